Background: an optimization exercise with open tools, aiming at small area. Do not read the settings as production practice.
RTL that was checked went through simulation tests only; none was proved equivalent to the original.
Order is by start time. A run may have started before the one above it ended, and the first run may already hold edits.
Some runs may be left out. An edit can pass the tests and still lose a function that they never use.
Only the layout flow was run in runs 3 to 7 and 10; the RTL was not checked for function there.

--- config.mk ---
export PLATFORM = sky130hd
export DESIGN_NAME = Digitales2_TopMod
export DESIGN_NICKNAME = Digitales2_TopMod
export VERILOG_FILES = /design/flow/design.v
export SDC_FILE = /design/flow/constraint.sdc
export NUM_CORES = 4
export LEC_CHECK = 0
export CAP_MARGIN = 20
export CORE_MARGIN = 2
export CORE_UTILIZATION = 40
export PLACE_DENSITY = 0.6
export SLEW_MARGIN = 20
--- design.v ---
`timescale 1ns / 1ps
module Clock_Contador(
    input wire clk,
	 input wire rst,
    output wire clk_mod,
	 output wire clk_control
    );
reg [17:0] cont;    
always @ (posedge clk, posedge rst)    
begin
	if (rst) begin cont<=0; end
	else begin cont<=cont+1'b1; end
end
assign clk_mod = (cont[16:0] == 17'h0FFFF);  
assign clk_control = (cont == 18'h1FFFF);  
endmodule
`timescale 1ns / 1ps
module FMS_Control(input wire act_0,
		input wire clk,
		input wire en,
		input wire rst,
		output wire EN_out,
		output wire EN_in,
		output reg [1:0] Est
    );
localparam State_0 = 2'd0, 
			  State_1 = 2'd1, 
			  State_2 = 2'd2,
			  State_3 = 2'd3;
reg [1:0] Est_act;
reg [1:0] Est_sig;
assign EN_out = (Est_act == State_3);
assign EN_in = (Est_act == State_1);
always @ *
begin
	Est = 2'b00;
	case (Est_act)
		State_1: begin Est = 2'b01; end
		State_2: begin Est = 2'b10; end
		State_3: begin Est = 2'b11; end
	endcase
end
always @ (posedge clk or posedge rst)
begin
	if (rst) Est_act <= State_0;
	else if (en) Est_act <= Est_sig;
end
always @ *
begin
	Est_sig = Est_act;
	case (Est_act)
		State_0: begin 
			if (act_0) Est_sig = State_1;
		end
		State_1: begin
			 Est_sig = State_2;
		end
		State_2: begin
			Est_sig = State_3;
		end
		State_3: begin Est_sig = State_1; end
	endcase
end
endmodule
`timescale 1ns / 1ps
module FMS_Display(input wire clk,
		input wire en,
		input wire rst,
		input wire [1:0] est,
		input wire [4:0] uni,
		input wire [1:0] dec,
		output reg [3:0] anodo,
		output reg [7:0] catodo
    );
localparam State_0 = 2'd0,     
			  State_1 = 2'd1, 	 
			  State_2 = 2'd2,
			  State_3 = 2'd3;
reg [1:0] Est_act;
reg [1:0] Est_sig;
always @ *
begin
	case (Est_act)
		State_0: begin
			anodo <= 4'b1110;
			case(est)       
			2'b00 : catodo = 8'b11000000;
			2'b01 : catodo = 8'b11111001;    
			2'b10 : catodo = 8'b10100100;    
			2'b11 : catodo = 8'b10110000;
			default : catodo = 8'b10000000;
			endcase
		end
		State_1: begin        
			anodo <= 4'b1101;
			 catodo=8'b10111111;
		end
		State_2: begin 
			anodo <= 4'b1011;       
			case(uni)
			5'b0000 : catodo = 8'b11000000;
			5'b0001 : catodo = 8'b11111001;
			5'b0010 : catodo = 8'b10100100;     
			5'b0011 : catodo = 8'b10110000;
			5'b0100 : catodo = 8'b10011001;
			5'b0101 : catodo = 8'b10010010;
			5'b0110 : catodo = 8'b10000010;
			5'b0111 : catodo = 8'b11111000;
			5'b1000 : catodo = 8'b10000000;
			5'b1001 : catodo = 8'b10010000;
			default : catodo = 8'b10000000;
			endcase
		end
		State_3: begin
			anodo <= 4'b0111;         
			case(dec)
			2'b00 : catodo = 8'b10100100;    
			2'b01 : catodo = 8'b10110000;	  
			2'b10 : catodo = 8'b10011001;
			2'b11 : catodo = 8'b10010010;
			endcase
		end
	endcase
end
always @ (posedge clk, posedge rst)      
begin
	if (rst) Est_act <= State_0;   
	else if (en) Est_act <= Est_sig;       
end
always @ *
begin
	Est_sig = Est_act;          
	case (Est_act)
		State_0: begin         
			Est_sig = State_1;     
		end
		State_1: begin
			Est_sig = State_2;
		end
		State_2: begin
			Est_sig = State_3;
		end
		State_3: begin 
			Est_sig = State_0; 
		end
	endcase
end
endmodule
`timescale 1ns / 1ps
module Reg_In(input wire [4:0] T,
		input wire C,
		input wire P,
		input wire EN,
		input wire rst,
		input wire clk,
		output reg [4:0] Temp,
		output reg Ca,
		output reg Pre
    );
always @(posedge clk or posedge rst)
begin
	if (rst) begin      
		Ca <= 1'b0;
		Temp <= 5'b0;
		Pre <= 1'b0;
	end
	else if (EN) begin     
		Ca <= C;            
		Temp <= T;
		Pre <= P;
	end
end
endmodule
`timescale 1ns / 1ps
module Reg_Out(input wire [1:0] LOG,
	input wire EN,
	input wire rst,
	input wire clk,
	output reg [1:0] out
    );
always @ (posedge clk or posedge rst)
begin
	if (rst) begin
		out <= 2'b0;     
	end
	else if (EN) begin   
		out <= LOG;
	end
end
endmodule
`timescale 1ns / 1ps
module Modulo_Logica(
    input wire[4:2] Tempe,
    input wire Carro,
    input wire Presencia,
    output wire [1:0] Salida
    );
	 reg [1:0] C_S;
	always @ *       
		if (Carro)      
			C_S = 2'B00;
		else if (!Presencia)   
			C_S=2'B00;
		else if(Tempe[4] | Tempe[3])   
			C_S = 2'B11;
		else if(Tempe[2])           
			C_S = 2'B01;
		else 
			C_S = 2'B00;
	assign Salida = C_S;  
endmodule
`timescale 1ns / 1ps
module Uni_Dec(input wire [4:0] temp,
		output reg [4:0] Uni,
		output reg [1:0] Dec
    );
always @ *
begin
	Uni = (temp<5'b01010) ? temp : (temp<5'b10100) ? (temp-5'b01010) :
		(temp<5'b11110) ? (temp-5'b10100) : (temp-5'b11110) ;
	Dec = (temp<5'b01010) ? 2'b00 : (temp<5'b10100) ? 2'b01 :
		(temp<5'b11110) ? 2'b10 : 2'b11 ;    
end
endmodule
`timescale 1ns / 1ps
module Sistema_Maestro(
		input [4:0] Temp,
		input Pres,
		input Carro,
		input clk,
		input m_rst,
		input active,
		output [1:0] Alarm_Vent,
		output [7:0] Catodos,
		output [3:0] Anodos
    );
wire clk_control;  
wire clk_mod;  
wire in_flag;  
wire out_flag;  
wire [1:0] state;  
wire [4:0] T;  
wire P;  
wire C;  
wire [1:0] log;  
wire [4:0] Uni;  
wire [1:0] Dec;  
FMS_Control Control (.act_0(active),
	.clk(clk),
	.en(clk_control),
	.rst(m_rst),
	.EN_out(out_flag),
	.EN_in(in_flag),
	.Est(state)
	);
Reg_In Entradas (.T(Temp),
	.C(Carro),
	.P(Pres),
	.EN(in_flag),
	.rst(m_rst),
	.clk(clk),
	.Temp(T),
	.Ca(C),
	.Pre(P)
	);
Modulo_Logica Logica (.Tempe(T[4:2]),
	.Carro(C),
	.Presencia(P),
	.Salida(log)
	);
Reg_Out Salidas (.LOG(log),
	.EN(out_flag),
	.rst(m_rst),
	.clk(clk),
	.out(Alarm_Vent)
	);
Uni_Dec BCD (.temp(T),
	.Uni(Uni),
	.Dec(Dec)
	);
FMS_Display Display (
      .clk(clk),
    .en(clk_mod), 
    .rst(m_rst),
	 .est(state), 
    .uni(Uni), 
    .dec(Dec), 
    .anodo(Anodos), 
    .catodo(Catodos)
    );
Clock_Contador CLOCK_modif (
    .clk(clk), 
    .rst(m_rst), 
    .clk_mod(clk_mod),
	 .clk_control(clk_control)
    );
endmodule
`timescale 1ns / 1ps
module Modulo_Activador(
    input wire [7:0] dato,
	 input wire tick,
	 input wire rst,
    output wire Inicio_Tomadatos
    );
reg Salida;
always @ *
	if (rst)
		Salida = 1'b0;
	else if (tick) 
		Salida =(dato==8'b00011101) ? 1'b1 : 1'b0;
	else 
		Salida = 1'b0;
assign Inicio_Tomadatos = Salida;	
endmodule
`timescale 1ns / 1ps
module Validador_Caracter(
    input wire rst,
    input wire [7:0] dato,
    input wire tick,
    output Verificador_C
    );
reg Reg_Sal;
always @ *
	if (rst)
		Reg_Sal = 1'b0;
	else if (tick)
		begin
		Reg_Sal = (dato==8'h16)? 1'b1 :
					(dato==8'h1E)? 1'b1 :
					(dato==8'h26)? 1'b1 :
					(dato==8'h25)? 1'b1 :
					(dato==8'h2E)? 1'b1 :
					(dato==8'h36)? 1'b1 :
					(dato==8'h3D)? 1'b1 :
					(dato==8'h3E)? 1'b1 :
					(dato==8'h46)? 1'b1 :
					(dato==8'h45)? 1'b1 :
					(dato==8'h43)? 1'b1 :
					(dato==8'h4D)? 1'b1 :
					(dato==8'h31)? 1'b1 :
					(dato==8'h5A)? 1'b1 : 1'b0;
		end
	else Reg_Sal = 1'b0;
assign Verificador_C = Reg_Sal;
endmodule
`timescale 1ns / 1ps
module Control_Recibir(
	 input wire rst,
    input wire clk,
    input wire cod_verificado,
    input wire inicio_datos,
    output reg active,
    output reg [3:0] registros
	 );
localparam 
			  State_1 = 3'b000, 
			  State_2 = 3'b001, 
			  State_3 = 3'b010,
			  State_4 = 3'b011,
			  State_5 = 3'b100,
			  State_6 = 3'b110;
reg [2:0]act_state,next_state; 
always @ (posedge clk, posedge rst)
	if (rst)  
		act_state <= State_1;
	else  
		act_state <= next_state;
always @ *
begin 
	next_state = act_state;
	case (act_state) 
		State_1: 
			if (inicio_datos==1'b1) 
				begin next_state = State_2; end
		State_2:  
			if (cod_verificado==1'b1) 
				begin next_state = State_3; end
		State_3:  
			if (cod_verificado==1'b1) 
				begin next_state = State_4; end
		State_4:  
			if (cod_verificado==1'b1)
				begin	next_state = State_5; end
		State_5:  
			if (cod_verificado==1'b1) 
				begin next_state = State_6; end	
		State_6:   
				begin next_state = State_1; end
	endcase
end
always @ *
	begin
		registros = 4'b0000;
		active = 1'b0;	
		case (act_state)
			State_1: begin 
				registros = 4'b0000;
				active = 1'b0;	
				end
			State_2: begin 
				registros = 4'b0001;
				active = 1'b0;	
				end
			State_3: begin 
				registros = 4'b0010;
				active = 1'b0;	
				end
			State_4: begin 
				registros = 4'b0100;
				active = 1'b0;	
				end
			State_5: begin 
				registros = 4'b1000;
				active = 1'b1;	
				end
			State_6: begin 
				registros = 4'b0000;
				active = 1'b1;	
				end
		endcase
	end
endmodule
`timescale 1ns / 1ps
module Reg_DatosListos(
		input wire [7:0] dato,
		input wire EN,
		input wire clk,
		input wire rst,
		output reg [7:0] dato_out
    );
always @ (posedge clk, posedge rst)
	if (rst)
		dato_out <= 8'b0;
	else if (EN)
		dato_out <= dato;
endmodule
`timescale 1ns / 1ps
module Decodificador_Datos(
	 input wire rst,
    input wire [7:0] decenas,
    input wire [7:0] unidades,
    input wire [7:0] presencia,
    input wire [7:0] ignicion,
    output reg [4:0] Temp,
    output reg Pres,
    output reg Carro
    );
reg [4:0] unidades_Decimal;
always @ *
	if(rst)
		begin
		unidades_Decimal = 5'd0;
		Temp = 5'b0;
		Pres = 0;
		Carro =0;
		end
	else
		begin
		unidades_Decimal = (unidades ==8'h16)? 5'd1:
								 (unidades ==8'h1E)? 5'd2:
								 (unidades ==8'h26)? 5'd3:
								 (unidades ==8'h25)? 5'd4:
								 (unidades ==8'h2E)? 5'd5:
								 (unidades ==8'h36)? 5'd6:
								 (unidades ==8'h3D)? 5'd7:
								 (unidades ==8'h3E)? 5'd8:
								 (unidades ==8'h46)? 5'd9: 5'd0;
		Pres = (presencia==8'h4D)? 1'b1:1'b0;
		Carro = (ignicion == 8'h43)? 1'b1 :1'b0;
		Temp = (decenas >= 8'h2E)? (unidades_Decimal+5'b11110):
				 (decenas == 8'h25)? (unidades_Decimal+5'b10100):
				 (decenas == 8'h26)? (unidades_Decimal+5'b01010): unidades_Decimal;
		end
endmodule
`timescale 1ns / 1ps
module Capturador_de_Datos(
    input [7:0] Dato,
    input Tick,
	 input rst,
	 input clk,
    output active,
    output [4:0] Temp,
    output Presencia,
    output Carro
    );
wire Yes;
wire Veri_Si;
wire [3:0] REG;
wire [7:0]C_Decenas;
wire [7:0]C_Unidades;
wire [7:0]C_Presencia;
wire [7:0]C_Ignicion;
 Modulo_Activador Activacion (
    .dato(Dato),
	 .tick(Tick),
	 .rst(rst),
    .Inicio_Tomadatos(Yes)
    );
 Validador_Caracter Validacion (
	 .rst(rst),
    .dato(Dato),
    .tick(Tick),
    .Verificador_C(Veri_Si)
	);
 Control_Recibir Control (
    .rst(rst),
    .clk(clk),
    .cod_verificado(Veri_Si),
    .inicio_datos(Yes),
    .active(active),
    .registros (REG)
	 );
 Reg_DatosListos Registro_Dec (
    .dato(Dato),
	 .EN(REG[0]),
    .clk(clk),
	 .rst(rst),
	 .dato_out(C_Decenas)
   );
 Reg_DatosListos Registro_Uni (
    .dato(Dato),
	 .EN(REG[1]),
    .clk(clk),
	 .rst(rst),
	 .dato_out(C_Unidades)
   );
 Reg_DatosListos Registro_Pre (
    .dato(Dato),
	 .EN(REG[2]),
    .clk(clk),
	 .rst(rst),
	 .dato_out(C_Presencia)
   );
 Reg_DatosListos Registro_Ign (
    .dato(Dato),
	 .EN(REG[3]),
    .clk(clk),
	 .rst(rst),
	 .dato_out(C_Ignicion)
   );
 Decodificador_Datos Salidas(
	 .rst(rst),
    .decenas(C_Decenas),
    .unidades(C_Unidades),
    .presencia(C_Presencia),
    .ignicion(C_Ignicion),
    .Temp(Temp),
    .Pres(Presencia),
    .Carro(Carro)
	 );
endmodule
`timescale 1ns / 1ps
module Proyecto_2(
    input wire [7:0] Dato ,
    input wire Tick,
    input wire clk,
    input wire rst,
    output [1:0] Alarma_Vent,
    output [7:0] Catodos,
    output [3:0] Anodos
    );
wire C_Active;
wire C_Presencia;
wire C_Carro;
wire [4:0] C_Temp;
Capturador_de_Datos Captador(
    .Dato(Dato),
    .Tick(Tick),
	 .rst(rst),
	 .clk(clk),
    .active(C_Active),
    .Temp(C_Temp),
    .Presencia(C_Presencia),
    .Carro(C_Carro)
    );
Sistema_Maestro Proyecto_1(
		.Temp(C_Temp),
		.Pres(C_Presencia),
		.Carro(C_Carro),
		.clk(clk),
		.m_rst(rst),
		.active(C_Active),
		.Alarm_Vent(Alarma_Vent),
		.Catodos(Catodos),
		.Anodos(Anodos)
    );
endmodule
`timescale 1ns / 1ps
module Get_Code_Mod(
    input wire clk, rst,
	 input wire [7:0] code,  
	 input wire tick_done,  
	 output reg tick_data,  
	 output reg tick_data2
	 );
localparam brk = 8'hf0;  
localparam wait_brk = 1'b0,  
			  get_code = 1'b1;  
reg act_state, next_state; 
always @ (posedge clk, posedge rst)
	if (rst)  
		act_state <= wait_brk;
	else  
		act_state <= next_state;
always @ *
begin 
	tick_data = 1'b0; 
	tick_data2= 1'b0;
	next_state = act_state;
	case (act_state)  
		wait_brk:  
			if (tick_done == 1'b1 && code == brk)  
				next_state = get_code;
		get_code:  
			if (tick_done)  
				begin
					tick_data = 1'b1;  
					tick_data2= 1'b1;
					next_state = wait_brk;
				end
	endcase
end
endmodule
`timescale 1ns / 1ps
module Protocolo_PS2(
		input wire clk, rst,EN,
		input wire data_in, ps2_c,
		output reg done_tick,
		output wire [7:0] data_out,
		output wire correct
    );
localparam [1:0]
	idle = 2'b00,
	cuenta = 2'b01,
	load = 2'b10;
reg [1:0] act_state, next_state;  
reg [7:0] filtro_act;  
wire [7:0] filtro_next;  
reg ps2_act;  
wire ps2_next;  
reg [3:0] cont_act, cont_next;  
reg [10:0] bus_act, bus_next;  
wire fall_edge;  
always @ (posedge clk, posedge rst)
	if (rst)  
		begin
			filtro_act <= 8'b0;
			ps2_act <= 1'b0;
		end
	else  
		begin
			filtro_act <= filtro_next;
			ps2_act <= ps2_next;
		end
assign filtro_next = {ps2_c, filtro_act[7:1]};  
assign ps2_next = (filtro_act == 8'hff) ? 1'b1 :  
						(filtro_act==8'h00) ? 1'b0 :  
						ps2_act;  
assign fall_edge = ps2_act & ~(ps2_next);  
always @ (posedge clk, posedge rst) 
	if(rst)  
		begin
			act_state <= idle;
			cont_act <= 4'b0;
			bus_act <= 11'b0;
		end
	else  
		begin
			act_state <= next_state;
			cont_act <= cont_next;
			bus_act <= bus_next;
		end
always @ * 
begin
	next_state = act_state; 
	done_tick = 1'b0;
	cont_next = cont_act;
	bus_next = bus_act;
	case (act_state)  
		idle:  
			if (fall_edge && EN)  
				begin
					bus_next = {data_in, bus_act[10:1]};  
					cont_next = 4'b1001;  
					next_state = cuenta;  
				end
		cuenta:  
			if (fall_edge)  
				begin
					bus_next = {data_in, bus_act[10:1]};  
					if (cont_act==0)  
						next_state = load;
					else  
						cont_next = cont_act - 1'b1; 
				end
		load:  
			begin
				next_state = idle;  
				done_tick = 1'b1;  
			end
		endcase
end
assign data_out = bus_act [8:1];  
assign correct = bus_act [0];
endmodule
`timescale 1ns / 1ps
module Reg_Data(
		input wire [7:0] dato,
		input wire EN,
		input wire clk,
		input wire rst,
		output reg [7:0] dato_out
    );
always @ (posedge clk, posedge rst)
	if (rst)
		dato_out <= 8'b0;
	else if (EN)
		dato_out <= dato;
endmodule
`timescale 1ns / 1ps
module Prueb_Teclado(
		input clk,
		input rst,
		input ps2d,
		input ps2c,
		input EN,
		output [7:0] code,
		output Tick,
		output correct
    );
wire tick_done;
wire tick_data;
wire [7:0] dato; 
Get_Code_Mod Toma_Dato (
    .clk(clk), 
    .rst(rst), 
    .code(dato), 
    .tick_done(tick_done), 
    .tick_data(tick_data),
	 .tick_data2(Tick)
    );
Protocolo_PS2 Protocolo (
    .clk(clk), 
    .rst(rst), 
	 .EN(EN),
    .data_in(ps2d), 
    .ps2_c(ps2c),  
    .done_tick(tick_done), 
    .data_out(dato), 
    .correct(correct)
    );
Reg_Data instance_name (
    .dato(dato), 
    .EN(tick_data), 
    .clk(clk), 
    .rst(rst), 
    .dato_out(code)
    );
endmodule
`timescale 1ns / 1ps
module Digitales2_TopMod(
		input clk, rst,EN,
		input ps2d, ps2c,
		output correct,
		output [1:0] Alarma_Vent,
		output [7:0] Catodos,
		output [3:0] Anodos 
    );
wire tick;
wire [7:0] Dato;
Proyecto_2 Enlace_P1_P2 (
    .Dato(Dato), 
    .Tick(tick), 
    .clk(clk), 
    .rst(rst), 
    .Alarma_Vent(Alarma_Vent), 
    .Catodos(Catodos), 
    .Anodos(Anodos)
    );
Prueb_Teclado Prueba(
		.clk(clk),
		.rst(rst),
		.EN(EN),
		.ps2d(ps2d),
		.ps2c(ps2c),
		.code(Dato),
		.Tick(tick),
		.correct(correct)
    );
endmodule
--- constraint.sdc ---
create_clock -name core_clock -period 10.0 [get_ports {clk}]
set_input_delay 2.0000 -clock core_clock [delete_from_list [all_inputs] [get_ports {clk}]]
set_output_delay 2.0000 -clock core_clock [all_outputs]
set_load 0.01 [all_outputs]
--- run.sh ---
#!/bin/bash
# synth_recipe.tcl (not shown) runs the flow's synth.tcl, then flattens the netlist and writes it again
# the make line also repeats each setting of config.mk as NAME=value (left out here)
make -C /OpenROAD-flow-scripts/flow DESIGN_CONFIG=/design/flow/config.mk WORK_HOME=/design/flow/orfs CLKGATE_MAP_FILE= SYNTH_SCRIPT=/design/flow/synth_recipe.tcl finish
==> flow_summary_export.csv, run 1 <==
group,metric,value,unit
route,drt_iter0_markers,203,
worst_setup_path,cp_num_buf_inv,3,
sta,finClkSkew,0.00813,ns
synthesis,netlist_area,5400,um2
grt,first_global_vias,3656,
clock_tree,cts_buffers,9,
clock_tree,root_buffer,"clkbuf_16",
floorplanning,initial_utilization,0.409,
sta,worst_slew_pin_slew,0.917,ns
floorplanning,die_y,120,um
clock_tree,h-tree-depth,3,
run,drv_cap,0,
worst_setup_path,worst-setup-path-type,"register to primary output",
worst_setup_path,arrival,3.49,ns
cells_and_area,layout.nets,578,
worst_setup_path,crit_family,"buffers and inverters",
worst_setup_path,end_kind,"primary output",
clock_tree,cts.sinks,101,
floorplanning,rows,42,
route,postRouteAntennaNets,0,
sta,setup_viol_count_final,0,
synthesis,syn_inst,524,
route,firstDrtPassIters,4,
grt,grt_pass1_wl,17.3,mm
grt,grt_usage,0.149,
placed_design,hpwl,7.04,mm
route,post_drt_via_cell_ratio,5.18,
clock_tree,cts_tree,"done",
synthesis,synth_cell_type_count,59,
route,drcViolationCount,0,
worst_hold_path,hp-class,"register to register",
synthesis,yosys-top-cells-area,"dfrtp_1, mux2_2, ha_1",
synthesis,synthArstFlopShare,1.00,
sta,period_needed,5.49,ns
sta,setup_tns,0,ns
route,finalWirelength,9.94,mm
synthesis,yosys.area.top_type,"dfrtp_1",
clock_tree,cts_setup_buffers,0,
sta,hold_viol_final,0,
sta,relSlewSlack,0.386,
route,wire_per_inst,13.9,um
worst_setup_path,start_kind,"register",
clock_tree,cts_resized,0,
synthesis,synth_seq_area_share,0.468,
floorplanning,dieArea,14400,um2
clock_tree,cts_hold_buf,0,
floorplanning,io_pins,20,
route,vias,3716,
worst_setup_path,crit_slowest_cell,"clkdlybuf4s50_1",
synthesis,synth_nets,566,
synthesis,ys_ff_latch,101,
worst_setup_path,max_stage_delay,0.54,ns
grt,grt_max_degree,69,
cells_and_area,area_delta_synth_final,11.5,%
synthesis,yosysTopAreaCellShare,0.468,
placed_design,port_buffers,18,
cells_and_area,drive_gt1_frac,0.128,
sta,clock.fmax,182,MHz
sta,final_max_slew_viol_count,0,
worst_setup_path,cp_cell_sequence,"inv_2 > ha_1 > nor2_1 > a21oi_1 > mux2i_1 > xnor2_1 > inv_1 > ha_1 > o311a_1 > a21oi_1 > clkdlybuf4s50_1",
outcome,status,"complete, no violations",
synthesis,avgSynthCellArea,10.3,um2
grt,grt_overflow,0,
placed_design,place.gp.congestion,0.826,
floorplanning,coreArea,13200,um2
worst_setup_path,required,8.00,ns
floorplanning,die_w,120,um
synthesis,yosysWarnings,15,
synthesis,synth_ff_type,"dfrtp_1",
cells_and_area,num_antenna_cells,0,
sta,rsz0062_at_grt,"no",
clock_tree,ctsLongestPathBuffers,2,
grt,antenna_found_initial,0,
worst_setup_path,crit_fanout,9,
synthesis,synth_edf_count,0,
sta,timing.final.crit_share,0.549,
clock_tree,clkSlewWorstSetupHoldPaths,0.07,ns
clock_tree,clk_latency,0.35,ns
==> synth_stat cells (3+ instances only) <==
library cell and number:
o22ai_1 7, o211ai_1 3, nor4_1 3, nand3_1 15, mux2_2 42, mux2i_1 10
nor4b_1 5, a31oi_1 3, a21oi_1 15, clkbuf_1 11, nor3_1 5, nand4_1 9
nand2b_1 13, xor2_1 10, nor2b_1 3, nand2_1 60, o21ai_0 24, nor3_2 3
o311a_1 3, and3_1 7, xnor2_1 11, nand3b_1 4, dfrtp_1 101, ha_1 37
o21ai_1 4, inv_1 38, buf_2 4, nor2_1 31
==> cells in the final DEF, fill, tap and decap left out, types with 4 or more instances in the layout <==
cell type,synthesis,layout
a21oi_1,15,15
clkdlybuf4s50_1,0,18
inv_1,38,37
nand4_1,9,9
nor2_1,31,31
nand2b_1,13,13
nor4b_1,5,5
and3_1,7,7
o21ai_1,4,4
ha_1,37,37
clkbuf_16,0,9
xor2_1,10,10
nor3_1,5,5
mux2_2,42,42
o22ai_1,7,7
nand3_1,15,15
o21ai_0,24,24
nand2_1,60,60
xnor2_1,11,11
dfrtp_1,101,101
mux2i_1,10,10
nand3b_1,4,4
==> metal layers <==
| layer | part of all wire | GRT usage | wire length, um |
|---|---|---|---|
| met5 | 0 | 0 | 0 |
| met3 | 0.029 | 0.0413 | 290 |
| met2 | 0.49 | 0.245 | 4830 |
| met1 | 0.47 | 0.193 | 4700 |
| met4 | 0.012 | 0.0382 | 121 |
==> final timing paths <==
check	slack, ns	depth (start not counted)	startpoint	to
worst min register to register	0.40	0	Prueba.Protocolo.filtro_act[5]	Prueba.Protocolo.filtro_act[4]
worst min-delay path	0.40	0	Prueba.Protocolo.filtro_act[5]	Prueba.Protocolo.filtro_act[4]
worst max register to register	7.59	6	Prueba.Protocolo.filtro_act[1]	Prueba.Protocolo.cont_act[2]
min in group asynchronous	2.13	2	rst	Enlace_P1_P2.Proyecto_1.Entradas.Ca
worst max-delay path	4.51	11	Enlace_P1_P2.Proyecto_1.Entradas.Temp[2]	Catodos[1]
max in group asynchronous	6.67	3	rst	Enlace_P1_P2.Proyecto_1.CLOCK_modif.cont[6]
==> registers in the layout, indices dropped and copies added, names as in the netlist <==
name and cells:
Enlace_P1_P2.Proyecto_1.Entradas.Temp 5, Enlace_P1_P2.Captador.Registro_Pre.dato_out 8, Prueba.Toma_Dato.act_state 1, Enlace_P1_P2.Proyecto_1.Display.Est_act 2
Enlace_P1_P2.Captador.Registro_Dec.dato_out 8, Enlace_P1_P2.Proyecto_1.Salidas.out 2, Enlace_P1_P2.Captador.Registro_Uni.dato_out 8, Enlace_P1_P2.Captador.Registro_Ign.dato_out 8
Enlace_P1_P2.Captador.Control.act_state 3, Prueba.Protocolo.filtro_act 8, Enlace_P1_P2.Proyecto_1.Entradas.Ca 1, Enlace_P1_P2.Proyecto_1.CLOCK_modif.cont 18
Enlace_P1_P2.Proyecto_1.Control.Est_act 2, Prueba.Protocolo.act_state 2, Prueba.Protocolo.ps2_act 1, Prueba.instance_name.dato_out 8
Enlace_P1_P2.Proyecto_1.Entradas.Pre 1, Prueba.Protocolo.cont_act 4, Prueba.Protocolo.bus_act 11
==> worst register-to-register path: stages, from the launching register on <==
cell and delay [ns]:
dfrtp_1 0.40, nor4_1 0.46, nand3_1 0.21, nor2_1 0.75, nand2_1 0.16, o21ai_0 0.23, a22o_1 0.15
==> kinds of logic (layout without fill, tap and decap cells) <==
logic type,count (synthesis),count (layout),share of synthesized area
AO/OA/AOI/OAI,83,83,0.100
XOR/XNOR,21,21,0.0341
adder cells (fa/ha/maj),37,37,0.0858
buffers and inverters,57,74,0.0422
flip-flops,101,101,0.468
multiplexers,52,52,0.106
other,1,1,0.000695
AND/OR/NAND/NOR,172,172,0.162
==> cell type report <==
type | count | area [um2]
sequential | 101 | 2530
inverter | 39 | 149
tap | 176 | 220
multi-input combinational | 366 | 2640
clock inverter | 6 | 51.3
fill | 1231 | 7170
timing repair buffer | 19 | 188
clock buffer | 10 | 239
==> metrics by stage <==
stage | util | cells | setup slack, ns | cell area [um2] | hold WS [ns]
finish | 0.456 | 717 | 4.51 | 6020 | 0.404
CTS | 0.456 | 717 | 4.55 | 6020 | 0.406
floorplan | - | 524 | 5.05 | 5400 | 0.374
global route | 0.456 | 717 | 4.25 | 6020 | 0.427
global placement | 0.434 | 701 | 5.01 | 5730 | 0.385
detailed placement | 0.434 | 701 | 4.93 | 5730 | 0.383
Power of run 1 is not shown: the default activity estimate is doubtful for this run.
==> run 2: changes to the inputs <==
==> design.v (replaced) <==
`timescale 1ns / 1ps
module Digitales2_TopMod(
		input clk, rst,EN,
		input ps2d, ps2c,
		output correct,
		output [1:0] Alarma_Vent,
		output [7:0] Catodos,
		output [3:0] Anodos
    );
reg       smp;
reg [2:0] run;
reg       ps2_act;
wire      sat      = (run == 3'd7);
wire      ps2_next = sat ? smp : ps2_act;
wire      fall_edge = ps2_act & sat & ~smp;
always @(posedge clk, posedge rst)
	if (rst) begin
		smp <= 1'b0;
		run <= 3'd7;
		ps2_act <= 1'b0;
	end else begin
		smp <= ps2c;
		run <= (ps2c != smp) ? 3'd0 : sat ? 3'd7 : run + 3'd1;
		ps2_act <= ps2_next;
	end
reg [3:0]  rq;
reg [10:0] bus;
wire done  = (rq == 4'd1);
wire shift = fall_edge & ((rq == 4'd0) ? EN : (rq != 4'd1));
always @(posedge clk, posedge rst)
	if (rst) begin
		rq <= 4'd0;
		bus <= 11'd0;
	end else begin
		if (shift) bus <= {ps2d, bus[10:1]};
		if (rq == 4'd0) begin
			if (fall_edge & EN) rq <= 4'd11;
		end else if (done | fall_edge)
			rq <= rq - 4'd1;
	end
assign correct = bus[0];
reg brk;
wire tick = brk & done;
always @(posedge clk, posedge rst)
	if (rst) brk <= 1'b0;
	else if (done) brk <= ~brk & (bus[8:1] == 8'hF0);
wire [7:0] code = bus[8:1];
reg  [3:0] cls_in;
always @* begin
	case (code)
		8'h16: cls_in = 4'd1;
		8'h1E: cls_in = 4'd2;
		8'h26: cls_in = 4'd3;
		8'h25: cls_in = 4'd4;
		8'h2E: cls_in = 4'd5;
		8'h36: cls_in = 4'd6;
		8'h3D: cls_in = 4'd7;
		8'h3E: cls_in = 4'd8;
		8'h46: cls_in = 4'd9;
		8'h1D: cls_in = 4'd10;
		8'h45, 8'h31, 8'h5A: cls_in = 4'd11;
		8'h43: cls_in = 4'd12;
		8'h4D: cls_in = 4'd13;
		default: cls_in = (code >= 8'h2E) ? 4'd14 : 4'd0;
	endcase
end
reg [3:0] cls;
always @(posedge clk, posedge rst)
	if (rst) cls <= 4'd0;
	else if (tick) cls <= cls_in;
wire c_w   = (cls == 4'd10);
wire c_acc = (cls != 4'd0) & (cls != 4'd10) & (cls != 4'd14);
wire [3:0] c_uni = (cls <= 4'd9) ? cls : 4'd0;
reg  [1:0] c_dec;
always @* begin
	case (cls)
		4'd3: c_dec = 2'd1;
		4'd4: c_dec = 2'd2;
		4'd5, 4'd6, 4'd7, 4'd8, 4'd9, 4'd11, 4'd12, 4'd13, 4'd14: c_dec = 2'd3;
		default: c_dec = 2'd0;
	endcase
end
localparam S1 = 3'b000, S2 = 3'b001, S3 = 3'b010, S4 = 3'b011, S5 = 3'b100, S6 = 3'b110;
reg [2:0] cs;
always @(posedge clk, posedge rst)
	if (rst) cs <= S1;
	else case (cs)
		S1: if (tick & c_w) cs <= S2;
		S2: if (tick & c_acc) cs <= S3;
		S3: if (tick & c_acc) cs <= S4;
		S4: if (tick & c_acc) cs <= S5;
		S5: if (tick & c_acc) cs <= S6;
		S6: cs <= S1;
		default: cs <= cs;
	endcase
wire active = (cs == S5) | (cs == S6);
reg [1:0] r_dec;
reg [3:0] r_uni;
reg       r_pre, r_ign;
always @(posedge clk, posedge rst)
	if (rst) begin
		r_dec <= 2'd0;
		r_uni <= 4'd0;
		r_pre <= 1'b0;
		r_ign <= 1'b0;
	end else begin
		if (cs == S2) r_dec <= c_dec;
		if (cs == S3) r_uni <= c_uni;
		if (cs == S4) r_pre <= (cls == 4'd13);
		if (cs == S5) r_ign <= (cls == 4'd12);
	end
wire [4:0] temp = {1'b0, r_uni} + ((r_dec == 2'd3) ? 5'd30 : (r_dec == 2'd2) ? 5'd20 :
                                   (r_dec == 2'd1) ? 5'd10 : 5'd0);
reg [17:0] cont;
always @(posedge clk, posedge rst)
	if (rst) cont <= 18'd0;
	else cont <= cont + 18'd1;
wire en_mod  = (cont[16:0] == 17'h0FFFF);
wire en_ctrl = (cont == 18'h1FFFF);
reg [1:0] est;
always @(posedge clk, posedge rst)
	if (rst) est <= 2'd0;
	else if (en_ctrl) begin
		case (est)
			2'd0: if (active) est <= 2'd1;
			2'd1: est <= 2'd2;
			2'd2: est <= 2'd3;
			2'd3: est <= 2'd1;
		endcase
	end
reg [4:0] T;
reg       ok;
always @(posedge clk, posedge rst)
	if (rst) begin
		T <= 5'd0;
		ok <= 1'b0;
	end else if (est == 2'd1) begin
		T <= temp;
		ok <= r_pre & ~r_ign;
	end
reg [1:0] alarm;
always @(posedge clk, posedge rst)
	if (rst) alarm <= 2'd0;
	else if (est == 2'd3)
		alarm <= ~ok ? 2'b00 : (T[4] | T[3]) ? 2'b11 : T[2] ? 2'b01 : 2'b00;
assign Alarma_Vent = alarm;
reg dsp_hi;
always @(posedge clk, posedge rst)
	if (rst) dsp_hi <= 1'b0;
	else if (cont == 18'h2FFFF) dsp_hi <= ~dsp_hi;
wire [1:0] dsp = {dsp_hi, cont[17] ^ cont[16]};
wire [4:0] uni = (T < 5'd10) ? T : (T < 5'd20) ? T - 5'd10 : (T < 5'd30) ? T - 5'd20 : T - 5'd30;
wire [1:0] dec = (T < 5'd10) ? 2'd0 : (T < 5'd20) ? 2'd1 : (T < 5'd30) ? 2'd2 : 2'd3;
reg [3:0] an;
reg [7:0] cat;
always @* begin
	case (dsp)
		2'd0: begin
			an = 4'b1110;
			case (est)
				2'd0: cat = 8'b11000000;
				2'd1: cat = 8'b11111001;
				2'd2: cat = 8'b10100100;
				default: cat = 8'b10110000;
			endcase
		end
		2'd1: begin
			an = 4'b1101;
			cat = 8'b10111111;
		end
		2'd2: begin
			an = 4'b1011;
			case (uni[3:0])
				4'd0: cat = 8'b11000000;
				4'd1: cat = 8'b11111001;
				4'd2: cat = 8'b10100100;
				4'd3: cat = 8'b10110000;
				4'd4: cat = 8'b10011001;
				4'd5: cat = 8'b10010010;
				4'd6: cat = 8'b10000010;
				4'd7: cat = 8'b11111000;
				4'd8: cat = 8'b10000000;
				default: cat = 8'b10010000;
			endcase
		end
		default: begin
			an = 4'b0111;
			case (dec)
				2'd0: cat = 8'b10100100;
				2'd1: cat = 8'b10110000;
				2'd2: cat = 8'b10011001;
				default: cat = 8'b10010010;
			endcase
		end
	endcase
end
assign Anodos = an;
assign Catodos = cat;
endmodule
==> flow_summary_export.csv, run 2 <==
group,metric,value,unit
sta,relSlewSlack,0.474,
synthesis,yosys.area.top_type,"dfrtp_1",
floorplanning,die_y,104,um
floorplanning,dieArea,10800,um2
worst_setup_path,arrival,3.08,ns
worst_setup_path,end_kind,"primary output",
sta,worst_slew_pin_slew,0.788,ns
sta,finClkSkew,0.00716,ns
sta,setup_tns,0,ns
synthesis,avgSynthCellArea,9.55,um2
synthesis,ys_ff_latch,65,
route,vias,2937,
sta,setup_viol_count_final,0,
synthesis,yosysWarnings,1,
worst_setup_path,cp_num_buf_inv,2,
outcome,status,"complete, no violations",
floorplanning,initial_utilization,0.411,
cells_and_area,postLayoutCoreUtil,0.452,
cells_and_area,final_common_cell,"dfrtp_1",
grt,grt_usage,0.138,
clock_tree,cts_setup_buffers,0,
worst_hold_path,hp-class,"register to register",
worst_setup_path,start_kind,"register",
floorplanning,io_pins,20,
clock_tree,cts_buffers,9,
worst_hold_path,whs_path_depth,1,
sta,holdWs,0.447,ns
placed_design,hpwl,4.90,mm
clock_tree,cts_hold_buf,0,
clock_tree,clkSlewWorstSetupHoldPaths,0.07,ns
cells_and_area,regMostFlops,"cont",
grt,grt_pass1_wl,12.6,mm
cells_and_area,finalNonFillerCells,561,
synthesis,synth_cell_type_count,68,
sta,timing.final.crit_share,0.508,
cells_and_area,drive_gt1_frac,0.121,
worst_setup_path,cpMostUsedCell,"ha_1",
sta,hold_viol_final,0,
floorplanning,die_w,104,um
grt,antenna_found_initial,0,
route,wire_per_inst,12.4,um
clock_tree,cts.sinks,65,
sta,final_max_slew_viol_count,0,
worst_setup_path,crit_family,"simple AND/OR/NAND/NOR gates",
floorplanning,rows,36,
synthesis,synthArstFlopShare,1.00,
run,drv_cap,0,
grt,grt_overflow,0,
placed_design,place.gp.congestion,0.860,
route,firstDrtPassIters,4,
route,postRouteAntennaNets,0,
clock_tree,clk_latency,0.33,ns
clock_tree,h-tree-depth,3,
route,drt_iter0_markers,179,
placed_design,placed_cells,545,
worst_setup_path,max_stage_delay,0.59,ns
grt,grt_max_degree,66,
clock_tree,cts_tree,"done",
worst_setup_path,crit_fanout,10,
cells_and_area,layout_common_cells,"dfrtp_1, nand2_1, nor2_1",
cells_and_area,area_delta_synth_final,10.0,%
clock_tree,ctsLongestPathBuffers,2,
synthesis,yosys-top-cells-area,"dfrtp_1, ha_1, mux2_2",
synthesis,yosysTopAreaCellShare,0.388,
route,finalWirelength,6.95,mm
grt,first_global_vias,2755,
worst_setup_path,required,8.00,ns
sta,period_needed,5.08,ns
cells_and_area,num_antenna_cells,0,
synthesis,synth_seq_area_share,0.408,
placed_design,port_buffers,18,
cells_and_area,largest_reg_flops,18,
synthesis,synth_nets,445,
synthesis,netlist_area,4000,um2
worst_setup_path,worst-path-stages,10,
cells_and_area,layout.nets,449,
worst_setup_path,worst-setup-path-type,"register to primary output",
floorplanning,coreArea,9730,um2
sta,clock.fmax,197,MHz
worst_setup_path,crit_slowest_cell,"clkdlybuf4s50_1",
clock_tree,cts_resized,0,
sta,rsz0062_at_grt,"no",
synthesis,synth_edf_count,0,
route,post_drt_via_cell_ratio,5.24,
worst_setup_path,cp_cell_sequence,"inv_1 > ha_1 > nor2b_1 > nor2_1 > or3_4 > nand2_1 > ha_1 > o21ai_0 > o32ai_1 > clkdlybuf4s50_1",
synthesis,synth_most_common_cell,"dfrtp_1",
cells_and_area,reg_top3,"cont: 18 flops, bus: 11 flops, T: 5 flops",
worst_setup_path,r2r_cells,5,
clock_tree,root_buffer,"clkbuf_8",
synthesis,synth_ff_type,"dfrtp_1",
synthesis,synthTopCellsByCount,"dfrtp_1, nand2_1, nor2_1",
route,drcViolationCount,0,
synthesis,syn_inst,419,
[run 2: cell types whose count changed after synthesis, sizes merged, moves of 5 or more]
cell and delta:
o21ai -6, a31oi +5, dfrtp -39, buf +8, o22ai -5, a21oi +11
mux2i -8, nand2 -20, inv -20, ha -17, mux2 -28
[run 2: cells by family after synthesis]
group / after synthesis / synth area share
other cells: 1 / 0.000937
simple gates: 148 / 0.201
xor+xnor: 24 / 0.0526
mux: 16 / 0.0444
compound gates: 98 / 0.170
buf+inv: 46 / 0.0563
fa+ha+maj: 21 / 0.0676
flops: 65 / 0.408
[run 2: path summary, 6_finish.rpt]
check,from,endpoint,slack (ns)
worst min register to register,cont[0],cont[0],0.45
worst min-delay path,cont[0],cont[0],0.45
worst max register to register,run[0],bus[2],8.07
min in group asynchronous,rst,bus[10],2.22
worst max-delay path,T[2],Catodos[6],4.92
max in group asynchronous,rst,r_pre,7.27
[run 2: final cells by class]
type | count | area, um2
tap | 133 | 166
timing repair buffer | 20 | 195
clock buffer | 14 | 183
multi-input combinational | 308 | 2140
fill | 950 | 5330
inverter | 19 | 71.3
clock inverter | 2 | 10.0
sequential | 65 | 1630
[run 2: through the flow]
step           cell area [um2]  setup WS, ns
2_1_floorplan             4000          6.02
3_3_place_gp              4210          5.40
3_5_place_dp              4210          5.30
4_1_cts                   4400          4.91
5_1_grt                   4400          4.69
6_report                  4400          4.92
[run 2: metal layers]
metal	global-route usage	vias to the layer above	routed length, um
li1	-	1499	-
met1	0.180	1379	3360
met2	0.225	51	3250
met3	0.0363	8	258
met4	0.0425	0	73
met5	0	-	0
Power of run 2 is not shown: the default activity estimate is doubtful for this run.
==> run 3: changes to the inputs <==
--- a/design.v
+++ b/design.v
@@ -99,22 +99,24 @@
 reg       r_pre, r_ign;
-always @(posedge clk, posedge rst)
-	if (rst) begin
-		r_dec <= 2'd0;
-		r_uni <= 4'd0;
-		r_pre <= 1'b0;
-		r_ign <= 1'b0;
+always @(posedge clk) begin
+	if (cs == S2) r_dec <= c_dec;
+	if (cs == S3) r_uni <= c_uni;
+	if (cs == S4) r_pre <= (cls == 4'd13);
+	if (cs == S5) r_ign <= (cls == 4'd12);
+end
+wire       wrap  = (r_dec == 2'd3) & (r_uni[3] | r_uni[2] | r_uni[1]);
+wire [3:0] t_uni = wrap ? r_uni - 4'd2 : r_uni;
+wire [1:0] t_dec = wrap ? 2'd0 : r_dec;
+reg [14:0] lf;
+reg [2:0]  hi;
+wire lf_z14 = (lf[13:0] == 14'd0);
+wire wrap15 = lf_z14 & ~lf[14];
+always @(posedge clk, posedge rst)
+	if (rst) begin
+		lf <= 15'd1;
+		hi <= 3'd0;
 	end else begin
-		if (cs == S2) r_dec <= c_dec;
-		if (cs == S3) r_uni <= c_uni;
-		if (cs == S4) r_pre <= (cls == 4'd13);
-		if (cs == S5) r_ign <= (cls == 4'd12);
-	end
-wire [4:0] temp = {1'b0, r_uni} + ((r_dec == 2'd3) ? 5'd30 : (r_dec == 2'd2) ? 5'd20 :
-                                   (r_dec == 2'd1) ? 5'd10 : 5'd0);
-reg [17:0] cont;
-always @(posedge clk, posedge rst)
-	if (rst) cont <= 18'd0;
-	else cont <= cont + 18'd1;
-wire en_mod  = (cont[16:0] == 17'h0FFFF);
-wire en_ctrl = (cont == 18'h1FFFF);
+		lf <= {lf[13:0], lf[14] ^ lf[13] ^ lf_z14};
+		if (wrap15) hi <= hi + 3'd1;
+	end
+wire en_ctrl = wrap15 & hi[0] & hi[1] & ~hi[2];    
 reg [1:0] est;
@@ -130,3 +132,4 @@
 	end
-reg [4:0] T;
+reg [3:0] T_uni;
+reg [1:0] T_dec;
 reg       ok;
@@ -134,8 +137,10 @@
 	if (rst) begin
-		T <= 5'd0;
-		ok <= 1'b0;
+		T_uni <= 4'd0;
+		T_dec <= 2'd0;
 	end else if (est == 2'd1) begin
-		T <= temp;
-		ok <= r_pre & ~r_ign;
-	end
+		T_uni <= t_uni;
+		T_dec <= t_dec;
+	end
+always @(posedge clk)
+	if (est == 2'd1) ok <= r_pre & ~r_ign;
 reg [1:0] alarm;
@@ -144,3 +149,3 @@
 	else if (est == 2'd3)
-		alarm <= ~ok ? 2'b00 : (T[4] | T[3]) ? 2'b11 : T[2] ? 2'b01 : 2'b00;
+		alarm <= ~ok ? 2'b00 : ((T_dec != 2'd0) | T_uni[3]) ? 2'b11 : T_uni[2] ? 2'b01 : 2'b00;
 assign Alarma_Vent = alarm;
@@ -149,6 +154,4 @@
 	if (rst) dsp_hi <= 1'b0;
-	else if (cont == 18'h2FFFF) dsp_hi <= ~dsp_hi;
-wire [1:0] dsp = {dsp_hi, cont[17] ^ cont[16]};
-wire [4:0] uni = (T < 5'd10) ? T : (T < 5'd20) ? T - 5'd10 : (T < 5'd30) ? T - 5'd20 : T - 5'd30;
-wire [1:0] dec = (T < 5'd10) ? 2'd0 : (T < 5'd20) ? 2'd1 : (T < 5'd30) ? 2'd2 : 2'd3;
+	else if (wrap15 & hi[0] & ~hi[1] & hi[2]) dsp_hi <= ~dsp_hi;
+wire [1:0] dsp = {dsp_hi, hi[2] ^ hi[1]};
 reg [3:0] an;
@@ -172,3 +175,3 @@
 			an = 4'b1011;
-			case (uni[3:0])
+			case (T_uni)
 				4'd0: cat = 8'b11000000;
@@ -182,3 +185,4 @@
 				4'd8: cat = 8'b10000000;
-				default: cat = 8'b10010000;
+				4'd9: cat = 8'b10010000;
+				default: cat = 8'b10000000;
 			endcase
@@ -187,3 +191,3 @@
 			an = 4'b0111;
-			case (dec)
+			case (T_dec)
 				2'd0: cat = 8'b10100100;
--- a/config.mk
+++ b/config.mk
@@ -7,2 +7,3 @@
 export LEC_CHECK = 0
+export ABC_AREA = 1
 export CAP_MARGIN = 20
==> flow_summary_export.csv, run 3 <==
group,metric,value,unit
worst_setup_path,arrival,2.40,ns
synthesis,avgSynthCellArea,8.46,um2
cells_and_area,multi_input_area,1460,um2
synthesis,synth_cell_type_count,39,
worst_setup_path,crit_fanout,16,
route,drt_iter0_markers,63,
synthesis,syn_inst,401,
synthesis,synth_edf_count,9,
grt,grt_usage,0.149,
route,finalWirelength,5.96,mm
cells_and_area,area_delta_synth_final,14.5,%
clock_tree,cts_buffers,9,
worst_setup_path,timing.rr.start,"run[0]",
cells_and_area,finalNonFillerCells,536,
sta,setup_tns,0,ns
clock_tree,cts_resized,0,
clock_tree,cts.sinks,66,
cells_and_area,num_antenna_cells,0,
synthesis,netlist_area,3390,um2
clock_tree,root_buffer,"clkbuf_8",
cells_and_area,seqCellArea,1700,um2
synthesis,yosysTopAreaCellShare,0.391,
synthesis,yosysWarnings,1,
grt,grt_max_degree,34,
cells_and_area,postLayoutCoreUtil,0.472,
grt,antenna_found_initial,0,
cells_and_area,regMostFlops,"lf",
synthesis,synthTopCellsByCount,"nand2_1, dfrtp_1, nor2_1",
worst_hold_path,hp-class,"register to register",
worst_setup_path,start_kind,"register",
floorplanning,die_w,96.1,um
synthesis,synth_most_common_cell,"nand2_1",
clock_tree,cts_setup_buffers,0,
synthesis,synth_seq_area_share,0.502,
cells_and_area,layout.nets,446,
sta,worst_slew_pin_slew,0.663,ns
cells_and_area,layout_common_cells,"nand2_1, dfrtp_1, nor2_1",
placed_design,placed_cells,520,
floorplanning,io_pins,20,
cells_and_area,reg_top3,"lf: 15 flops, bus: 11 flops",
grt,grt_pass1_wl,10.7,mm
clock_tree,cts_hold_buf,0,
sta,clock.fmax,228,MHz
floorplanning,rows,33,
worst_setup_path,startpoint,"est[1]",
clock_tree,ctsLongestPathBuffers,2,
synthesis,yosys.area.top_type,"dfrtp_1",
floorplanning,die_y,96.1,um
route,wire_per_inst,11.1,um
synthesis,synth_nets,421,
route,vias,2567,
sta,holdWs,0.379,ns
clock_tree,clk_latency,0.34,ns
outcome,status,"complete, no violations",
synthesis,yosys-top-cells-area,"dfrtp_1, nand2_1, edfxtp_1",
sta,relSlewSlack,0.557,
cells_and_area,nFillCells,818,
worst_setup_path,required,8.00,ns
sta,final_max_slew_viol_count,0,
synthesis,synthArstFlopShare,0.864,
cells_and_area,final_common_cell,"nand2_1",
route,postRouteAntennaNets,0,
placed_design,place.gp.congestion,0.864,
sta,hold_viol_final,0,
clock_tree,h-tree-depth,3,
run,drv_cap,0,
route,drcViolationCount,0,
worst_setup_path,end_kind,"primary output",
sta,period_needed,4.40,ns
route,post_drt_via_cell_ratio,4.79,
clock_tree,clkSlewWorstSetupHoldPaths,0.08,ns
synthesis,ys_ff_latch,66,
grt,first_global_vias,2524,
sta,setup_viol_count_final,0,
floorplanning,initial_utilization,0.413,
sta,finClkSkew,0.00788,ns
floorplanning,dieArea,9230,um2
worst_hold_path,hold_start,"lf[6]",
worst_setup_path,worst-setup-path-type,"register to primary output",
placed_design,hpwl,4.49,mm
sta,timing.final.crit_share,0.440,
worst_setup_path,r2r_setup_slack,7.99,ns
cells_and_area,largest_reg_flops,15,
route,firstDrtPassIters,4,
grt,grt_overflow,0,
placed_design,port_buffers,18,
synthesis,synth_ff_type,"dfrtp_1",
cells_and_area,drive_gt1_frac,0.107,
clock_tree,cts_tree,"done",
sta,rsz0062_at_grt,"no",
floorplanning,coreArea,8220,um2
## run 3: layout make-up
type / instances / area share
clock buffer: 9 / 0.0319
clock inverter: 7 / 0.0197
inverter: 53 / 0.0519
multi-input combinational: 277 / 0.376
sequential: 66 / 0.438
tap: 105 / 0.0338
timing repair buffer: 19 / 0.0484
## run 3: final timing paths
| path | end | cells past startpoint |
|---|---|---|
| setup / recovery | Catodos[4] | 7 |
| hold / removal | lf[7] | 0 |
| setup reg to reg | bus[1] | 5 |
| hold reg to reg | lf[7] | 0 |
| max in group asynchronous | run[2] | 3 |
| min in group asynchronous | hi[0] | 2 |
## run 3: cell families (layout without fill, tap and decap cells)
kind of cell,Yosys count,count (layout),synth area share
AO/OA/AOI/OAI,60,60,0.102
other,1,1,0.00111
adder cells (fa/ha/maj),15,15,0.0554
XOR/XNOR,9,9,0.0232
buffers and inverters,58,88,0.0679
AND/OR/NAND/NOR,192,192,0.248
flip-flops,66,66,0.502
## run 3: per-layer routing
layer / GRT usage / part of all wire
met5: 0 / 0
met4: 0.0512 / 0.017
met3: 0.0540 / 0.034
met2: 0.244 / 0.47
met1: 0.180 / 0.48
## run 3: stage by stage
stage,cell area [um2],setup WS (ns)
after floorplan,3390,6.61
after global placement,3680,6.04
after detailed placement,3680,6.00
after CTS,3880,5.61
after global routing,3880,5.38
final,3880,5.60
## run 3: critical path: stages (launching register included)
cell and delay (ns):
dfrtp_1 0.42, inv_1 0.09, ha_1 0.47, inv_1 0.12
nand2_1 0.10, a21oi_1 0.07, a32oi_1 0.22, clkdlybuf4s50_1 0.56
Power of run 3 is not shown: the default activity estimate is doubtful for this run.
==> run 4: changes to the inputs <==
--- a/config.mk
+++ b/config.mk
@@ -11,2 +11,3 @@
 export CORE_UTILIZATION = 40
+export CTS_BUF_LIST = sky130_fd_sc_hd__clkbuf_4
 export PLACE_DENSITY = 0.6
==> flow_summary_export.csv, run 4 <==
group,metric,value,unit
placed_design,port_buffers,18,
floorplanning,initial_utilization,0.413,
route,drt_iter0_markers,90,
sta,worst_slew_pin_slew,0.664,ns
grt,antenna_found_initial,0,
clock_tree,clkSlewWorstSetupHoldPaths,0.12,ns
synthesis,synth_cell_type_count,39,
sta,hold_viol_final,0,
clock_tree,cts_tree,"done",
clock_tree,ctsLongestPathBuffers,2,
route,vias,2572,
worst_setup_path,worst-setup-path-type,"register to primary output",
floorplanning,coreArea,8220,um2
worst_setup_path,cp_cell_sequence,"inv_1 > ha_1 > inv_1 > nand2_1 > a21oi_1 > a32oi_1 > clkdlybuf4s50_1",
worst_setup_path,cpMostUsedCell,"inv_1",
worst_hold_path,hp-class,"register to register",
route,firstDrtPassIters,4,
floorplanning,die_y,96.1,um
sta,relSlewSlack,0.556,
grt,grt_pass1_wl,10.7,mm
route,post_drt_via_cell_ratio,4.80,
cells_and_area,regMostFlops,"lf",
synthesis,yosys-top-cells-area,"dfrtp_1, nand2_1, edfxtp_1",
synthesis,avgSynthCellArea,8.46,um2
cells_and_area,layout.nets,446,
sta,rsz0062_at_grt,"no",
clock_tree,h-tree-depth,3,
worst_setup_path,start_kind,"register",
worst_setup_path,max_stage_delay,0.56,ns
cells_and_area,final_common_cell,"nand2_1",
route,finalWirelength,6.00,mm
placed_design,place.gp.congestion,0.864,
clock_tree,cts.sinks,66,
outcome,status,"complete, no violations",
route,wire_per_inst,11.2,um
grt,grt_usage,0.149,
cells_and_area,nFillCells,821,
sta,clock.fmax,223,MHz
synthesis,netlist_area,3390,um2
synthesis,yosys.area.top_type,"dfrtp_1",
grt,grt_max_degree,34,
cells_and_area,num_antenna_cells,0,
floorplanning,rows,33,
worst_setup_path,crit_fanout,16,
clock_tree,cts_setup_buffers,0,
clock_tree,clk_latency,0.41,ns
run,drv_cap,0,
synthesis,synth_edf_count,9,
sta,finClkSkew,0.0135,ns
clock_tree,root_buffer,"clkbuf_4",
clock_tree,cts_hold_buf,0,
clock_tree,cts_resized,0,
worst_setup_path,required,8.00,ns
placed_design,post-place-ws,6.00,ns
synthesis,synthArstFlopShare,0.864,
worst_setup_path,crit_slowest_cell,"clkdlybuf4s50_1",
sta,timing.final.crit_share,0.448,
synthesis,syn_inst,401,
sta,setup_tns,0,ns
sta,final_max_slew_viol_count,0,
cells_and_area,area_delta_synth_final,12.8,%
clock_tree,cts_buffers,9,
synthesis,synth_seq_area_share,0.502,
synthesis,yosysTopAreaCellShare,0.391,
cells_and_area,drive_gt1_frac,0.107,
synthesis,synthTopCellsByCount,"nand2_1, dfrtp_1, nor2_1",
worst_setup_path,end_kind,"primary output",
synthesis,yosysWarnings,1,
cells_and_area,reg_top3,"lf: 15 flops, bus: 11 flops",
synthesis,synth_most_common_cell,"nand2_1",
sta,worst_slack,5.52,ns
placed_design,hpwl,4.49,mm
synthesis,ys_ff_latch,66,
floorplanning,die_w,96.1,um
route,drcViolationCount,0,
synthesis,synth_nets,421,
route,postRouteAntennaNets,0,
grt,first_global_vias,2530,
cells_and_area,largest_reg_flops,15,
worst_setup_path,arrival,2.48,ns
floorplanning,io_pins,20,
sta,period_needed,4.48,ns
sta,setup_viol_count_final,0,
floorplanning,dieArea,9230,um2
synthesis,synth_ff_type,"dfrtp_1",
cells_and_area,layout_common_cells,"nand2_1, dfrtp_1, nor2_1",
grt,grt_overflow,0,
==> run 4: worst paths after layout <==
check	start	to	slack, ns	cells after the start
worst max register to register	run[0]	bus[1]	7.98	5
worst min register to register	lf[4]	lf[5]	0.39	0
min in group asynchronous	rst	hi[0]	1.92	2
max in group asynchronous	rst	run[2]	7.25	3
worst max-delay path	est[1]	Catodos[4]	5.52	7
worst min-delay path	lf[4]	lf[5]	0.39	0
==> run 4: layer usage <==
metal	vias to the layer above	global-route usage	routed length, um
met4	0	0.0583	99
li1	1353	-	-
met2	42	0.244	2810
met1	1166	0.181	2850
met3	11	0.0517	244
met5	-	0	0
==> run 4: final cells by class <==
| cell class | count | area [um2] | area share |
|---|---|---|---|
| Sequential cell | 66 | 1700 | 0.445 |
| Inverter | 53 | 201 | 0.0527 |
| Clock inverter | 7 | 76.3 | 0.0200 |
| Clock buffer | 9 | 67.6 | 0.0177 |
| Multi-Input combinational cell | 277 | 1460 | 0.381 |
| Tap cell | 105 | 131 | 0.0343 |
| Timing Repair Buffer | 19 | 188 | 0.0491 |
==> run 4: critical path: cells and delay by family (launching register included) <==
family,cells,cell delay [ns]
adder cells (fa/ha/maj),1,0.46
flip-flops,1,0.43
buffers and inverters,3,0.77
AO/OA/AOI/OAI,2,0.29
AND/OR/NAND/NOR,1,0.10
==> run 4: cell families after synthesis <==
kind of cell	count (synthesis)	synth area share
flip-flops	66	0.502
other	1	0.00111
AO/OA/AOI/OAI	60	0.102
buffers and inverters	58	0.0679
adder cells (fa/ha/maj)	15	0.0554
AND/OR/NAND/NOR	192	0.248
XOR/XNOR	9	0.0232
==> run 4: stage by stage <==
step                hold slack, ns  std cells  utilization  area, um2
floorplan                    0.354        401            -       3390
global placement             0.356        520        0.448       3680
global route                 0.408        536        0.466       3820
detailed placement           0.359        520        0.448       3680
CTS                          0.391        536        0.466       3820
finish                       0.385        536        0.466       3820
Power of run 4 is not shown: the default activity estimate is doubtful for this run.
==> run 5: changes to the inputs <==
==> flow/run.sh (new file) <==
#!/bin/bash
set -euo pipefail
bash standard.sh \
  "ADDER_MAP_FILE=" \
  "BUFFER_PORTS_ARGS=-buffer_cell sky130_fd_sc_hd__buf_1" \
  "CTS_ARGS=-sink_clustering_enable -repair_clock_nets -dont_use_dummy_load -buf_list sky130_fd_sc_hd__clkbuf_4" \
  finish > flow_make.log 2>&1
==> standard.sh (new file) <==
#!/bin/bash
# synth_recipe.tcl (not shown) runs the flow's synth.tcl, then flattens the netlist and writes it again
# the make line also repeats each setting of config.mk as NAME=value (left out here)
make -C /OpenROAD-flow-scripts/flow DESIGN_CONFIG=/design/flow/config.mk WORK_HOME=/design/flow/orfs CLKGATE_MAP_FILE= SYNTH_SCRIPT=/design/flow/synth_recipe.tcl "${@:-finish}"
--- a/config.mk
+++ b/config.mk
@@ -11,3 +11,2 @@
 export CORE_UTILIZATION = 40
-export CTS_BUF_LIST = sky130_fd_sc_hd__clkbuf_4
 export PLACE_DENSITY = 0.6
removed: run.sh
==> flow_summary_export.csv, run 5 <==
group,metric,value,unit
clock_tree,clkSlewWorstSetupHoldPaths,0.12,ns
worst_setup_path,arrival,2.22,ns
placed_design,place.gp.congestion,0.907,
floorplanning,dieArea,8880,um2
clock_tree,cts_buffers,9,
clock_tree,ctsLongestPathBuffers,2,
synthesis,synthTopCellsByCount,"nand2_1, dfrtp_1, nor2_1",
synthesis,synth_most_common_cell,"nand2_1",
sta,relSlewSlack,0.422,
sta,worst_slew_pin_slew,0.864,ns
synthesis,yosys.area.top_type,"dfrtp_1",
sta,setup_viol_count_final,0,
clock_tree,cts_hold_buf,0,
worst_setup_path,crit_slowest_cell,"nor2_1",
clock_tree,clk_latency,0.40,ns
sta,rsz0062_at_grt,"no",
grt,first_global_vias,2491,
synthesis,yosysWarnings,1,
placed_design,hpwl,4.39,mm
cells_and_area,final_common_cell,"nand2_1",
synthesis,ys_ff_latch,66,
clock_tree,h-tree-depth,3,
worst_setup_path,crit_fanout,16,
sta,setup_tns,0,ns
grt,grt_usage,0.155,
synthesis,synth_seq_area_share,0.522,
worst_setup_path,cp_cell_sequence,"inv_1 > nor2_1 > o21ai_0 > o31ai_1 > inv_1 > o31ai_1 > buf_1",
outcome,status,"complete, no violations",
worst_hold_path,hp-class,"register to register",
synthesis,synth_nets,391,
sta,hold_viol_final,0,
sta,clock.fmax,237,MHz
floorplanning,io_pins,20,
synthesis,syn_inst,386,
worst_setup_path,r2r_setup_slack,8.27,ns
cells_and_area,largest_reg_flops,15,
cells_and_area,regMostFlops,"lf",
sta,final_max_slew_viol_count,0,
synthesis,synth_ff_type,"dfrtp_1",
clock_tree,cts_tree,"done",
clock_tree,cts_resized,0,
synthesis,avgSynthCellArea,8.44,um2
worst_setup_path,required,8.00,ns
sta,finClkSkew,0.0356,ns
route,drt_iter0_markers,93,
worst_setup_path,end_kind,"primary output",
grt,grt_overflow,0,
cells_and_area,area_delta_synth_final,7.18,%
floorplanning,rows,32,
grt,antenna_found_initial,0,
cells_and_area,layout_common_cells,"nand2_1, dfrtp_1, nor2_1",
run,drv_cap,0,
route,finalWirelength,6.00,mm
floorplanning,die_w,94.3,um
cells_and_area,num_antenna_cells,0,
synthesis,synthArstFlopShare,0.864,
synthesis,yosysTopAreaCellShare,0.407,
synthesis,synth_edf_count,9,
grt,grt_max_degree,58,
cells_and_area,drive_gt1_frac,0.108,
clock_tree,cts_setup_buffers,0,
floorplanning,die_y,94.3,um
route,drcViolationCount,0,
route,firstDrtPassIters,5,
worst_setup_path,worst-setup-path-type,"register to primary output",
route,post_drt_via_cell_ratio,5.00,
route,wire_per_inst,11.7,um
grt,grt_pass1_wl,10.8,mm
floorplanning,initial_utilization,0.417,
worst_setup_path,start_kind,"register",
floorplanning,coreArea,7810,um2
synthesis,netlist_area,3260,um2
sta,period_needed,4.22,ns
placed_design,port_buffers,18,
synthesis,yosys-top-cells-area,"dfrtp_1, nand2_1, edfxtp_1",
worst_setup_path,max_stage_delay,0.66,ns
cells_and_area,reg_top3,"lf: 15 flops, bus: 11 flops",
cells_and_area,layout.nets,416,
clock_tree,cts.sinks,66,
synthesis,synth_cell_type_count,40,
clock_tree,root_buffer,"clkbuf_4",
sta,timing.final.crit_share,0.422,
route,postRouteAntennaNets,0,
route,vias,2553,
## run 5: cell types whose count changed in the layout (fill, tap and decap cells not counted), moves of 5 or more
cell / before / now
clkdlybuf4s50_1: 18 / 0
o21ai_1: 4 / 12
o31ai_1: 0 / 5
nand3_1: 13 / 18
buf_1: 0 / 18
ha_1: 15 / 0
nand2_1: 99 / 90
o21ai_0: 26 / 16
xor2_1: 9 / 4
## run 5: worst max-delay path, delay by kind of cell, from the launching register on
family,cells,cell delay [ns]
simple gates,1,0.66
buf+inv,3,0.33
compound gates,3,0.41
flops,1,0.42
## run 5: final cells by class
| cell class | count | area (um2) |
|---|---|---|
| fillers | 772 | 4320 |
| clock buffers | 9 | 67.6 |
| multi-input cells | 264 | 1330 |
| repair buffers | 19 | 75.1 |
| inverters | 51 | 191 |
| well taps | 102 | 128 |
| flip-flops and latches | 66 | 1700 |
## run 5: routing by layer
layer  vias up  track usage  wire length (um)
met3         6       0.0514               206
met1      1196        0.193              2850
met2        43        0.257              2870
met4         0       0.0447                69
met5         -            0                 0
li1       1308            -                 -
## run 5: logic make-up after synthesis
group / synth area share
and+or+nand+nor: 0.279
AOI/OAI and AO/OA: 0.109
other: 0.00115
DFF: 0.522
buffers and inverters: 0.0699
xor gates and xnor gates: 0.0188
## run 5: final timing paths
path,endpoint,cells past startpoint,startpoint
worst max-delay path,Catodos[0],7,est[0]
worst min-delay path,lf[7],0,lf[6]
worst max register to register,bus[3],6,run[0]
worst min register to register,lf[7],0,lf[6]
max in group asynchronous,est[1],3,rst
min in group asynchronous,brk,3,rst
## run 5: per-stage QoR
step	util	hold slack (ns)	area [um2]	setup slack, ns	cells
floorplan	-	0.354	3260	6.61	386
global placement	0.439	0.359	3420	6.32	502
detailed placement	0.439	0.360	3420	6.17	502
CTS	0.447	0.346	3490	5.74	511
global route	0.447	0.359	3490	5.53	511
finish	0.447	0.340	3490	5.78	511
Power of run 5 is not shown: the default activity estimate is doubtful for this run.
==> run 6: changes to the inputs <==
==> flow/run.sh (replaced) <==
#!/bin/bash
set -euo pipefail
bash standard.sh \
  "ADDER_MAP_FILE=" \
  "BUFFER_PORTS_ARGS=-buffer_cell sky130_fd_sc_hd__buf_1" \
  "CTS_ARGS=-sink_clustering_enable -repair_clock_nets -dont_use_dummy_load -buf_list sky130_fd_sc_hd__clkbuf_8 -sink_clustering_size 25 -sink_clustering_max_diameter 200" \
  "RECOVER_POWER=100" \
  finish > flow_make.log 2>&1
==> flow_summary_export.csv, run 6 <==
group,metric,value,unit
route,drt_iter0_markers,106,
placed_design,hpwl,4.39,mm
cells_and_area,layout.nets,416,
sta,setup_viol_count_final,0,
outcome,violations,"capacitance limit, slew limit",
floorplanning,io_pins,20,
sta,rsz0062_at_grt,"no",
cells_and_area,reg_top3,"lf: 15 flops, bus: 11 flops",
synthesis,synth_simple_gate_area_frac,0.279,
sta,worst_slew_pin_slew,3.05,ns
clock_tree,cts_buffers,9,
cells_and_area,area_delta_synth_final,7.07,%
route,finalWirelength,6.06,mm
sta,period_needed,4.56,ns
outcome,status,"failed layout checks",
synthesis,synth_most_common_cell,"nand2_1",
clock_tree,root_buffer,"clkbuf_8",
synthesis,synthMuxAreaShare,0,
placed_design,placed_area,3420,um2
route,vias,2568,
cells_and_area,num_antenna_cells,0,
sta,clock.fmax,220,MHz
floorplanning,die_y,94.3,um
synthesis,synthAdderAreaFrac,0,
sta,timing.final.crit_share,0.456,
grt,grt_overflow,0,
synthesis,synth_ff_type,"dfrtp_1",
worst_setup_path,worst-setup-path-type,"input pin to asynchronous set/reset pin",
worst_setup_path,arrival,4.30,ns
worst_setup_path,start_kind,"input pin",
sta,hold_viol_final,0,
grt,grt_pass1_wl,10.8,mm
worst_setup_path,crit_fanout,57,
route,post_drt_via_cell_ratio,5.03,
grt,grt_usage,0.155,
floorplanning,die_w,94.3,um
cells_and_area,largest_reg_flops,15,
synthesis,avgSynthCellArea,8.44,um2
floorplanning,coreArea,7810,um2
synthesis,synth_seq_area_share,0.522,
clock_tree,clkSlewWorstSetupHoldPaths,0.08,ns
placed_design,place.gp.congestion,0.907,
cells_and_area,drive_gt1_frac,0.0782,
synthesis,yosysWarnings,1,
synthesis,yosys-top-cells-area,"dfrtp_1, nand2_1, edfxtp_1",
synthesis,synth_nets,391,
clock_tree,cts.sinks,66,
placed_design,port_buffers,18,
sta,holdWs,0.350,ns
cells_and_area,nFillCells,771,
worst_setup_path,required,9.75,ns
clock_tree,cts_resized,0,
synthesis,synth_edf_count,9,
synthesis,syn_inst,386,
synthesis,netlist_area,3260,um2
synthesis,synth_cell_type_count,40,
floorplanning,rows,32,
synthesis,synth_xor_area_frac,0.0188,
clock_tree,cts_tree,"done",
floorplanning,dieArea,8880,um2
worst_setup_path,end_kind,"asynchronous set/reset pin",
clock_tree,clk_latency,0.33,ns
route,drcViolationCount,0,
synthesis,synth_top_family_by_area,"simple AND/OR/NAND/NOR gates",
synthesis,synthArstFlopShare,0.864,
cells_and_area,layout_common_cells,"nand2_1, nor2_1, dfrtp_1",
sta,finClkSkew,0.0217,ns
grt,antenna_found_initial,0,
route,firstDrtPassIters,5,
synthesis,yosys.area.top_type,"dfrtp_1",
worst_hold_path,hp-class,"register to register",
synthesis,synthTopCellsByCount,"nand2_1, dfrtp_1, nor2_1",
cells_and_area,regMostFlops,"lf",
cells_and_area,postLayoutCoreUtil,0.447,
clock_tree,cts_hold_buf,0,
synthesis,synth_compound_area_frac,0.109,
clock_tree,ctsLongestPathBuffers,2,
cells_and_area,final_common_cell,"nand2_1",
cells_and_area,stdcell_area,3490,um2
route,postRouteAntennaNets,0,
clock_tree,h-tree-depth,3,
clock_tree,cts_setup_buffers,0,
sta,final_max_slew_viol_count,58,
route,wire_per_inst,11.9,um
synthesis,yosysTopAreaCellShare,0.407,
floorplanning,initial_utilization,0.417,
sta,relSlewSlack,-1.03,
grt,grt_max_degree,58,
run,drv_cap,1,
sta,setup_tns,0,ns
grt,first_global_vias,2509,
synthesis,ys_ff_latch,66,
-- run 6: layer usage --
metal | wire [um] | share of wire | vias to the layer above | GRT usage
li1 | - | - | 1307 | -
met1 | 2890 | 0.48 | 1211 | 0.194
met2 | 2900 | 0.48 | 48 | 0.253
met3 | 246 | 0.041 | 2 | 0.0498
met4 | 23 | 0.0038 | 0 | 0.0519
met5 | 0 | 0 | - | 0
-- run 6: stage by stage --
step,cells,worst slack (ns)
after floorplan,386,6.61
after global placement,502,6.32
after detailed placement,502,6.17
after global routing,511,4.72
after CTS,511,5.82
final,511,5.44
-- run 6: worst max-delay path, stage by stage --
cell	delay [ns]
buf_1	0.07
clkinv_1	0.03
clkbuf_1	2.13
-- run 6: cells by family after synthesis --
logic type,count (synthesis)
AOI/OAI and AO/OA,60
other,1
and+or+nand+nor,196
buffers and inverters,56
DFF,66
xor gates and xnor gates,7
-- run 6: cell type report --
class | count | area, um2 | share of cell area
flip-flops and latches | 66 | 1700 | 0.488
repair buffers | 19 | 71.3 | 0.0204
well taps | 102 | 128 | 0.0366
clock buffers | 9 | 124 | 0.0355
inverters | 51 | 191 | 0.0549
multi-input cells | 264 | 1270 | 0.365
-- run 6: final timing paths --
kind	startpoint	end	slack [ns]	cells past startpoint
worst max-delay path	rst	T_uni[2]	5.44	3
worst min-delay path	lf[6]	lf[7]	0.35	0
worst max register to register	run[0]	bus[3]	8.00	6
worst min register to register	lf[6]	lf[7]	0.35	0
max in group core_clock	est[0]	Catodos[0]	5.83	7
min in group asynchronous	rst	bus[9]	2.81	3
Power of run 6 is not shown: the default activity estimate is doubtful for this run.
==> run 7: changes to the inputs <==
==> flow/run.sh (replaced) <==
#!/bin/bash
set -euo pipefail
bash standard.sh \
  "ADDER_MAP_FILE=" \
  "BUFFER_PORTS_ARGS=-buffer_cell sky130_fd_sc_hd__buf_1" \
  "CTS_ARGS=-sink_clustering_enable -repair_clock_nets -dont_use_dummy_load -buf_list sky130_fd_sc_hd__clkbuf_4" \
  "RECOVER_POWER=100" \
  finish > flow_make.log 2>&1
==> flow_summary_export.csv, run 7 <==
group,metric,value,unit
sta,finClkSkew,0.0329,ns
synthesis,yosysWarnings,1,
synthesis,syn_inst,386,
synthesis,synth_nets,391,
cells_and_area,num_antenna_cells,0,
run,drv_cap,1,
floorplanning,io_pins,20,
grt,grt_max_degree,58,
grt,grt_pass1_wl,10.8,mm
sta,hold_viol_final,0,
placed_design,place.gp.congestion,0.907,
cells_and_area,largest_reg_flops,15,
synthesis,synth_seq_area_share,0.522,
outcome,violations,"capacitance limit, slew limit",
sta,setup_tns,0,ns
floorplanning,initial_utilization,0.417,
clock_tree,cts_setup_buffers,0,
synthesis,synth_cell_type_count,40,
clock_tree,root_buffer,"clkbuf_4",
worst_setup_path,start_kind,"input pin",
placed_design,hpwl,4.39,mm
synthesis,yosys-top-cells-area,"dfrtp_1, nand2_1, edfxtp_1",
clock_tree,cts_hold_buf,0,
route,wire_per_inst,11.8,um
synthesis,netlist_area,3260,um2
placed_design,port_buffers,18,
synthesis,synthTopCellsByCount,"nand2_1, dfrtp_1, nor2_1",
floorplanning,rows,32,
sta,relSlewSlack,-1.04,
route,drcViolationCount,0,
clock_tree,h-tree-depth,3,
sta,final_max_slew_viol_count,58,
route,drt_iter0_markers,102,
cells_and_area,multi_input_area,1270,um2
worst_setup_path,crit_fanout,57,
cells_and_area,drive_gt1_frac,0.0782,
cells_and_area,layout.nets,416,
clock_tree,cts.sinks,66,
grt,grt_overflow,0,
cells_and_area,regMostFlops,"lf",
clock_tree,clk_latency,0.40,ns
synthesis,yosysTopAreaCellShare,0.407,
clock_tree,cts_resized,0,
worst_setup_path,worst-setup-path-type,"input pin to asynchronous set/reset pin",
synthesis,synth_most_common_cell,"nand2_1",
sta,period_needed,4.48,ns
clock_tree,ctsLongestPathBuffers,2,
sta,worst_slew_pin_slew,3.06,ns
cells_and_area,seqCellArea,1700,um2
clock_tree,cts_buffers,9,
floorplanning,die_w,94.3,um
route,firstDrtPassIters,4,
synthesis,synth_edf_count,9,
grt,grt_usage,0.155,
cells_and_area,reg_top3,"lf: 15 flops, bus: 11 flops",
route,postRouteAntennaNets,0,
route,finalWirelength,6.02,mm
outcome,status,"failed layout checks",
sta,rsz0062_at_grt,"no",
sta,clock.fmax,223,MHz
grt,first_global_vias,2491,
floorplanning,dieArea,8880,um2
worst_setup_path,end_kind,"asynchronous set/reset pin",
floorplanning,die_y,94.3,um
cells_and_area,final_common_cell,"nand2_1",
synthesis,yosys.area.top_type,"dfrtp_1",
sta,setup_viol_count_final,0,
cells_and_area,nFillCells,780,
route,vias,2562,
cells_and_area,layout_common_cells,"nand2_1, nor2_1, dfrtp_1",
worst_hold_path,hp-class,"register to register",
synthesis,avgSynthCellArea,8.44,um2
worst_setup_path,r2r_setup_slack,7.99,ns
grt,antenna_found_initial,0,
worst_setup_path,arrival,4.29,ns
worst_setup_path,required,9.81,ns
floorplanning,coreArea,7810,um2
clock_tree,clkSlewWorstSetupHoldPaths,0.12,ns
route,post_drt_via_cell_ratio,5.01,
synthesis,ys_ff_latch,66,
cells_and_area,area_delta_synth_final,5.34,%
clock_tree,cts_tree,"done",
synthesis,synthArstFlopShare,0.864,
sta,timing.final.crit_share,0.448,
cells_and_area,postLayoutCoreUtil,0.440,
synthesis,synth_ff_type,"dfrtp_1",
[run 7: cell count changes in the layout (fill, tap and decap cells not counted)]
cell / delta
clkbuf_4: +9
clkbuf_8: -9
[run 7: layout make-up]
cell class / count / area share
clock buffer: 9 / 0.0197
inverter: 51 / 0.0558
multi-input combinational: 264 / 0.371
sequential: 66 / 0.496
tap: 102 / 0.0372
timing repair buffer: 19 / 0.0208
[run 7: final timing paths]
kind	startpoint	to	cells after the start
max	rst	T_uni[2]	3
min	lf[6]	lf[7]	0
max reg2reg	run[0]	bus[3]	6
min reg2reg	lf[6]	lf[7]	0
max in group core_clock	est[0]	Catodos[0]	7
min in group asynchronous	rst	bus[9]	3
[run 7: cell families (layout without fill, tap and decap cells)]
| kind of cell | after synthesis | in the layout | share of synthesized area |
|---|---|---|---|
| other | 1 | 1 | 0.00115 |
| buffers and inverters | 56 | 79 | 0.0699 |
| AO/OA/AOI/OAI | 60 | 60 | 0.109 |
| flip-flops | 66 | 66 | 0.522 |
| XOR/XNOR | 7 | 7 | 0.0188 |
| AND/OR/NAND/NOR | 196 | 196 | 0.279 |
[run 7: stage by stage]
stage / std cells / instance area [um2] / hold WS [ns] / setup slack, ns
after floorplan: 386 / 3260 / 0.354 / 6.61
after global placement: 502 / 3420 / 0.359 / 6.32
after detailed placement: 502 / 3420 / 0.360 / 6.17
after CTS: 511 / 3490 / 0.346 / 5.74
after global routing: 511 / 3430 / 0.359 / 4.80
final: 511 / 3430 / 0.342 / 5.52
[run 7: critical path, stage by stage]
cell and delay, ns:
buf_1 0.07, clkinv_1 0.03, clkbuf_1 2.14
[run 7: layer usage]
layer	global-route usage	share of wire	up-vias
met5	0	0	-
met4	0.0447	0.011	0
met3	0.0514	0.029	6
met2	0.257	0.48	33
met1	0.193	0.48	1215
li1	-	-	1308
Power of run 7 is not shown: the default activity estimate is doubtful for this run.
==> run 8: changes to the inputs <==
--- a/design.v
+++ b/design.v
@@ -18,3 +18,2 @@
 		smp <= 1'b0;
-		run <= 3'd7;
 		ps2_act <= 1'b0;
@@ -22,5 +21,6 @@
 		smp <= ps2c;
-		run <= (ps2c != smp) ? 3'd0 : sat ? 3'd7 : run + 3'd1;
 		ps2_act <= ps2_next;
 	end
+always @(posedge clk)
+	run <= (ps2c != smp) ? 3'd0 : sat ? 3'd7 : run + 3'd1;
 reg [3:0]  rq;
@@ -46,2 +46,10 @@
 	else if (done) brk <= ~brk & (bus[8:1] == 8'hF0);
+localparam [3:0] K_OLOW = 4'd2,    
+                 K_D1 = 4'd6, K_D2 = 4'd4, K_D3 = 4'd13, K_D4 = 4'd0, K_D5 = 4'd3,
+                 K_D6 = 4'd15, K_D7 = 4'd7, K_D8 = 4'd5, K_D9 = 4'd1,    
+                 K_W = 4'd10,      
+                 K_ACC = 4'd14,    
+                 K_IGN = 4'd9,     
+                 K_PRE = 4'd11,    
+                 K_OHIGH = 4'd12;  
 wire [7:0] code = bus[8:1];
@@ -50,16 +58,16 @@
 	case (code)
-		8'h16: cls_in = 4'd1;
-		8'h1E: cls_in = 4'd2;
-		8'h26: cls_in = 4'd3;
-		8'h25: cls_in = 4'd4;
-		8'h2E: cls_in = 4'd5;
-		8'h36: cls_in = 4'd6;
-		8'h3D: cls_in = 4'd7;
-		8'h3E: cls_in = 4'd8;
-		8'h46: cls_in = 4'd9;
-		8'h1D: cls_in = 4'd10;
-		8'h45, 8'h31, 8'h5A: cls_in = 4'd11;
-		8'h43: cls_in = 4'd12;
-		8'h4D: cls_in = 4'd13;
-		default: cls_in = (code >= 8'h2E) ? 4'd14 : 4'd0;
+		8'h16: cls_in = K_D1;
+		8'h1E: cls_in = K_D2;
+		8'h26: cls_in = K_D3;
+		8'h25: cls_in = K_D4;
+		8'h2E: cls_in = K_D5;
+		8'h36: cls_in = K_D6;
+		8'h3D: cls_in = K_D7;
+		8'h3E: cls_in = K_D8;
+		8'h46: cls_in = K_D9;
+		8'h1D: cls_in = K_W;
+		8'h45, 8'h31, 8'h5A: cls_in = K_ACC;
+		8'h43: cls_in = K_IGN;
+		8'h4D: cls_in = K_PRE;
+		default: cls_in = (code >= 8'h2E) ? K_OHIGH : K_OLOW;
 	endcase
@@ -68,14 +76,27 @@
 always @(posedge clk, posedge rst)
-	if (rst) cls <= 4'd0;
-	else if (tick) cls <= cls_in;
-wire c_w   = (cls == 4'd10);
-wire c_acc = (cls != 4'd0) & (cls != 4'd10) & (cls != 4'd14);
-wire [3:0] c_uni = (cls <= 4'd9) ? cls : 4'd0;
-reg  [1:0] c_dec;
+	if (rst) cls[3] <= 1'b0;
+	else if (tick) cls[3] <= cls_in[3];
+always @(posedge clk)
+	if (tick) cls[2:0] <= cls_in[2:0];
+reg       c_w, c_acc, c_pre, c_ign;
+reg [3:0] c_uni;
+reg [1:0] c_dec;
 always @* begin
+	c_w = 1'b0; c_acc = 1'b1; c_pre = 1'b0; c_ign = 1'b0; c_uni = 4'd0; c_dec = 2'd3;
 	case (cls)
-		4'd3: c_dec = 2'd1;
-		4'd4: c_dec = 2'd2;
-		4'd5, 4'd6, 4'd7, 4'd8, 4'd9, 4'd11, 4'd12, 4'd13, 4'd14: c_dec = 2'd3;
-		default: c_dec = 2'd0;
+		K_D1: begin c_uni = 4'd1; c_dec = 2'd0; end
+		K_D2: begin c_uni = 4'd2; c_dec = 2'd0; end
+		K_D3: begin c_uni = 4'd3; c_dec = 2'd1; end
+		K_D4: begin c_uni = 4'd4; c_dec = 2'd2; end
+		K_D5: c_uni = 4'd5;
+		K_D6: c_uni = 4'd6;
+		K_D7: c_uni = 4'd7;
+		K_D8: c_uni = 4'd8;
+		K_D9: c_uni = 4'd9;
+		K_W: begin c_w = 1'b1; c_acc = 1'b0; c_dec = 2'd0; end
+		K_ACC: ;
+		K_IGN: c_ign = 1'b1;
+		K_PRE: c_pre = 1'b1;
+		K_OHIGH: c_acc = 1'b0;
+		default: begin c_acc = 1'b0; c_dec = 2'd0; end    
 	endcase
@@ -102,4 +123,4 @@
 	if (cs == S3) r_uni <= c_uni;
-	if (cs == S4) r_pre <= (cls == 4'd13);
-	if (cs == S5) r_ign <= (cls == 4'd12);
+	if (cs == S4) r_pre <= c_pre;
+	if (cs == S5) r_ign <= c_ign;
 end
==> flow/run.sh (replaced) <==
#!/bin/bash
# Own layout flow: the standard layout (standard.sh), with
#  1. synthesis without half/full-adder cell extraction (ADDER_MAP_FILE empty);
#  2. the combinational logic of the synthesized netlist re-mapped by ABC for
#     area (remap.abc); every register cell, its name and its nets are kept, and
#     the new netlist is used only if a SAT proof shows it equal to the old one
#     with the registers cut (check.ys); otherwise the standard netlist is kept;
#  3. port buffers of sky130_fd_sc_hd__buf_1 (every port still gets one);
#  4. a clock tree of clkbuf_4 without dummy loads.
# Each tool writes its full output to its own log in this folder (flow_*.log),
# besides ORFS's own logs under orfs/logs.
set -euo pipefail
HERE=$(pwd)
F=$HERE/flow
R=$HERE/orfs/results/$FLOW_PLATFORM/Digitales2_TopMod/base
LIB=$FLOW_HOME/platforms/$FLOW_PLATFORM/lib/sky130_fd_sc_hd__tt_025C_1v80.lib
YOSYS=$FLOW_HOME/../tools/install/yosys/bin/yosys
[[ -x $YOSYS ]] || YOSYS=$(command -v yosys)

bash standard.sh "ADDER_MAP_FILE=" synth > flow_synth.log 2>&1

cp $R/1_2_yosys.v $HERE/netlist_std.v
SEQ=$(grep -o "sky130_fd_sc_hd__[a-z0-9_]*" $HERE/netlist_std.v | sort -u | grep -E "__(df|edf|sdf|dl|conb)" | tr '\n' ' ')
DU=$(cat $F/dont_use.txt)
cat > $HERE/remap.ys <<EOF
read_liberty -ignore_miss_func $LIB
blackbox $SEQ
read_verilog $HERE/netlist_std.v
hierarchy -top $FLOW_TOP
flatten
rename -hide w:*.*
opt -purge
abc -script $F/remap.abc -liberty $LIB $DU
opt_clean -purge
hilomap -singleton -hicell sky130_fd_sc_hd__conb_1 HI -locell sky130_fd_sc_hd__conb_1 LO
insbuf -buf sky130_fd_sc_hd__buf_4 A X
opt_clean -purge
check -mapped
stat -liberty $LIB
write_verilog -noattr -nohex -nodec $HERE/netlist_remap.v
EOF
use_remap=0
if $YOSYS -s $HERE/remap.ys > flow_remap.log 2>&1; then
  python3 $F/cutff.py $HERE/netlist_std.v $HERE/cut_std.v
  python3 $F/cutff.py $HERE/netlist_remap.v $HERE/cut_remap.v
  cat > $HERE/check.ys <<EOF
read_liberty -ignore_miss_func $LIB
read_verilog $HERE/cut_std.v
rename $FLOW_TOP gold
read_verilog $HERE/cut_remap.v
rename $FLOW_TOP gate
flatten gold gate
miter -equiv -flatten -make_outputs gold gate miter
hierarchy -top miter
sat -verify -prove trigger 0 miter
EOF
  if $YOSYS -s $HERE/check.ys > flow_check.log 2>&1; then use_remap=1; fi
fi
echo "use_remap=$use_remap" > flow_choice.log
if [[ $use_remap == 1 ]]; then
  cp $HERE/netlist_remap.v $R/1_2_yosys.v
  rm -f $R/1_synth.odb
fi

bash standard.sh "ADDER_MAP_FILE=" \
  "BUFFER_PORTS_ARGS=-buffer_cell sky130_fd_sc_hd__buf_1" \
  "CTS_ARGS=-sink_clustering_enable -repair_clock_nets -dont_use_dummy_load -buf_list {sky130_fd_sc_hd__clkbuf_4 sky130_fd_sc_hd__clkbuf_8}" \
  finish > flow_finish.log 2>&1
==> flow/cutff.py (new file) <==
import re,sys
# cut sequential cells out of a yosys-written flat netlist: Q nets become inputs, other pins outputs
src=open(sys.argv[1]).read()
seqpat=re.compile(r'\n\s*(sky130_fd_sc_hd__(?:df|edf|sdf|dl)\w*)\s+(\\\S+|\w+)\s*\((.*?)\);', re.S)
ins=[];outs=[];assigns=[]
def repl(m):
    cell,name,pins=m.group(1),m.group(2),m.group(3)
    key=re.sub(r'\W','_',name)
    for pm in re.finditer(r'\.(\w+)\(([^()]*)\)',pins):
        pin,net=pm.group(1),pm.group(2).strip()+' '
        if pin in ('Q','Q_N'):
            ins.append(f'ff_{key}_{pin}'); assigns.append(f'assign {net} = ff_{key}_{pin};')
        elif pin not in ('CLK','CLK_N'):
            outs.append(f'ff_{key}_{pin}'); assigns.append(f'assign ff_{key}_{pin} = {net};')
    return '\n'
conbpat=re.compile(r'\n\s*sky130_fd_sc_hd__conb_1\s+(\\\S+|\w+)\s*\((.*?)\);', re.S)
def rc(m):
    out=[]
    for pm in re.finditer(r'\.(\w+)\(([^()]*)\)',m.group(2)):
        pin,net=pm.group(1),pm.group(2).strip()+' '
        if net.strip(): out.append(f"assign {net} = 1'b{1 if pin=='HI' else 0};")
    return '\n'+'\n'.join(out)+'\n'
src=conbpat.sub(rc,src)
body=seqpat.sub(repl,src)
# add ports
m=re.search(r'module\s+(\w+)\s*\((.*?)\);',body,re.S)
ports=m.group(2).strip()
newports=ports+(', ' if ports else '')+', '.join(ins+outs)
decl='\n'.join([f'  input {p};' for p in ins]+[f'  output {p};' for p in outs]+assigns)
body=body[:m.start()]+f'module {m.group(1)}({newports});\n'+decl+body[m.end():]
open(sys.argv[2],'w').write(body)
==> flow/dont_use.txt (new file) <==
-dont_use sky130_fd_sc_hd__lpflow_bleeder_1 -dont_use sky130_fd_sc_hd__lpflow_clkbufkapwr_1 -dont_use sky130_fd_sc_hd__lpflow_clkbufkapwr_16 -dont_use sky130_fd_sc_hd__lpflow_clkbufkapwr_2 -dont_use sky130_fd_sc_hd__lpflow_clkbufkapwr_4 -dont_use sky130_fd_sc_hd__lpflow_clkbufkapwr_8 -dont_use sky130_fd_sc_hd__lpflow_clkinvkapwr_1 -dont_use sky130_fd_sc_hd__lpflow_clkinvkapwr_16 -dont_use sky130_fd_sc_hd__lpflow_clkinvkapwr_2 -dont_use sky130_fd_sc_hd__lpflow_clkinvkapwr_4 -dont_use sky130_fd_sc_hd__lpflow_clkinvkapwr_8 -dont_use sky130_fd_sc_hd__lpflow_decapkapwr_12 -dont_use sky130_fd_sc_hd__lpflow_decapkapwr_3 -dont_use sky130_fd_sc_hd__lpflow_decapkapwr_4 -dont_use sky130_fd_sc_hd__lpflow_decapkapwr_6 -dont_use sky130_fd_sc_hd__lpflow_decapkapwr_8 -dont_use sky130_fd_sc_hd__lpflow_inputiso0n_1 -dont_use sky130_fd_sc_hd__lpflow_inputiso0p_1 -dont_use sky130_fd_sc_hd__lpflow_inputiso1n_1 -dont_use sky130_fd_sc_hd__lpflow_inputiso1p_1 -dont_use sky130_fd_sc_hd__lpflow_inputisolatch_1 -dont_use sky130_fd_sc_hd__lpflow_isobufsrc_1 -dont_use sky130_fd_sc_hd__lpflow_isobufsrc_16 -dont_use sky130_fd_sc_hd__lpflow_isobufsrc_2 -dont_use sky130_fd_sc_hd__lpflow_isobufsrc_4 -dont_use sky130_fd_sc_hd__lpflow_isobufsrc_8 -dont_use sky130_fd_sc_hd__lpflow_isobufsrckapwr_16 -dont_use sky130_fd_sc_hd__lpflow_lsbuf_lh_hl_isowell_tap_1 -dont_use sky130_fd_sc_hd__lpflow_lsbuf_lh_hl_isowell_tap_2 -dont_use sky130_fd_sc_hd__lpflow_lsbuf_lh_hl_isowell_tap_4 -dont_use sky130_fd_sc_hd__lpflow_lsbuf_lh_isowell_4 -dont_use sky130_fd_sc_hd__lpflow_lsbuf_lh_isowell_tap_1 -dont_use sky130_fd_sc_hd__lpflow_lsbuf_lh_isowell_tap_2 -dont_use sky130_fd_sc_hd__lpflow_lsbuf_lh_isowell_tap_4 -dont_use sky130_fd_sc_hd__probe_p_8 -dont_use sky130_fd_sc_hd__probec_p_8 
==> flow/remap.abc (new file) <==
strash
&get -n
&deepsyn -T 20
&put
dch -f
amap
==> flow_summary_export.csv, run 8 <==
group,metric,value,unit
sta,worst_slew_pin_slew,0.834,ns
sta,hold_viol_final,0,
cells_and_area,reg_top3,"lf: 15 flops, bus: 11 flops",
synthesis,yosysWarnings,1,
worst_hold_path,whs_path_depth,0,
worst_setup_path,rr_endpoint,"cls[1]",
cells_and_area,num_antenna_cells,0,
floorplanning,rows,30,
sta,setup_tns,0,ns
synthesis,netlist_area,2870,um2
clock_tree,h-tree-depth,3,
grt,grt_max_degree,52,
worst_setup_path,end_kind,"primary output",
route,wl_met3,253,um
clock_tree,cts_buffers,9,
route,wire_per_inst,12.0,um
floorplanning,dieArea,7860,um2
placed_design,place.gp.congestion,0.845,
clock_tree,ctsLongestPathBuffers,2,
sta,period_needed,4.47,ns
placed_design,placed_area,3050,um2
grt,grt_overflow,0,
grt,grt_usage,0.151,
clock_tree,cts_setup_buffers,0,
route,postRouteAntennaNets,0,
sta,timing.final.crit_share,0.447,
worst_setup_path,crit_family,"compound AO/OA/AOI/OAI gates",
cells_and_area,layout.nets,335,
route,highest_layer,"met4",
worst_setup_path,max_stage_delay,0.37,ns
worst_hold_path,holdPathEnd,"lf[10]",
floorplanning,io_pins,20,
worst_hold_path,hold_start,"lf[9]",
clock_tree,cts.sinks,66,
clock_tree,clkSlewWorstSetupHoldPaths,0.07,ns
route,drt_iter0_markers,125,
worst_setup_path,arrival,2.47,ns
run,drv_cap,0,
worst_setup_path,cp_cell_sequence,"clkinv_1 > o22ai_1 > clkinv_1 > nand3_1 > o22ai_1 > o21a_1 > a311o_1 > or2_0 > buf_1",
route,drcViolationCount,0,
cells_and_area,nFillCells,682,
synthesis,synth_nets,307,
route,firstDrtPassIters,4,
clock_tree,root_buffer,"clkbuf_8",
outcome,status,"complete, no violations",
worst_setup_path,required,8.00,ns
clock_tree,clk_latency,0.34,ns
sta,clock.fmax,223,MHz
worst_setup_path,r2r_setup_slack,7.56,ns
clock_tree,cts_tree,"done",
cells_and_area,regMostFlops,"lf",
route,post_drt_via_cell_ratio,5.20,
cells_and_area,area_delta_synth_final,10.6,%
cells_and_area,stdcell_area,3170,um2
worst_setup_path,cp_num_buf_inv,3,
route,met2_length,2.55,mm
floorplanning,initial_utilization,0.417,
worst_setup_path,crit_fanout,6,
floorplanning,die_y,88.7,um
worst_setup_path,worst-setup-path-type,"register to primary output",
sta,relSlewSlack,0.444,
route,vias,2203,
worst_setup_path,r2r_cells,14,
sta,worst_slack,5.53,ns
cells_and_area,postLayoutCoreUtil,0.462,
grt,grt_pass1_wl,9.18,mm
worst_setup_path,timing.rr.start,"bus[2]",
worst_setup_path,crit_slowest_cell,"o22ai_1",
sta,final_max_slew_viol_count,0,
grt,antenna_found_initial,0,
cells_and_area,largest_reg_flops,15,
clock_tree,cts_hold_buf,0,
route,finalWirelength,5.10,mm
sta,setup_viol_count_final,0,
placed_design,post-place-ws,5.94,ns
worst_setup_path,start_kind,"register",
cells_and_area,layout_common_cells,"dfrtp_1, clkinv_1, nor2_1",
worst_hold_path,hp-class,"register to register",
cells_and_area,drive_gt1_frac,0.0335,
sta,finClkSkew,0.0249,ns
floorplanning,coreArea,6870,um2
worst_setup_path,worst-path-stages,9,
clock_tree,cts_resized,0,
floorplanning,die_w,88.7,um
placed_design,hpwl,3.71,mm
placed_design,port_buffers,18,
route,wl_met1,2.23,mm
synthesis,avgSynthCellArea,9.50,um2
synthesis,syn_inst,302,
sta,rsz0062_at_grt,"no",
grt,first_global_vias,2116,
## run 8: worst max-delay path by stage
| stage | startpoint | endpoint |
|---|---|---|
| 2_1_floorplan | hi[2] | Catodos[3] |
| 4_1_cts | hi[2] | Catodos[3] |
| 5_1_grt | hi[2] | Catodos[3] |
| 3_3_place_gp | hi[2] | Catodos[3] |
| 6_report | hi[2] | Catodos[3] |
| 3_5_place_dp | hi[2] | Catodos[3] |
## run 8: worst reg2reg max path, stage by stage (launching register included)
cell and delay [ns]:
dfrtp_1 0.39, clkinv_1 0.16, nor2_1 0.22, a32oi_1 0.08, nor3_1 0.21, nor2_1 0.08, nor3_1 0.20, nand2_1 0.13
o21ai_0 0.13, a31oi_1 0.10, o21ai_0 0.10, o21a_1 0.16, o21ai_0 0.10, a21oi_1 0.14, nand2b_1 0.10
## run 8: layout make-up
class                   count  area (um2)  share of cell area
flip-flops and latches     66        1700               0.535
multi-input cells         184         971               0.306
inverters                  51         193              0.0607
clock buffers               9         124              0.0390
well taps                  96         120              0.0379
repair buffers             18        67.6              0.0213
## run 8: per-layer routing
metal / track usage / vias up
met5: 0 / -
met4: 0.0427 / 0
met3: 0.0597 / 9
met2: 0.254 / 42
met1: 0.179 / 1039
li1: - / 1113
## run 8: stage by stage
stage          cells  hold WS (ns)
6_report         424         0.360
5_1_grt          424         0.367
4_1_cts          424         0.361
3_5_place_dp     415         0.362
3_3_place_gp     415         0.362
2_1_floorplan    302         0.354
Power of run 8 is not shown: the default activity estimate is doubtful for this run.
==> run 9: changes to the inputs <==
--- a/flow/run.sh
+++ b/flow/run.sh
@@ -66,3 +66,3 @@
   "BUFFER_PORTS_ARGS=-buffer_cell sky130_fd_sc_hd__buf_1" \
-  "CTS_ARGS=-sink_clustering_enable -repair_clock_nets -dont_use_dummy_load -buf_list {sky130_fd_sc_hd__clkbuf_4 sky130_fd_sc_hd__clkbuf_8}" \
+  "CTS_ARGS=-sink_clustering_enable -repair_clock_nets -dont_use_dummy_load -buf_list sky130_fd_sc_hd__clkbuf_4 -sink_clustering_size 8 -sink_clustering_max_diameter 60" \
   finish > flow_finish.log 2>&1
==> flow_summary_export.csv, run 9 <==
group,metric,value,unit
synthesis,avgSynthCellArea,9.53,um2
route,postRouteAntennaNets,0,
route,drt_iter0_markers,111,
sta,setup_viol_count_final,0,
clock_tree,clk_latency,0.39,ns
worst_setup_path,cp_cell_sequence,"clkinv_1 > o22ai_1 > clkinv_1 > nand3_1 > o22ai_1 > o21a_1 > a311o_1 > or2_0 > buf_1",
clock_tree,cts.sinks,66,
cells_and_area,area_delta_synth_final,8.82,%
grt,grt_pass1_wl,8.92,mm
cells_and_area,largest_reg_flops,15,
floorplanning,coreArea,6870,um2
cells_and_area,final_common_cell,"dfrtp_1",
clock_tree,cts_resized,0,
worst_setup_path,r2r_setup_slack,7.65,ns
worst_setup_path,crit_fanout,6,
cells_and_area,seqCellArea,1700,um2
synthesis,synth_nets,307,
sta,relSlewSlack,0.448,
floorplanning,die_w,88.8,um
placed_design,post-place-ws,5.83,ns
cells_and_area,regMostFlops,"lf",
grt,grt_usage,0.149,
sta,hold_viol_final,0,
grt,grt_max_degree,52,
placed_design,place.gp.congestion,0.870,
clock_tree,cts_tree,"done",
worst_setup_path,end_kind,"primary output",
clock_tree,clkSlewWorstSetupHoldPaths,0.10,ns
route,drcViolationCount,0,
worst_setup_path,required,8.00,ns
sta,worst_slew_pin_slew,0.827,ns
worst_hold_path,hold_start,"lf[8]",
worst_hold_path,whs_path_depth,0,
synthesis,yosysWarnings,1,
sta,finClkSkew,0.0253,ns
worst_hold_path,holdPathEnd,"lf[9]",
sta,worst_slack,5.41,ns
floorplanning,initial_utilization,0.419,
outcome,status,"complete, no violations",
worst_setup_path,arrival,2.59,ns
worst_setup_path,worst-setup-path-type,"register to primary output",
floorplanning,die_y,88.8,um
sta,timing.final.crit_share,0.459,
route,post_drt_via_cell_ratio,5.13,
cells_and_area,layout_common_cells,"dfrtp_1, clkinv_1, nor2_1",
route,firstDrtPassIters,6,
worst_setup_path,crit_slowest_cell,"o22ai_1",
floorplanning,dieArea,7890,um2
route,vias,2177,
sta,setup_tns,0,ns
clock_tree,cts_hold_buf,0,
sta,period_needed,4.59,ns
sta,clock.fmax,218,MHz
grt,antenna_found_initial,0,
cells_and_area,reg_top3,"lf: 15 flops, bus: 11 flops",
sta,final_max_slew_viol_count,0,
synthesis,syn_inst,302,
cells_and_area,multi_input_area,998,um2
sta,holdWs,0.381,ns
route,wire_per_inst,12.1,um
run,drv_cap,0,
placed_design,hpwl,3.74,mm
grt,first_global_vias,2059,
cells_and_area,layout.nets,335,
placed_design,port_buffers,18,
cells_and_area,num_antenna_cells,0,
grt,grt_overflow,0,
worst_setup_path,r2r_cells,10,
floorplanning,rows,30,
clock_tree,cts_setup_buffers,0,
worst_setup_path,start_kind,"register",
clock_tree,root_buffer,"clkbuf_4",
worst_setup_path,rr_endpoint,"bus[10]",
clock_tree,cts_buffers,9,
worst_setup_path,timing.rr.start,"run[0]",
worst_hold_path,hp-class,"register to register",
cells_and_area,drive_gt1_frac,0.0366,
synthesis,netlist_area,2880,um2
cells_and_area,nFillCells,673,
sta,rsz0062_at_grt,"no",
clock_tree,h-tree-depth,3,
floorplanning,io_pins,20,
worst_setup_path,max_stage_delay,0.40,ns
route,finalWirelength,5.12,mm
clock_tree,ctsLongestPathBuffers,2,
[run 9: how the worst max path moves through the flow]
stage	startpoint	end	slack, ns	depth (start not counted)
detailed placement	hi[2]	Catodos[3]	5.83	9
CTS	hi[2]	Catodos[3]	5.36	9
finish	hi[2]	Catodos[3]	5.41	9
floorplan	hi[2]	Catodos[3]	6.06	8
global placement	hi[2]	Catodos[3]	5.90	9
global route	hi[2]	Catodos[3]	5.09	9
[run 9: per-layer routing]
layer	global-route usage	vias up	routed length [um]
met3	0.0476	10	228
met2	0.244	48	2450
met1	0.181	1002	2360
met5	0	-	0
li1	-	1117	-
met4	0.0620	0	86
[run 9: area by class of cell]
type	instances	area share
clock buffers	9	0.0216
repair buffers	18	0.0216
well taps	96	0.0383
flip-flops and latches	66	0.542
inverters	48	0.0579
multi-input cells	187	0.319
[run 9: critical path: cells and delay by family, from the launching register on]
family | cells | cell delay, ns
AND/OR/NAND/NOR | 2 | 0.36
buffers and inverters | 3 | 0.48
AO/OA/AOI/OAI | 4 | 0.97
flip-flops | 1 | 0.38
[run 9: through the flow]
stage | cells | area [um2] | utilization
floorplan | 302 | 2880 | -
global placement | 415 | 3060 | 0.445
detailed placement | 415 | 3060 | 0.445
CTS | 424 | 3130 | 0.455
global route | 424 | 3130 | 0.456
finish | 424 | 3130 | 0.456
Power of run 9 is not shown: the default activity estimate is doubtful for this run.
==> run 10: changes to the inputs <==
--- a/design.v
+++ b/design.v
@@ -46,10 +46,10 @@
 	else if (done) brk <= ~brk & (bus[8:1] == 8'hF0);
-localparam [3:0] K_OLOW = 4'd2,    
-                 K_D1 = 4'd6, K_D2 = 4'd4, K_D3 = 4'd13, K_D4 = 4'd0, K_D5 = 4'd3,
-                 K_D6 = 4'd15, K_D7 = 4'd7, K_D8 = 4'd5, K_D9 = 4'd1,    
+localparam [3:0] K_OLOW = 4'd0,    
+                 K_D1 = 4'd13, K_D2 = 4'd2, K_D3 = 4'd3, K_D4 = 4'd15, K_D5 = 4'd5,
+                 K_D6 = 4'd4, K_D7 = 4'd7, K_D8 = 4'd8, K_D9 = 4'd9,    
                  K_W = 4'd10,      
-                 K_ACC = 4'd14,    
-                 K_IGN = 4'd9,     
-                 K_PRE = 4'd11,    
-                 K_OHIGH = 4'd12;  
+                 K_ACC = 4'd6,    
+                 K_IGN = 4'd11,     
+                 K_PRE = 4'd12,    
+                 K_OHIGH = 4'd14;  
 wire [7:0] code = bus[8:1];
@@ -119,3 +119,3 @@
 reg [3:0] r_uni;
-reg       r_pre, r_ign;
+reg       r_ok;    
 always @(posedge clk) begin
@@ -123,4 +123,4 @@
 	if (cs == S3) r_uni <= c_uni;
-	if (cs == S4) r_pre <= c_pre;
-	if (cs == S5) r_ign <= c_ign;
+	if (cs == S4) r_ok <= c_pre;
+	else if (cs == S5) r_ok <= r_ok & ~c_ign;
 end
@@ -165,3 +165,3 @@
 always @(posedge clk)
-	if (est == 2'd1) ok <= r_pre & ~r_ign;
+	if (est == 2'd1) ok <= r_ok;
 reg [1:0] alarm;
--- a/flow/run.sh
+++ b/flow/run.sh
@@ -4,5 +4,6 @@
 #  2. the combinational logic of the synthesized netlist re-mapped by ABC for
-#     area (remap.abc); every register cell, its name and its nets are kept, and
+#     area; every register cell, its name and its nets are kept, and
 #     the new netlist is used only if a SAT proof shows it equal to the old one
-#     with the registers cut (check.ys); otherwise the standard netlist is kept;
+#     with the registers cut (check_*.ys); ABC runs with four seeds and the
+#     smallest proven netlist is used; without one the standard netlist is kept;
 #  3. port buffers of sky130_fd_sc_hd__buf_1 (every port still gets one);
@@ -24,3 +25,8 @@
 DU=$(cat $F/dont_use.txt)
-cat > $HERE/remap.ys <<EOF
+# ABC runs with four random seeds in parallel; the smallest netlist that passes
+# the equivalence proof is used.
+remap() {  # remap SEED
+  local S=$1
+  printf 'strash\n&get -n\n&deepsyn -T 20 -S %s\n&put\ndch -f\namap\n' $S > $HERE/remap_$S.abc
+  cat > $HERE/remap_$S.ys <<EOF
 read_liberty -ignore_miss_func $LIB
@@ -32,3 +38,3 @@
 opt -purge
-abc -script $F/remap.abc -liberty $LIB $DU
+abc -script $HERE/remap_$S.abc -liberty $LIB $DU
 opt_clean -purge
@@ -38,10 +44,8 @@
 check -mapped
-stat -liberty $LIB
-write_verilog -noattr -nohex -nodec $HERE/netlist_remap.v
+tee -o $HERE/remap_$S.area stat -liberty $LIB
+write_verilog -noattr -nohex -nodec $HERE/netlist_remap_$S.v
 EOF
-use_remap=0
-if $YOSYS -s $HERE/remap.ys > flow_remap.log 2>&1; then
-  python3 $F/cutff.py $HERE/netlist_std.v $HERE/cut_std.v
-  python3 $F/cutff.py $HERE/netlist_remap.v $HERE/cut_remap.v
-  cat > $HERE/check.ys <<EOF
+  $YOSYS -s $HERE/remap_$S.ys > flow_remap_$S.log 2>&1 || return 1
+  python3 $F/cutff.py $HERE/netlist_remap_$S.v $HERE/cut_remap_$S.v || return 1
+  cat > $HERE/check_$S.ys <<EOF
 read_liberty -ignore_miss_func $LIB
@@ -49,3 +53,3 @@
 rename $FLOW_TOP gold
-read_verilog $HERE/cut_remap.v
+read_verilog $HERE/cut_remap_$S.v
 rename $FLOW_TOP gate
@@ -56,7 +60,19 @@
 EOF
-  if $YOSYS -s $HERE/check.ys > flow_check.log 2>&1; then use_remap=1; fi
+  $YOSYS -s $HERE/check_$S.ys > flow_check_$S.log 2>&1 || return 1
+  grep "Chip area" $HERE/remap_$S.area | tail -1 | awk '{print $NF}' > $HERE/remap_$S.ok
+}
+use_remap=0
+best=""
+if python3 $F/cutff.py $HERE/netlist_std.v $HERE/cut_std.v; then
+  for S in 0 1 2 3; do remap $S & done
+  wait || true
+  for S in 0 1 2 3; do
+    if [[ -s $HERE/remap_$S.ok ]]; then echo "$(cat $HERE/remap_$S.ok) $S"; fi
+  done > $HERE/remap_areas.txt
+  best=$(sort -g $HERE/remap_areas.txt | head -1 | awk '{print $2}') || best=""
+  [[ -n $best ]] && use_remap=1
 fi
-echo "use_remap=$use_remap" > flow_choice.log
+echo "use_remap=$use_remap seed=$best" > flow_choice.log
 if [[ $use_remap == 1 ]]; then
-  cp $HERE/netlist_remap.v $R/1_2_yosys.v
+  cp $HERE/netlist_remap_$best.v $R/1_2_yosys.v
   rm -f $R/1_synth.odb
removed: flow/remap.abc
==> flow_summary_export.csv, run 10 <==
group,metric,value,unit
route,postRouteAntennaNets,0,
route,post_drt_via_cell_ratio,5.18,
grt,grt_usage,0.148,
synthesis,netlist_area,2850,um2
grt,grt_overflow,0,
floorplanning,rows,30,
placed_design,hpwl,3.72,mm
route,finalWirelength,5.02,mm
clock_tree,cts_setup_buffers,0,
sta,finClkSkew,0.0307,ns
sta,rsz0062_at_grt,"no",
clock_tree,h-tree-depth,3,
cells_and_area,reg_top3,"lf: 15 flops, bus: 11 flops",
placed_design,port_buffers,18,
worst_setup_path,end_kind,"primary output",
grt,grt_max_degree,52,
sta,timing.final.crit_share,0.447,
sta,final_max_slew_viol_count,0,
sta,setup_viol_count_final,0,
cells_and_area,area_delta_synth_final,8.72,%
floorplanning,initial_utilization,0.418,
grt,antenna_found_initial,0,
cells_and_area,regMostFlops,"lf",
floorplanning,io_pins,20,
placed_design,post-place-ws,5.96,ns
grt,grt_pass1_wl,8.92,mm
sta,worst_slew_pin_slew,0.842,ns
floorplanning,coreArea,6830,um2
worst_setup_path,required,8.00,ns
grt,first_global_vias,2078,
clock_tree,cts_resized,0,
route,wire_per_inst,11.9,um
sta,clock.fmax,224,MHz
worst_hold_path,hp-class,"register to register",
route,drcViolationCount,0,
clock_tree,cts_hold_buf,0,
clock_tree,cts_tree,"done",
route,vias,2180,
clock_tree,root_buffer,"clkbuf_4",
route,firstDrtPassIters,6,
clock_tree,cts.sinks,65,
cells_and_area,largest_reg_flops,15,
cells_and_area,final_common_cell,"clkinv_1",
cells_and_area,nFillCells,685,
worst_setup_path,start_kind,"register",
sta,hold_viol_final,0,
cells_and_area,layout_common_cells,"clkinv_1, dfrtp_1, nor2_1",
placed_design,place.gp.congestion,0.859,
cells_and_area,finalNonFillerCells,421,
sta,relSlewSlack,0.438,
sta,period_needed,4.47,ns
clock_tree,ctsLongestPathBuffers,2,
floorplanning,dieArea,7830,um2
synthesis,avgSynthCellArea,9.55,um2
worst_setup_path,worst-setup-path-type,"register to primary output",
worst_setup_path,arrival,2.47,ns
floorplanning,die_w,88.5,um
sta,worst_slack,5.53,ns
cells_and_area,drive_gt1_frac,0.0338,
route,drt_iter0_markers,82,
synthesis,syn_inst,299,
floorplanning,die_y,88.5,um
clock_tree,clk_latency,0.40,ns
synthesis,synth_nets,304,
outcome,status,"complete, no violations",
sta,setup_tns,0,ns
cells_and_area,layout.nets,332,
cells_and_area,num_antenna_cells,0,
clock_tree,cts_buffers,9,
clock_tree,clkSlewWorstSetupHoldPaths,0.11,ns
placed_design,placed_cells,412,
synthesis,yosysWarnings,1,
run,drv_cap,0,
cells_and_area,postLayoutCoreUtil,0.454,
worst_setup_path,crit_fanout,6,
-- run 10: final timing paths --
path                       cells after the start  slack (ns)    from    endpoint
max in group asynchronous                      2        7.76     rst      cls[3]
min in group asynchronous                      2        1.70     rst       rq[3]
setup reg to reg                               9        7.40  bus[2]      cls[2]
hold / removal                                 0        0.37   lf[5]       lf[6]
hold reg to reg                                0        0.37   lf[5]       lf[6]
setup / recovery                              11        5.53   hi[1]  Catodos[3]
-- run 10: layout make-up --
class                           instances  area, um2  area share
Inverter                               52        196      0.0633
Sequential cell                        65       1670       0.537
Multi-Input combinational cell        181        983       0.317
Clock buffer                            9       67.6      0.0218
Timing Repair Buffer                   18       67.6      0.0218
Tap cell                               96        120      0.0387
-- run 10: critical path, stage by stage (launching register included) --
cell and delay (ns):
dfrtp_1 0.38, clkinv_1 0.13, o22ai_1 0.41, clkinv_1 0.19, nand2_1 0.15, nor2_1 0.08
nand2_1 0.09, nor3_1 0.05, a31oi_1 0.14, o221ai_1 0.14, or2_0 0.21, buf_1 0.12
-- run 10: layer usage --
metal,global-route usage,routed length [um],share of wire
met4,0.0840,136,0.027
met1,0.178,2310,0.46
met5,0,0,0
met3,0.0317,173,0.034
met2,0.245,2400,0.48
-- run 10: metrics by stage --
stage / hold WS [ns] / instance area, um2
after detailed placement: 0.363 / 3030
after global routing: 0.407 / 3100
final: 0.374 / 3100
after floorplan: 0.354 / 2850
after CTS: 0.381 / 3100
after global placement: 0.364 / 3030
Power of run 10 is not shown: the default activity estimate is doubtful for this run.
==> run 11: changes to the inputs <==
--- a/design.v
+++ b/design.v
@@ -46,10 +46,10 @@
 	else if (done) brk <= ~brk & (bus[8:1] == 8'hF0);
-localparam [3:0] K_OLOW = 4'd0,    
-                 K_D1 = 4'd13, K_D2 = 4'd2, K_D3 = 4'd3, K_D4 = 4'd15, K_D5 = 4'd5,
-                 K_D6 = 4'd4, K_D7 = 4'd7, K_D8 = 4'd8, K_D9 = 4'd9,    
+localparam [3:0] K_OLOW = 4'd2,    
+                 K_D1 = 4'd6, K_D2 = 4'd4, K_D3 = 4'd13, K_D4 = 4'd0, K_D5 = 4'd3,
+                 K_D6 = 4'd15, K_D7 = 4'd7, K_D8 = 4'd5, K_D9 = 4'd1,    
                  K_W = 4'd10,      
-                 K_ACC = 4'd6,    
-                 K_IGN = 4'd11,     
-                 K_PRE = 4'd12,    
-                 K_OHIGH = 4'd14;  
+                 K_ACC = 4'd14,    
+                 K_IGN = 4'd9,     
+                 K_PRE = 4'd11,    
+                 K_OHIGH = 4'd12;  
 wire [7:0] code = bus[8:1];
@@ -103,3 +103,3 @@
 end
-localparam S1 = 3'b000, S2 = 3'b001, S3 = 3'b010, S4 = 3'b011, S5 = 3'b100, S6 = 3'b110;
+localparam S1 = 3'b000, S2 = 3'b001, S3 = 3'b011, S4 = 3'b010, S5 = 3'b110, S6 = 3'b100;
 reg [2:0] cs;
@@ -116,3 +116,3 @@
 	endcase
-wire active = (cs == S5) | (cs == S6);
+wire active = cs[2];
 reg [1:0] r_dec;
==> flow_summary_export.csv, run 11 <==
group,metric,value,unit
outcome,status,"complete, no violations",
synthesis,avgSynthCellArea,9.66,um2
sta,setup_viol_count_final,0,
worst_setup_path,required,8.00,ns
cells_and_area,stdcell_area,3050,um2
route,finalWirelength,5.06,mm
route,post_drt_via_cell_ratio,5.21,
cells_and_area,num_antenna_cells,0,
floorplanning,io_pins,20,
grt,grt_max_degree,52,
grt,grt_usage,0.151,
route,postRouteAntennaNets,0,
sta,holdWs,0.381,ns
clock_tree,ctsLongestPathBuffers,2,
route,drt_iter0_markers,96,
route,firstDrtPassIters,4,
cells_and_area,finalNonFillerCells,412,
worst_setup_path,start_kind,"register",
sta,relSlewSlack,0.429,
worst_setup_path,arrival,2.43,ns
sta,rsz0062_at_grt,"no",
floorplanning,dieArea,7690,um2
sta,finClkSkew,0.0330,ns
clock_tree,clkSlewWorstSetupHoldPaths,0.09,ns
sta,period_needed,4.43,ns
clock_tree,h-tree-depth,3,
sta,final_max_slew_viol_count,0,
sta,setup_tns,0,ns
worst_setup_path,end_kind,"primary output",
sta,hold_viol_final,0,
floorplanning,die_y,87.7,um
clock_tree,cts_setup_buffers,0,
placed_design,placed_area,2980,um2
cells_and_area,reg_top3,"lf: 15 flops, bus: 11 flops",
grt,grt_pass1_wl,8.94,mm
cells_and_area,final_common_cell,"dfrtp_1",
floorplanning,initial_utilization,0.412,
route,vias,2148,
worst_hold_path,hp-class,"register to register",
clock_tree,root_buffer,"clkbuf_4",
floorplanning,die_w,87.7,um
cells_and_area,drive_gt1_frac,0.0348,
cells_and_area,multi_input_area,963,um2
floorplanning,coreArea,6790,um2
worst_setup_path,crit_fanout,11,
route,drcViolationCount,0,
clock_tree,cts_hold_buf,0,
sta,worst_slew_pin_slew,0.856,ns
clock_tree,cts.sinks,65,
floorplanning,rows,30,
clock_tree,cts_resized,0,
cells_and_area,largest_reg_flops,15,
cells_and_area,layout.nets,323,
run,drv_cap,0,
worst_setup_path,worst-setup-path-type,"register to primary output",
sta,timing.final.crit_share,0.443,
synthesis,synth_nets,295,
sta,clock.fmax,226,MHz
grt,first_global_vias,2088,
route,wire_per_inst,12.3,um
synthesis,netlist_area,2800,um2
cells_and_area,seqCellArea,1670,um2
placed_design,place.gp.congestion,0.861,
synthesis,syn_inst,290,
clock_tree,clk_latency,0.38,ns
cells_and_area,layout_common_cells,"dfrtp_1, nor2_1, clkinv_1",
placed_design,placed_cells,403,
grt,antenna_found_initial,0,
cells_and_area,nFillCells,660,
placed_design,port_buffers,18,
clock_tree,cts_buffers,9,
clock_tree,cts_tree,"done",
cells_and_area,area_delta_synth_final,8.89,%
cells_and_area,regMostFlops,"lf",
placed_design,hpwl,3.67,mm
worst_setup_path,r2r_setup_slack,7.78,ns
grt,grt_overflow,0,
synthesis,yosysWarnings,1,
run 11: changes by cell type in the layout (fill, tap and decap cells not counted), sizes merged, moves of 5 or more:
| cell | previous run | this run |
|---|---|---|
| clkinv | 52 | 43 |
| nand2 | 20 | 27 |
| nor2 | 39 | 44 |
| o21ai | 20 | 11 |
| o22ai | 8 | 16 |
| or2 | 5 | 0 |
run 11: path summary, 6_finish.rpt:
check | to | startpoint | cells after the start
hold / removal | lf[8] | lf[7] | 0
min in group asynchronous | bus[8] | rst | 2
max in group asynchronous | cls[3] | rst | 2
setup / recovery | Catodos[0] | est[0] | 8
setup reg to reg | bus[10] | run[0] | 8
hold reg to reg | lf[8] | lf[7] | 0
run 11: stage by stage:
step           setup slack [ns]   util
6_report                   5.57  0.449
2_1_floorplan              6.27      -
5_1_grt                    5.29  0.449
4_1_cts                    5.53  0.449
3_5_place_dp               6.00  0.439
3_3_place_gp               6.11  0.439
run 11: worst max-delay path: stages (launching register included):
cell and delay, ns:
dfrtp_1 0.39, clkinv_1 0.10, nor2_1 0.53, clkinv_1 0.34
a21oi_1 0.20, a31oi_1 0.05, o21ai_0 0.13, o21a_1 0.16
buf_1 0.15
run 11: cell type report:
cell class,instances,share of cell area
Clock buffer,9,0.0222
Inverter,43,0.0533
Multi-Input combinational cell,181,0.316
Sequential cell,65,0.547
Tap cell,96,0.0394
Timing Repair Buffer,18,0.0222
run 11: metal layers:
layer	global-route usage	share of wire	vias to the layer above	routed length, um
li1	-	-	1083	-
met1	0.174	0.44	1006	2250
met2	0.260	0.49	53	2480
met3	0.0575	0.052	6	262
met4	0.0476	0.013	0	67
met5	0	0	-	0
Power of run 11 is not shown: the default activity estimate is doubtful for this run.
==> run 12: changes to the inputs <==
--- a/flow/run.sh
+++ b/flow/run.sh
@@ -82,3 +82,3 @@
   "BUFFER_PORTS_ARGS=-buffer_cell sky130_fd_sc_hd__buf_1" \
-  "CTS_ARGS=-sink_clustering_enable -repair_clock_nets -dont_use_dummy_load -buf_list sky130_fd_sc_hd__clkbuf_4 -sink_clustering_size 8 -sink_clustering_max_diameter 60" \
+  "CTS_ARGS=-sink_clustering_enable -repair_clock_nets -dont_use_dummy_load -buf_list sky130_fd_sc_hd__clkbuf_4 -sink_clustering_size 16 -sink_clustering_max_diameter 100" \
   finish > flow_finish.log 2>&1
==> flow_summary_export.csv, run 12 <==
group,metric,value,unit
route,wire_per_inst,12.3,um
grt,grt_pass1_wl,8.94,mm
route,firstDrtPassIters,4,
cells_and_area,layout_common_cells,"dfrtp_1, nor2_1, clkinv_1",
worst_hold_path,hp-class,"register to register",
sta,setup_viol_count_final,0,
worst_setup_path,cp_cell_sequence,"clkinv_1 > nor2_1 > clkinv_1 > a21oi_1 > a31oi_1 > o21ai_0 > o21a_1 > buf_1",
placed_design,placed_cells,403,
synthesis,avgSynthCellArea,9.66,um2
worst_setup_path,crit_fanout,11,
placed_design,port_buffers,18,
sta,finClkSkew,0.0330,ns
worst_setup_path,rr_endpoint,"bus[10]",
worst_setup_path,startpoint,"est[0]",
placed_design,hpwl,3.67,mm
sta,worst_slew_pin_slew,0.856,ns
floorplanning,dieArea,7690,um2
cells_and_area,drive_gt1_frac,0.0348,
run,drv_cap,0,
floorplanning,initial_utilization,0.412,
cells_and_area,largest_reg_flops,15,
cells_and_area,final_common_cell,"dfrtp_1",
sta,setup_tns,0,ns
route,drt_iter0_markers,96,
worst_setup_path,r2r_setup_slack,7.78,ns
worst_setup_path,r2r_cells,8,
worst_setup_path,cp_num_buf_inv,3,
sta,worst_slack,5.57,ns
clock_tree,cts.sinks,65,
placed_design,post-place-ws,6.00,ns
outcome,status,"complete, no violations",
cells_and_area,regMostFlops,"lf",
clock_tree,clkSlewWorstSetupHoldPaths,0.09,ns
synthesis,netlist_area,2800,um2
cells_and_area,reg_top3,"lf: 15 flops, bus: 11 flops",
placed_design,place.gp.congestion,0.861,
sta,period_needed,4.43,ns
floorplanning,die_y,87.7,um
worst_hold_path,hold_start,"lf[7]",
grt,grt_overflow,0,
clock_tree,h-tree-depth,3,
grt,grt_usage,0.151,
worst_setup_path,max_stage_delay,0.53,ns
worst_setup_path,end_kind,"primary output",
cells_and_area,area_delta_synth_final,8.89,%
clock_tree,cts_buffers,9,
sta,clock.fmax,226,MHz
worst_setup_path,crit_slowest_cell,"nor2_1",
sta,hold_viol_final,0,
worst_setup_path,required,8.00,ns
floorplanning,die_w,87.7,um
synthesis,synth_nets,295,
sta,relSlewSlack,0.429,
grt,grt_max_degree,52,
grt,first_global_vias,2088,
grt,antenna_found_initial,0,
synthesis,syn_inst,290,
floorplanning,rows,30,
route,finalWirelength,5.06,mm
worst_setup_path,timing.rr.start,"run[0]",
route,drcViolationCount,0,
cells_and_area,finalNonFillerCells,412,
sta,timing.final.crit_share,0.443,
route,vias,2148,
clock_tree,clk_latency,0.38,ns
worst_hold_path,whs_path_depth,0,
clock_tree,cts_tree,"done",
floorplanning,coreArea,6790,um2
clock_tree,cts_setup_buffers,0,
clock_tree,ctsLongestPathBuffers,2,
route,post_drt_via_cell_ratio,5.21,
worst_setup_path,crit_family,"buffers and inverters",
sta,final_max_slew_viol_count,0,
route,postRouteAntennaNets,0,
sta,rsz0062_at_grt,"no",
clock_tree,root_buffer,"clkbuf_4",
worst_setup_path,worst-setup-path-type,"register to primary output",
cells_and_area,num_antenna_cells,0,
floorplanning,io_pins,20,
worst_setup_path,start_kind,"register",
worst_setup_path,arrival,2.43,ns
worst_setup_path,cpMostUsedCell,"clkinv_1",
cells_and_area,layout.nets,323,
clock_tree,cts_hold_buf,0,
cells_and_area,postLayoutCoreUtil,0.449,
clock_tree,cts_resized,0,
synthesis,yosysWarnings,1,
worst_hold_path,holdPathEnd,"lf[8]",
==> run 12: cell counts in the layout (fill, tap and decap cells not counted) <==
Identical to the previous run, type by type.
==> run 12: worst max path at each step <==
stage / end / slack [ns] / cells past startpoint
CTS: Catodos[0] / 5.53 / 8
detailed placement: Catodos[0] / 6.00 / 8
finish: Catodos[0] / 5.57 / 8
global route: Catodos[0] / 5.29 / 8
floorplan: Catodos[0] / 6.27 / 7
global placement: Catodos[0] / 6.11 / 8
==> run 12: final cells by class <==
| class | instances | area [um2] |
|---|---|---|
| tap | 96 | 120 |
| inverter | 43 | 163 |
| clock buffer | 9 | 67.6 |
| fill | 660 | 3740 |
| sequential | 65 | 1670 |
| timing repair buffer | 18 | 67.6 |
| multi-input combinational | 181 | 963 |
==> run 12: routing by layer <==
metal  GRT usage  vias up  share of wire
met4      0.0476        0          0.013
met2       0.260       53           0.49
li1            -     1083              -
met5           0        -              0
met1       0.174     1006           0.44
met3      0.0575        6          0.052
==> run 12: stage by stage <==
stage | hold WS, ns | instance area (um2)
after floorplan | 0.354 | 2800
after global placement | 0.360 | 2980
after detailed placement | 0.361 | 2980
after CTS | 0.375 | 3050
after global routing | 0.385 | 3050
final | 0.381 | 3050
Power of run 12 is not shown: the default activity estimate is doubtful for this run.
==> run 13: changes to the inputs <==
--- a/config.mk
+++ b/config.mk
@@ -10,4 +10,4 @@
 export CORE_MARGIN = 2
-export CORE_UTILIZATION = 40
-export PLACE_DENSITY = 0.6
+export CORE_UTILIZATION = 65
+export PLACE_DENSITY = 0.85
 export SLEW_MARGIN = 20
==> flow_summary_export.csv, run 13 <==
group,metric,value,unit
grt,grt.busiest_layer,"met2",
route,drt_iter0_markers,126,
clock_tree,cts.sinks,65,
cells_and_area,multi_input_area,977,um2
placed_design,port_buffers,18,
sta,final_max_slew_viol_count,0,
outcome,status,"complete, no violations",
sta,timing.final.crit_share,0.452,
worst_hold_path,hp-class,"register to register",
worst_setup_path,cpMostUsedCell,"clkinv_1",
worst_setup_path,r2r_setup_slack,7.61,ns
run,drv_cap,0,
floorplanning,io_pins,20,
worst_setup_path,timing.rr.start,"run[1]",
cells_and_area,area_delta_synth_final,6.78,%
worst_setup_path,worst-setup-path-type,"register to primary output",
sta,setup_tns,0,ns
clock_tree,cts_tree,"done",
grt,antenna_found_initial,0,
floorplanning,coreArea,4090,um2
clock_tree,root_buffer,"clkbuf_4",
worst_setup_path,cp_cell_sequence,"clkinv_1 > o22ai_1 > clkinv_1 > nand3_1 > a221oi_1 > a311o_1 > o21a_1 > buf_1",
worst_setup_path,r2r_cells,9,
sta,rsz0062_at_grt,"no",
worst_setup_path,rr_endpoint,"bus[8]",
route,drcViolationCount,0,
clock_tree,cts_buffers,9,
cells_and_area,nFillCells,278,
cells_and_area,layout.nets,325,
worst_setup_path,crit_fanout,7,
grt,grtUsageMet3,0.0851,
worst_setup_path,end_kind,"primary output",
sta,setup_viol_count_final,0,
floorplanning,die_y,69.9,um
worst_setup_path,start_kind,"register",
route,finalWirelength,5.97,mm
floorplanning,rows,23,
clock_tree,cts_hold_buf,0,
placed_design,place.gp.congestion,1.00,
worst_setup_path,crit_slowest_cell,"o22ai_1",
synthesis,syn_inst,292,
sta,hold_viol_final,0,
worst_setup_path,crit_family,"compound AO/OA/AOI/OAI gates",
cells_and_area,num_antenna_cells,0,
synthesis,yosysWarnings,1,
worst_setup_path,cp_num_buf_inv,3,
cells_and_area,seqCellArea,1670,um2
route,vias,2261,
grt,grt_max_degree,52,
route,firstDrtPassIters,6,
worst_hold_path,hold_start,"lf[8]",
route,postRouteAntennaNets,0,
cells_and_area,layout_common_cells,"dfrtp_1, clkinv_1, nor2_1",
floorplanning,dieArea,4890,um2
clock_tree,clkSlewWorstSetupHoldPaths,0.12,ns
grt,grtUsageMet2,0.479,
sta,relSlewSlack,0.428,
cells_and_area,drive_gt1_frac,0.0346,
synthesis,netlist_area,2830,um2
clock_tree,cts_setup_buffers,0,
sta,period_needed,4.52,ns
grt,grt_overflow,0,
route,wire_per_inst,16.2,um
cells_and_area,largest_reg_flops,15,
sta,worst_slew_pin_slew,0.856,ns
worst_setup_path,arrival,2.52,ns
synthesis,avgSynthCellArea,9.68,um2
route,post_drt_via_cell_ratio,6.14,
cells_and_area,final_common_cell,"dfrtp_1",
sta,clock.fmax,221,MHz
worst_setup_path,required,8.00,ns
clock_tree,h-tree-depth,3,
clock_tree,ctsLongestPathBuffers,2,
cells_and_area,reg_top3,"lf: 15 flops, bus: 11 flops",
worst_hold_path,whs_path_depth,0,
floorplanning,initial_utilization,0.691,
clock_tree,clk_latency,0.42,ns
grt,first_global_vias,2309,
worst_setup_path,max_stage_delay,0.42,ns
synthesis,synth_nets,297,
grt,grt_usage,0.271,
cells_and_area,regMostFlops,"lf",
sta,finClkSkew,0.0236,ns
clock_tree,cts_resized,0,
grt,grt_pass1_wl,10.2,mm
grt,grt_util_met1,0.305,
worst_hold_path,holdPathEnd,"lf[9]",
floorplanning,die_w,69.9,um
placed_design,hpwl,4.41,mm
[run 13: cell types whose count changed in the layout (fill, tap and decap cells not counted), sizes merged, moves of 3 or more]
cell / before / now
nand2: 27 / 30
o21ai: 11 / 14
nor2: 44 / 40
clkinv: 43 / 46
a21oi: 17 / 12
o22ai: 16 / 13
or2: 0 / 4
nor3: 14 / 9
[run 13: final cells by class]
class,instances,share of cell area
multi-input cells,180,0.324
repair buffers,18,0.0224
clock buffers,9,0.0224
flip-flops and latches,65,0.553
well taps,50,0.0207
inverters,46,0.0577
[run 13: worst reg2reg max path, stage by stage, from the launching register on]
cell,delay [ns]
dfxtp_1,0.36
nand2_1,0.08
clkinv_1,0.06
nand2_1,0.06
clkinv_1,0.08
nand3_1,0.13
nor2_1,0.65
clkinv_1,0.54
nor2_1,0.24
a21oi_1,0.07
[run 13: worst max-delay path by stage]
stage,start,cells after the start,end
finish,hi[1],8,Catodos[0]
global route,hi[2],8,Catodos[0]
CTS,hi[1],8,Catodos[0]
detailed placement,hi[1],8,Catodos[0]
global placement,hi[1],8,Catodos[0]
floorplan,hi[1],7,Catodos[0]
[run 13: metrics by stage]
| stage | cell area [um2] | worst slack [ns] | instances | util | hold slack, ns |
|---|---|---|---|---|---|
| final | 3020 | 5.48 | 368 | 0.738 | 0.376 |
| after global routing | 3020 | 5.21 | 368 | 0.738 | 0.392 |
| after CTS | 3020 | 5.53 | 368 | 0.738 | 0.377 |
| after detailed placement | 2950 | 5.98 | 359 | 0.721 | 0.365 |
| after global placement | 2950 | 6.07 | 359 | 0.721 | 0.359 |
| after floorplan | 2830 | 6.27 | 292 | - | 0.354 |
[run 13: layer usage]
metal	share of wire	vias up
li1	-	1080
met1	0.40	1079
met2	0.53	87
met3	0.054	15
met4	0.017	0
met5	0	-
Power of run 13 is not shown: the default activity estimate is doubtful for this run.
==> run 14: changes to the inputs <==
--- a/flow/run.sh
+++ b/flow/run.sh
@@ -82,3 +82,3 @@
   "BUFFER_PORTS_ARGS=-buffer_cell sky130_fd_sc_hd__buf_1" \
-  "CTS_ARGS=-sink_clustering_enable -repair_clock_nets -dont_use_dummy_load -buf_list sky130_fd_sc_hd__clkbuf_4 -sink_clustering_size 16 -sink_clustering_max_diameter 100" \
+  "CTS_ARGS=-sink_clustering_enable -repair_clock_nets -dont_use_dummy_load -buf_list sky130_fd_sc_hd__clkbuf_4 -sink_clustering_size 8 -sink_clustering_max_diameter 60" \
   finish > flow_finish.log 2>&1
--- a/config.mk
+++ b/config.mk
@@ -7,7 +7,6 @@
 export LEC_CHECK = 0
-export ABC_AREA = 1
 export CAP_MARGIN = 20
 export CORE_MARGIN = 2
-export CORE_UTILIZATION = 65
-export PLACE_DENSITY = 0.85
+export CORE_UTILIZATION = 40
+export PLACE_DENSITY = 0.6
 export SLEW_MARGIN = 20
==> flow_summary_export.csv, run 14 <==
group,metric,value,unit
cells_and_area,drive_gt1_frac,0.0346,
grt,antenna_found_initial,0,
cells_and_area,area_delta_synth_final,8.23,%
cells_and_area,finalNonFillerCells,398,
sta,relSlewSlack,0.437,
sta,holdWs,0.380,ns
placed_design,post-place-ws,6.01,ns
outcome,status,"complete, no violations",
route,wire_per_inst,12.5,um
synthesis,syn_inst,292,
clock_tree,root_buffer,"clkbuf_4",
worst_setup_path,start_kind,"register",
synthesis,synth_nets,297,
floorplanning,coreArea,6760,um2
sta,finClkSkew,0.0227,ns
route,drt_iter0_markers,98,
placed_design,placed_cells,389,
sta,timing.final.crit_share,0.441,
clock_tree,ctsLongestPathBuffers,2,
sta,clock.fmax,227,MHz
worst_setup_path,crit_family,"simple AND/OR/NAND/NOR gates",
clock_tree,cts_buffers,9,
cells_and_area,regMostFlops,"lf",
worst_setup_path,cp_num_buf_inv,3,
route,postRouteAntennaNets,0,
worst_setup_path,crit_fanout,11,
clock_tree,cts_hold_buf,0,
sta,hold_viol_final,0,
route,firstDrtPassIters,4,
clock_tree,cts_tree,"done",
route,finalWirelength,4.96,mm
sta,setup_tns,0,ns
grt,grt_max_degree,52,
placed_design,place.gp.congestion,0.881,
placed_design,port_buffers,18,
floorplanning,rows,30,
worst_setup_path,worst-setup-path-type,"register to primary output",
worst_setup_path,max_stage_delay,0.52,ns
worst_setup_path,required,8.00,ns
route,drcViolationCount,0,
sta,rsz0062_at_grt,"no",
cells_and_area,layout_common_cells,"dfrtp_1, clkinv_1, nor2_1",
placed_design,hpwl,3.56,mm
worst_hold_path,hp-class,"register to register",
synthesis,netlist_area,2780,um2
cells_and_area,final_common_cell,"dfrtp_1",
cells_and_area,largest_reg_flops,15,
cells_and_area,nFillCells,655,
worst_setup_path,cpMostUsedCell,"clkinv_1",
sta,period_needed,4.41,ns
cells_and_area,seqCellArea,1670,um2
floorplanning,die_w,87.4,um
sta,worst_slack,5.59,ns
cells_and_area,reg_top3,"lf: 15 flops, bus: 11 flops",
grt,first_global_vias,2000,
worst_setup_path,r2r_setup_slack,7.44,ns
grt,grt_pass1_wl,8.79,mm
route,post_drt_via_cell_ratio,5.34,
floorplanning,initial_utilization,0.412,
sta,worst_slew_pin_slew,0.843,ns
clock_tree,h-tree-depth,3,
worst_setup_path,cp_cell_sequence,"clkinv_1 > nor2_1 > clkinv_1 > a21oi_1 > a31oi_1 > o311ai_0 > or2_0 > buf_1",
grt,grt_usage,0.149,
route,vias,2124,
floorplanning,io_pins,20,
worst_setup_path,crit_slowest_cell,"nor2_1",
sta,final_max_slew_viol_count,0,
clock_tree,cts_resized,0,
synthesis,yosysWarnings,1,
clock_tree,clk_latency,0.40,ns
floorplanning,die_y,87.4,um
clock_tree,cts.sinks,65,
worst_setup_path,end_kind,"primary output",
cells_and_area,layout.nets,325,
cells_and_area,multi_input_area,933,um2
run,drv_cap,0,
floorplanning,dieArea,7640,um2
cells_and_area,num_antenna_cells,0,
sta,setup_viol_count_final,0,
grt,grt_overflow,0,
clock_tree,cts_setup_buffers,0,
worst_setup_path,arrival,2.41,ns
clock_tree,clkSlewWorstSetupHoldPaths,0.10,ns
synthesis,avgSynthCellArea,9.53,um2
run 14: final cells by class:
type / instances / share of cell area
Inverter: 46 / 0.0578
Timing Repair Buffer: 18 / 0.0224
Clock buffer: 9 / 0.0224
Sequential cell: 65 / 0.554
Tap cell: 80 / 0.0333
Multi-Input combinational cell: 180 / 0.310
run 14: layer usage:
| metal | vias up | global-route usage | routed length [um] |
|---|---|---|---|
| met5 | - | 0 | 0 |
| met2 | 44 | 0.242 | 2380 |
| met1 | 990 | 0.180 | 2270 |
| li1 | 1079 | - | - |
| met4 | 0 | 0.0587 | 100 |
| met3 | 11 | 0.0531 | 211 |
run 14: path summary, 6_finish.rpt:
check	start	endpoint	cells past startpoint
setup / recovery	est[0]	Catodos[3]	8
hold / removal	lf[8]	lf[9]	0
setup reg to reg	bus[2]	cls[1]	10
hold reg to reg	lf[8]	lf[9]	0
max in group asynchronous	rst	cls[3]	2
min in group asynchronous	rst	lf[10]	2
run 14: metrics by stage:
stage	utilization	area, um2
after CTS	0.445	3010
final	0.446	3010
after detailed placement	0.435	2940
after global placement	0.435	2940
after floorplan	-	2780
after global routing	0.446	3010
run 14: worst register-to-register path, stage by stage (launching register included):
cell and delay (ns):
dfrtp_1 0.39, clkinv_1 0.16, nor2_1 0.17, nand2_1 0.12, clkinv_1 0.08, a311oi_1 0.05
o41ai_1 0.39, o21ai_0 0.22, or3_1 0.34, a222oi_1 0.26, nor4_1 0.11
Power of run 14 is not shown: the default activity estimate is doubtful for this run.
==> run 15: changes to the inputs <==
--- a/design.v
+++ b/design.v
@@ -130,5 +130,7 @@
 reg [14:0] lf;
-reg [2:0]  hi;
+reg [1:0]  hi;
+reg [1:0]  dsp;
 wire lf_z14 = (lf[13:0] == 14'd0);
 wire wrap15 = lf_z14 & ~lf[14];
+wire en_mod = wrap15 & hi[0] & ~hi[1];               
 always @(posedge clk, posedge rst)
@@ -136,8 +138,10 @@
 		lf <= 15'd1;
-		hi <= 3'd0;
+		hi <= 2'd0;
+		dsp <= 2'd0;
 	end else begin
 		lf <= {lf[13:0], lf[14] ^ lf[13] ^ lf_z14};
-		if (wrap15) hi <= hi + 3'd1;
-	end
-wire en_ctrl = wrap15 & hi[0] & hi[1] & ~hi[2];    
+		if (wrap15) hi <= hi + 2'd1;
+		if (en_mod) dsp <= dsp + 2'd1;
+	end
+wire en_ctrl = wrap15 & hi[0] & hi[1] & dsp[0];
 reg [1:0] est;
@@ -172,7 +176,2 @@
 assign Alarma_Vent = alarm;
-reg dsp_hi;
-always @(posedge clk, posedge rst)
-	if (rst) dsp_hi <= 1'b0;
-	else if (wrap15 & hi[0] & ~hi[1] & hi[2]) dsp_hi <= ~dsp_hi;
-wire [1:0] dsp = {dsp_hi, hi[2] ^ hi[1]};
 reg [3:0] an;
==> flow_summary_export.csv, run 15 <==
group,metric,value,unit
placed_design,port_buffers,18,
sta,setup_tns,0,ns
sta,period_needed,4.45,ns
floorplanning,coreArea,6760,um2
worst_setup_path,start_kind,"register",
grt,grt_pass1_wl,8.69,mm
clock_tree,clk_latency,0.39,ns
sta,rsz0062_at_grt,"no",
cells_and_area,num_antenna_cells,0,
sta,final_max_slew_viol_count,0,
clock_tree,cts_hold_buf,0,
route,finalWirelength,4.88,mm
worst_setup_path,arrival,2.45,ns
synthesis,netlist_area,2790,um2
synthesis,yosysWarnings,1,
worst_setup_path,max_stage_delay,0.52,ns
sta,hold_viol_final,0,
worst_hold_path,hold_start,"lf[3]",
placed_design,place.gp.congestion,0.794,
cells_and_area,drive_gt1_frac,0.0344,
worst_setup_path,required,8.00,ns
sta,timing.final.crit_share,0.445,
cells_and_area,layout_common_cells,"dfrtp_1, clkinv_1, nor2_1",
cells_and_area,reg_top3,"lf: 15 flops, bus: 11 flops",
cells_and_area,largest_reg_flops,15,
clock_tree,clkSlewWorstSetupHoldPaths,0.11,ns
worst_setup_path,crit_slowest_cell,"nor2_1",
grt,first_global_vias,1998,
synthesis,syn_inst,294,
clock_tree,cts_buffers,9,
grt,antenna_found_initial,0,
floorplanning,io_pins,20,
run,drv_cap,0,
outcome,status,"complete, no violations",
sta,clock.fmax,225,MHz
placed_design,hpwl,3.49,mm
cells_and_area,regMostFlops,"lf",
route,vias,2118,
worst_setup_path,timing.rr.start,"bus[1]",
synthesis,synth_nets,299,
sta,worst_slew_pin_slew,0.844,ns
cells_and_area,final_common_cell,"dfrtp_1",
worst_setup_path,end_kind,"primary output",
floorplanning,initial_utilization,0.413,
clock_tree,cts_resized,0,
worst_setup_path,crit_fanout,11,
worst_setup_path,cpMostUsedCell,"clkinv_1",
sta,relSlewSlack,0.437,
route,drt_iter0_markers,69,
cells_and_area,area_delta_synth_final,8.21,%
route,drcViolationCount,0,
cells_and_area,nFillCells,684,
sta,finClkSkew,0.0306,ns
worst_setup_path,worst-setup-path-type,"register to primary output",
worst_setup_path,rr_endpoint,"cls[1]",
floorplanning,rows,30,
route,firstDrtPassIters,4,
clock_tree,h-tree-depth,3,
placed_design,placed_cells,391,
clock_tree,ctsLongestPathBuffers,2,
worst_hold_path,hp-class,"register to register",
placed_design,placed_area,2950,um2
cells_and_area,seqCellArea,1670,um2
grt,grt_usage,0.146,
route,wire_per_inst,12.2,um
clock_tree,cts.sinks,65,
cells_and_area,layout.nets,327,
route,postRouteAntennaNets,0,
worst_setup_path,endpoint,"Catodos[3]",
cells_and_area,finalNonFillerCells,400,
clock_tree,root_buffer,"clkbuf_4",
clock_tree,cts_tree,"done",
floorplanning,die_y,87.5,um
cells_and_area,multi_input_area,936,um2
grt,grt_max_degree,52,
worst_setup_path,r2r_setup_slack,7.62,ns
synthesis,avgSynthCellArea,9.48,um2
floorplanning,die_w,87.5,um
clock_tree,cts_setup_buffers,0,
worst_setup_path,r2r_cells,10,
worst_setup_path,cp_cell_sequence,"clkinv_1 > nor2_1 > clkinv_1 > a21oi_1 > a211oi_1 > o21ai_0 > or2_0 > buf_1",
floorplanning,dieArea,7650,um2
sta,setup_viol_count_final,0,
worst_setup_path,startpoint,"est[0]",
grt,grt_overflow,0,
route,post_drt_via_cell_ratio,5.30,
cells_and_area,stdcell_area,3020,um2
==> run 15: worst min path at each step <==
stage | endpoint | slack [ns] | depth (start not counted)
3_3_place_gp | lf[12] | 0.36 | 0
3_5_place_dp | lf[12] | 0.36 | 0
6_report | lf[4] | 0.36 | 0
5_1_grt | lf[4] | 0.38 | 0
2_1_floorplan | lf[12] | 0.35 | 0
4_1_cts | lf[4] | 0.36 | 0
==> run 15: area by class of cell <==
cell class | instances | area share
timing repair buffer | 18 | 0.0224
sequential | 65 | 0.553
clock buffer | 9 | 0.0224
inverter | 47 | 0.0589
multi-input combinational | 181 | 0.310
tap | 80 | 0.0332
==> run 15: critical path, delay by kind of cell, from the launching register on <==
family                 cells  cell delay, ns
AO/OA/AOI/OAI              3            0.45
buffers and inverters      3            0.58
flip-flops                 1            0.40
AND/OR/NAND/NOR            2            0.65
==> run 15: per-layer routing <==
metal	global-route usage	share of wire
met1	0.185	0.48
met2	0.231	0.46
met3	0.0313	0.036
met4	0.0839	0.022
met5	0	0
==> run 15: through the flow <==
stage	hold WS (ns)	setup WS [ns]	utilization
final	0.356	5.55	0.446
after global routing	0.380	5.16	0.446
after CTS	0.359	5.52	0.446
after detailed placement	0.364	5.97	0.436
after global placement	0.363	6.02	0.436
after floorplan	0.354	6.22	-
Power of run 15 is not shown: the default activity estimate is doubtful for this run.
==> run 16: changes to the inputs <==
--- a/flow/run.sh
+++ b/flow/run.sh
@@ -6,4 +6,4 @@
 #     the new netlist is used only if a SAT proof shows it equal to the old one
-#     with the registers cut (check_*.ys); ABC runs with four seeds and the
-#     smallest proven netlist is used; without one the standard netlist is kept;
+#     with the registers cut (check_*.ys); ABC runs eight times (seeds and limits)
+#     and the smallest proven netlist is used; without one the standard netlist is kept;
 #  3. port buffers of sky130_fd_sc_hd__buf_1 (every port still gets one);
@@ -25,7 +25,11 @@
 DU=$(cat $F/dont_use.txt)
-# ABC runs with four random seeds in parallel; the smallest netlist that passes
-# the equivalence proof is used.
-remap() {  # remap SEED
+# ABC runs eight times, four at a time; the smallest netlist that passes the
+# equivalence proof is used.
+remap() {  # remap N: N 0-3 deepsyn for 30 s with seed N, N 4-7 deepsyn to 100 steps without gain
   local S=$1
-  printf 'strash\n&get -n\n&deepsyn -T 20 -S %s\n&put\ndch -f\namap\n' $S > $HERE/remap_$S.abc
+  if (( S < 4 )); then
+    printf 'strash\n&get -n\n&deepsyn -T 30 -S %s\n&put\ndch -f\namap\n' $S > $HERE/remap_$S.abc
+  else
+    printf 'strash\n&get -n\n&deepsyn -J 100 -S %s\n&put\ndch -f\namap\n' $((S - 4)) > $HERE/remap_$S.abc
+  fi
   cat > $HERE/remap_$S.ys <<EOF
@@ -68,3 +72,5 @@
   wait || true
-  for S in 0 1 2 3; do
+  for S in 4 5 6 7; do remap $S & done
+  wait || true
+  for S in 0 1 2 3 4 5 6 7; do
     if [[ -s $HERE/remap_$S.ok ]]; then echo "$(cat $HERE/remap_$S.ok) $S"; fi
==> flow_summary_export.csv, run 16 <==
group,metric,value,unit
route,drt_iter0_markers,69,
sta,period_needed,4.45,ns
floorplanning,die_y,87.5,um
clock_tree,clkSlewWorstSetupHoldPaths,0.11,ns
outcome,status,"complete, no violations",
cells_and_area,reg_top3,"lf: 15 flops, bus: 11 flops",
route,wire_per_inst,12.2,um
grt,antenna_found_initial,0,
sta,timing.final.crit_share,0.445,
sta,setup_viol_count_final,0,
clock_tree,cts_buffers,9,
worst_hold_path,hp-class,"register to register",
worst_setup_path,required,8.00,ns
clock_tree,cts.sinks,65,
worst_setup_path,r2r_setup_slack,7.62,ns
clock_tree,h-tree-depth,3,
grt,grt_usage,0.146,
cells_and_area,finalNonFillerCells,400,
worst_setup_path,start_kind,"register",
grt,grt_pass1_wl,8.69,mm
cells_and_area,seqCellArea,1670,um2
cells_and_area,drive_gt1_frac,0.0344,
sta,finClkSkew,0.0306,ns
worst_hold_path,hold_start,"lf[3]",
sta,setup_tns,0,ns
route,firstDrtPassIters,4,
route,post_drt_via_cell_ratio,5.30,
sta,final_max_slew_viol_count,0,
synthesis,netlist_area,2790,um2
worst_setup_path,arrival,2.45,ns
worst_setup_path,timing.rr.start,"bus[1]",
synthesis,avgSynthCellArea,9.48,um2
grt,first_global_vias,1998,
worst_setup_path,worst-setup-path-type,"register to primary output",
synthesis,yosysWarnings,1,
placed_design,placed_cells,391,
clock_tree,clk_latency,0.39,ns
cells_and_area,num_antenna_cells,0,
floorplanning,io_pins,20,
clock_tree,root_buffer,"clkbuf_4",
worst_hold_path,holdPathEnd,"lf[4]",
worst_setup_path,crit_fanout,11,
grt,grt_max_degree,52,
worst_setup_path,r2r_cells,10,
grt,grt_overflow,0,
cells_and_area,largest_reg_flops,15,
sta,hold_viol_final,0,
placed_design,port_buffers,18,
worst_setup_path,rr_endpoint,"cls[1]",
placed_design,hpwl,3.49,mm
worst_hold_path,whs_path_depth,0,
route,postRouteAntennaNets,0,
clock_tree,cts_tree,"done",
sta,rsz0062_at_grt,"no",
route,vias,2118,
clock_tree,ctsLongestPathBuffers,2,
route,finalWirelength,4.88,mm
placed_design,place.gp.congestion,0.794,
cells_and_area,area_delta_synth_final,8.21,%
synthesis,syn_inst,294,
cells_and_area,layout_common_cells,"dfrtp_1, clkinv_1, nor2_1",
cells_and_area,regMostFlops,"lf",
clock_tree,cts_setup_buffers,0,
floorplanning,die_w,87.5,um
cells_and_area,final_common_cell,"dfrtp_1",
cells_and_area,multi_input_area,936,um2
cells_and_area,nFillCells,684,
worst_setup_path,end_kind,"primary output",
floorplanning,dieArea,7650,um2
synthesis,synth_nets,299,
floorplanning,initial_utilization,0.413,
sta,relSlewSlack,0.437,
floorplanning,rows,30,
run,drv_cap,0,
clock_tree,cts_resized,0,
cells_and_area,postLayoutCoreUtil,0.446,
route,drcViolationCount,0,
cells_and_area,layout.nets,327,
sta,worst_slew_pin_slew,0.844,ns
sta,clock.fmax,225,MHz
floorplanning,coreArea,6760,um2
clock_tree,cts_hold_buf,0,
run 16: cell counts in the layout (fill, tap and decap cells not counted):
No cell type changed its count.
run 16: per-layer routing:
metal  track usage  up-vias  routed length (um)
met5             0        -                   0
met4        0.0839        0                 106
met3        0.0313       12                 176
met2         0.231       44                2260
met1         0.185      984                2340
li1              -     1078                   -
run 16: worst max-delay path, stage by stage (launching register included):
cell and delay (ns):
dfrtp_1 0.40, clkinv_1 0.13, nor2_1 0.52, clkinv_1 0.30, a21oi_1 0.26, a211oi_1 0.08, o21ai_0 0.11, or2_0 0.13
buf_1 0.15
run 16: metrics by stage:
stage	worst slack (ns)	hold WS (ns)	cell area (um2)
3_3_place_gp	6.02	0.363	2950
3_5_place_dp	5.97	0.364	2950
4_1_cts	5.52	0.359	3020
6_report	5.55	0.356	3020
5_1_grt	5.16	0.380	3020
2_1_floorplan	6.22	0.354	2790
run 16: cell type report:
| cell class | instances | share of cell area |
|---|---|---|
| Clock buffer | 9 | 0.0224 |
| Inverter | 47 | 0.0589 |
| Multi-Input combinational cell | 181 | 0.310 |
| Sequential cell | 65 | 0.553 |
| Tap cell | 80 | 0.0332 |
| Timing Repair Buffer | 18 | 0.0224 |
run 16: worst max-delay path by stage:
stage,startpoint,to,slack [ns],cells past startpoint
2_1_floorplan,est[0],Catodos[3],6.22,7
3_3_place_gp,est[0],Catodos[3],6.02,8
3_5_place_dp,est[0],Catodos[3],5.97,8
4_1_cts,est[0],Catodos[3],5.52,8
5_1_grt,est[0],Catodos[3],5.16,8
6_report,est[0],Catodos[3],5.55,8
Power of run 16 is not shown: the default activity estimate is doubtful for this run.
==> run 17: changes to the inputs <==
--- a/flow/run.sh
+++ b/flow/run.sh
@@ -27,9 +27,7 @@
 # equivalence proof is used.
-remap() {  # remap N: N 0-3 deepsyn for 30 s with seed N, N 4-7 deepsyn to 100 steps without gain
+remap() {  # remap N: deepsyn with seed N % 4 for 20 s (N 0-3) or 30 s (N 4-7)
   local S=$1
-  if (( S < 4 )); then
-    printf 'strash\n&get -n\n&deepsyn -T 30 -S %s\n&put\ndch -f\namap\n' $S > $HERE/remap_$S.abc
-  else
-    printf 'strash\n&get -n\n&deepsyn -J 100 -S %s\n&put\ndch -f\namap\n' $((S - 4)) > $HERE/remap_$S.abc
-  fi
+  local T=20
+  (( S < 4 )) || T=30
+  printf 'strash\n&get -n\n&deepsyn -T %s -S %s\n&put\ndch -f\namap\n' $T $((S % 4)) > $HERE/remap_$S.abc
   cat > $HERE/remap_$S.ys <<EOF
==> flow_summary_export.csv, run 17 <==
group,metric,value,unit
sta,hold_viol_final,0,
sta,setup_viol_count_final,0,
sta,finClkSkew,0.0298,ns
worst_setup_path,rr_endpoint,"cls[2]",
worst_hold_path,holdPathEnd,"lf[13]",
synthesis,netlist_area,2760,um2
outcome,status,"complete, no violations",
sta,final_max_slew_viol_count,0,
clock_tree,cts.sinks,65,
placed_design,port_buffers,18,
placed_design,hpwl,3.45,mm
worst_setup_path,required,8.00,ns
sta,rsz0062_at_grt,"no",
synthesis,synth_nets,291,
clock_tree,cts_resized,0,
floorplanning,io_pins,20,
cells_and_area,area_delta_synth_final,8.28,%
sta,period_needed,4.09,ns
synthesis,yosysWarnings,1,
sta,timing.final.crit_share,0.409,
cells_and_area,regMostFlops,"lf",
clock_tree,cts_buffers,9,
worst_setup_path,start_kind,"register",
route,post_drt_via_cell_ratio,5.33,
route,vias,2091,
clock_tree,cts_hold_buf,0,
cells_and_area,drive_gt1_frac,0.0353,
worst_hold_path,hp-class,"register to register",
route,postRouteAntennaNets,0,
synthesis,avgSynthCellArea,9.66,um2
worst_hold_path,whs_path_depth,0,
worst_setup_path,crit_fanout,7,
sta,worst_slew_pin_slew,0.853,ns
grt,grt_max_degree,52,
synthesis,syn_inst,286,
worst_setup_path,r2r_cells,7,
route,wire_per_inst,12.3,um
route,finalWirelength,4.82,mm
cells_and_area,finalNonFillerCells,392,
route,firstDrtPassIters,4,
clock_tree,clk_latency,0.39,ns
floorplanning,initial_utilization,0.409,
cells_and_area,layout_common_cells,"dfrtp_1, nor2_1, clkinv_1",
floorplanning,die_w,87.1,um
worst_setup_path,arrival,2.09,ns
sta,relSlewSlack,0.431,
floorplanning,coreArea,6760,um2
floorplanning,die_y,87.1,um
clock_tree,clkSlewWorstSetupHoldPaths,0.09,ns
cells_and_area,layout.nets,319,
clock_tree,ctsLongestPathBuffers,2,
placed_design,placed_cells,383,
grt,first_global_vias,1904,
sta,holdWs,0.380,ns
worst_setup_path,worst-setup-path-type,"register to primary output",
worst_setup_path,r2r_setup_slack,7.50,ns
cells_and_area,postLayoutCoreUtil,0.443,
cells_and_area,largest_reg_flops,15,
cells_and_area,num_antenna_cells,0,
floorplanning,rows,30,
route,drcViolationCount,0,
sta,clock.fmax,245,MHz
cells_and_area,reg_top3,"lf: 15 flops, bus: 11 flops",
floorplanning,dieArea,7590,um2
run,drv_cap,0,
clock_tree,root_buffer,"clkbuf_4",
route,drt_iter0_markers,93,
clock_tree,cts_tree,"done",
worst_setup_path,startpoint,"dsp[0]",
grt,antenna_found_initial,0,
worst_setup_path,end_kind,"primary output",
grt,grt_overflow,0,
cells_and_area,nFillCells,665,
grt,grt_usage,0.140,
placed_design,place.gp.congestion,0.862,
sta,setup_tns,0,ns
grt,grt_pass1_wl,8.29,mm
worst_hold_path,hold_start,"lf[12]",
clock_tree,h-tree-depth,3,
worst_setup_path,timing.rr.start,"bus[2]",
clock_tree,cts_setup_buffers,0,
## run 17: worst max-delay path, cell delays in order, from the launching register on
cell      delay (ns)
dfrtp_1         0.45
clkinv_1        0.13
nand2_1         0.15
nor2_1          0.06
a21oi_1         0.18
nor2_1          0.06
a311oi_1        0.25
o21ai_0         0.17
o21a_1          0.13
buf_1           0.12
## run 17: area by class of cell
cell class                 count  area [um2]  share of cell area
sequential                    65        1670               0.557
clock buffer                   9        67.6              0.0226
timing repair buffer          18        67.6              0.0226
tap                           80         100              0.0334
inverter                      39         148              0.0493
multi-input combinational    181         942               0.315
## run 17: worst max-delay path by stage
stage / endpoint / depth (start not counted)
floorplan: Catodos[0] / 7
global placement: Catodos[0] / 9
detailed placement: Catodos[0] / 9
CTS: Catodos[0] / 9
global route: Catodos[0] / 9
finish: Catodos[0] / 9
## run 17: per-stage QoR
| stage | worst slack [ns] | cell area [um2] |
|---|---|---|
| floorplan | 6.40 | 2760 |
| global placement | 6.40 | 2920 |
| detailed placement | 6.30 | 2920 |
| CTS | 5.87 | 2990 |
| global route | 5.61 | 2990 |
| finish | 5.91 | 2990 |
## run 17: routing by layer
layer | wire [um] | GRT usage | vias to the layer above | share of wire
li1 | - | - | 1061 | -
met2 | 2270 | 0.224 | 56 | 0.47
met3 | 242 | 0.0559 | 9 | 0.050
met4 | 89 | 0.0545 | 0 | 0.018
met1 | 2210 | 0.170 | 965 | 0.46
met5 | 0 | 0 | - | 0
Power of run 17 is not shown: the default activity estimate is doubtful for this run.

-- static timing again, ports no longer ideal --
Ports are ideal in the flow. The routed layouts listed here were re-timed in OpenROAD.
Step 1 assumes that a clkbuf_16 drives the clock port and a buf_2 every other input.
Step 2 also shifts input and output timing later by t, the mid clock arrival at the registers, as if the neighbouring blocks saw the same clock.
Slacks: ideal / step 1 / step 2; pairs: ideal / step 1.
run	t, ns	slack for setup (ns)	hold WS [ns]
run 1	0.382	4.509 / 4.472 / 4.854	0.404 / 0.404 / 0.404
run 2	0.355	4.923 / 4.893 / 5.248	0.447 / 0.447 / 0.447
run 3	0.364	5.605 / 5.573 / 5.937	0.379 / 0.379 / 0.379
run 4	0.434	5.520 / 5.491 / 5.925	0.385 / 0.385 / 0.385
run 5	0.408	5.783 / 5.757 / 6.165	0.340 / 0.340 / 0.340
run 6	0.352	5.444 / 5.454 / 5.102	0.350 / 0.350 / 0.350
run 7	0.407	5.516 / 5.523 / 5.115	0.342 / 0.342 / 0.342
run 8	0.355	5.526 / 5.497 / 5.852	0.360 / 0.360 / 0.360
run 9	0.406	5.414 / 5.386 / 5.793	0.381 / 0.381 / 0.381
run 10	0.410	5.530 / 5.504 / 5.914	0.374 / 0.374 / 0.374
run 11	0.393	5.573 / 5.546 / 5.939	0.381 / 0.381 / 0.381
run 12	0.393	5.573 / 5.546 / 5.939	0.381 / 0.381 / 0.381
run 13	0.427	5.477 / 5.453 / 5.880	0.376 / 0.376 / 0.376
run 14	0.412	5.588 / 5.560 / 5.972	0.380 / 0.380 / 0.380
run 15	0.405	5.555 / 5.526 / 5.932	0.356 / 0.356 / 0.356
run 16	0.405	5.555 / 5.526 / 5.932	0.356 / 0.356 / 0.356
run 17	0.405	5.911 / 5.885 / 6.290	0.380 / 0.380 / 0.380
The setup slack of run 7, which loses most, moves by +0.007 ns with the drivers and by -0.401 ns with both steps. The worst setup slack also covers recovery checks on asynchronous resets.
